From an optimization exercise on the open Yosys and OpenROAD flow, aimed at small area; shortcuts taken in it are not production practice. The RTL was checked by simulation tests, not by an equivalence proof against the original design. The runs stand in the order in which they began. Some may have run side by side, so a run need not build on the results above it, and the first need not be the original design. Some runs may be left out. An edit can pass the tests and still lose a function that they never use. In runs 6 and 10 to 17 the design's own scripts or RTL, not TritonCTS, make the clock network. No driver is modelled on the clock port, so clock power and skew are understated where the tree is cut down; a real chip needs a root buffer or a tree. Power figures rest on the tool's default switching activity, not on a simulated workload.

===== design/flow/config.mk =====
export PLATFORM = sky130hd
export DESIGN_NAME = Timer_PWM_Generator
export DESIGN_NICKNAME = Timer_PWM_Generator
export VERILOG_FILES = /design/flow/design.v
export SDC_FILE = /design/flow/constraint.sdc
export NUM_CORES = 4
export LEC_CHECK = 0
export CAP_MARGIN = 20
export CORE_MARGIN = 2
export CORE_UTILIZATION = 40
export SLEW_MARGIN = 20

===== design/flow/design.v =====
module Timer_NormalMode(
    input wire clk,
    input wire reset,
    output reg irq_timer,
    output reg [15:0] timer_cnt
);
    always @(posedge clk or posedge reset) begin
        if (reset) begin
            timer_cnt <= 16'b0;
            irq_timer <= 1'b0;
        end else begin
            timer_cnt <= timer_cnt + 1;
            if (timer_cnt == 16'hFFFF) begin
                irq_timer <= 1'b1;  
            end else begin
                irq_timer <= 1'b0;
            end
        end
    end
endmodule
module Fast_PWM(
    input wire clk,
    input wire reset,
    input wire [15:0] timer_top,
    input wire [15:0] pwm_cnta,
    input wire [15:0] pwm_cntb,
    output reg pwm_outa,
    output reg pwm_outb
);
    reg [15:0] pwm_counter;
    always @(posedge clk or posedge reset) begin
        if (reset) begin
            pwm_counter <= 0;
            pwm_outa <= 0;
            pwm_outb <= 0;
        end else begin
            if (pwm_counter < timer_top) begin
                pwm_counter <= pwm_counter + 1;
            end else begin
                pwm_counter <= 0;
            end
            pwm_outa <= (pwm_counter < pwm_cnta) ? 1'b1 : 1'b0;
            pwm_outb <= (pwm_counter < pwm_cntb) ? 1'b1 : 1'b0;
        end
    end
endmodule
module PhaseCorrectPWM(
    input wire clk,
    input wire reset,
    input wire [15:0] top,
    input wire [15:0] pwm_a,
    input wire [15:0] pwm_b,
    output reg pwm_outa,
    output reg pwm_outb
);
    reg [15:0] counter;
    reg direction;  
    always @(posedge clk or posedge reset) begin
        if (reset) begin
            counter <= 0;
            direction <= 0;
            pwm_outa <= 0;
            pwm_outb <= 0;
        end else begin
            if (direction == 0) begin
                if (counter < top) begin
                    counter <= counter + 1;
                end else begin
                    direction <= 1;
                end
            end else begin
                if (counter > 0) begin
                    counter <= counter - 1;
                end else begin
                    direction <= 0;
                end
            end
            pwm_outa <= (counter < pwm_a) ? 1'b1 : 1'b0;
            pwm_outb <= (counter < pwm_b) ? 1'b1 : 1'b0;
        end
    end
endmodule
module Timer_PWM_Generator(
    input wire clk,                 
    input wire reset,               
    input wire [1:0] TMR_SRC,       
    input wire [1:0] TMR_MODE,      
    input wire [15:0] TIMER_TOP,    
    input wire [15:0] PWM_CNTA,     
    input wire [15:0] PWM_CNTB,     
    output reg PWM_OUTA,            
    output reg PWM_OUTB,            
    output reg timer_interrupt      
);
    wire irq_timer_normal;
    wire pwm_outa_fast, pwm_outb_fast;
    wire pwm_outa_phase, pwm_outb_phase;
    wire [15:0] timer_cnt_normal_wire;
    reg [15:0] timer_cnt_normal;
    Timer_NormalMode normal_mode_inst (
        .clk(clk),
        .reset(reset),
        .irq_timer(irq_timer_normal),
        .timer_cnt(timer_cnt_normal_wire)
    );
    always @(posedge clk or posedge reset) begin
        if (reset) begin
            timer_cnt_normal <= 0;
        end else begin
            timer_cnt_normal <= timer_cnt_normal_wire;
        end
    end
    Fast_PWM fast_pwm_inst (
        .clk(clk),
        .reset(reset),
        .pwm_outa(pwm_outa_fast),
        .pwm_outb(pwm_outb_fast),
        .timer_top(TIMER_TOP),
        .pwm_cnta(PWM_CNTA),
        .pwm_cntb(PWM_CNTB)
    );
    PhaseCorrectPWM phase_pwm_inst (
        .clk(clk),
        .reset(reset),
        .top(TIMER_TOP),
        .pwm_a(PWM_CNTA),
        .pwm_b(PWM_CNTB),
        .pwm_outa(pwm_outa_phase),
        .pwm_outb(pwm_outb_phase)
    );
    always @(*) begin
        case (TMR_MODE)
            2'b00: begin
                PWM_OUTA = 0;
                PWM_OUTB = 0;
                timer_interrupt = irq_timer_normal;
            end
            2'b01: begin
                PWM_OUTA = pwm_outa_fast;
                PWM_OUTB = pwm_outb_fast;
                timer_interrupt = 0;
            end
            2'b10: begin
                PWM_OUTA = pwm_outa_phase;
                PWM_OUTB = pwm_outb_phase;
                timer_interrupt = 0;
            end
            default: begin
                PWM_OUTA = 0;
                PWM_OUTB = 0;
                timer_interrupt = 0;
            end
        endcase
    end
endmodule

===== design/flow/run.sh =====
#!/bin/bash
# synth_recipe.tcl (not shown) runs the flow's synth.tcl, then flattens the netlist and writes it again
# the make line also repeats each setting of config.mk as NAME=value (left out here)
make -C /OpenROAD-flow-scripts/flow DESIGN_CONFIG=/design/flow/config.mk WORK_HOME=/design/flow/orfs CLKGATE_MAP_FILE= SYNTH_SCRIPT=/design/flow/synth_recipe.tcl finish

===== design/flow/constraint.sdc =====
create_clock -name core_clock -period 4.0 [get_ports {clk}]
set_input_delay 0.8000 -clock core_clock [delete_from_list [all_inputs] [get_ports {clk}]]
set_output_delay 0.8000 -clock core_clock [all_outputs]
set_load 0.01 [all_outputs]

==> run notes, run 1 <==
First-pass GRT wire length: 20290 microns
RSZ-0062 raised after global routing: no
Endpoints failing setup: 0
Htree depth: 2
CP cell instances: clkdlybuf4s50_1 -> inv_1 -> ha_1 -> nor2b_1 -> clkdlybuf4s50_1
Cell area power density: 552.4 mW/mm^2
CP max stage cell: clkdlybuf4s50_1
Outcome: no timing/DRC/antenna violations
Crit share post-route: 0.7742
# nets final: 761
Cell count after synthesis: 539
Clock Path Buffers: 2
Worst hold stages: 1
Sequential cell area: 0.001351 sq mm
Crit end category: primary output
Placement Setup Slack: 0.6293 ns
Min-Delay Endpoint: normal_mode_inst.timer_cnt[14]$_DFF_PP0_
Area of the multi-input gates: 0.003535 sq mm
Die width: 117.0 microns
Hpwl dp: 10010 microns
Routed WL per cell: 16.03 microns
Max VDD drop: 363.1 uV
Clk root buf: clkbuf_16
Clock sink count: 54
Post-synth top area share: 0.2672
Die area: 0.01368 sq mm
Crit path setup slack, layout: 0.9032 ns
Core Rows: 41
DRC violations left: 0
N_diodes: 0
Layout cells sized above 1: 0.05025
Setup TNS: 0 ns
P&R area growth vs syn: 17.84%
Most common cell in the netlist: ha_1
Slowest Stage Delay on Critical Path: 0.54 ns
Via count: 4141
Family with the most delay on the worst path: buffers and inverters
Layout fillers: 1175
Total of max-cap violations: 0
Hold WC Path Type: flip-flop to flip-flop
Worst Max-Slew Pin Slew: 0.8006 ns
Hold path start: normal_mode_inst.timer_cnt[14]$_DFF_PP0_
Top cells by instance count after synthesis: ha_1, dfrtp_1, inv_1
Drt first-iter violations: 193
CTS tree: done
Fmax: 322.9 MHz
Register area share after synthesis: 0.2647
CP arrival: 2.30 ns
Post-route ant nets: 0
Largest cells by area after synthesis: ha_1, dfrtp_1, a21o_1, xnor2_1, inv_1
Hold_ws: 0.4628 ns
Buffers plus inverters on the worst setup path: 3
Max Slew Vio Count: 0
Clock period minus final worst setup slack: 3.097 ns
Initial antenna violation count: 0
Io pins: 57
Library cells used by synthesis: 51
Total GRT Usage: 0.1898
Most frequent CP cell: clkdlybuf4s50_1
Path depth of the worst reg2reg path: 7
Reg2reg end: phase_pwm_inst.counter[14]$_DFFE_PP0P_
Leakage: 3.035 nW
Post-synth EDFFs: 0
Total Wirelength: 12330 microns
Net Count, Synth: 703
Clock slew seen by the registers of the worst setup and hold paths: 0.07 ns
FF+latch count, synth: 54
Setup slack, reg-to-reg: 1.11 ns
Number of buffers created by CTS: 5
Tot Pwr: 3.323 mW
Critical path fanouts, max: 2
Resized cells post-CTS: 0
Die extent in y: 117.0 microns
DR vias/cell: 5.385
Cell taking the most area after synthesis: ha_1
CP Data Required Time: 3.20 ns
Hold Vio Cnt, Final: 0
Synth Area per Inst: 9.471 sq um
Syn Std Cell Area: 0.005105 sq mm
Cts hold-fix bufs: 0
R2r startpoint: phase_pwm_inst.direction$_DFF_PP0_
Total congestion overflow: 0
Initial DRT Pass Iterations: 4
Postcts setup bufs: 0
Setup crit start kind: input port
Synth warn: 4
Slew headroom: 0.4663
Clock latency at the later pin of the worst-skew pair: 0.30 ns
Vias in the first global route: 4228
Initial core utilization: 0.4078
Async set-reset flop share out of synthesis: 1.000
Core Box Area: 0.01252 sq mm
WS Path Type: input port to primary output
Largest net degree at the start of global routing: 36
Routability cong.: 0.9130
Ys flop type: dfrtp_1
Worst Skew: 0.005273 ns
Number of port buffers: 54
-- cell usage in the layout (no fill, tap or decap), types with 18 or more instances in the layout --
| cell type | instances |
|---|---|
| inv_1 | 51 |
| nor2_1 | 38 |
| ha_1 | 109 |
| dfrtp_1 | 54 |
| a21oi_1 | 29 |
| a21o_1 | 31 |
| clkdlybuf4s50_1 | 54 |
| xor2_1 | 19 |
| nand2_1 | 22 |
| xnor2_1 | 23 |
| o21ai_0 | 18 |
-- per-stage QoR --
stage | util | instance area [sq um] | instances
detailed placement | 0.4672 | 5848 | 762
global placement | 0.4672 | 5848 | 762
CTS | 0.4803 | 6012 | 769
floorplan | - | 5105 | 539
finish | 0.4806 | 6016 | 769
global route | 0.4806 | 6016 | 769
-- state kept, by name (all words and copies together) (netlist names) --
signal                      cells
fast_pwm_inst.pwm_counter      16
fast_pwm_inst.pwm_outa          1
fast_pwm_inst.pwm_outb          1
normal_mode_inst.irq_timer      1
normal_mode_inst.timer_cnt     16
phase_pwm_inst.counter         16
phase_pwm_inst.direction        1
phase_pwm_inst.pwm_outa         1
phase_pwm_inst.pwm_outb         1
-- cell families (layout without fill, tap and decap cells) --
family / after synthesis / in the layout / share of synthesized area
muxes: 13 / 13 / 0.03456
xor gates and xnor gates: 42 / 42 / 0.07206
DFF: 54 / 54 / 0.2647
adders and majority gates: 110 / 110 / 0.2711
and+or+nand+nor: 127 / 127 / 0.1279
AOI/OAI and AO/OA: 136 / 136 / 0.1860
buffers and inverters: 57 / 115 / 0.04363
-- layout make-up --
type,instances,share of cell area
inverters,52,0.03245
flip-flops and latches,54,0.2246
clock inverters,2,0.006448
well taps,172,0.03577
multi-input cells,428,0.5876
repair buffers,56,0.09235
clock buffers,5,0.02080
-- how the worst max path moves through the flow --
stage / startpoint / endpoint / cells after the start
3_5_place_dp: TIMER_TOP[2] / phase_pwm_inst.counter[5]$_DFFE_PP0P_ / 10
6_report: TMR_MODE[0] / PWM_OUTB / 5
3_3_place_gp: TIMER_TOP[2] / phase_pwm_inst.counter[8]$_DFFE_PP0P_ / 10
2_1_floorplan: TIMER_TOP[2] / phase_pwm_inst.counter[10]$_DFFE_PP0P_ / 9
5_1_grt: TIMER_TOP[2] / phase_pwm_inst.counter[5]$_DFFE_PP0P_ / 10
4_1_cts: TMR_MODE[0] / PWM_OUTB / 5
-- worst register-to-register path: stages (launching register included) --
cell and delay (ns):
dfrtp_1 0.87, ha_1 0.41, a21o_1 0.23, a221oi_4 0.37, a21oi_2 0.16, a2111oi_2 0.36
a311oi_1 0.10, mux2_4 0.28
-- per-layer routing --
| metal | vias up | share of wire | global-route usage |
|---|---|---|---|
| met2 | 64 | 0.50 | 0.3403 |
| met1 | 1977 | 0.46 | 0.2420 |
| li1 | 2085 | - | - |
| met3 | 15 | 0.029 | 0.02317 |
| met4 | 0 | 0.016 | 0.04941 |
| met5 | - | 0 | 0 |
-- where the power goes --
part,internal (mW),switching (mW),total (mW),leakage (nW)
sequential,0.681,0.290,0.971,0.672
clock,0.293,0.201,0.495,0.0799
combinational,0.961,0.896,1.86,2.28
total,1.94,1.39,3.32,3.04
==> run 2, diff against run 1 <==
==> design/flow/design.v (replaced) <==
module Timer_NormalMode(
    input wire clk,
    input wire reset,
    output reg irq_timer,
    output reg [15:0] timer_cnt
);
    always @(posedge clk or posedge reset) begin
        if (reset) begin
            timer_cnt <= 16'b0;
            irq_timer <= 1'b0;
        end else begin
            timer_cnt <= timer_cnt + 1'b1;
            irq_timer <= &timer_cnt;
        end
    end
endmodule
module Fast_PWM(
    input wire clk,
    input wire reset,
    input wire [15:0] timer_top,
    input wire [15:0] pwm_cnta,
    input wire [15:0] pwm_cntb,
    output reg pwm_outa,
    output reg pwm_outb
);
    function ltn(input [15:0] na, input [15:0] b);
        integer i;
        reg r;
        begin
            r = 1'b0;
            for (i = 0; i < 16; i = i + 1)
                r = (na[i] & b[i]) | (na[i] & r) | (b[i] & r);
            ltn = r;
        end
    endfunction
    reg [15:0] cnt_n;
    always @(posedge clk or posedge reset) begin
        if (reset) begin
            cnt_n <= 16'hFFFF;
            pwm_outa <= 0;
            pwm_outb <= 0;
        end else begin
            cnt_n <= ltn(cnt_n, timer_top) ? cnt_n - 1'b1 : 16'hFFFF;
            pwm_outa <= ltn(cnt_n, pwm_cnta);
            pwm_outb <= ltn(cnt_n, pwm_cntb);
        end
    end
endmodule
module PhaseCorrectPWM(
    input wire clk,
    input wire reset,
    input wire [15:0] top,
    input wire [15:0] pwm_a,
    input wire [15:0] pwm_b,
    output reg pwm_outa,
    output reg pwm_outb
);
    function ltn(input [15:0] na, input [15:0] b);
        integer i;
        reg r;
        begin
            r = 1'b0;
            for (i = 0; i < 16; i = i + 1)
                r = (na[i] & b[i]) | (na[i] & r) | (b[i] & r);
            ltn = r;
        end
    endfunction
    reg [15:0] cnt_n;
    reg direction;  
    wire up_ok = ltn(cnt_n, top);
    wire dn_ok = ~&cnt_n;
    wire move = direction ? dn_ok : up_ok;
    reg [15:0] nxt;
    reg t;
    integer i;
    always @(*) begin
        t = 1'b1;
        for (i = 0; i < 16; i = i + 1) begin
            nxt[i] = cnt_n[i] ^ t;
            t = t & ~(cnt_n[i] ^ direction);
        end
    end
    always @(posedge clk or posedge reset) begin
        if (reset) begin
            cnt_n <= 16'hFFFF;
            direction <= 0;
            pwm_outa <= 0;
            pwm_outb <= 0;
        end else begin
            if (move) cnt_n <= nxt;
            else direction <= ~direction;
            pwm_outa <= ltn(cnt_n, pwm_a);
            pwm_outb <= ltn(cnt_n, pwm_b);
        end
    end
endmodule
module Timer_PWM_Generator(
    input wire clk,                 
    input wire reset,               
    input wire [1:0] TMR_SRC,       
    input wire [1:0] TMR_MODE,      
    input wire [15:0] TIMER_TOP,    
    input wire [15:0] PWM_CNTA,     
    input wire [15:0] PWM_CNTB,     
    output wire PWM_OUTA,           
    output wire PWM_OUTB,           
    output wire timer_interrupt     
);
    wire irq_timer_normal;
    wire pwm_outa_fast, pwm_outb_fast;
    wire pwm_outa_phase, pwm_outb_phase;
    wire [15:0] timer_cnt_normal;
    Timer_NormalMode normal_mode_inst (
        .clk(clk),
        .reset(reset),
        .irq_timer(irq_timer_normal),
        .timer_cnt(timer_cnt_normal)
    );
    Fast_PWM fast_pwm_inst (
        .clk(clk),
        .reset(reset),
        .pwm_outa(pwm_outa_fast),
        .pwm_outb(pwm_outb_fast),
        .timer_top(TIMER_TOP),
        .pwm_cnta(PWM_CNTA),
        .pwm_cntb(PWM_CNTB)
    );
    PhaseCorrectPWM phase_pwm_inst (
        .clk(clk),
        .reset(reset),
        .top(TIMER_TOP),
        .pwm_a(PWM_CNTA),
        .pwm_b(PWM_CNTB),
        .pwm_outa(pwm_outa_phase),
        .pwm_outb(pwm_outb_phase)
    );
    assign PWM_OUTA = TMR_MODE[0] ? (~TMR_MODE[1] & pwm_outa_fast)
                                  : ( TMR_MODE[1] & pwm_outa_phase);
    assign PWM_OUTB = TMR_MODE[0] ? (~TMR_MODE[1] & pwm_outb_fast)
                                  : ( TMR_MODE[1] & pwm_outb_phase);
    assign timer_interrupt = ~TMR_MODE[0] & ~TMR_MODE[1] & irq_timer_normal;
endmodule
==> run notes, run 2 <==
Post-route ant nets: 0 (unchanged)
N_diodes: 0 (unchanged)
RSZ-0062 raised after global routing: no (unchanged)
Max VDD drop: 178.9 uV (was 363.1 uV)
FF+latch count, synth: 54 (unchanged)
Leakage: 1.717 nW (was 3.035 nW)
DRC violations left: 0 (unchanged)
Total of max-cap violations: 0 (unchanged)
Synth warn: 3 (was 4)
Total Wirelength: 10550 microns (was 12330 microns)
Worst Max-Slew Pin Slew: 0.7867 ns (was 0.8006 ns)
Clk root buf: clkbuf_8 (was clkbuf_16)
Vias in the first global route: 3597 (was 4228)
Async set-reset flop share out of synthesis: 1.000 (unchanged)
Cell taking the most area after synthesis: dfstp_2 (was ha_1)
Area of the multi-input gates: 0.002561 sq mm (was 0.003535 sq mm)
Io pins: 57 (unchanged)
Cell area power density: 364.7 mW/mm^2 (was 552.4 mW/mm^2)
Number of buffers created by CTS: 5 (unchanged)
Post-synth EDFFs: 0 (unchanged)
Layout cells sized above 1: 0.1073 (was 0.05025)
Clock share of power: 0.193 (was 0.149)
Endpoints failing setup: 0 (unchanged)
Net Count, Synth: 568 (was 703)
Seq pwr share: 0.502 (was 0.292)
Postcts setup bufs: 0 (unchanged)
Resized cells post-CTS: 0 (unchanged)
Hpwl dp: 7898 microns (was 10010 microns)
First-pass GRT wire length: 18170 microns (was 20290 microns)
Critical path fanouts, max: 10 (was 2)
Crit share post-route: 0.8747 (was 0.7742)
Number of port buffers: 54 (unchanged)
CTS tree: done (unchanged)
Ys flop type: dfstp_2 (was dfrtp_1)
Top cells by instance count after synthesis: nand2_1, xnor2_1, nor2_1 (was ha_1, dfrtp_1, inv_1)
Initial core utilization: 0.4097 (was 0.4078)
Fmax: 285.8 MHz (was 322.9 MHz)
Clock sink count: 54 (unchanged)
Drt first-iter violations: 186 (was 193)
Initial antenna violation count: 0 (unchanged)
Register area share after synthesis: 0.3319 (was 0.2647)
Synth Area per Inst: 8.187 sq um (was 9.471 sq um)
Core Rows: 37 (was 41)
Outcome: no timing/DRC/antenna violations (unchanged)
Switching part of the total: 0.3874 (was 0.4175)
Comb power frac: 0.305 (was 0.559)
Most frequent cells in the layout: clkdlybuf4s50_1, nand2_1, xnor2_1, nor2_1, dfstp_2 (was ha_1, dfrtp_1, clkdlybuf4s50_1, inv_1, nor2_1)
Clock slew seen by the registers of the worst setup and hold paths: 0.11 ns (was 0.07 ns)
Clock period minus final worst setup slack: 3.499 ns (was 3.097 ns)
Largest cells by area after synthesis: dfstp_2, dfrtp_1, xnor2_1, nand2_1, nor2_1 (was ha_1, dfrtp_1, a21o_1, xnor2_1, inv_1)
DR vias/cell: 5.729 (was 5.385)
Path depth of the worst reg2reg path: 9 (was 7)
Total GRT Usage: 0.1957 (was 0.1898)
Setup crit start kind: input port (unchanged)
Util after Layout: 0.4712 (was 0.4806)
Cts hold-fix bufs: 0 (unchanged)
Die extent in y: 106.4 microns (was 117.0 microns)
Clock Path Buffers: 2 (unchanged)
Core Box Area: 0.01023 sq mm (was 0.01252 sq mm)
Clock latency at the later pin of the worst-skew pair: 0.32 ns (was 0.30 ns)
Routed WL per cell: 15.82 microns (was 16.03 microns)
Total congestion overflow: 0 (unchanged)
Net switching power: 0.6810 mW (was 1.387 mW)
Cell count after synthesis: 512 (was 539)
CP Data Required Time: 4.25 ns (was 3.20 ns)
Max Slew Vio Count: 0 (unchanged)
Htree depth: 2 (unchanged)
Largest registers: fast_pwm_inst.cnt_n: 16 flops, normal_mode_inst.timer_cnt: 16 flops, phase_pwm_inst.cnt_n: 16 flops (was fast_pwm_inst.pwm_counter: 16 flops, normal_mode_inst.timer_cnt: 16 flops, phase_pwm_inst.counter: 16 flops)
Post-synth top area share: 0.2006 (was 0.2672)
Initial DRT Pass Iterations: 5 (was 4)
# nets final: 586 (was 761)
Worst hold stages: 1 (unchanged)
Most common cell after layout, fill and taps aside: clkdlybuf4s50_1 (was ha_1)
Via count: 3821 (was 4141)
Die area: 0.01131 sq mm (was 0.01368 sq mm)
Largest net degree at the start of global routing: 39 (was 36)
Crit end category: flip-flop (was primary output)
Layout fillers: 983 (was 1175)
P&R area growth vs syn: 15.01% (was 17.84%)
CP arrival: 3.75 ns (was 2.30 ns)
Syn Std Cell Area: 0.004192 sq mm (was 0.005105 sq mm)
Sequential cell area: 0.001391 sq mm (was 0.001351 sq mm)
Worst Skew: 0.01183 ns (was 0.005273 ns)
Die width: 106.4 microns (was 117.0 microns)
Slew headroom: 0.4755 (was 0.4663)
Most common cell in the netlist: nand2_1 (was ha_1)
WS Path Type: input port to flip-flop (was input port to primary output)
Pint: 1.077 mW (was 1.936 mW)
Library cells used by synthesis: 65 (was 51)
Hold WC Path Type: flip-flop to flip-flop (unchanged)
Routability cong.: 0.8419 (was 0.9130)
Setup TNS: 0 ns (unchanged)
Hold Vio Cnt, Final: 0 (unchanged)
run 2: cell count changes after synthesis, moves of 30 or more:
cell / before / now
clkbuf_1: 3 / 34
dfrtp_1: 54 / 22
dfstp_2: 0 / 32
ha_1: 109 / 2
inv_1: 52 / 14
nand2_1: 22 / 52
run 2: stage by stage:
step	cells	cell area (sq um)	hold WS [ns]	total power, mW	setup WS (ns)
floorplan	512	4192	0.4214	1.246	1.109
global placement	659	4723	0.4418	1.409	0.2141
detailed placement	659	4723	0.4499	1.426	0.1645
CTS	667	4821	0.4654	1.773	0.5011
global route	667	4821	0.4726	1.894	0.1959
finish	667	4821	0.4558	1.758	0.5014
run 2: final cells by class:
type / instances / area share
Clock buffer: 5 / 0.01427
Clock inverter: 3 / 0.005969
Inverter: 14 / 0.01090
Multi-Input combinational cell: 400 / 0.5313
Sequential cell: 54 / 0.2886
Tap cell: 136 / 0.03530
Timing Repair Buffer: 55 / 0.1137
run 2: critical path, stage by stage:
cell	delay (ns)
clkdlybuf4s50_1	0.56
and3_1	0.20
a2111oi_0	0.09
nor4_1	0.37
o31a_1	0.31
a31oi_4	0.12
o31ai_2	0.45
and3_1	0.51
o211ai_2	0.17
xnor2_1	0.16
run 2: cells by family (layout without fill, tap and decap cells):
kind of cell | count (synthesis) | count (layout) | share of synthesized area
xor gates and xnor gates | 48 | 48 | 0.1003
adders and majority gates | 17 | 17 | 0.04209
DFF | 54 | 54 | 0.3319
AOI/OAI and AO/OA | 157 | 157 | 0.2645
buffers and inverters | 58 | 77 | 0.05701
and+or+nand+nor | 178 | 178 | 0.2042
run 2: path summary, 6_finish.rpt:
kind                                                         start                                       to  slack (ns)
hold / removal             normal_mode_inst.timer_cnt[0]$_DFF_PP0_  normal_mode_inst.timer_cnt[0]$_DFF_PP0_        0.46
setup / recovery                                     TIMER_TOP[11]     phase_pwm_inst.cnt_n[14]$_DFFE_PP1P_        0.50
max in group asynchronous                                    reset        fast_pwm_inst.cnt_n[14]$_DFF_PP1_        2.27
hold reg to reg            normal_mode_inst.timer_cnt[0]$_DFF_PP0_  normal_mode_inst.timer_cnt[0]$_DFF_PP0_        0.46
setup reg to reg              phase_pwm_inst.cnt_n[11]$_DFFE_PP1P_     phase_pwm_inst.cnt_n[14]$_DFFE_PP1P_        0.78
min in group asynchronous                                    reset     phase_pwm_inst.direction$_DFFE_PP0N_        0.93
run 2: power groups by stage:
stage	Combinational, mW	Sequential [mW]	Clock [mW]
2_1_floorplan	0.546	0.700	0
3_3_place_gp	0.520	0.889	0
3_5_place_dp	0.533	0.893	0
4_1_cts	0.538	0.883	0.351
5_1_grt	0.608	0.916	0.370
6_report	0.537	0.883	0.339
run 2: layer usage:
layer	up-vias	part of all wire	track usage
li1	1912	-	-
met1	1785	0.49	0.2814
met2	111	0.45	0.3118
met3	13	0.049	0.02514
met4	0	0.015	0.04699
met5	-	0	0
==> run 3, diff against run 2 <==
==> design/flow/flow/run.sh (new file) <==
#!/bin/bash
# Own layout flow: the standard synthesis script, except that ABC maps the
# logic with an area-oriented script (flow/area.abc); then the standard ORFS
# steps, with small port buffers and a clock tree without dummy loads.
set -euo pipefail
W=$(pwd)
F=$W/flow
mkdir -p $W/myflow
# synth.tcl with the ABC script replaced
sed 's#^\(\s*\)log_cmd abc {\*}\$abc_args#\1set abc_args [lreplace $abc_args 1 1 '"$F"'/area.abc]\n\1log_cmd abc {*}$abc_args#' \
  $FLOW_HOME/scripts/synth.tcl > $W/myflow/synth.tcl
grep -q "area.abc" $W/myflow/synth.tcl
sed 's#\$::env(SCRIPTS_DIR)/synth.tcl#'"$W"'/myflow/synth.tcl#' $W/synth_recipe.tcl > $W/myflow/synth_recipe.tcl
grep -q "myflow/synth.tcl" $W/myflow/synth_recipe.tcl

KNOBS=()
[[ -f $F/knobs.txt ]] && mapfile -t KNOBS < <(grep -v '^#' $F/knobs.txt | grep .)

make -C $FLOW_HOME DESIGN_CONFIG=$W/config.mk WORK_HOME=$W/orfs CLKGATE_MAP_FILE= \
  SYNTH_SCRIPT=$W/myflow/synth_recipe.tcl "${KNOBS[@]}" finish > $W/make_finish.log 2>&1
R=$W/orfs/results/$FLOW_PLATFORM/Timer_PWM_Generator/base
: # left out here: write the final layout as DEF
==> design/flow/flow/area.abc (new file) <==
strash; &get -n; &fraig -x; &put; scorr; dc2; dretime; strash; &get -n; &dch -f; &nf -R 1000; &put; topo; stime -p
==> design/flow/flow/knobs.txt (new file) <==
# extra make variables for the ORFS run, one per line
BUFFER_PORTS_ARGS=-buffer_cell sky130_fd_sc_hd__buf_1
CTS_ARGS=-sink_clustering_enable -repair_clock_nets -dont_use_dummy_load
==> design/flow/standard.sh (new file) <==
#!/bin/bash
# synth_recipe.tcl (not shown) runs the flow's synth.tcl, then flattens the netlist and writes it again
# the make line also repeats each setting of config.mk as NAME=value (left out here)
make -C /OpenROAD-flow-scripts/flow DESIGN_CONFIG=/design/flow/config.mk WORK_HOME=/design/flow/orfs CLKGATE_MAP_FILE= SYNTH_SCRIPT=/design/flow/synth_recipe.tcl "${@:-finish}"
removed: design/flow/run.sh
==> run notes, run 3 <==
Outcome: no timing/DRC/antenna violations (unchanged)
Largest cells by area after synthesis: dfstp_2, dfrtp_1, a22oi_1, o22ai_1, xor2_1 (was dfstp_2, dfrtp_1, xnor2_1, nand2_1, nor2_1)
Post-route ant nets: 0 (unchanged)
Initial core utilization: 0.4157 (was 0.4097)
P&R area growth vs syn: 12.99% (was 15.01%)
Largest net degree at the start of global routing: 37 (was 39)
Postcts setup bufs: 0 (unchanged)
Core Rows: 32 (was 37)
Number of buffers created by CTS: 5 (unchanged)
Hpwl dp: 5736 microns (was 7898 microns)
R2r startpoint: phase_pwm_inst.cnt_n[2]$_DFFE_PP1P_ (was phase_pwm_inst.cnt_n[11]$_DFFE_PP1P_)
Pint: 0.8212 mW (was 1.077 mW)
Cts hold-fix bufs: 0 (unchanged)
Max VDD drop: 275.1 uV (was 178.9 uV)
Routability cong.: 0.7791 (was 0.8419)
Setup crit start kind: flip-flop (was input port)
Clock period minus final worst setup slack: 3.416 ns (was 3.499 ns)
RSZ-0062 raised after global routing: no (unchanged)
Slew headroom: 0.3063 (was 0.4755)
Path depth of the worst reg2reg path: 18 (was 9)
WS Path Type: flip-flop to flip-flop (was input port to flip-flop)
Layout cells sized above 1: 0.09976 (was 0.1073)
Cell area power density: 317.2 mW/mm^2 (was 364.7 mW/mm^2)
Ys flop type: dfstp_2 (unchanged)
CP arrival: 3.66 ns (was 3.75 ns)
Fmax: 292.8 MHz (was 285.8 MHz)
Reg2reg end: phase_pwm_inst.cnt_n[15]$_DFFE_PP1P_ (was phase_pwm_inst.cnt_n[14]$_DFFE_PP1P_)
Cell taking the most area after synthesis: dfstp_2 (unchanged)
Net Count, Synth: 405 (was 568)
DR vias/cell: 5.735 (was 5.729)
CP Data Required Time: 4.25 ns (about the same)
Via count: 2942 (was 3821)
Async set-reset flop share out of synthesis: 1.000 (unchanged)
Htree depth: 2 (unchanged)
Net switching power: 0.3419 mW (was 0.6810 mW)
Crit end category: flip-flop (unchanged)
Crit share post-route: 0.8539 (was 0.8747)
Most common cell in the netlist: nor2_1 (was nand2_1)
Max Slew Vio Count: 0 (unchanged)
FF+latch count, synth: 54 (unchanged)
Drt first-iter violations: 82 (was 186)
# nets final: 469 (was 586)
Hold WC Path Type: flip-flop to flip-flop (unchanged)
Worst Max-Slew Pin Slew: 1.037 ns (was 0.7867 ns)
Worst Skew: 0.02286 ns (was 0.01183 ns)
Sequential cell area: 0.001391 sq mm (unchanged)
Total GRT Usage: 0.1829 (was 0.1957)
Comb power frac: 0.178 (was 0.305)
Post-synth EDFFs: 0 (unchanged)
Clock share of power: 0.237 (was 0.193)
Total congestion overflow: 0 (unchanged)
Top cells by instance count after synthesis: nor2_1, dfstp_2, a22oi_1 (was nand2_1, xnor2_1, nor2_1)
Switching part of the total: 0.2940 (was 0.3874)
Clock slew seen by the registers of the worst setup and hold paths: 0.10 ns (was 0.11 ns)
Endpoints failing setup: 0 (unchanged)
DRC violations left: 0 (unchanged)
Most frequent cells in the layout: buf_1, nor2_1, dfstp_2, a22oi_1, o22ai_1 (was clkdlybuf4s50_1, nand2_1, xnor2_1, nor2_1, dfstp_2)
Clock latency at the later pin of the worst-skew pair: 0.31 ns (was 0.32 ns)
Area of the multi-input gates: 0.001832 sq mm (was 0.002561 sq mm)
Resized cells post-CTS: 0 (unchanged)
Clock sink count: 54 (unchanged)
Seq pwr share: 0.585 (was 0.502)
Total of max-cap violations: 0 (unchanged)
Worst Setup SP: phase_pwm_inst.cnt_n[2]$_DFFE_PP1P_ (was TIMER_TOP[11])
Layout fillers: 810 (was 983)
Total Wirelength: 7692 microns (was 10550 microns)
Core Box Area: 0.007807 sq mm (was 0.01023 sq mm)
Clk root buf: clkbuf_8 (unchanged)
Most common cell after layout, fill and taps aside: buf_1 (was clkdlybuf4s50_1)
Library cells used by synthesis: 29 (was 65)
Number of port buffers: 54 (unchanged)
Clock Path Buffers: 2 (unchanged)
Worst hold stages: 1 (unchanged)
Setup slack, reg-to-reg: 0.58 ns (was 0.78 ns)
Vias in the first global route: 2757 (was 3597)
Post-synth top area share: 0.2591 (was 0.2006)
Cell count after synthesis: 349 (was 512)
Leakage: 1.274 nW (was 1.717 nW)
Setup TNS: 0 ns (unchanged)
Critical path fanouts, max: 11 (was 10)
Tot Pwr: 1.163 mW (was 1.758 mW)
N_diodes: 0 (unchanged)
First-pass GRT wire length: 13210 microns (was 18170 microns)
Synth Area per Inst: 9.300 sq um (was 8.187 sq um)
CTS tree: done (unchanged)
Syn Std Cell Area: 0.003246 sq mm (was 0.004192 sq mm)
Die area: 0.008850 sq mm (was 0.01131 sq mm)
Crit path to: phase_pwm_inst.cnt_n[15]$_DFFE_PP1P_ (was phase_pwm_inst.cnt_n[14]$_DFFE_PP1P_)
Io pins: 57 (unchanged)
Largest registers: fast_pwm_inst.cnt_n: 16 flops, normal_mode_inst.timer_cnt: 16 flops, phase_pwm_inst.cnt_n: 16 flops (unchanged)
Routed WL per cell: 14.99 microns (was 15.82 microns)
Register area share after synthesis: 0.4287 (was 0.3319)
Initial antenna violation count: 0 (unchanged)
Die width: 94.08 microns (was 106.4 microns)
Synth warn: 3 (unchanged)
Die extent in y: 94.08 microns (was 106.4 microns)
Hold Vio Cnt, Final: 0 (unchanged)
Initial DRT Pass Iterations: 4 (was 5)
-- run 3: final cells by class --
type                    count  area share
multi-input cells         289      0.4995
clock buffers               5     0.01876
well taps                 102     0.03480
repair buffers             57     0.06141
flip-flops and latches     54      0.3794
inverters                   6    0.006141
-- run 3: kinds of logic after synthesis --
logic type / synth area share
AND/OR/NAND/NOR: 0.1715
flip-flops: 0.4287
adder cells (fa/ha/maj): 0.007709
buffers and inverters: 0.006939
XOR/XNOR: 0.09985
AO/OA/AOI/OAI: 0.2853
-- run 3: stage by stage --
step | utilization | area [sq um] | hold WS [ns] | setup slack, ns | instances
after floorplan | - | 3246 | 0.4423 | 0.8706 | 349
after global placement | 0.4609 | 3598 | 0.4636 | 0.3085 | 508
after detailed placement | 0.4609 | 3598 | 0.4670 | 0.2608 | 508
after CTS | 0.4697 | 3667 | 0.4822 | 0.5860 | 513
after global routing | 0.4697 | 3667 | 0.5004 | 0.2329 | 513
final | 0.4697 | 3667 | 0.4789 | 0.5844 | 513
-- run 3: worst min path at each step --
stage                                                        start                                  endpoint
after floorplan           normal_mode_inst.timer_cnt[15]$_DFF_PP0_  normal_mode_inst.timer_cnt[15]$_DFF_PP0_
after global placement    normal_mode_inst.timer_cnt[15]$_DFF_PP0_  normal_mode_inst.timer_cnt[15]$_DFF_PP0_
after CTS                 normal_mode_inst.timer_cnt[15]$_DFF_PP0_  normal_mode_inst.timer_cnt[15]$_DFF_PP0_
after detailed placement  normal_mode_inst.timer_cnt[15]$_DFF_PP0_  normal_mode_inst.timer_cnt[15]$_DFF_PP0_
final                     normal_mode_inst.timer_cnt[15]$_DFF_PP0_  normal_mode_inst.timer_cnt[15]$_DFF_PP0_
after global routing      normal_mode_inst.timer_cnt[15]$_DFF_PP0_  normal_mode_inst.timer_cnt[15]$_DFF_PP0_
-- run 3: power groups by stage --
stage                     clock (mW)  sequential [mW]  combinational (mW)
after CTS                      0.291            0.682               0.208
final                          0.276            0.680               0.207
after detailed placement           0            0.691               0.208
after global routing           0.313            0.693               0.241
after floorplan                    0            0.667               0.147
after global placement             0            0.692               0.201
-- run 3: worst max-delay path, cell delays in order, from the launching register on --
cell and delay [ns]:
dfstp_2 0.66, o22ai_1 0.10, o21ai_0 0.16, o221ai_1 0.15
a21oi_1 0.16, a221oi_1 0.07, nor2_1 0.11, a221oi_1 0.05
o21ai_0 0.17, o221ai_1 0.13, a21oi_1 0.14, a221oi_1 0.06
nor3_1 0.29, a21o_1 0.23, nand2_1 0.14, a21oi_1 0.25
o21ai_0 0.19, nor2_1 0.16, xor2_1 0.15
-- run 3: routing by layer --
layer / GRT usage / part of all wire
met1: 0.2472 / 0.48
met2: 0.3012 / 0.45
met5: 0 / 0
met4: 0.03261 / 0.0069
met3: 0.04575 / 0.060
==> run 4, diff against run 3 <==
--- a/design/flow/design.v
+++ b/design/flow/design.v
@@ -4,13 +4,20 @@
     output reg irq_timer,
     output reg [15:0] timer_cnt
 );
+    reg [16:0] c;
+    integer i;
+    always @(*) begin
+        c[0] = 1'b1;
+        for (i = 0; i < 16; i = i + 1)
+            c[i+1] = c[i] & timer_cnt[i];
+    end
     always @(posedge clk or posedge reset) begin
         if (reset) begin
             timer_cnt <= 16'b0;
             irq_timer <= 1'b0;
         end else begin
-            timer_cnt <= timer_cnt + 1'b1;
-            irq_timer <= &timer_cnt;
+            timer_cnt <= timer_cnt ^ c[15:0];
+            irq_timer <= c[16];
         end
     end
 endmodule
@@ -67,19 +74,15 @@
     endfunction
     reg [15:0] cnt_n;
     reg direction;  
-    wire up_ok = ltn(cnt_n, top);
-    wire dn_ok = ~&cnt_n;
-    wire move = direction ? dn_ok : up_ok;
-    reg [15:0] nxt;
-    reg t;
+    reg [16:0] t;
     integer i;
     always @(*) begin
-        t = 1'b1;
-        for (i = 0; i < 16; i = i + 1) begin
-            nxt[i] = cnt_n[i] ^ t;
-            t = t & ~(cnt_n[i] ^ direction);
-        end
+        t[0] = 1'b1;
+        for (i = 0; i < 16; i = i + 1)
+            t[i+1] = t[i] & ~(cnt_n[i] ^ direction);
     end
+    wire up_ok = ltn(cnt_n, top);
+    wire move = direction ? ~t[16] : up_ok;
     always @(posedge clk or posedge reset) begin
         if (reset) begin
             cnt_n <= 16'hFFFF;
@@ -87,7 +90,7 @@
             pwm_outa <= 0;
             pwm_outb <= 0;
         end else begin
-            if (move) cnt_n <= nxt;
+            if (move) cnt_n <= cnt_n ^ t[15:0];
             else direction <= ~direction;
             pwm_outa <= ltn(cnt_n, pwm_a);
             pwm_outb <= ltn(cnt_n, pwm_b);
==> design/flow/flow/area.abc (replaced) <==
strash; &get -n; &fraig -x; &put; scorr; dc2; dretime; strash; &get -n; &dch -f; &nf -R 1000; &put
==> design/flow/flow/knobs.txt (replaced) <==
# extra make variables for the ORFS run, one per line
BUFFER_PORTS_ARGS=-buffer_cell sky130_fd_sc_hd__buf_1
ADDER_MAP_FILE=
CTS_ARGS=-sink_clustering_enable -repair_clock_nets -dont_use_dummy_load -buf_list sky130_fd_sc_hd__clkbuf_8 -root_buf sky130_fd_sc_hd__clkbuf_8 -sink_clustering_size 30 -sink_clustering_max_diameter 200
==> run notes, run 4 <==
Largest net degree at the start of global routing: 55 (was 37)
Number of buffers created by CTS: 5 (unchanged)
Total Wirelength: 7521 microns (was 7692 microns)
Most frequent cells in the layout: buf_1, nor2_1, dfstp_2, a22oi_1, o22ai_1 (unchanged)
Largest registers: fast_pwm_inst.cnt_n: 16 flops, normal_mode_inst.timer_cnt: 16 flops, phase_pwm_inst.cnt_n: 16 flops (unchanged)
Placed cell count: 490 (was 508)
Most common cell in the netlist: nor2_1 (unchanged)
Die width: 92.72 microns (was 94.08 microns)
Clock sink count: 54 (unchanged)
Postcts setup bufs: 0 (unchanged)
Clock slew seen by the registers of the worst setup and hold paths: 0.10 ns (about the same)
R2r startpoint: phase_pwm_inst.cnt_n[0]$_DFFE_PP1P_ (was phase_pwm_inst.cnt_n[2]$_DFFE_PP1P_)
Worst hold stages: 1 (unchanged)
Max VDD drop: 218.6 uV (was 275.1 uV)
Hpwl dp: 5596 microns (was 5736 microns)
First-pass GRT wire length: 12630 microns (was 13210 microns)
DR vias/cell: 5.871 (was 5.735)
Initial antenna violation count: 0 (unchanged)
Die area: 0.008596 sq mm (was 0.008850 sq mm)
Htree depth: 2 (unchanged)
Library cells used by synthesis: 28 (was 29)
Largest cells by area after synthesis: dfstp_2, dfrtp_1, a22oi_1, o22ai_1, xnor2_1 (was dfstp_2, dfrtp_1, a22oi_1, o22ai_1, xor2_1)
Worst Max-Slew Pin Slew: 0.6709 ns (was 1.037 ns)
Clk root buf: clkbuf_8 (unchanged)
Post-synth EDFFs: 0 (unchanged)
Hold path start: normal_mode_inst.timer_cnt[6]$_DFF_PP0_ (was normal_mode_inst.timer_cnt[15]$_DFF_PP0_)
Via count: 2906 (was 2942)
Most common cell after layout, fill and taps aside: buf_1 (unchanged)
Net Count, Synth: 386 (was 405)
Synth warn: 3 (unchanged)
Leakage: 1.292 nW (was 1.274 nW)
Setup slack, reg-to-reg: 0.51 ns (was 0.58 ns)
Total GRT Usage: 0.1808 (was 0.1829)
Reg2reg end: phase_pwm_inst.cnt_n[9]$_DFFE_PP1P_ (was phase_pwm_inst.cnt_n[15]$_DFFE_PP1P_)
Clock period minus final worst setup slack: 3.524 ns (was 3.416 ns)
Slew headroom: 0.5522 (was 0.3063)
Crit end category: flip-flop (unchanged)
Setup crit start kind: input port (was flip-flop)
Endpoints failing setup: 0 (unchanged)
Ys flop type: dfstp_2 (unchanged)
Die extent in y: 92.72 microns (was 94.08 microns)
Routed WL per cell: 15.19 microns (was 14.99 microns)
Post-route ant nets: 0 (unchanged)
Util after Layout: 0.4640 (was 0.4697)
CP Data Required Time: 4.25 ns (about the same)
Core Rows: 32 (unchanged)
N_diodes: 0 (unchanged)
Cts hold-fix bufs: 0 (unchanged)
Fmax: 283.8 MHz (was 292.8 MHz)
Cell area power density: 325.9 mW/mm^2 (was 317.2 mW/mm^2)
# nets final: 449 (was 469)
Hold_ws: 0.4785 ns (was 0.4789 ns)
CTS tree: done (unchanged)
FF+latch count, synth: 54 (unchanged)
RSZ-0062 raised after global routing: no (unchanged)
Path depth of the worst reg2reg path: 19 (was 18)
Cell count after synthesis: 332 (was 349)
P&R area growth vs syn: 13.31% (was 12.99%)
Synth Area per Inst: 9.482 sq um (was 9.300 sq um)
Crit share post-route: 0.8810 (was 0.8539)
Worst Skew: 0.01928 ns (was 0.02286 ns)
Clock Path Buffers: 2 (unchanged)
Core Box Area: 0.007687 sq mm (was 0.007807 sq mm)
Hold WC Path Type: flip-flop to flip-flop (unchanged)
Hold Vio Cnt, Final: 0 (unchanged)
Resized cells post-CTS: 0 (unchanged)
Routability cong.: 0.8722 (was 0.7791)
Layout cells sized above 1: 0.1043 (was 0.09976)
Layout Cells excl Fill: 495 (was 513)
Max Slew Vio Count: 0 (unchanged)
CP arrival: 3.77 ns (was 3.66 ns)
Placement Setup Slack: 0.1903 ns (was 0.2608 ns)
Tot Pwr: 1.162 mW (was 1.163 mW)
Clock latency at the later pin of the worst-skew pair: 0.31 ns (about the same)
Total congestion overflow: 0 (unchanged)
Total of max-cap violations: 0 (unchanged)
Layout fillers: 760 (was 810)
Vias in the first global route: 2557 (was 2757)
Top cells by instance count after synthesis: nor2_1, dfstp_2, a22oi_1 (unchanged)
Critical path fanouts, max: 4 (was 11)
Initial DRT Pass Iterations: 5 (was 4)
Setup TNS: 0 ns (unchanged)
Min-Delay Endpoint: normal_mode_inst.timer_cnt[6]$_DFF_PP0_ (was normal_mode_inst.timer_cnt[15]$_DFF_PP0_)
Post-synth top area share: 0.2671 (was 0.2591)
Drt first-iter violations: 144 (was 82)
WS Path Type: input port to flip-flop (was flip-flop to flip-flop)
Cell taking the most area after synthesis: dfstp_2 (unchanged)
Io pins: 57 (unchanged)
Syn Std Cell Area: 0.003148 sq mm (was 0.003246 sq mm)
Number of port buffers: 54 (unchanged)
Initial core utilization: 0.4095 (was 0.4157)
Async set-reset flop share out of synthesis: 1.000 (unchanged)
Cell area after layout: 0.003567 sq mm (was 0.003667 sq mm)
Crit path setup slack, layout: 0.4760 ns (was 0.5844 ns)
Outcome: no timing/DRC/antenna violations (unchanged)
Placed Area: 0.003496 sq mm (was 0.003598 sq mm)
DRC violations left: 0 (unchanged)
Register area share after synthesis: 0.4420 (was 0.4287)
run 4: cells by family after synthesis:
kind of cell	after synthesis	share of synthesized area
AND/OR/NAND/NOR	98	0.1498
XOR/XNOR	37	0.1029
AO/OA/AOI/OAI	134	0.2874
multiplexers	3	0.01073
flip-flops	54	0.4420
buffers and inverters	6	0.007154
run 4: power breakdown:
part	switching (mW)	leakage, nW	internal, mW	total, mW
Combinational	0.103	0.645	0.101	0.204
Sequential	0.0767	0.612	0.602	0.679
Clock	0.166	0.0359	0.114	0.279
Total	0.345	1.29	0.817	1.16
run 4: layout make-up:
cell class                      count  area, sq um  share of cell area
Multi-Input combinational cell    272         1737              0.4868
Sequential cell                    54         1391              0.3900
Timing Repair Buffer               56        217.7             0.06103
Tap cell                          102        127.6             0.03578
Clock buffer                        5        68.82             0.01929
Inverter                            6        25.02            0.007015
run 4: how the worst max path moves through the flow:
stage	start	end	slack, ns
after floorplan	TIMER_TOP[1]	phase_pwm_inst.cnt_n[9]$_DFFE_PP1P_	0.78
after global placement	TIMER_TOP[1]	phase_pwm_inst.cnt_n[9]$_DFFE_PP1P_	0.27
after detailed placement	TIMER_TOP[1]	phase_pwm_inst.cnt_n[9]$_DFFE_PP1P_	0.19
after CTS	TIMER_TOP[1]	phase_pwm_inst.cnt_n[9]$_DFFE_PP1P_	0.53
after global routing	phase_pwm_inst.cnt_n[2]$_DFFE_PP1P_	phase_pwm_inst.cnt_n[9]$_DFFE_PP1P_	0.07
final	TIMER_TOP[1]	phase_pwm_inst.cnt_n[9]$_DFFE_PP1P_	0.48
run 4: metal layers:
metal,part of all wire,track usage,wire [microns]
met5,0,0,0
met2,0.45,0.2889,3420
met1,0.47,0.2539,3511
met3,0.064,0.03824,485
met4,0.014,0.04044,102
run 4: worst max-delay path, stage by stage:
cell	delay, ns
buf_1	0.15
a22oi_1	0.11
o21ai_0	0.17
o221ai_1	0.14
a21oi_1	0.16
a221oi_1	0.06
o21ai_0	0.20
o221ai_1	0.15
a21oi_1	0.15
a221oi_1	0.06
nor2_1	0.11
a221oi_1	0.05
nor3_1	0.32
a21oi_1	0.12
nor2_1	0.24
nand2_1	0.14
nor2_1	0.22
nand2_1	0.12
nor2_1	0.15
xor2_1	0.15
==> run 5, diff against run 4 <==
==> design/flow/flow/knobs.txt (replaced) <==
# extra make variables for the ORFS run, one per line (@FLOW@ is this folder)
BUFFER_PORTS_ARGS=-buffer_cell sky130_fd_sc_hd__buf_1
ADDER_MAP_FILE=
CTS_ARGS=-sink_clustering_enable -repair_clock_nets -dont_use_dummy_load -buf_list sky130_fd_sc_hd__clkbuf_8 -root_buf sky130_fd_sc_hd__clkbuf_8
GPL_TIMING_DRIVEN=0
==> run notes, run 5 <==
Outcome: no timing/DRC/antenna violations (unchanged)
Initial core utilization: 0.4095 (unchanged)
Clk root buf: clkbuf_8 (unchanged)
Register area share after synthesis: 0.4420 (unchanged)
Clock sink count: 54 (unchanged)
Total Wirelength: 7468 microns (was 7521 microns)
Util after Layout: 0.4648 (was 0.4640)
Crit end category: flip-flop (unchanged)
Max VDD drop: 224.5 uV (was 218.6 uV)
Cell area power density: 324.4 mW/mm^2 (was 325.9 mW/mm^2)
# nets final: 448 (was 449)
Library cells used by synthesis: 28 (unchanged)
DRC violations left: 0 (unchanged)
Die extent in y: 92.72 microns (unchanged)
Async set-reset flop share out of synthesis: 1.000 (unchanged)
Clock period minus final worst setup slack: 3.675 ns (was 3.524 ns)
Net Count, Synth: 386 (unchanged)
Hpwl dp: 5576 microns (was 5596 microns)
Synth warn: 3 (unchanged)
Ys flop type: dfstp_2 (unchanged)
Io pins: 57 (unchanged)
Vias in the first global route: 2613 (was 2557)
Via count: 2803 (was 2906)
WS Path Type: flip-flop to flip-flop (was input port to flip-flop)
FF+latch count, synth: 54 (unchanged)
Worst Setup SP: phase_pwm_inst.cnt_n[1]$_DFFE_PP1P_ (was TIMER_TOP[1])
Clock Path Buffers: 2 (unchanged)
Number of buffers created by CTS: 5 (unchanged)
Clock latency at the later pin of the worst-skew pair: 0.31 ns (about the same)
Hold WC Path Type: input port to async pin (was flip-flop to flip-flop)
RSZ-0062 raised after global routing: no (unchanged)
Die width: 92.72 microns (unchanged)
CP Data Required Time: 4.23 ns (was 4.25 ns)
Core Rows: 32 (unchanged)
Top cells by instance count after synthesis: nor2_1, dfstp_2, a22oi_1 (unchanged)
Crit share post-route: 0.9188 (was 0.8810)
Htree depth: 2 (unchanged)
DR vias/cell: 5.674 (was 5.871)
Routed WL per cell: 15.12 microns (was 15.19 microns)
Most common cell after layout, fill and taps aside: buf_1 (unchanged)
Largest cells by area after synthesis: dfstp_2, dfrtp_1, a22oi_1, o22ai_1, xnor2_1 (unchanged)
Die area: 0.008596 sq mm (unchanged)
Layout cells sized above 1: 0.1046 (was 0.1043)
Setup slack, reg-to-reg: 0.32 ns (was 0.51 ns)
Crit path to: phase_pwm_inst.cnt_n[9]$_DFFE_PP1P_ (unchanged)
Max Slew Vio Count: 0 (unchanged)
Clock slew seen by the registers of the worst setup and hold paths: 0.11 ns (was 0.10 ns)
Endpoints failing setup: 0 (unchanged)
Setup crit start kind: flip-flop (was input port)
Initial DRT Pass Iterations: 5 (unchanged)
Total of max-cap violations: 0 (unchanged)
Initial antenna violation count: 0 (unchanged)
Routability cong.: 0.8409 (was 0.8722)
Crit path setup slack, layout: 0.3246 ns (was 0.4760 ns)
Fmax: 272.1 MHz (was 283.8 MHz)
CP arrival: 3.91 ns (was 3.77 ns)
Post-route ant nets: 0 (unchanged)
Total GRT Usage: 0.1838 (was 0.1808)
Cell area after layout: 0.003573 sq mm (was 0.003567 sq mm)
N_diodes: 0 (unchanged)
Placed Area: 0.003500 sq mm (was 0.003496 sq mm)
Post-synth EDFFs: 0 (unchanged)
Reg2reg end: phase_pwm_inst.cnt_n[9]$_DFFE_PP1P_ (unchanged)
Syn Std Cell Area: 0.003148 sq mm (unchanged)
Leakage: 1.290 nW (was 1.292 nW)
Most common cell in the netlist: nor2_1 (unchanged)
Largest registers: fast_pwm_inst.cnt_n: 16 flops, normal_mode_inst.timer_cnt: 16 flops, phase_pwm_inst.cnt_n: 16 flops (unchanged)
P&R area growth vs syn: 13.51% (was 13.31%)
Critical path fanouts, max: 8 (was 4)
Path depth of the worst reg2reg path: 19 (unchanged)
Cell taking the most area after synthesis: dfstp_2 (unchanged)
Number of port buffers: 54 (unchanged)
Total congestion overflow: 0 (unchanged)
Post-synth top area share: 0.2671 (unchanged)
Resized cells post-CTS: 0 (unchanged)
Worst Skew: 0.02416 ns (was 0.01928 ns)
Tot Pwr: 1.159 mW (was 1.162 mW)
R2r startpoint: phase_pwm_inst.cnt_n[1]$_DFFE_PP1P_ (was phase_pwm_inst.cnt_n[0]$_DFFE_PP1P_)
First-pass GRT wire length: 12780 microns (was 12630 microns)
Slew headroom: 0.5269 (was 0.5522)
Hold Vio Cnt, Final: 0 (unchanged)
CTS tree: done (unchanged)
Synth Area per Inst: 9.482 sq um (unchanged)
Core Box Area: 0.007687 sq mm (unchanged)
Cts hold-fix bufs: 0 (unchanged)
Largest net degree at the start of global routing: 34 (was 55)
Drt first-iter violations: 132 (was 144)
Worst Max-Slew Pin Slew: 0.7089 ns (was 0.6709 ns)
Postcts setup bufs: 0 (unchanged)
Most frequent cells in the layout: buf_1, nor2_1, dfstp_2, a22oi_1, o22ai_1 (unchanged)
Cell count after synthesis: 332 (unchanged)
Placement Setup Slack: -0.01558 ns (was 0.1903 ns)
[run 5: cell counts after synthesis]
Identical to the previous run, type by type.
[run 5: area by class of cell]
cell class	count	area, sq um
flip-flops and latches	54	1391
clock buffers	5	68.82
multi-input cells	272	1739
fillers	785	4114
inverters	6	23.77
repair buffers	55	222.7
well taps	102	127.6
[run 5: worst min path at each step]
stage / start / end / slack, ns / cells after the start
2_1_floorplan: normal_mode_inst.timer_cnt[12]$_DFF_PP0_ / normal_mode_inst.timer_cnt[12]$_DFF_PP0_ / 0.45 / 1
3_3_place_gp: normal_mode_inst.timer_cnt[9]$_DFF_PP0_ / normal_mode_inst.timer_cnt[9]$_DFF_PP0_ / 0.46 / 1
3_5_place_dp: normal_mode_inst.timer_cnt[6]$_DFF_PP0_ / normal_mode_inst.timer_cnt[6]$_DFF_PP0_ / 0.47 / 1
4_1_cts: reset / normal_mode_inst.timer_cnt[8]$_DFF_PP0_ / 0.43 / 2
5_1_grt: reset / normal_mode_inst.timer_cnt[9]$_DFF_PP0_ / 0.44 / 2
6_report: reset / normal_mode_inst.timer_cnt[8]$_DFF_PP0_ / 0.42 / 2
[run 5: routing by layer]
metal  part of all wire  global-route usage  vias to the layer above
met2               0.47              0.2944                       81
met5                  0                   0                        -
met1               0.47              0.2552                     1294
met3              0.057             0.03987                        6
met4             0.0068             0.04412                        0
li1                   -                   -                     1422
[run 5: critical path, cell delays in order, from the launching register on]
cell and delay (ns):
dfstp_2 0.65, a22oi_1 0.11, o21ai_0 0.18, o221ai_1 0.15
a21oi_1 0.16, a221oi_1 0.06, o21ai_0 0.20, o221ai_1 0.15
a21oi_1 0.15, a221oi_1 0.06, nor2_1 0.11, a221oi_1 0.05
nor3_1 0.31, a21oi_1 0.22, nor2_2 0.25, nand2_1 0.14
nor2_1 0.23, nand2_1 0.13, nor2_1 0.14, xor2_1 0.15
[run 5: kinds of logic (layout without fill, tap and decap cells)]
| family | count (synthesis) | count (layout) | synth area share |
|---|---|---|---|
| flip-flops | 54 | 54 | 0.4420 |
| XOR/XNOR | 37 | 37 | 0.1029 |
| multiplexers | 3 | 3 | 0.01073 |
| buffers and inverters | 6 | 66 | 0.007154 |
| AND/OR/NAND/NOR | 98 | 98 | 0.1498 |
| AO/OA/AOI/OAI | 134 | 134 | 0.2874 |
[run 5: power by group]
group / switching, mW / leakage (nW) / internal [mW]
Sequential: 0.0738 / 0.612 / 0.602
Combinational: 0.101 / 0.642 / 0.103
Clock: 0.166 / 0.0359 / 0.114
[run 5: metrics by stage]
stage           TNS, ns  cells  hold WS, ns
2_1_floorplan         0    332       0.4457
3_3_place_gp          0    488       0.4608
3_5_place_dp   -0.01558    489       0.4699
4_1_cts               0    494       0.4292
5_1_grt               0    494       0.4441
6_report              0    494       0.4204
==> run 6, diff against run 5 <==
--- a/design/flow/flow/run.sh
+++ b/design/flow/flow/run.sh
@@ -14,7 +14,7 @@
 grep -q "myflow/synth.tcl" $W/myflow/synth_recipe.tcl
 
 KNOBS=()
-[[ -f $F/knobs.txt ]] && mapfile -t KNOBS < <(grep -v '^#' $F/knobs.txt | grep .)
+[[ -f $F/knobs.txt ]] && mapfile -t KNOBS < <(grep -v '^#' $F/knobs.txt | grep . | sed "s|@FLOW@|$F|g")
 
 make -C $FLOW_HOME DESIGN_CONFIG=$W/config.mk WORK_HOME=$W/orfs CLKGATE_MAP_FILE= \
   SYNTH_SCRIPT=$W/myflow/synth_recipe.tcl "${KNOBS[@]}" finish > $W/make_finish.log 2>&1
==> design/flow/flow/clock.tcl (new file) <==
# Used as PRE_CTS_TCL: replaces the clock tree synthesis command for this small
# design with one level of clock buffers fed by the clock port. The registers
# are split by position into MYCLK_N groups, each driven by one MYCLK_CELL.
proc clock_tree_synthesis {args} {
  set block [ord::get_db_block]
  set db [ord::get_db]
  set n $::env(MYCLK_N)
  set master [$db findMaster $::env(MYCLK_CELL)]
  set clk [[$block findBTerm clk] getNet]
  set sinks {}
  foreach it [$clk getITerms] {
    if { [$it isInputSignal] } {
      set inst [$it getInst]
      set box [$inst getBBox]
      lappend sinks [list [expr {([$box xMin] + [$box xMax]) / 2}] [expr {([$box yMin] + [$box yMax]) / 2}] $it]
    }
  }
  set sinks [lsort -integer -index 0 $sinks]
  set total [llength $sinks]
  for {set g 0} {$g < $n} {incr g} {
    set lo [expr {$g * $total / $n}]
    set hi [expr {($g + 1) * $total / $n - 1}]
    set group [lrange $sinks $lo $hi]
    set sx 0; set sy 0
    foreach s $group { incr sx [lindex $s 0]; incr sy [lindex $s 1] }
    set cx [expr {$sx / [llength $group]}]
    set cy [expr {$sy / [llength $group]}]
    set buf [odb::dbInst_create $block $master "clkbuf_leaf_${g}_clk"]
    set net [odb::dbNet_create $block "clknet_leaf_${g}_clk"]
    $net setSigType CLOCK
    foreach s $group {
      set it [lindex $s 2]
      $it disconnect
      $it connect $net
    }
    [$buf findITerm A] connect $clk
    [$buf findITerm X] connect $net
    $buf setLocation $cx $cy
    $buf setPlacementStatus PLACED
    puts "clock buffer $g: [llength $group] sinks at $cx $cy"
  }
  $clk setSigType CLOCK
  global_connect
  set_propagated_clock [all_clocks]
}
==> design/flow/flow/knobs.txt (replaced) <==
# extra make variables for the ORFS run, one per line (@FLOW@ is this folder)
BUFFER_PORTS_ARGS=-buffer_cell sky130_fd_sc_hd__buf_1
ADDER_MAP_FILE=
PRE_CTS_TCL=@FLOW@/clock.tcl
MYCLK_N=2
MYCLK_CELL=sky130_fd_sc_hd__clkbuf_16
GPL_TIMING_DRIVEN=0
==> run notes, run 6 <==
Die width: 92.72 microns (unchanged)
Crit end category: flip-flop (unchanged)
Met2 Usage GRT: 0.2938 (was 0.2944)
Clock slew seen by the registers of the worst setup and hold paths: 0.11 ns (about the same)
Max VDD drop: 224.1 uV (was 224.5 uV)
CP arrival: 3.76 ns (was 3.91 ns)
Core Rows: 32 (unchanged)
Hpwl dp: 5576 microns (unchanged)
DR vias/cell: 5.673 (was 5.674)
Syn Std Cell Area: 0.003148 sq mm (unchanged)
Family with the most delay on the worst path: compound AO/OA/AOI/OAI gates (unchanged)
# nets final: 446 (was 448)
DRC violations left: 0 (unchanged)
First-pass GRT wire length: 12660 microns (was 12780 microns)
Most frequent cells in the layout: buf_1, dfstp_2, nor2_1, a22oi_1, o22ai_1 (was buf_1, nor2_1, dfstp_2, a22oi_1, o22ai_1)
Die extent in y: 92.72 microns (unchanged)
WS Path Type: input port to flip-flop (was flip-flop to flip-flop)
Worst Skew: 0.005606 ns (was 0.02416 ns)
Io pins: 57 (unchanged)
Cell area after layout: 0.003565 sq mm (was 0.003573 sq mm)
Ys flop type: dfstp_2 (unchanged)
CP max stage cell: nor3_1 (was dfstp_2)
Sequential cell area: 0.001391 sq mm (unchanged)
Post-synth EDFFs: 0 (unchanged)
Area of the multi-input gates: 0.001742 sq mm (was 0.001739 sq mm)
Hold Vio Cnt, Final: 0 (unchanged)
Synth warn: 3 (unchanged)
Initial core utilization: 0.4095 (unchanged)
Top cells by instance count after synthesis: nor2_1, dfstp_2, a22oi_1 (unchanged)
Tot Pwr: 1.113 mW (was 1.159 mW)
Total GRT Usage: 0.1737 (was 0.1838)
Stages on worst setup path: 20 (was 19)
Post-route ant nets: 0 (unchanged)
RSZ-0062 raised after global routing: no (unchanged)
Number of port buffers: 54 (unchanged)
Worst Max-Slew Pin Slew: 0.7119 ns (was 0.7089 ns)
FF+latch count, synth: 54 (unchanged)
GR Layer Usage met3: 0.02116 (was 0.03987)
Util after Layout: 0.4637 (was 0.4648)
Cell count after synthesis: 332 (unchanged)
Core Box Area: 0.007687 sq mm (unchanged)
Library cells used by synthesis: 28 (unchanged)
Met1 global-route usage: 0.2526 (was 0.2552)
Clock period minus final worst setup slack: 3.657 ns (was 3.675 ns)
Synth Area per Inst: 9.482 sq um (unchanged)
Endpoints failing setup: 0 (unchanged)
Most common cell in the netlist: nor2_1 (unchanged)
N_diodes: 0 (unchanged)
Critical path fanouts, max: 7 (was 8)
Async set-reset flop share out of synthesis: 1.000 (unchanged)
Initial antenna violation count: 0 (unchanged)
Cell area power density: 312.3 mW/mm^2 (was 324.4 mW/mm^2)
Vias in the first global route: 2588 (was 2613)
Leakage: 1.285 nW (was 1.290 nW)
Largest cells by area after synthesis: dfstp_2, dfrtp_1, a22oi_1, o22ai_1, xnor2_1 (unchanged)
Drt first-iter violations: 133 (was 132)
Via count: 2791 (was 2803)
Crit share post-route: 0.9143 (was 0.9188)
Total Wirelength: 7365 microns (was 7468 microns)
Slew headroom: 0.5249 (was 0.5269)
Cell taking the most area after synthesis: dfstp_2 (unchanged)
CP cell instances: buf_1 -> a22oi_1 -> o21ai_0 -> o221ai_1 -> a21oi_1 -> a221oi_1 -> o21ai_0 -> o221ai_1 -> a21oi_1 -> a221oi_1 -> nor2_1 -> a221oi_1 -> nor3_1 -> a21oi_1 -> nor2_2 -> nand2_1 -> nor2_2 -> nand2_1 -> nor2_1 -> xor2_1 (was a22oi_1 -> o21ai_0 -> o221ai_1 -> a21oi_1 -> a221oi_1 -> o21ai_0 -> o221ai_1 -> a21oi_1 -> a221oi_1 -> nor2_1 -> a221oi_1 -> nor3_1 -> a21oi_1 -> nor2_2 -> nand2_1 -> nor2_1 -> nand2_1 -> nor2_1 -> xor2_1)
Setup crit start kind: input port (was flip-flop)
Routability cong.: 0.8409 (unchanged)
Post-synth top area share: 0.2671 (unchanged)
Total congestion overflow: 0 (unchanged)
CP Data Required Time: 4.10 ns (was 4.23 ns)
Largest registers: fast_pwm_inst.cnt_n: 16 flops, normal_mode_inst.timer_cnt: 16 flops, phase_pwm_inst.cnt_n: 16 flops (unchanged)
Register area share after synthesis: 0.4420 (unchanged)
Slowest Stage Delay on Critical Path: 0.31 ns (was 0.65 ns)
Outcome: no timing/DRC/antenna violations (unchanged)
Total of max-cap violations: 0 (unchanged)
Routed WL per cell: 14.97 microns (was 15.12 microns)
Placed Area: 0.003500 sq mm (unchanged)
Layout fillers: 778 (was 785)
Largest net degree at the start of global routing: 34 (unchanged)
Path depth of the worst reg2reg path: 19 (unchanged)
Worst hold stages: 1
Buffers plus inverters on the worst setup path: 1 (was 0)
Clock latency at the later pin of the worst-skew pair: 0.17 ns (was 0.31 ns)
GRT busiest layer: met2 (unchanged)
Fmax: 273.4 MHz (was 272.1 MHz)
Hold WC Path Type: flip-flop to flip-flop (was input port to async pin)
Most common cell after layout, fill and taps aside: buf_1 (unchanged)
P&R area growth vs syn: 13.24% (was 13.51%)
Initial DRT Pass Iterations: 5 (unchanged)
Die area: 0.008596 sq mm (unchanged)
Layout cells sized above 1: 0.1026 (was 0.1046)
Net Count, Synth: 386 (unchanged)
Max Slew Vio Count: 0 (unchanged)
-- run 6: cell counts after synthesis --
No cell type changed its count.
-- run 6: metrics by stage --
stage / instances / worst slack, ns / setup TNS [ns] / hold slack [ns]
2_1_floorplan: 332 / 0.7798 / 0 / 0.4457
3_3_place_gp: 488 / 0.04032 / 0 / 0.4608
3_5_place_dp: 489 / -0.01558 / -0.01558 / 0.4699
4_1_cts: 491 / 0.1554 / 0 / 0.4873
5_1_grt: 492 / 0.008572 / 0 / 0.4960
6_report: 492 / 0.3428 / 0 / 0.4796
-- run 6: logic make-up after synthesis --
| family | count (synthesis) | synth area share |
|---|---|---|
| buffers and inverters | 6 | 0.007154 |
| muxes | 3 | 0.01073 |
| xor gates and xnor gates | 37 | 0.1029 |
| and+or+nand+nor | 98 | 0.1498 |
| DFF | 54 | 0.4420 |
| AOI/OAI and AO/OA | 134 | 0.2874 |
-- run 6: worst paths after layout --
| check | from | slack [ns] | end |
|---|---|---|---|
| worst min register to register | normal_mode_inst.timer_cnt[12]$_DFF_PP0_ | 0.48 | normal_mode_inst.timer_cnt[12]$_DFF_PP0_ |
| worst max-delay path | TIMER_TOP[1] | 0.34 | phase_pwm_inst.cnt_n[9]$_DFFE_PP1P_ |
| worst min-delay path | normal_mode_inst.timer_cnt[12]$_DFF_PP0_ | 0.48 | normal_mode_inst.timer_cnt[12]$_DFF_PP0_ |
| min in group asynchronous | reset | 0.57 | normal_mode_inst.timer_cnt[2]$_DFF_PP0_ |
| worst max register to register | phase_pwm_inst.cnt_n[1]$_DFFE_PP1P_ | 0.48 | phase_pwm_inst.cnt_n[9]$_DFFE_PP1P_ |
| max in group asynchronous | reset | 2.87 | fast_pwm_inst.cnt_n[12]$_DFF_PP1_ |
-- run 6: area by class of cell --
class                   count  area share
inverters                   6    0.006669
repair buffers             56     0.06458
multi-input cells         272      0.4886
plain buffers               2     0.01404
flip-flops and latches     54      0.3903
well taps                 102     0.03580
-- run 6: timing repair --
| action | CTS | global route |
|---|---|---|
| hold buffers | 0 | 0 |
| gates resized for setup | 0 | 2 |
| endpoints found under the setup margin | 0 | 3 |
| setup buffers | 0 | 1 |
-- run 6: metal layers --
metal	vias up	wire length (microns)
met4	0	24
li1	1416	-
met3	2	422
met2	71	3407
met1	1302	3511
met5	-	0
-- run 6: worst register-to-register path, cell delays in order (launching register included) --
cell	delay (ns)
dfstp_2	0.65
a22oi_1	0.11
o21ai_0	0.17
o221ai_1	0.14
a21oi_1	0.16
a221oi_1	0.06
o21ai_0	0.19
o221ai_1	0.15
a21oi_1	0.15
a221oi_1	0.06
nor2_1	0.11
a221oi_1	0.05
nor3_1	0.31
a21oi_1	0.21
nor2_2	0.21
nand2_1	0.13
nor2_2	0.17
nand2_1	0.11
nor2_1	0.13
xor2_1	0.15
-- run 6: power breakdown --
part | switching, mW | internal, mW
clock | 0.140 | 0.0927
sequential | 0.0748 | 0.602
combinational | 0.100 | 0.103
total | 0.315 | 0.798
==> run 7, diff against run 6 <==
--- a/design/flow/flow/run.sh
+++ b/design/flow/flow/run.sh
@@ -14,7 +14,7 @@
 grep -q "myflow/synth.tcl" $W/myflow/synth_recipe.tcl
 
 KNOBS=()
-[[ -f $F/knobs.txt ]] && mapfile -t KNOBS < <(grep -v '^#' $F/knobs.txt | grep . | sed "s|@FLOW@|$F|g")
+[[ -f $F/knobs.txt ]] && mapfile -t KNOBS < <(grep -v '^#' $F/knobs.txt | grep .)
 
 make -C $FLOW_HOME DESIGN_CONFIG=$W/config.mk WORK_HOME=$W/orfs CLKGATE_MAP_FILE= \
   SYNTH_SCRIPT=$W/myflow/synth_recipe.tcl "${KNOBS[@]}" finish > $W/make_finish.log 2>&1
==> design/flow/flow/knobs.txt (replaced) <==
# extra make variables for the ORFS run, one per line
BUFFER_PORTS_ARGS=-buffer_cell sky130_fd_sc_hd__buf_1
ADDER_MAP_FILE=
CTS_ARGS=-sink_clustering_enable -repair_clock_nets -dont_use_dummy_load -buf_list sky130_fd_sc_hd__clkbuf_8 -root_buf sky130_fd_sc_hd__clkbuf_8 -sink_clustering_size 30 -sink_clustering_max_diameter 200
CORE_UTILIZATION=60
removed: design/flow/flow/clock.tcl
==> run notes, run 7 <==
Die area: 0.005842 sq mm (was 0.008596 sq mm)
CP Data Required Time: 4.22 ns (was 4.10 ns)
Crit end category: flip-flop (unchanged)
Seq pwr share: 0.585 (was 0.608)
Hold Vio Cnt, Final: 0 (unchanged)
Number of port buffers: 54 (unchanged)
First-pass GRT wire length: 12940 microns (was 12660 microns)
Clk root buf: clkbuf_8
Largest cells by area after synthesis: dfstp_2, dfrtp_1, a22oi_1, o22ai_1, xnor2_1 (unchanged)
RSZ-0062 raised after global routing: no (unchanged)
Post-route ant nets: 0 (unchanged)
Total GRT Usage: 0.2668 (was 0.1737)
Most common cell in the netlist: nor2_1 (unchanged)
CP arrival: 3.82 ns (was 3.76 ns)
Most frequent CP cell: nor2_1
Routed WL per cell: 15.95 microns (was 14.97 microns)
Via count: 2907 (was 2791)
Core Rows: 26 (was 32)
Leakage: 1.291 nW (was 1.285 nW)
Die width: 76.44 microns (was 92.72 microns)
Total of max-cap violations: 0 (unchanged)
Worst Setup SP: TIMER_TOP[1] (unchanged)
Outcome: no timing/DRC/antenna violations (unchanged)
Io pins: 57 (unchanged)
Ys flop type: dfstp_2 (unchanged)
Cell count after synthesis: 332 (unchanged)
Async set-reset flop share out of synthesis: 1.000 (unchanged)
Hold path start: normal_mode_inst.timer_cnt[12]$_DFF_PP0_ (unchanged)
Synth warn: 3 (unchanged)
Routability cong.: 0.8838 (was 0.8409)
Clock latency at the later pin of the worst-skew pair: 0.31 ns (was 0.17 ns)
Comb power frac: 0.176 (was 0.183)
Slowest Stage Delay on Critical Path: 0.32 ns (was 0.31 ns)
Initial core utilization: 0.6203 (was 0.4095)
Post-synth top area share: 0.2671 (unchanged)
Net switching power: 0.3410 mW (was 0.3150 mW)
Clock Path Buffers: 2
Top cells by instance count after synthesis: nor2_1, dfstp_2, a22oi_1 (unchanged)
Largest registers: fast_pwm_inst.cnt_n: 16 flops, normal_mode_inst.timer_cnt: 16 flops, phase_pwm_inst.cnt_n: 16 flops (unchanged)
Total congestion overflow: 0 (unchanged)
Hold WC Path Type: flip-flop to flip-flop (unchanged)
Fmax: 277.9 MHz (was 273.4 MHz)
R2r startpoint: phase_pwm_inst.cnt_n[1]$_DFFE_PP1P_ (unchanged)
CP cell instances: buf_1 -> a22oi_1 -> o21ai_0 -> o221ai_1 -> a21oi_1 -> a221oi_1 -> o21ai_0 -> o221ai_1 -> a21oi_1 -> a221oi_1 -> nor2_1 -> a221oi_1 -> nor3_1 -> a21oi_1 -> nor2_1 -> nand2_1 -> nor2_1 -> nand2_1 -> nor2_1 -> xor2_1 (was buf_1 -> a22oi_1 -> o21ai_0 -> o221ai_1 -> a21oi_1 -> a221oi_1 -> o21ai_0 -> o221ai_1 -> a21oi_1 -> a221oi_1 -> nor2_1 -> a221oi_1 -> nor3_1 -> a21oi_1 -> nor2_2 -> nand2_1 -> nor2_2 -> nand2_1 -> nor2_1 -> xor2_1)
Postcts setup bufs: 0 (unchanged)
Clock sink count: 54
Htree depth: 2
Clock slew seen by the registers of the worst setup and hold paths: 0.09 ns (was 0.11 ns)
Setup crit start kind: input port (unchanged)
Crit share post-route: 0.8995 (was 0.9143)
Vias in the first global route: 2800 (was 2588)
Worst Max-Slew Pin Slew: 0.8916 ns (was 0.7119 ns)
Post-synth EDFFs: 0 (unchanged)
Core Box Area: 0.005075 sq mm (was 0.007687 sq mm)
Register area share after synthesis: 0.4420 (unchanged)
Slew headroom: 0.4049 (was 0.5249)
Switching part of the total: 0.2945 (was 0.2830)
Endpoints failing setup: 0 (unchanged)
N_diodes: 0 (unchanged)
Most frequent cells in the layout: buf_1, nor2_1, dfstp_2, a22oi_1, o22ai_1 (was buf_1, dfstp_2, nor2_1, a22oi_1, o22ai_1)
Most common cell after layout, fill and taps aside: buf_1 (unchanged)
Drt first-iter violations: 222 (was 133)
Syn Std Cell Area: 0.003148 sq mm (unchanged)
Worst Skew: 0.01533 ns (was 0.005606 ns)
Hpwl dp: 5529 microns (was 5576 microns)
Layout cells sized above 1: 0.1018 (was 0.1026)
WS Path Type: input port to flip-flop (unchanged)
Cell area power density: 328.3 mW/mm^2 (was 312.3 mW/mm^2)
FF+latch count, synth: 54 (unchanged)
Number of buffers created by CTS: 5
Hold_ws: 0.4760 ns (was 0.4796 ns)
Critical path fanouts, max: 4 (was 7)
Largest net degree at the start of global routing: 55 (was 34)
Clock period minus final worst setup slack: 3.598 ns (was 3.657 ns)
DRC violations left: 0 (unchanged)
Die extent in y: 76.44 microns (was 92.72 microns)
P&R area growth vs syn: 12.04% (was 13.24%)
Initial DRT Pass Iterations: 5 (unchanged)
DR vias/cell: 6.279 (was 5.673)
Initial antenna violation count: 0 (unchanged)
Clock share of power: 0.239 (was 0.209)
Pint: 0.8169 mW (was 0.7981 mW)
Library cells used by synthesis: 28 (unchanged)
Synth Area per Inst: 9.482 sq um (unchanged)
Net Count, Synth: 386 (unchanged)
Total Wirelength: 7384 microns (was 7365 microns)
Cell taking the most area after synthesis: dfstp_2 (unchanged)
Resized cells post-CTS: 0 (unchanged)
Max Slew Vio Count: 0 (unchanged)
Cts hold-fix bufs: 0 (unchanged)
# nets final: 449 (was 446)
CP max stage cell: nor3_1 (unchanged)
Max VDD drop: 285.5 uV (was 224.1 uV)
Setup TNS: 0 ns (unchanged)
CTS tree: done
[run 7: cell counts after synthesis]
No cell type changed its count.
[run 7: critical path, delay by kind of cell]
family	cells	cell delay, ns
buffers and inverters	1	0.15
and+or+nand+nor	7	1.38
xor gates and xnor gates	1	0.16
AOI/OAI and AO/OA	11	1.34
[run 7: through the flow]
| step | cells | power (mW) | instance area, sq um | utilization | setup WS (ns) |
|---|---|---|---|---|---|
| global placement | 457 | 0.8781 | 3446 | 0.6790 | 0.3375 |
| finish | 463 | 1.158 | 3527 | 0.6950 | 0.4019 |
| global route | 463 | 1.221 | 3527 | 0.6950 | 0.1068 |
| CTS | 463 | 1.163 | 3526 | 0.6948 | 0.4389 |
| detailed placement | 458 | 0.8870 | 3457 | 0.6812 | 0.1637 |
| floorplan | 332 | 0.8040 | 3148 | - | 0.7798 |
[run 7: area by class of cell]
| class | count | area [sq um] |
|---|---|---|
| multi-input cells | 272 | 1734 |
| fillers | 441 | 1548 |
| flip-flops and latches | 54 | 1391 |
| repair buffers | 56 | 221.5 |
| well taps | 70 | 87.58 |
| clock buffers | 5 | 68.82 |
| inverters | 6 | 23.77 |
[run 7: layer usage]
layer / global-route usage / vias up / wire [microns]
met3: 0.04976 / 15 / 497
met1: 0.3460 / 1348 / 3179
met5: 0 / - / 0
li1: - / 1429 / -
met2: 0.4619 / 115 / 3596
met4: 0.06727 / 0 / 111
[run 7: logic make-up (layout without fill, tap and decap cells)]
group	after synthesis	in the layout	synth area share
AOI/OAI and AO/OA	134	134	0.2874
and+or+nand+nor	98	98	0.1498
DFF	54	54	0.4420
xor gates and xnor gates	37	37	0.1029
buffers and inverters	6	67	0.007154
muxes	3	3	0.01073
[run 7: power by group through the flow]
stage               Combinational (mW)  Sequential, mW  Clock, mW
floorplan                        0.142           0.662          0
global placement                 0.194           0.684          0
detailed placement               0.201           0.686          0
CTS                              0.203           0.677      0.284
global route                     0.234           0.688      0.299
finish                           0.204           0.678      0.276
[run 7: final timing paths]
check                                                            to  slack [ns]  cells past startpoint
setup / recovery                phase_pwm_inst.cnt_n[9]$_DFFE_PP1P_        0.40                     20
hold / removal             normal_mode_inst.timer_cnt[12]$_DFF_PP0_        0.48                      1
setup reg to reg                phase_pwm_inst.cnt_n[9]$_DFFE_PP1P_        0.41                     19
hold reg to reg            normal_mode_inst.timer_cnt[12]$_DFF_PP0_        0.48                      1
max in group asynchronous          fast_pwm_inst.pwm_outb$_DFF_PP0_        2.85                      2
min in group asynchronous  normal_mode_inst.timer_cnt[11]$_DFF_PP0_        0.63                      2
==> run 8, diff against run 7 <==
==> design/flow/flow/knobs.txt (replaced) <==
# extra make variables for the ORFS run, one per line
BUFFER_PORTS_ARGS=-buffer_cell sky130_fd_sc_hd__buf_1
ADDER_MAP_FILE=
CTS_ARGS=-sink_clustering_enable -repair_clock_nets -dont_use_dummy_load -buf_list sky130_fd_sc_hd__clkbuf_8 -root_buf sky130_fd_sc_hd__clkbuf_8 -sink_clustering_size 30 -sink_clustering_max_diameter 200
CORE_UTILIZATION=70
PLACE_DENSITY=0.85
==> run notes, run 8 <==
Outcome: no timing/DRC/antenna violations (unchanged)
Die area: 0.005050 sq mm (was 0.005842 sq mm)
Slew headroom: 0.4010 (was 0.4049)
Resized cells post-CTS: 0 (unchanged)
Cell area after layout: 0.003496 sq mm (was 0.003527 sq mm)
Library cells used by synthesis: 28 (unchanged)
Number of buffers created by CTS: 5 (unchanged)
Crit end category: flip-flop (unchanged)
Largest registers: fast_pwm_inst.cnt_n: 16 flops, normal_mode_inst.timer_cnt: 16 flops, phase_pwm_inst.cnt_n: 16 flops (unchanged)
Layout cells sized above 1: 0.1020 (was 0.1018)
# nets final: 448 (was 449)
Postcts setup bufs: 0 (unchanged)
Post-synth top area share: 0.2671 (unchanged)
Crit share post-route: 0.8825 (was 0.8995)
Number of port buffers: 54 (unchanged)
DRC violations left: 0 (unchanged)
Cts hold-fix bufs: 0 (unchanged)
CP arrival: 3.75 ns (was 3.82 ns)
Cell count after synthesis: 332 (unchanged)
Io pins: 57 (unchanged)
Crit path setup slack, layout: 0.4699 ns (was 0.4019 ns)
Synth warn: 3 (unchanged)
Core Rows: 24 (was 26)
Largest net degree at the start of global routing: 55 (unchanged)
Vias in the first global route: 2882 (was 2800)
Core Box Area: 0.004354 sq mm (was 0.005075 sq mm)
Clock period minus final worst setup slack: 3.530 ns (was 3.598 ns)
Register area share after synthesis: 0.4420 (unchanged)
Initial core utilization: 0.7230 (was 0.6203)
P&R area growth vs syn: 11.05% (was 12.04%)
Syn Std Cell Area: 0.003148 sq mm (unchanged)
Synth Area per Inst: 9.482 sq um (unchanged)
WS Path Type: input port to flip-flop (unchanged)
Placed cell count: 439 (was 458)
Cell area power density: 330.9 mW/mm^2 (was 328.3 mW/mm^2)
Hold WC Path Type: flip-flop to flip-flop (unchanged)
CTS tree: done (unchanged)
GR Layer Usage met3: 0.04274 (was 0.04976)
Total congestion overflow: 0 (unchanged)
Layout fillers: 301 (was 441)
Worst Max-Slew Pin Slew: 0.8975 ns (was 0.8916 ns)
Ys flop type: dfstp_2 (unchanged)
Drt first-iter violations: 231 (was 222)
Initial antenna violation count: 0 (unchanged)
Met2 Usage GRT: 0.5514 (was 0.4619)
N_diodes: 0 (unchanged)
Cell taking the most area after synthesis: dfstp_2 (unchanged)
Total Wirelength: 7382 microns (was 7384 microns)
Die width: 71.06 microns (was 76.44 microns)
GRT busiest layer: met2 (unchanged)
Most common cell after layout, fill and taps aside: buf_1 (unchanged)
Largest cells by area after synthesis: dfstp_2, dfrtp_1, a22oi_1, o22ai_1, xnor2_1 (unchanged)
Total GRT Usage: 0.3072 (was 0.2668)
RSZ-0062 raised after global routing: no (unchanged)
Top cells by instance count after synthesis: nor2_1, dfstp_2, a22oi_1 (unchanged)
DR vias/cell: 6.689 (was 6.279)
Via count: 2970 (was 2907)
Most frequent cells in the layout: buf_1, nor2_1, dfstp_2, a22oi_1, o22ai_1 (unchanged)
Die extent in y: 71.06 microns (was 76.44 microns)
Layout Cells excl Fill: 444 (was 463)
Total of max-cap violations: 0 (unchanged)
Fmax: 283.3 MHz (was 277.9 MHz)
CP Data Required Time: 4.22 ns (about the same)
Placed Area: 0.003423 sq mm (was 0.003457 sq mm)
Hpwl dp: 5458 microns (was 5529 microns)
Clock sink count: 54 (unchanged)
Clk root buf: clkbuf_8 (unchanged)
Net Count, Synth: 386 (unchanged)
Routability cong.: 0.8878 (was 0.8838)
Setup crit start kind: input port (unchanged)
Util after Layout: 0.8029 (was 0.6950)
Worst Skew: 0.02274 ns (was 0.01533 ns)
FF+latch count, synth: 54 (unchanged)
Hold Vio Cnt, Final: 0 (unchanged)
Post-synth EDFFs: 0 (unchanged)
Initial DRT Pass Iterations: 5 (unchanged)
Clock Path Buffers: 2 (unchanged)
Leakage: 1.286 nW (was 1.291 nW)
Placement Setup Slack: 0.2672 ns (was 0.1637 ns)
Clock latency at the later pin of the worst-skew pair: 0.31 ns (about the same)
Htree depth: 2 (unchanged)
Async set-reset flop share out of synthesis: 1.000 (unchanged)
Setup TNS: 0 ns (unchanged)
Most common cell in the netlist: nor2_1 (unchanged)
Max VDD drop: 297.7 uV (was 285.5 uV)
Met1 global-route usage: 0.3818 (was 0.3460)
Max Slew Vio Count: 0 (unchanged)
Critical path fanouts, max: 4 (unchanged)
Post-route ant nets: 0 (unchanged)
Clock slew seen by the registers of the worst setup and hold paths: 0.10 ns (was 0.09 ns)
Endpoints failing setup: 0 (unchanged)
Routed WL per cell: 16.63 microns (was 15.95 microns)
First-pass GRT wire length: 12660 microns (was 12940 microns)
[run 8: cell counts after synthesis]
Identical to the previous run, type by type.
[run 8: cell families (layout without fill, tap and decap cells)]
| kind of cell | after synthesis | count (layout) | share of synthesized area |
|---|---|---|---|
| buf+inv | 6 | 66 | 0.007154 |
| compound gates | 134 | 134 | 0.2874 |
| simple gates | 98 | 98 | 0.1498 |
| xor+xnor | 37 | 37 | 0.1029 |
| flops | 54 | 54 | 0.4420 |
| mux | 3 | 3 | 0.01073 |
[run 8: worst max-delay path: stages]
cell and delay [ns]:
buf_1 0.14, a22oi_1 0.11, o21ai_0 0.16, o221ai_1 0.14, a21oi_1 0.15, a221oi_1 0.06, o21ai_0 0.17, o221ai_1 0.14
a21oi_1 0.16, a221oi_1 0.06, nor2_1 0.11, a221oi_1 0.05, nor3_1 0.29, a21oi_1 0.12, nor2_1 0.26, nand2_1 0.15
nor2_1 0.24, nand2_1 0.13, nor2_1 0.14, xor2_1 0.15
[run 8: worst paths after layout]
path / startpoint / endpoint / slack (ns) / cells after the start
setup reg to reg: phase_pwm_inst.cnt_n[1]$_DFFE_PP1P_ / phase_pwm_inst.cnt_n[9]$_DFFE_PP1P_ / 0.48 / 19
min in group asynchronous: reset / normal_mode_inst.timer_cnt[11]$_DFF_PP0_ / 0.62 / 2
setup / recovery: TIMER_TOP[1] / phase_pwm_inst.cnt_n[9]$_DFFE_PP1P_ / 0.47 / 20
hold reg to reg: normal_mode_inst.timer_cnt[9]$_DFF_PP0_ / normal_mode_inst.timer_cnt[9]$_DFF_PP0_ / 0.48 / 1
hold / removal: normal_mode_inst.timer_cnt[9]$_DFF_PP0_ / normal_mode_inst.timer_cnt[9]$_DFF_PP0_ / 0.48 / 1
max in group asynchronous: reset / phase_pwm_inst.pwm_outb$_DFF_PP0_ / 2.83 / 2
[run 8: where the power goes]
| part | switching (mW) | total, mW | internal (mW) |
|---|---|---|---|
| combinational | 0.102 | 0.204 | 0.101 |
| sequential | 0.0770 | 0.679 | 0.602 |
| clock | 0.160 | 0.274 | 0.113 |
[run 8: area by class of cell]
type / count / area (sq um) / share of cell area
well taps: 52 / 65.06 / 0.01861
multi-input cells: 272 / 1737 / 0.4968
inverters: 6 / 23.77 / 0.006800
clock buffers: 5 / 68.82 / 0.01969
flip-flops and latches: 54 / 1391 / 0.3980
repair buffers: 55 / 210.2 / 0.06013
[run 8: per-layer routing]
layer	vias up	part of all wire	wire, microns
met5	-	0	0
met4	0	0.0092	68
met3	6	0.069	506
met2	141	0.51	3792
met1	1399	0.41	3014
li1	1424	-	-
[run 8: metrics by stage]
stage | hold slack (ns) | total power, mW
after floorplan | 0.4457 | 0.8040
final | 0.4813 | 1.157
after detailed placement | 0.4642 | 0.8864
after CTS | 0.4827 | 1.158
after global routing | 0.5051 | 1.214
after global placement | 0.4599 | 0.8785
==> run 9, diff against run 8 <==
--- a/design/flow/design.v
+++ b/design/flow/design.v
@@ -1,23 +1,18 @@
 module Timer_NormalMode(
     input wire clk,
     input wire reset,
-    output reg irq_timer,
-    output reg [15:0] timer_cnt
+    output reg irq_timer
 );
-    reg [16:0] c;
-    integer i;
-    always @(*) begin
-        c[0] = 1'b1;
-        for (i = 0; i < 16; i = i + 1)
-            c[i+1] = c[i] & timer_cnt[i];
-    end
+    reg [15:0] lfsr;
+    wire low_zero = ~|lfsr[14:0];
+    wire feedback = lfsr[15] ^ lfsr[13] ^ lfsr[12] ^ lfsr[10] ^ low_zero;
     always @(posedge clk or posedge reset) begin
         if (reset) begin
-            timer_cnt <= 16'b0;
+            lfsr <= 16'b0;
             irq_timer <= 1'b0;
         end else begin
-            timer_cnt <= timer_cnt ^ c[15:0];
-            irq_timer <= c[16];
+            lfsr <= {lfsr[14:0], feedback};
+            irq_timer <= lfsr[15] & low_zero;   
         end
     end
 endmodule
@@ -112,12 +107,10 @@
     wire irq_timer_normal;
     wire pwm_outa_fast, pwm_outb_fast;
     wire pwm_outa_phase, pwm_outb_phase;
-    wire [15:0] timer_cnt_normal;
     Timer_NormalMode normal_mode_inst (
         .clk(clk),
         .reset(reset),
-        .irq_timer(irq_timer_normal),
-        .timer_cnt(timer_cnt_normal)
+        .irq_timer(irq_timer_normal)
     );
     Fast_PWM fast_pwm_inst (
         .clk(clk),
==> design/flow/flow/knobs.txt (replaced) <==
# extra make variables for the ORFS run, one per line
BUFFER_PORTS_ARGS=-buffer_cell sky130_fd_sc_hd__buf_1
ADDER_MAP_FILE=
CTS_ARGS=-sink_clustering_enable -repair_clock_nets -dont_use_dummy_load -buf_list sky130_fd_sc_hd__clkbuf_8 -root_buf sky130_fd_sc_hd__clkbuf_8 -sink_clustering_size 30 -sink_clustering_max_diameter 200
==> run notes, run 9 <==
Die width: 91.02 microns (was 71.06 microns)
Syn Std Cell Area: 0.003029 sq mm (was 0.003148 sq mm)
P&R area growth vs syn: 14.04% (was 11.05%)
CP Data Required Time: 4.23 ns (was 4.22 ns)
RSZ-0062 raised after global routing: no (unchanged)
Layout cells sized above 1: 0.1129 (was 0.1020)
Initial antenna violation count: 0 (unchanged)
Critical path fanouts, max: 9 (was 4)
Via count: 2707 (was 2970)
Top cells by instance count after synthesis: dfstp_2, a22oi_1, o22ai_1 (was nor2_1, dfstp_2, a22oi_1)
Outcome: no timing/DRC/antenna violations (unchanged)
Hold Vio Cnt, Final: 0 (unchanged)
Family with the most delay on the worst path: compound AO/OA/AOI/OAI gates (unchanged)
Slowest Stage Delay on Critical Path: 0.64 ns (was 0.29 ns)
Leakage: 1.174 nW (was 1.286 nW)
Total of max-cap violations: 0 (unchanged)
Net Count, Synth: 363 (was 386)
Layout Cells excl Fill: 471 (was 444)
CTS tree: done (unchanged)
Largest registers: fast_pwm_inst.cnt_n: 16 flops, normal_mode_inst.lfsr: 16 flops, phase_pwm_inst.cnt_n: 16 flops (was fast_pwm_inst.cnt_n: 16 flops, normal_mode_inst.timer_cnt: 16 flops, phase_pwm_inst.cnt_n: 16 flops)
Placed cell count: 466 (was 439)
Post-synth EDFFs: 0 (unchanged)
Setup TNS: 0 ns (unchanged)
Synth Area per Inst: 9.803 sq um (was 9.482 sq um)
Largest net degree at the start of global routing: 40 (was 55)
Slew headroom: 0.4435 (was 0.4010)
Die area: 0.008285 sq mm (was 0.005050 sq mm)
CP cell instances: a22oi_1 -> o21ai_0 -> o221ai_1 -> a21oi_1 -> a221oi_1 -> nor2_1 -> a221oi_1 -> o21ai_0 -> o221ai_1 -> a21oi_1 -> a221oi_1 -> nor3_1 -> a21oi_1 -> buf_4 -> nor2_1 -> nand2_1 -> nor2_1 -> nand2_1 -> xnor2_1 (was buf_1 -> a22oi_1 -> o21ai_0 -> o221ai_1 -> a21oi_1 -> a221oi_1 -> o21ai_0 -> o221ai_1 -> a21oi_1 -> a221oi_1 -> nor2_1 -> a221oi_1 -> nor3_1 -> a21oi_1 -> nor2_1 -> nand2_1 -> nor2_1 -> nand2_1 -> nor2_1 -> xor2_1)
# nets final: 428 (was 448)
FF+latch count, synth: 54 (unchanged)
CP max stage cell: dfstp_2 (was nor3_1)
Synth warn: 3 (unchanged)
Clk root buf: clkbuf_8 (unchanged)
Core Rows: 31 (was 24)
DRT met1 WL: 3516 microns (was 3014 microns)
First-pass GRT wire length: 12620 microns (was 12660 microns)
Hpwl dp: 5552 microns (was 5458 microns)
Vias in the first global route: 2533 (was 2882)
N_diodes: 0 (unchanged)
Routability cong.: 0.8307 (was 0.8878)
WS Path Type: flip-flop to flip-flop (was input port to flip-flop)
Cell area power density: 335.0 mW/mm^2 (was 330.9 mW/mm^2)
Cell count after synthesis: 309 (was 332)
Worst Skew: 0.02310 ns (was 0.02274 ns)
Largest cells by area after synthesis: dfstp_2, dfrtp_1, a22oi_1, o22ai_1, xnor2_1 (unchanged)
Most common cell in the netlist: dfstp_2 (was nor2_1)
Library cells used by synthesis: 31 (was 28)
DR WL met3: 441 microns (was 506 microns)
Most common cell after layout, fill and taps aside: buf_1 (unchanged)
Tot Pwr: 1.157 mW (about the same)
Hold WC Path Type: flip-flop to flip-flop (unchanged)
Most frequent cells in the layout: buf_1, dfstp_2, a22oi_1, o22ai_1, nor2_1 (was buf_1, nor2_1, dfstp_2, a22oi_1, o22ai_1)
Fmax: 297.5 MHz (was 283.3 MHz)
Post-synth top area share: 0.2776 (was 0.2671)
Initial core utilization: 0.4154 (was 0.7230)
Top sig layer: met4 (unchanged)
Htree depth: 2 (unchanged)
Core Box Area: 0.007292 sq mm (was 0.004354 sq mm)
Total Wirelength: 7367 microns (was 7382 microns)
CP arrival: 3.59 ns (was 3.75 ns)
Clock latency at the later pin of the worst-skew pair: 0.30 ns (was 0.31 ns)
Max VDD drop: 233.1 uV (was 297.7 uV)
DRC violations left: 0 (unchanged)
Io pins: 57 (unchanged)
Max Slew Vio Count: 0 (unchanged)
Placement Setup Slack: 0.3091 ns (was 0.2672 ns)
Worst Max-Slew Pin Slew: 0.8336 ns (was 0.8975 ns)
Number of port buffers: 54 (unchanged)
Register area share after synthesis: 0.4593 (was 0.4420)
Total congestion overflow: 0 (unchanged)
Postcts setup bufs: 0 (unchanged)
Setup crit start kind: flip-flop (was input port)
Util after Layout: 0.4737 (was 0.8029)
Crit path setup slack, layout: 0.6384 ns (was 0.4699 ns)
Clock Path Buffers: 2 (unchanged)
Resized cells post-CTS: 0 (unchanged)
Drt first-iter violations: 178 (was 231)
Ys flop type: dfstp_2 (unchanged)
DR vias/cell: 5.747 (was 6.689)
Clock sink count: 54 (unchanged)
Cell taking the most area after synthesis: dfstp_2 (unchanged)
Cts hold-fix bufs: 0 (unchanged)
Post-route ant nets: 0 (unchanged)
Async set-reset flop share out of synthesis: 1.000 (unchanged)
Initial DRT Pass Iterations: 5 (unchanged)
Endpoints failing setup: 0 (unchanged)
Met2 WL post-DR: 3378 microns (was 3792 microns)
Buffers plus inverters on the worst setup path: 1 (unchanged)
Number of buffers created by CTS: 5 (unchanged)
Clock slew seen by the registers of the worst setup and hold paths: 0.11 ns (was 0.10 ns)
Crit end category: flip-flop (unchanged)
Crit share post-route: 0.8404 (was 0.8825)
Routed WL per cell: 15.64 microns (was 16.63 microns)
Total GRT Usage: 0.1846 (was 0.3072)
Clock period minus final worst setup slack: 3.362 ns (was 3.530 ns)
Die extent in y: 91.02 microns (was 71.06 microns)
## run 9: worst paths after layout
| kind | to | slack, ns | depth (start not counted) | start |
|---|---|---|---|---|
| worst max-delay path | phase_pwm_inst.cnt_n[13]$_DFFE_PP1P_ | 0.64 | 19 | phase_pwm_inst.cnt_n[1]$_DFFE_PP1P_ |
| worst min-delay path | normal_mode_inst.lfsr[6]$_DFF_PP0_ | 0.36 | 0 | normal_mode_inst.lfsr[5]$_DFF_PP0_ |
| worst max register to register | phase_pwm_inst.cnt_n[13]$_DFFE_PP1P_ | 0.64 | 19 | phase_pwm_inst.cnt_n[1]$_DFFE_PP1P_ |
| worst min register to register | normal_mode_inst.lfsr[6]$_DFF_PP0_ | 0.36 | 0 | normal_mode_inst.lfsr[5]$_DFF_PP0_ |
| max in group asynchronous | phase_pwm_inst.cnt_n[8]$_DFFE_PP1P_ | 2.53 | 3 | reset |
| min in group asynchronous | normal_mode_inst.lfsr[3]$_DFF_PP0_ | 0.63 | 2 | reset |
## run 9: kinds of logic (layout without fill, tap and decap cells)
| family | Yosys count | after routing | share of synthesized area |
|---|---|---|---|
| AO/OA/AOI/OAI | 131 | 131 | 0.2953 |
| buffers and inverters | 3 | 66 | 0.003717 |
| AND/OR/NAND/NOR | 89 | 89 | 0.1466 |
| flip-flops | 54 | 54 | 0.4593 |
| XOR/XNOR | 29 | 29 | 0.08385 |
| multiplexers | 3 | 3 | 0.01115 |
## run 9: final cells by class
type	instances	area, sq um
clock buffers	5	68.82
fillers	756	3837
inverters	3	11.26
multi-input cells	252	1627
flip-flops and latches	54	1391
well taps	99	123.9
repair buffers	58	232.7
## run 9: metrics by stage
| step | hold slack [ns] | instance area [sq um] |
|---|---|---|
| global route | 0.3788 | 3455 |
| CTS | 0.3626 | 3455 |
| detailed placement | 0.3621 | 3386 |
| finish | 0.3585 | 3455 |
| global placement | 0.3582 | 3386 |
| floorplan | 0.3540 | 3029 |
## run 9: worst register-to-register path, delay by kind of cell, from the launching register on
family,cells,cell delay (ns)
AND/OR/NAND/NOR,6,1.03
AO/OA/AOI/OAI,11,1.30
XOR/XNOR,1,0.13
buffers and inverters,1,0.17
flip-flops,1,0.64
## run 9: power by group
group / internal, mW / switching (mW)
Clock: 0.114 / 0.165
Sequential: 0.602 / 0.0754
Combinational: 0.102 / 0.0994
Total: 0.818 / 0.340
## run 9: routing by layer
metal	track usage	vias up
li1	-	1354
met4	0.03662	0
met2	0.2901	70
met3	0.04730	2
met1	0.2595	1281
met5	0	-
==> run 10, diff against run 9 <==
--- a/design/flow/flow/run.sh
+++ b/design/flow/flow/run.sh
@@ -14,7 +14,7 @@
 grep -q "myflow/synth.tcl" $W/myflow/synth_recipe.tcl
 
 KNOBS=()
-[[ -f $F/knobs.txt ]] && mapfile -t KNOBS < <(grep -v '^#' $F/knobs.txt | grep .)
+[[ -f $F/knobs.txt ]] && mapfile -t KNOBS < <(grep -v '^#' $F/knobs.txt | grep . | sed "s|@FLOW@|$F|g")
 
 make -C $FLOW_HOME DESIGN_CONFIG=$W/config.mk WORK_HOME=$W/orfs CLKGATE_MAP_FILE= \
   SYNTH_SCRIPT=$W/myflow/synth_recipe.tcl "${KNOBS[@]}" finish > $W/make_finish.log 2>&1
==> design/flow/flow/clock.tcl (new file) <==
proc clock_tree_synthesis {args} {
  set block [ord::get_db_block]
  set db [ord::get_db]
  set n $::env(MYCLK_N)
  set master [$db findMaster $::env(MYCLK_CELL)]
  set clk [[$block findBTerm clk] getNet]
  set sinks {}
  foreach it [$clk getITerms] {
    if { [$it isInputSignal] } {
      set box [[$it getInst] getBBox]
      lappend sinks [list [expr {([$box xMin] + [$box xMax]) / 2}] \
        [expr {([$box yMin] + [$box yMax]) / 2}] $it]
    }
  }
  set total [llength $sinks]
  set cap [expr {($total + $n - 1) / $n}]
  # start from strips along x, then balanced k-means: each sink goes to the
  # nearest centre that still has room, sinks taken in order of distance
  set sinks [lsort -integer -index 0 $sinks]
  set centres {}
  for {set g 0} {$g < $n} {incr g} {
    set grp [lrange $sinks [expr {$g * $total / $n}] [expr {($g + 1) * $total / $n - 1}]]
    set sx 0; set sy 0
    foreach s $grp { incr sx [lindex $s 0]; incr sy [lindex $s 1] }
    lappend centres [list [expr {$sx / [llength $grp]}] [expr {$sy / [llength $grp]}]]
  }
  for {set iter 0} {$iter < 20} {incr iter} {
    set pairs {}
    set k 0
    foreach s $sinks {
      for {set g 0} {$g < $n} {incr g} {
        set c [lindex $centres $g]
        set d [expr {abs([lindex $s 0] - [lindex $c 0]) + abs([lindex $s 1] - [lindex $c 1])}]
        lappend pairs [list $d $k $g]
      }
      incr k
    }
    set pairs [lsort -integer -index 0 $pairs]
    array unset asg
    array unset cnt
    for {set g 0} {$g < $n} {incr g} { set cnt($g) 0 }
    foreach p $pairs {
      lassign $p d k g
      if { [info exists asg($k)] || $cnt($g) >= $cap } { continue }
      set asg($k) $g
      incr cnt($g)
    }
    set new {}
    for {set g 0} {$g < $n} {incr g} {
      set sx 0; set sy 0; set m 0
      for {set k 0} {$k < $total} {incr k} {
        if { $asg($k) == $g } {
          incr sx [lindex [lindex $sinks $k] 0]; incr sy [lindex [lindex $sinks $k] 1]; incr m
        }
      }
      if { $m > 0 } { lappend new [list [expr {$sx / $m}] [expr {$sy / $m}]] } else { lappend new [lindex $centres $g] }
    }
    set centres $new
  }
  for {set g 0} {$g < $n} {incr g} {
    set buf [odb::dbInst_create $block $master "clkbuf_leaf_${g}_clk"]
    set net [odb::dbNet_create $block "clknet_leaf_${g}_clk"]
    $net setSigType CLOCK
    set m 0
    for {set k 0} {$k < $total} {incr k} {
      if { $asg($k) == $g } {
        set it [lindex [lindex $sinks $k] 2]
        $it disconnect
        $it connect $net
        incr m
      }
    }
    [$buf findITerm A] connect $clk
    [$buf findITerm X] connect $net
    lassign [lindex $centres $g] cx cy
    $buf setLocation $cx $cy
    $buf setPlacementStatus PLACED
    puts "clock buffer $g: $m sinks at $cx $cy"
  }
  $clk setSigType CLOCK
  global_connect
  set_propagated_clock [all_clocks]
}
==> design/flow/flow/knobs.txt (replaced) <==
# extra make variables for the ORFS run, one per line (@FLOW@ is this folder)
BUFFER_PORTS_ARGS=-buffer_cell sky130_fd_sc_hd__buf_1
ADDER_MAP_FILE=
PRE_CTS_TCL=@FLOW@/clock.tcl
MYCLK_N=3
MYCLK_CELL=sky130_fd_sc_hd__clkbuf_8
==> run notes, run 10 <==
Outcome: no timing/DRC/antenna violations (unchanged)
Cell area power density: 318.6 mW/mm^2 (was 335.0 mW/mm^2)
DR vias/cell: 5.753 (was 5.747)
RSZ-0062 raised after global routing: no (unchanged)
Largest registers: fast_pwm_inst.cnt_n: 16 flops, normal_mode_inst.lfsr: 16 flops, phase_pwm_inst.cnt_n: 16 flops (unchanged)
Clock slew seen by the registers of the worst setup and hold paths: 0.11 ns (about the same)
Clock latency at the later pin of the worst-skew pair: 0.17 ns (was 0.30 ns)
CP cell instances: buf_1 -> a22oi_1 -> o21ai_0 -> o221ai_1 -> a21oi_1 -> a221oi_1 -> nor2_1 -> a221oi_1 -> o21ai_0 -> o221ai_1 -> a21oi_1 -> a221oi_1 -> nor3_1 -> a21oi_1 -> buf_4 -> nor2_1 -> nand2_1 -> nor2_1 -> nand2_1 -> xnor2_1 (was a22oi_1 -> o21ai_0 -> o221ai_1 -> a21oi_1 -> a221oi_1 -> nor2_1 -> a221oi_1 -> o21ai_0 -> o221ai_1 -> a21oi_1 -> a221oi_1 -> nor3_1 -> a21oi_1 -> buf_4 -> nor2_1 -> nand2_1 -> nor2_1 -> nand2_1 -> xnor2_1)
Total Wirelength: 7355 microns (was 7367 microns)
Hpwl dp: 5552 microns (unchanged)
Reg2reg end: phase_pwm_inst.cnt_n[13]$_DFFE_PP1P_ (unchanged)
Cts hold-fix bufs: 0 (unchanged)
Total of max-cap violations: 0 (unchanged)
Hold Vio Cnt, Final: 0 (unchanged)
Worst Max-Slew Pin Slew: 0.8371 ns (was 0.8336 ns)
Register area share after synthesis: 0.4593 (unchanged)
Most common cell after layout, fill and taps aside: buf_1 (unchanged)
Critical path fanouts, max: 5 (was 9)
CP max stage cell: nor3_1 (was dfstp_2)
Postcts setup bufs: 0 (unchanged)
Resized cells post-CTS: 0 (unchanged)
Die width: 91.02 microns (unchanged)
FF+latch count, synth: 54 (unchanged)
DRC violations left: 0 (unchanged)
Most frequent cells in the layout: buf_1, dfstp_2, a22oi_1, o22ai_1, nor2_1 (unchanged)
Cell count after synthesis: 309 (unchanged)
Initial DRT Pass Iterations: 4 (was 5)
Via count: 2698 (was 2707)
Core Rows: 31 (unchanged)
Largest cells by area after synthesis: dfstp_2, dfrtp_1, a22oi_1, o22ai_1, xnor2_1 (unchanged)
Most common cell in the netlist: dfstp_2 (unchanged)
CP arrival: 3.58 ns (was 3.59 ns)
Routability cong.: 0.8307 (unchanged)
Crit path to: phase_pwm_inst.cnt_n[13]$_DFFE_PP1P_ (unchanged)
Routed WL per cell: 15.68 microns (was 15.64 microns)
P&R area growth vs syn: 13.14% (was 14.04%)
Buffers plus inverters on the worst setup path: 2 (was 1)
Fmax: 288.3 MHz (was 297.5 MHz)
Worst Skew: 0.01468 ns (was 0.02310 ns)
Library cells used by synthesis: 31 (unchanged)
Total GRT Usage: 0.1768 (was 0.1846)
Slew headroom: 0.4419 (was 0.4435)
First-pass GRT wire length: 12540 microns (was 12620 microns)
Crit share post-route: 0.8671 (was 0.8404)
Setup slack, reg-to-reg: 0.65 ns (was 0.64 ns)
Family with the most delay on the worst path: compound AO/OA/AOI/OAI gates (unchanged)
Largest net degree at the start of global routing: 40 (unchanged)
Drt first-iter violations: 126 (was 178)
Die area: 0.008285 sq mm (unchanged)
Leakage: 1.159 nW (was 1.174 nW)
Path depth of the worst reg2reg path: 19 (unchanged)
Crit end category: flip-flop (unchanged)
Post-synth top area share: 0.2776 (unchanged)
Core Box Area: 0.007292 sq mm (unchanged)
Post-synth EDFFs: 0 (unchanged)
Max VDD drop: 233.0 uV (was 233.1 uV)
Worst hold stages: 0 (unchanged)
Synth warn: 3 (unchanged)
WS Path Type: input port to flip-flop (was flip-flop to flip-flop)
Initial core utilization: 0.4154 (unchanged)
Hold WC Path Type: flip-flop to flip-flop (unchanged)
Slowest Stage Delay on Critical Path: 0.31 ns (was 0.64 ns)
Io pins: 57 (unchanged)
R2r startpoint: phase_pwm_inst.cnt_n[1]$_DFFE_PP1P_ (unchanged)
Post-route ant nets: 0 (unchanged)
Number of port buffers: 54 (unchanged)
N_diodes: 0 (unchanged)
Async set-reset flop share out of synthesis: 1.000 (unchanged)
Worst Setup SP: TIMER_TOP[1] (was phase_pwm_inst.cnt_n[1]$_DFFE_PP1P_)
Synth Area per Inst: 9.803 sq um (unchanged)
Die extent in y: 91.02 microns (unchanged)
Vias in the first global route: 2498 (was 2533)
Setup crit start kind: input port (was flip-flop)
Placement Setup Slack: 0.3091 ns (unchanged)
Net Count, Synth: 363 (unchanged)
Layout cells sized above 1: 0.1081 (was 0.1129)
Syn Std Cell Area: 0.003029 sq mm (unchanged)
CP Data Required Time: 4.11 ns (was 4.23 ns)
# nets final: 426 (was 428)
Stages on worst setup path: 20 (was 19)
Clock period minus final worst setup slack: 3.468 ns (was 3.362 ns)
Endpoints failing setup: 0 (unchanged)
Cell taking the most area after synthesis: dfstp_2 (unchanged)
Max Slew Vio Count: 0 (unchanged)
Ys flop type: dfstp_2 (unchanged)
Total congestion overflow: 0 (unchanged)
Top cells by instance count after synthesis: dfstp_2, a22oi_1, o22ai_1 (unchanged)
Initial antenna violation count: 0 (unchanged)
Setup TNS: 0 ns (unchanged)
Crit path setup slack, layout: 0.5315 ns (was 0.6384 ns)
==> run 10: cell types whose count changed in the layout (fill, tap and decap cells not counted), sizes merged <==
| cell | previous run | this run |
|---|---|---|
| clkbuf | 5 | 3 |
==> run 10: metrics by stage <==
stage          hold slack, ns  power, mW  area (sq um)  utilization  std cells
6_report               0.3811      1.092          3427       0.4700        469
5_1_grt                0.3926      1.159          3427       0.4700        469
4_1_cts                0.3843      1.103          3427       0.4700        469
3_5_place_dp           0.3621     0.8860          3386       0.4643        466
3_3_place_gp           0.3582     0.8805          3386       0.4643        466
2_1_floorplan          0.3540     0.8034          3029            -        309
==> run 10: worst min path at each step <==
| stage | startpoint | to |
|---|---|---|
| after global placement | normal_mode_inst.lfsr[14]$_DFF_PP0_ | normal_mode_inst.lfsr[15]$_DFF_PP0_ |
| after global routing | normal_mode_inst.lfsr[8]$_DFF_PP0_ | normal_mode_inst.lfsr[9]$_DFF_PP0_ |
| after CTS | normal_mode_inst.lfsr[8]$_DFF_PP0_ | normal_mode_inst.lfsr[9]$_DFF_PP0_ |
| after floorplan | normal_mode_inst.lfsr[1]$_DFF_PP0_ | normal_mode_inst.lfsr[2]$_DFF_PP0_ |
| final | normal_mode_inst.lfsr[9]$_DFF_PP0_ | normal_mode_inst.lfsr[10]$_DFF_PP0_ |
| after detailed placement | normal_mode_inst.lfsr[5]$_DFF_PP0_ | normal_mode_inst.lfsr[6]$_DFF_PP0_ |
==> run 10: where the power goes <==
group	switching [mW]	internal, mW	total [mW]
clock	0.144	0.0703	0.214
sequential	0.0752	0.602	0.677
combinational	0.0988	0.102	0.201
total	0.318	0.774	1.09
==> run 10: layout make-up <==
| class | instances | area [sq um] |
|---|---|---|
| well taps | 99 | 123.9 |
| flip-flops and latches | 54 | 1391 |
| plain buffers | 3 | 41.29 |
| multi-input cells | 252 | 1627 |
| repair buffers | 58 | 232.7 |
| fillers | 755 | 3865 |
| inverters | 3 | 11.26 |
==> run 10: logic make-up (layout without fill, tap and decap cells) <==
logic type / count (synthesis) / count (layout) / synth area share
buffers and inverters: 3 / 64 / 0.003717
multiplexers: 3 / 3 / 0.01115
XOR/XNOR: 29 / 29 / 0.08385
AO/OA/AOI/OAI: 131 / 131 / 0.2953
flip-flops: 54 / 54 / 0.4593
AND/OR/NAND/NOR: 89 / 89 / 0.1466
==> run 10: worst reg2reg max path, delay by kind of cell, from the launching register on <==
| kind | cells | cell delay [ns] |
|---|---|---|
| xor gates and xnor gates | 1 | 0.13 |
| AOI/OAI and AO/OA | 11 | 1.30 |
| buffers and inverters | 1 | 0.17 |
| and+or+nand+nor | 6 | 1.02 |
| DFF | 1 | 0.65 |
==> run 10: metal layers <==
layer | track usage | vias up | wire [microns]
li1 | - | 1352 | -
met1 | 0.2600 | 1277 | 3501
met2 | 0.2883 | 66 | 3338
met3 | 0.02822 | 3 | 469
met4 | 0.01263 | 0 | 44
met5 | 0 | - | 0
==> run 11, diff against run 10 <==
==> design/flow/flow/knobs.txt (replaced) <==
# extra make variables for the ORFS run, one per line (@FLOW@ is this folder)
BUFFER_PORTS_ARGS=-buffer_cell sky130_fd_sc_hd__buf_1
ADDER_MAP_FILE=
PRE_CTS_TCL=@FLOW@/clock.tcl
MYCLK_N=2
MYCLK_CELL=sky130_fd_sc_hd__clkbuf_16
==> run notes, run 11 <==
Placed Area: 0.003386 sq mm (unchanged)
CP cell instances: buf_1 -> a22oi_1 -> o21ai_0 -> o221ai_1 -> a21oi_1 -> a221oi_1 -> nor2_1 -> a221oi_1 -> o21ai_0 -> o221ai_1 -> a21oi_1 -> a221oi_1 -> nor3_1 -> a21oi_1 -> buf_4 -> nor2_1 -> nand2_1 -> nor2_1 -> nand2_1 -> xnor2_1 (unchanged)
Most common cell after layout, fill and taps aside: buf_1 (unchanged)
Reg2reg end: phase_pwm_inst.cnt_n[13]$_DFFE_PP1P_ (unchanged)
Cell area after layout: 0.003436 sq mm (was 0.003427 sq mm)
Cell taking the most area after synthesis: dfstp_2 (unchanged)
Most frequent cells in the layout: buf_1, dfstp_2, a22oi_1, o22ai_1, nor2_1 (unchanged)
Async set-reset flop share out of synthesis: 1.000 (unchanged)
Setup slack, reg-to-reg: 0.62 ns (was 0.65 ns)
Clock slew seen by the registers of the worst setup and hold paths: 0.10 ns (was 0.11 ns)
Met2 WL post-DR: 3317 microns (was 3338 microns)
Total Wirelength: 7382 microns (was 7355 microns)
Cts hold-fix bufs: 0 (unchanged)
Die width: 91.02 microns (unchanged)
Critical path fanouts, max: 5 (unchanged)
Synth Area per Inst: 9.803 sq um (unchanged)
CP max stage cell: nor3_1 (unchanged)
Layout cells sized above 1: 0.1057 (was 0.1081)
Crit end category: flip-flop (unchanged)
Placement Setup Slack: 0.3091 ns (unchanged)
Core Box Area: 0.007292 sq mm (unchanged)
Outcome: no timing/DRC/antenna violations (unchanged)
Clock period minus final worst setup slack: 3.497 ns (was 3.468 ns)
Slew headroom: 0.4387 (was 0.4419)
DRT met1 WL: 3622 microns (was 3501 microns)
FF+latch count, synth: 54 (unchanged)
Top sig layer: met4 (unchanged)
Ys flop type: dfstp_2 (unchanged)
Total GRT Usage: 0.1777 (was 0.1768)
Largest registers: fast_pwm_inst.cnt_n: 16 flops, normal_mode_inst.lfsr: 16 flops, phase_pwm_inst.cnt_n: 16 flops (unchanged)
Largest net degree at the start of global routing: 40 (unchanged)
Via count: 2703 (was 2698)
RSZ-0062 raised after global routing: no (unchanged)
Worst Max-Slew Pin Slew: 0.8408 ns (was 0.8371 ns)
Post-synth EDFFs: 0 (unchanged)
Total of max-cap violations: 0 (unchanged)
Util after Layout: 0.4712 (was 0.4700)
Hold Vio Cnt, Final: 0 (unchanged)
Net Count, Synth: 363 (unchanged)
Family with the most delay on the worst path: compound AO/OA/AOI/OAI gates (unchanged)
Routed WL per cell: 15.77 microns (was 15.68 microns)
Routability cong.: 0.8307 (unchanged)
Max VDD drop: 233.4 uV (was 233.0 uV)
WS Path Type: input port to flip-flop (unchanged)
Clock latency at the later pin of the worst-skew pair: 0.17 ns (about the same)
Synth warn: 3 (unchanged)
Library cells used by synthesis: 31 (unchanged)
Syn Std Cell Area: 0.003029 sq mm (unchanged)
Max Slew Vio Count: 0 (unchanged)
Endpoints failing setup: 0 (unchanged)
Postcts setup bufs: 0 (unchanged)
Initial DRT Pass Iterations: 4 (unchanged)
Hold WC Path Type: flip-flop to flip-flop (unchanged)
Crit path to: phase_pwm_inst.cnt_n[13]$_DFFE_PP1P_ (unchanged)
Die area: 0.008285 sq mm (unchanged)
Top cells by instance count after synthesis: dfstp_2, a22oi_1, o22ai_1 (unchanged)
Slowest Stage Delay on Critical Path: 0.31 ns (about the same)
Worst Setup SP: TIMER_TOP[1] (unchanged)
Resized cells post-CTS: 0 (unchanged)
# nets final: 425 (was 426)
DRC violations left: 0 (unchanged)
N_diodes: 0 (unchanged)
CP arrival: 3.60 ns (was 3.58 ns)
Crit share post-route: 0.8742 (was 0.8671)
First-pass GRT wire length: 12610 microns (was 12540 microns)
Largest cells by area after synthesis: dfstp_2, dfrtp_1, a22oi_1, o22ai_1, xnor2_1 (unchanged)
Vias in the first global route: 2493 (was 2498)
Number of port buffers: 54 (unchanged)
Initial core utilization: 0.4154 (unchanged)
Worst Skew: 0.009237 ns (was 0.01468 ns)
CP Data Required Time: 4.10 ns (was 4.11 ns)
DR vias/cell: 5.776 (was 5.753)
Drt first-iter violations: 205 (was 126)
Cell area power density: 324.6 mW/mm^2 (was 318.6 mW/mm^2)
Buffers plus inverters on the worst setup path: 2 (unchanged)
Die extent in y: 91.02 microns (unchanged)
Crit path setup slack, layout: 0.5030 ns (was 0.5315 ns)
P&R area growth vs syn: 13.42% (was 13.14%)
DR WL met3: 396 microns (was 469 microns)
Cell count after synthesis: 309 (unchanged)
Setup TNS: 0 ns (unchanged)
Post-route ant nets: 0 (unchanged)
Io pins: 57 (unchanged)
Total congestion overflow: 0 (unchanged)
Initial antenna violation count: 0 (unchanged)
Path depth of the worst reg2reg path: 19 (unchanged)
Fmax: 286.0 MHz (was 288.3 MHz)
Most common cell in the netlist: dfstp_2 (unchanged)
Core Rows: 31 (unchanged)
Post-synth top area share: 0.2776 (unchanged)
Register area share after synthesis: 0.4593 (unchanged)
Hold_ws: 0.3811 ns (about the same)
Stages on worst setup path: 20 (unchanged)
Setup crit start kind: input port (unchanged)
Hpwl dp: 5552 microns (unchanged)
R2r startpoint: phase_pwm_inst.cnt_n[1]$_DFFE_PP1P_ (unchanged)
Leakage: 1.162 nW (was 1.159 nW)
==> run 11: cell types whose count changed in the layout (fill, tap and decap cells not counted), sizes merged <==
cell,before,now
clkbuf,3,2
==> run 11: routing by layer <==
layer,global-route usage,vias to the layer above
met4,0.01136,0
met2,0.2864,56
met5,0,-
met1,0.2658,1291
li1,-,1353
met3,0.02656,3
==> run 11: logic make-up after synthesis <==
logic type | Yosys count | share of synthesized area
buf+inv | 3 | 0.003717
flops | 54 | 0.4593
xor+xnor | 29 | 0.08385
mux | 3 | 0.01115
compound gates | 131 | 0.2953
simple gates | 89 | 0.1466
==> run 11: how the worst min path moves through the flow <==
stage	to	cells after the start	startpoint
finish	normal_mode_inst.lfsr[9]$_DFF_PP0_	0	normal_mode_inst.lfsr[8]$_DFF_PP0_
global route	normal_mode_inst.lfsr[9]$_DFF_PP0_	0	normal_mode_inst.lfsr[8]$_DFF_PP0_
detailed placement	normal_mode_inst.lfsr[6]$_DFF_PP0_	0	normal_mode_inst.lfsr[5]$_DFF_PP0_
CTS	normal_mode_inst.lfsr[9]$_DFF_PP0_	0	normal_mode_inst.lfsr[8]$_DFF_PP0_
floorplan	normal_mode_inst.lfsr[2]$_DFF_PP0_	0	normal_mode_inst.lfsr[1]$_DFF_PP0_
global placement	normal_mode_inst.lfsr[15]$_DFF_PP0_	0	normal_mode_inst.lfsr[14]$_DFF_PP0_
==> run 11: area by class of cell <==
cell class	count	area [sq um]
sequential	54	1391
multi-input combinational	252	1627
inverter	3	11.26
tap	99	123.9
buffer	2	50.05
fill	755	3856
timing repair buffer	58	232.7
==> run 11: worst reg2reg max path, cell delays in order, from the launching register on <==
cell	delay, ns
dfstp_2	0.65
a22oi_1	0.11
o21ai_0	0.16
o221ai_1	0.14
a21oi_1	0.15
a221oi_1	0.07
nor2_1	0.11
a221oi_1	0.05
o21ai_0	0.18
o221ai_1	0.13
a21oi_1	0.14
a221oi_1	0.06
nor3_1	0.31
a21oi_1	0.12
buf_4	0.17
nor2_1	0.20
nand2_1	0.15
nor2_1	0.18
nand2_1	0.09
xnor2_1	0.13
==> run 11: metrics by stage <==
step	total power, mW	instances
2_1_floorplan	0.8034	309
3_3_place_gp	0.8805	466
3_5_place_dp	0.8860	466
4_1_cts	1.126	468
5_1_grt	1.188	468
6_report	1.115	468
==> run 11: where the power goes <==
group | internal, mW | leakage [nW] | switching (mW)
Sequential | 0.602 | 0.575 | 0.0747
Clock | 0.0929 | 0.0246 | 0.145
Combinational | 0.102 | 0.562 | 0.0987
Total | 0.797 | 1.16 | 0.318
==> run 12, diff against run 11 <==
==> design/flow/flow/knobs.txt (replaced) <==
# extra make variables for the ORFS run, one per line (@FLOW@ is this folder)
BUFFER_PORTS_ARGS=-buffer_cell sky130_fd_sc_hd__buf_1
ADDER_MAP_FILE=
PRE_CTS_TCL=@FLOW@/clock.tcl
MYCLK_N=3
MYCLK_CELL=sky130_fd_sc_hd__clkbuf_8
CORE_UTILIZATION=70
PLACE_DENSITY=0.85
==> run notes, run 12 <==
Outcome: no timing/DRC/antenna violations (unchanged)
Largest registers: fast_pwm_inst.cnt_n: 16 flops, normal_mode_inst.lfsr: 16 flops, phase_pwm_inst.cnt_n: 16 flops (unchanged)
Hold Vio Cnt, Final: 0 (unchanged)
Die area: 0.004869 sq mm (was 0.008285 sq mm)
Synth Area per Inst: 9.803 sq um (unchanged)
First-pass GRT wire length: 12120 microns (was 12610 microns)
Net Count, Synth: 363 (unchanged)
Core Box Area: 0.004086 sq mm (was 0.007292 sq mm)
Met1 global-route usage: 0.4272 (was 0.2658)
DRC violations left: 0 (unchanged)
Cell count after synthesis: 309 (unchanged)
Worst Skew: 0.008818 ns (was 0.009237 ns)
Fmax: 283.1 MHz (was 286.0 MHz)
Largest net degree at the start of global routing: 55 (was 40)
Family with the most delay on the worst path: compound AO/OA/AOI/OAI gates (unchanged)
Setup TNS: 0 ns (unchanged)
Vias in the first global route: 2613 (was 2493)
Routed WL per cell: 16.67 microns (was 15.77 microns)
# nets final: 425 (unchanged)
Endpoints failing setup: 0 (unchanged)
WS Path Type: input port to flip-flop (unchanged)
Hpwl dp: 5100 microns (was 5552 microns)
Total of max-cap violations: 0 (unchanged)
Io pins: 57 (unchanged)
Most common cell in the netlist: dfstp_2 (unchanged)
Layout cells sized above 1: 0.1057 (unchanged)
Setup slack, reg-to-reg: 0.61 ns (was 0.62 ns)
Postcts setup bufs: 0 (unchanged)
Buffers plus inverters on the worst setup path: 2 (unchanged)
Clock latency at the later pin of the worst-skew pair: 0.17 ns (about the same)
Initial core utilization: 0.7413 (was 0.4154)
P&R area growth vs syn: 10.90% (was 13.42%)
Setup crit start kind: input port (unchanged)
Total congestion overflow: 0 (unchanged)
Most common cell after layout, fill and taps aside: buf_1 (unchanged)
Slowest Stage Delay on Critical Path: 0.29 ns (was 0.31 ns)
Hold WC Path Type: flip-flop to flip-flop (unchanged)
Register area share after synthesis: 0.4593 (unchanged)
Total GRT Usage: 0.2965 (was 0.1777)
GRT busiest layer: met2 (unchanged)
CP Data Required Time: 4.09 ns (was 4.10 ns)
Crit share post-route: 0.8832 (was 0.8742)
Cts hold-fix bufs: 0 (unchanged)
Post-synth EDFFs: 0 (unchanged)
Clock slew seen by the registers of the worst setup and hold paths: 0.11 ns (was 0.10 ns)
Number of port buffers: 54 (unchanged)
Ys flop type: dfstp_2 (unchanged)
CP arrival: 3.63 ns (was 3.60 ns)
Resized cells post-CTS: 0 (unchanged)
Max VDD drop: 408.2 uV (was 233.4 uV)
RSZ-0062 raised after global routing: no (unchanged)
Via count: 2798 (was 2703)
Crit end category: flip-flop (unchanged)
Cell area power density: 323.2 mW/mm^2 (was 324.6 mW/mm^2)
Critical path fanouts, max: 5 (unchanged)
Max Slew Vio Count: 0 (unchanged)
Layout fillers: 266 (was 755)
Placement Setup Slack: 0.3251 ns (was 0.3091 ns)
Crit path setup slack, layout: 0.4672 ns (was 0.5030 ns)
CP max stage cell: nor3_1 (unchanged)
Syn Std Cell Area: 0.003029 sq mm (unchanged)
Cell taking the most area after synthesis: dfstp_2 (unchanged)
Top cells by instance count after synthesis: dfstp_2, a22oi_1, o22ai_1 (unchanged)
N_diodes: 0 (unchanged)
Slew headroom: 0.4018 (was 0.4387)
Async set-reset flop share out of synthesis: 1.000 (unchanged)
Synth warn: 3 (unchanged)
Routability cong.: 0.8711 (was 0.8307)
GR Layer Usage met3: 0.02326 (was 0.02656)
Largest cells by area after synthesis: dfstp_2, dfrtp_1, a22oi_1, o22ai_1, xnor2_1 (unchanged)
Met2 Usage GRT: 0.4942 (was 0.2864)
Total Wirelength: 6984 microns (was 7382 microns)
Most frequent cells in the layout: buf_1, dfstp_2, a22oi_1, o22ai_1, nor2_1 (unchanged)
Initial DRT Pass Iterations: 7 (was 4)
Die extent in y: 69.78 microns (was 91.02 microns)
Post-route ant nets: 0 (unchanged)
Library cells used by synthesis: 31 (unchanged)
Clock period minus final worst setup slack: 3.533 ns (was 3.497 ns)
Leakage: 1.154 nW (was 1.162 nW)
Post-synth top area share: 0.2776 (unchanged)
Initial antenna violation count: 0 (unchanged)
Worst Max-Slew Pin Slew: 0.8963 ns (was 0.8408 ns)
Core Rows: 23 (was 31)
Util after Layout: 0.8221 (was 0.4712)
FF+latch count, synth: 54 (unchanged)
DR vias/cell: 6.678 (was 5.776)
CP cell instances: buf_1 -> a22oi_1 -> o21ai_0 -> o221ai_1 -> a21oi_1 -> a221oi_1 -> nor2_1 -> a221oi_1 -> o21ai_0 -> o221ai_1 -> a21oi_1 -> a221oi_1 -> nor3_1 -> a21oi_1 -> buf_4 -> nor2_1 -> nand2_1 -> nor2_1 -> nand2_1 -> xnor2_1 (unchanged)
Tot Pwr: 1.086 mW (was 1.115 mW)
Die width: 69.78 microns (was 91.02 microns)
Drt first-iter violations: 261 (was 205)
run 12: cell counts after synthesis:
No cell type changed its count.
run 12: metal layers:
layer  vias up  part of all wire
li1       1352                 -
met1      1300              0.44
met2       134              0.48
met3        12             0.066
met4         0             0.017
met5         -                 0
run 12: worst reg2reg max path: stages (launching register included):
cell,delay [ns]
dfstp_2,0.65
a22oi_1,0.11
o21ai_0,0.16
o221ai_1,0.13
a21oi_1,0.14
a221oi_1,0.07
nor2_1,0.11
a221oi_1,0.05
o21ai_0,0.18
o221ai_1,0.13
a21oi_1,0.16
a221oi_1,0.07
nor3_1,0.29
a21oi_1,0.12
buf_4,0.17
nor2_1,0.19
nand2_1,0.14
nor2_1,0.19
nand2_1,0.10
xnor2_1,0.16
run 12: path summary, 6_finish.rpt:
check                                                        to  depth (start not counted)                           startpoint
max                        phase_pwm_inst.cnt_n[13]$_DFFE_PP1P_                         20                         TIMER_TOP[1]
min                         normal_mode_inst.lfsr[10]$_DFF_PP0_                          0   normal_mode_inst.lfsr[9]$_DFF_PP0_
max reg2reg                phase_pwm_inst.cnt_n[13]$_DFFE_PP1P_                         19  phase_pwm_inst.cnt_n[1]$_DFFE_PP1P_
min reg2reg                 normal_mode_inst.lfsr[10]$_DFF_PP0_                          0   normal_mode_inst.lfsr[9]$_DFF_PP0_
max in group asynchronous      fast_pwm_inst.pwm_outa$_DFF_PP0_                          2                                reset
min in group asynchronous  phase_pwm_inst.direction$_DFFE_PP0N_                          2                                reset
run 12: logic make-up after synthesis:
| kind of cell | Yosys count | synth area share |
|---|---|---|
| AO/OA/AOI/OAI | 131 | 0.2953 |
| XOR/XNOR | 29 | 0.08385 |
| buffers and inverters | 3 | 0.003717 |
| flip-flops | 54 | 0.4593 |
| multiplexers | 3 | 0.01115 |
| AND/OR/NAND/NOR | 89 | 0.1466 |
run 12: where the power goes:
| part | switching [mW] | total [mW] | internal, mW |
|---|---|---|---|
| clock | 0.139 | 0.209 | 0.0701 |
| sequential | 0.0723 | 0.674 | 0.602 |
| combinational | 0.101 | 0.203 | 0.101 |
| total | 0.312 | 1.09 | 0.774 |
run 12: cell type report:
type	instances	area [sq um]	area share
Buffer	3	41.29	0.01229
Inverter	3	12.51	0.003724
Multi-Input combinational cell	252	1627	0.4842
Sequential cell	54	1391	0.4142
Tap cell	50	62.56	0.01862
Timing Repair Buffer	57	225.2	0.06704
run 12: through the flow:
stage | hold slack, ns | cells | area, sq um
floorplan | 0.3540 | 309 | 3029
global placement | 0.3608 | 416 | 3317
detailed placement | 0.3609 | 416 | 3317
CTS | 0.3864 | 419 | 3358
global route | 0.3929 | 419 | 3359
finish | 0.3817 | 419 | 3359
==> run 13, diff against run 12 <==
--- a/design/flow/flow/knobs.txt
+++ b/design/flow/flow/knobs.txt
@@ -6,3 +6,5 @@
 MYCLK_CELL=sky130_fd_sc_hd__clkbuf_8
 CORE_UTILIZATION=70
 PLACE_DENSITY=0.85
+SLEW_MARGIN=0
+CAP_MARGIN=0
==> run notes, run 13 <==
Largest net degree at the start of global routing: 55 (unchanged)
Critical path fanouts, max: 5 (unchanged)
Layout cells sized above 1: 0.1057 (unchanged)
Largest cells by area after synthesis: dfstp_2, dfrtp_1, a22oi_1, o22ai_1, xnor2_1 (unchanged)
Worst Skew: 0.009029 ns (was 0.008818 ns)
Most common cell in the netlist: dfstp_2 (unchanged)
Library cells used by synthesis: 31 (unchanged)
Net Count, Synth: 363 (unchanged)
Hold_ws: 0.3816 ns (was 0.3817 ns)
Crit path to: phase_pwm_inst.cnt_n[13]$_DFFE_PP1P_ (unchanged)
Clock latency at the later pin of the worst-skew pair: 0.17 ns (about the same)
Outcome: no timing/DRC/antenna violations (unchanged)
Crit share post-route: 0.8841 (was 0.8832)
Worst Max-Slew Pin Slew: 1.085 ns (was 0.8963 ns)
Layout Cells excl Fill: 419 (unchanged)
Hpwl dp: 5100 microns (unchanged)
Crit path setup slack, layout: 0.4636 ns (was 0.4672 ns)
DR vias/cell: 6.678 (unchanged)
Largest registers: fast_pwm_inst.cnt_n: 16 flops, normal_mode_inst.lfsr: 16 flops, phase_pwm_inst.cnt_n: 16 flops (unchanged)
Reg2reg end: phase_pwm_inst.cnt_n[13]$_DFFE_PP1P_ (unchanged)
Resized cells post-CTS: 0 (unchanged)
Drt first-iter violations: 261 (unchanged)
Cts hold-fix bufs: 0 (unchanged)
Clock slew seen by the registers of the worst setup and hold paths: 0.11 ns (about the same)
Via count: 2798 (unchanged)
Hold WC Path Type: flip-flop to flip-flop (unchanged)
Placed cell count: 416 (unchanged)
Post-synth top area share: 0.2776 (unchanged)
Total Wirelength: 6985 microns (was 6984 microns)
Clock period minus final worst setup slack: 3.536 ns (was 3.533 ns)
Core Box Area: 0.004086 sq mm (unchanged)
Placement Setup Slack: 0.3251 ns (unchanged)
Leakage: 1.154 nW (about the same)
Postcts setup bufs: 0 (unchanged)
Setup crit start kind: input port (unchanged)
Vias in the first global route: 2613 (unchanged)
Path depth of the worst reg2reg path: 19 (unchanged)
Area of the multi-input gates: 0.001627 sq mm (unchanged)
# nets final: 425 (unchanged)
Total congestion overflow: 0 (unchanged)
CP Data Required Time: 4.09 ns (about the same)
Initial core utilization: 0.7413 (unchanged)
Top cells by instance count after synthesis: dfstp_2, a22oi_1, o22ai_1 (unchanged)
First-pass GRT wire length: 12120 microns (unchanged)
Worst Setup SP: TIMER_TOP[1] (unchanged)
WS Path Type: input port to flip-flop (unchanged)
CP arrival: 3.63 ns (about the same)
Synth warn: 3 (unchanged)
Max Slew Vio Count: 0 (unchanged)
FF+latch count, synth: 54 (unchanged)
Post-route ant nets: 0 (unchanged)
Post-synth EDFFs: 0 (unchanged)
Synth Area per Inst: 9.803 sq um (unchanged)
Most common cell after layout, fill and taps aside: buf_1 (unchanged)
Setup slack, reg-to-reg: 0.61 ns (about the same)
Register area share after synthesis: 0.4593 (unchanged)
Async set-reset flop share out of synthesis: 1.000 (unchanged)
Routed WL per cell: 16.67 microns (about the same)
Total GRT Usage: 0.2965 (unchanged)
Die area: 0.004869 sq mm (unchanged)
Core Rows: 23 (unchanged)
Layout fillers: 267 (was 266)
DRC violations left: 0 (unchanged)
Routability cong.: 0.8711 (unchanged)
Most frequent cells in the layout: buf_1, dfstp_2, a22oi_1, o22ai_1, nor2_1 (unchanged)
Die width: 69.78 microns (unchanged)
Ys flop type: dfstp_2 (unchanged)
Slew headroom: 0.2755 (was 0.4018)
Crit end category: flip-flop (unchanged)
Initial antenna violation count: 0 (unchanged)
Endpoints failing setup: 0 (unchanged)
Fmax: 282.8 MHz (was 283.1 MHz)
R2r startpoint: phase_pwm_inst.cnt_n[1]$_DFFE_PP1P_ (unchanged)
N_diodes: 0 (unchanged)
Total of max-cap violations: 0 (unchanged)
Cell taking the most area after synthesis: dfstp_2 (unchanged)
Cell area power density: 323.2 mW/mm^2 (about the same)
RSZ-0062 raised after global routing: no (unchanged)
Cell count after synthesis: 309 (unchanged)
Hold Vio Cnt, Final: 0 (unchanged)
Setup TNS: 0 ns (unchanged)
P&R area growth vs syn: 10.86% (was 10.90%)
Max VDD drop: 408.1 uV (was 408.2 uV)
Die extent in y: 69.78 microns (unchanged)
Syn Std Cell Area: 0.003029 sq mm (unchanged)
Number of port buffers: 54 (unchanged)
Initial DRT Pass Iterations: 6 (was 7)
Sequential cell area: 0.001391 sq mm (unchanged)
Io pins: 57 (unchanged)
run 13: cell counts after synthesis:
Identical to the previous run, type by type.
run 13: how the worst min path moves through the flow:
stage / endpoint / start / depth (start not counted)
4_1_cts: normal_mode_inst.lfsr[9]$_DFF_PP0_ / normal_mode_inst.lfsr[8]$_DFF_PP0_ / 0
3_3_place_gp: normal_mode_inst.lfsr[15]$_DFF_PP0_ / normal_mode_inst.lfsr[14]$_DFF_PP0_ / 0
3_5_place_dp: normal_mode_inst.lfsr[4]$_DFF_PP0_ / normal_mode_inst.lfsr[3]$_DFF_PP0_ / 0
5_1_grt: normal_mode_inst.lfsr[9]$_DFF_PP0_ / normal_mode_inst.lfsr[8]$_DFF_PP0_ / 0
6_report: normal_mode_inst.lfsr[10]$_DFF_PP0_ / normal_mode_inst.lfsr[9]$_DFF_PP0_ / 0
2_1_floorplan: normal_mode_inst.lfsr[2]$_DFF_PP0_ / normal_mode_inst.lfsr[1]$_DFF_PP0_ / 0
run 13: final cells by class:
cell class	count	share of cell area
tap	50	0.01863
multi-input combinational	252	0.4844
timing repair buffer	57	0.06706
buffer	3	0.01230
sequential	54	0.4143
inverter	3	0.003353
run 13: stage by stage:
step	instance area, sq um	utilization	power, mW
4_1_cts	3358	0.8218	1.088
3_3_place_gp	3317	0.8117	0.8718
3_5_place_dp	3317	0.8117	0.8822
2_1_floorplan	3029	-	0.8034
6_report	3358	0.8218	1.086
5_1_grt	3358	0.8218	1.149
run 13: report_power, final:
group	internal, mW	switching, mW	leakage (nW)	total (mW)
logic	0.101	0.102	0.558	0.203
registers	0.602	0.0721	0.575	0.674
clock network	0.0701	0.138	0.0216	0.209
run 13: cell families (layout without fill, tap and decap cells):
group / Yosys count / in the layout / synth area share
compound gates: 131 / 131 / 0.2953
simple gates: 89 / 89 / 0.1466
flops: 54 / 54 / 0.4593
xor+xnor: 29 / 29 / 0.08385
mux: 3 / 3 / 0.01115
buf+inv: 3 / 63 / 0.003717
run 13: per-layer routing:
layer | vias up | global-route usage | wire length [microns]
li1 | 1352 | - | -
met1 | 1309 | 0.4272 | 3063
met2 | 125 | 0.4942 | 3357
met3 | 12 | 0.02326 | 448
met4 | 0 | 0.06624 | 116
met5 | - | 0 | 0
run 13: critical path, cell delays in order:
cell and delay [ns]:
buf_1 0.17, a22oi_1 0.11, o21ai_0 0.16, o221ai_1 0.13, a21oi_1 0.14, a221oi_1 0.07
nor2_1 0.11, a221oi_1 0.05, o21ai_0 0.18, o221ai_1 0.13, a21oi_1 0.16, a221oi_1 0.07
nor3_1 0.29, a21oi_1 0.12, buf_4 0.17, nor2_1 0.19, nand2_1 0.14, nor2_1 0.19
nand2_1 0.10, xnor2_1 0.16
==> run 14, diff against run 13 <==
--- a/design/flow/flow/knobs.txt
+++ b/design/flow/flow/knobs.txt
@@ -8,3 +8,4 @@
 PLACE_DENSITY=0.85
 SLEW_MARGIN=0
 CAP_MARGIN=0
+GPL_TIMING_DRIVEN=0
==> run notes, run 14 <==
Slew headroom: 0.05385 (was 0.2755)
Cell count after synthesis: 309 (unchanged)
Largest registers: fast_pwm_inst.cnt_n: 16 flops, normal_mode_inst.lfsr: 16 flops, phase_pwm_inst.cnt_n: 16 flops (unchanged)
Hold WC Path Type: flip-flop to flip-flop (unchanged)
# nets final: 422 (was 425)
Clock slew seen by the registers of the worst setup and hold paths: 0.12 ns (was 0.11 ns)
Total Wirelength: 7111 microns (was 6985 microns)
Core Box Area: 0.004086 sq mm (unchanged)
Max VDD drop: 382.9 uV (was 408.1 uV)
Placed Area: 0.003296 sq mm (was 0.003317 sq mm)
Via count: 2838 (was 2798)
Pint: 0.7737 mW (was 0.7735 mW)
Postcts setup bufs: 0 (unchanged)
Net Count, Synth: 363 (unchanged)
N_diodes: 0 (unchanged)
Outcome: no timing/DRC/antenna violations (unchanged)
Initial antenna violation count: 0 (unchanged)
Fmax: 276.8 MHz (was 282.8 MHz)
Total congestion overflow: 0 (unchanged)
Layout Cells excl Fill: 416 (was 419)
FF+latch count, synth: 54 (unchanged)
Seq pwr share: 0.626 (was 0.621)
Library cells used by synthesis: 31 (unchanged)
Layout fillers: 280 (was 267)
Total GRT Usage: 0.2937 (was 0.2965)
Synth Area in Compound Gates: 0.2953 (unchanged)
Syn Std Cell Area: 0.003029 sq mm (unchanged)
RSZ-0062 raised after global routing: no (unchanged)
Comb power frac: 0.188 (was 0.187)
Tot Pwr: 1.081 mW (was 1.086 mW)
Adder-Cell Fraction of Synth Area: 0 (unchanged)
Register area share after synthesis: 0.4593 (unchanged)
Initial DRT Pass Iterations: 5 (was 6)
Worst Skew: 0.02084 ns (was 0.009029 ns)
Largest net degree at the start of global routing: 55 (unchanged)
Post-Synth Simple-Gate Area: 0.1466 (unchanged)
Mux contribution to synthesized area: 0.01115 (unchanged)
Ys flop type: dfstp_2 (unchanged)
Xor and xnor fraction of the mapped netlist area: 0.08385 (unchanged)
Clock share of power: 0.185 (was 0.192)
Net switching power: 0.3073 mW (was 0.3121 mW)
DRC violations left: 0 (unchanged)
Initial core utilization: 0.7413 (unchanged)
Synth Area per Inst: 9.803 sq um (unchanged)
Largest cells by area after synthesis: dfstp_2, dfrtp_1, a22oi_1, o22ai_1, xnor2_1 (unchanged)
Hold_ws: 0.3741 ns (was 0.3816 ns)
Post-route ant nets: 0 (unchanged)
CP arrival: 3.70 ns (was 3.63 ns)
Switching part of the total: 0.2843 (was 0.2875)
Most frequent cells in the layout: buf_1, dfstp_2, a22oi_1, o22ai_1, nor2_1 (unchanged)
Clock latency at the later pin of the worst-skew pair: 0.17 ns (about the same)
Die area: 0.004869 sq mm (unchanged)
Worst Max-Slew Pin Slew: 1.419 ns (was 1.085 ns)
Routability cong.: 0.8807 (was 0.8711)
Crit share post-route: 0.9030 (was 0.8841)
DR vias/cell: 6.822 (was 6.678)
Die extent in y: 69.78 microns (unchanged)
Async set-reset flop share out of synthesis: 1.000 (unchanged)
Placement Setup Slack: 0.1990 ns (was 0.3251 ns)
Hold Vio Cnt, Final: 0 (unchanged)
Routed WL per cell: 17.09 microns (was 16.67 microns)
Synth warn: 3 (unchanged)
Setup TNS: 0 ns (unchanged)
Critical path fanouts, max: 6 (was 5)
Setup crit start kind: input port (unchanged)
P&R area growth vs syn: 10.33% (was 10.86%)
Crit end category: flip-flop (unchanged)
Leakage: 1.140 nW (was 1.154 nW)
Cell area power density: 323.4 mW/mm^2 (was 323.2 mW/mm^2)
Vias in the first global route: 2603 (was 2613)
Number of port buffers: 54 (unchanged)
Post-synth top area share: 0.2776 (unchanged)
Core Rows: 23 (unchanged)
Cts hold-fix bufs: 0 (unchanged)
First-pass GRT wire length: 12090 microns (was 12120 microns)
Clock period minus final worst setup slack: 3.612 ns (was 3.536 ns)
Crit path setup slack, layout: 0.3879 ns (was 0.4636 ns)
Post-synth EDFFs: 0 (unchanged)
Placed cell count: 413 (was 416)
Die width: 69.78 microns (unchanged)
Hpwl dp: 5225 microns (was 5100 microns)
Max Slew Vio Count: 0 (unchanged)
Most common cell after layout, fill and taps aside: buf_1 (unchanged)
Largest family of logic cells by synthesized area: compound AO/OA/AOI/OAI gates (unchanged)
Most common cell in the netlist: dfstp_2 (unchanged)
Total of max-cap violations: 0 (unchanged)
Layout cells sized above 1: 0.1038 (was 0.1057)
Drt first-iter violations: 256 (was 261)
CP Data Required Time: 4.09 ns (about the same)
Util after Layout: 0.8178 (was 0.8218)
Io pins: 57 (unchanged)
Cell taking the most area after synthesis: dfstp_2 (unchanged)
WS Path Type: input port to flip-flop (unchanged)
Top cells by instance count after synthesis: dfstp_2, a22oi_1, o22ai_1 (unchanged)
Endpoints failing setup: 0 (unchanged)
Cell area after layout: 0.003342 sq mm (was 0.003358 sq mm)
## run 14: worst paths after layout
check                      cells past startpoint                              endpoint                           startpoint  slack (ns)
setup / recovery                              19   phase_pwm_inst.cnt_n[7]$_DFFE_PP1P_                         TIMER_TOP[1]        0.39
hold / removal                                 0   normal_mode_inst.lfsr[10]$_DFF_PP0_   normal_mode_inst.lfsr[9]$_DFF_PP0_        0.37
setup reg to reg                              18   phase_pwm_inst.cnt_n[7]$_DFFE_PP1P_  phase_pwm_inst.cnt_n[1]$_DFFE_PP1P_        0.55
hold reg to reg                                0   normal_mode_inst.lfsr[10]$_DFF_PP0_   normal_mode_inst.lfsr[9]$_DFF_PP0_        0.37
max in group asynchronous                      2  phase_pwm_inst.direction$_DFFE_PP0N_                                reset        2.65
min in group asynchronous                      2   normal_mode_inst.lfsr[10]$_DFF_PP0_                                reset        0.76
## run 14: cell type report
cell class                      instances  area [sq um]  share of cell area
Buffer                                  3         41.29             0.01235
Inverter                                3         12.51            0.003744
Multi-Input combinational cell        252          1630              0.4878
Sequential cell                        54          1393              0.4167
Tap cell                               50         62.56             0.01872
Timing Repair Buffer                   54         202.7             0.06065
## run 14: power groups by stage
stage	sequential, mW	clock (mW)	combinational (mW)
2_1_floorplan	0.662	0	0.141
3_3_place_gp	0.681	0	0.192
3_5_place_dp	0.684	0	0.200
4_1_cts	0.674	0.206	0.201
5_1_grt	0.690	0.224	0.232
6_report	0.677	0.200	0.204
## run 14: cells by family (layout without fill, tap and decap cells)
kind of cell	count (synthesis)	in the layout
xor+xnor	29	29
flops	54	54
mux	3	3
simple gates	89	89
buf+inv	3	60
compound gates	131	131
## run 14: what timing repair did
action,in CTS,in global routing
hold endpoints to repair,0,0
setup endpoints to repair,0,7
gates resized for setup,0,3
## run 14: worst max-delay path, stage by stage
cell      delay (ns)
buf_1           0.15
a22oi_1         0.10
o21ai_0         0.17
o221ai_1        0.14
a21oi_1         0.15
a221oi_1        0.06
nor2_1          0.13
a221oi_1        0.06
o21ai_0         0.17
o221ai_1        0.14
a21oi_1         0.17
a221oi_1        0.07
nor3_1          0.30
a21oi_2         0.13
nand2b_1        0.22
or2_0           0.28
nor2_1          0.22
nand2_1         0.10
xnor2_1         0.14
## run 14: routing by layer
layer  vias up  wire [microns]  GRT usage  part of all wire
met2       143            3547     0.5164              0.50
li1       1351               -          -                 -
met3        14             543    0.02326             0.076
met1      1330            2901     0.4021              0.41
met5         -               0          0                 0
met4         0             119    0.05769             0.017
==> run 15, diff against run 14 <==
==> design/flow/flow/knobs.txt (replaced) <==
# extra make variables for the ORFS run, one per line (@FLOW@ is this folder)
BUFFER_PORTS_ARGS=-buffer_cell sky130_fd_sc_hd__buf_1
ADDER_MAP_FILE=
PRE_CTS_TCL=@FLOW@/clock.tcl
MYCLK_N=2
MYCLK_CELL=sky130_fd_sc_hd__clkbuf_16
CORE_UTILIZATION=70
PLACE_DENSITY=0.85
SLEW_MARGIN=0
CAP_MARGIN=0
GPL_TIMING_DRIVEN=0
==> run notes, run 15 <==
Crit end category: flip-flop (unchanged)
Hold WC Path Type: flip-flop to flip-flop (unchanged)
Io pins: 57 (unchanged)
Crit share post-route: 0.9003 (was 0.9030)
Number of port buffers: 54 (unchanged)
Synth Area per Inst: 9.803 sq um (unchanged)
DR vias/cell: 6.863 (was 6.822)
Die width: 69.78 microns (unchanged)
Setup crit start kind: input port (unchanged)
Layout fillers: 272 (was 280)
Initial DRT Pass Iterations: 6 (was 5)
Max Slew Vio Count: 0 (unchanged)
Worst Skew: 0.006304 ns (was 0.02084 ns)
Cell area after layout: 0.003351 sq mm (was 0.003342 sq mm)
Cell taking the most area after synthesis: dfstp_2 (unchanged)
Post-synth EDFFs: 0 (unchanged)
Clock latency at the later pin of the worst-skew pair: 0.16 ns (was 0.17 ns)
Cell area power density: 329.5 mW/mm^2 (was 323.4 mW/mm^2)
Setup slack, reg-to-reg: 0.48 ns (was 0.55 ns)
Ys flop type: dfstp_2 (unchanged)
Hold Vio Cnt, Final: 0 (unchanged)
Register area share after synthesis: 0.4593 (unchanged)
Placed Area: 0.003296 sq mm (unchanged)
Critical path fanouts, max: 6 (unchanged)
Most common cell after layout, fill and taps aside: buf_1 (unchanged)
FF+latch count, synth: 54 (unchanged)
Die area: 0.004869 sq mm (unchanged)
Largest cells by area after synthesis: dfstp_2, dfrtp_1, a22oi_1, o22ai_1, xnor2_1 (unchanged)
Vias in the first global route: 2537 (was 2603)
Worst Max-Slew Pin Slew: 1.401 ns (was 1.419 ns)
Syn Std Cell Area: 0.003029 sq mm (unchanged)
Synth Area in Compound Gates: 0.2953 (unchanged)
Post-Synth Simple-Gate Area: 0.1466 (unchanged)
P&R area growth vs syn: 10.62% (was 10.33%)
Via count: 2848 (was 2838)
Initial core utilization: 0.7413 (unchanged)
RSZ-0062 raised after global routing: no (unchanged)
Hpwl dp: 5225 microns (unchanged)
Most frequent cells in the layout: buf_1, dfstp_2, a22oi_1, o22ai_1, nor2_1 (unchanged)
Xor and xnor fraction of the mapped netlist area: 0.08385 (unchanged)
Total GRT Usage: 0.2857 (was 0.2937)
Cell count after synthesis: 309 (unchanged)
Max VDD drop: 421.1 uV (was 382.9 uV)
Path depth of the worst reg2reg path: 13 (was 18)
Outcome: no timing/DRC/antenna violations (unchanged)
Clock period minus final worst setup slack: 3.601 ns (was 3.612 ns)
WS Path Type: input port to flip-flop (unchanged)
Post-synth top area share: 0.2776 (unchanged)
Cts hold-fix bufs: 0 (unchanged)
Async set-reset flop share out of synthesis: 1.000 (unchanged)
Most common cell in the netlist: dfstp_2 (unchanged)
Routed WL per cell: 16.71 microns (was 17.09 microns)
Post-route ant nets: 0 (unchanged)
Core Rows: 23 (unchanged)
Crit path to: phase_pwm_inst.cnt_n[7]$_DFFE_PP1P_ (unchanged)
Drt first-iter violations: 263 (was 256)
Initial antenna violation count: 0 (unchanged)
CP arrival: 3.69 ns (was 3.70 ns)
Synth warn: 3 (unchanged)
Slew headroom: 0.06573 (was 0.05385)
Layout cells sized above 1: 0.1014 (was 0.1038)
# nets final: 421 (was 422)
R2r startpoint: phase_pwm_inst.direction$_DFFE_PP0N_ (was phase_pwm_inst.cnt_n[1]$_DFFE_PP1P_)
Mux contribution to synthesized area: 0.01115 (unchanged)
Top cells by instance count after synthesis: dfstp_2, a22oi_1, o22ai_1 (unchanged)
Adder-Cell Fraction of Synth Area: 0 (unchanged)
Total of max-cap violations: 0 (unchanged)
Core Box Area: 0.004086 sq mm (unchanged)
Library cells used by synthesis: 31 (unchanged)
Setup TNS: 0 ns (unchanged)
DRC violations left: 0 (unchanged)
Endpoints failing setup: 0 (unchanged)
Die extent in y: 69.78 microns (unchanged)
Clock slew seen by the registers of the worst setup and hold paths: 0.10 ns (was 0.12 ns)
N_diodes: 0 (unchanged)
Leakage: 1.143 nW (was 1.140 nW)
Reg2reg end: phase_pwm_inst.cnt_n[7]$_DFFE_PP1P_ (unchanged)
First-pass GRT wire length: 11790 microns (was 12090 microns)
Largest registers: fast_pwm_inst.cnt_n: 16 flops, normal_mode_inst.lfsr: 16 flops, phase_pwm_inst.cnt_n: 16 flops (unchanged)
Worst Setup SP: TIMER_TOP[1] (unchanged)
Largest net degree at the start of global routing: 55 (unchanged)
Total Wirelength: 6936 microns (was 7111 microns)
Net Count, Synth: 363 (unchanged)
CP Data Required Time: 4.09 ns (about the same)
Largest family of logic cells by synthesized area: compound AO/OA/AOI/OAI gates (unchanged)
Total congestion overflow: 0 (unchanged)
Routability cong.: 0.8807 (unchanged)
Fmax: 277.7 MHz (was 276.8 MHz)
-- run 15: cell counts after synthesis --
Identical to the previous run, type by type.
-- run 15: through the flow --
| step | hold slack [ns] | std cells | worst slack (ns) | utilization | total power, mW |
|---|---|---|---|---|---|
| final | 0.3827 | 415 | 0.3986 | 0.8200 | 1.104 |
| after global routing | 0.3926 | 415 | 0.07124 | 0.8200 | 1.169 |
| after CTS | 0.3834 | 415 | 0.2325 | 0.8187 | 1.107 |
| after detailed placement | 0.3600 | 413 | 0.1990 | 0.8065 | 0.8842 |
| after global placement | 0.3582 | 413 | 0.2630 | 0.8062 | 0.8726 |
| after floorplan | 0.3540 | 309 | 0.8225 | - | 0.8034 |
-- run 15: critical path: stages --
cell and delay [ns]:
buf_1 0.14, a22oi_1 0.10, o21ai_0 0.17, o221ai_1 0.14, a21oi_1 0.15, a221oi_1 0.06, nor2_1 0.13, a221oi_1 0.06
o21ai_0 0.17, o221ai_1 0.14, a21oi_1 0.16, a221oi_1 0.07, nor3_1 0.31, a21oi_2 0.13, nand2b_1 0.22, or2_0 0.28
nor2_1 0.21, nand2_1 0.09, xnor2_1 0.14
-- run 15: timing repair --
| item | CTS | global route |
|---|---|---|
| setup endpoints to repair | 0 | 7 |
| hold endpoints to repair | 0 | 0 |
| buffers inserted | 0 | 0 |
| resized for setup | 0 | 2 |
-- run 15: area by class of cell --
class	instances	area [sq um]	area share
buffer	2	50.05	0.01494
inverter	3	12.51	0.003734
multi-input combinational	252	1630	0.4866
sequential	54	1393	0.4156
tap	50	62.56	0.01867
timing repair buffer	54	202.7	0.06049
-- run 15: logic make-up after synthesis --
logic type | Yosys count
flops | 54
mux | 3
simple gates | 89
xor+xnor | 29
compound gates | 131
buf+inv | 3
-- run 15: report_power, final --
| group | switching [mW] | leakage (nW) | internal, mW |
|---|---|---|---|
| clock network | 0.134 | 0.0246 | 0.0924 |
| registers | 0.0726 | 0.575 | 0.602 |
| logic | 0.101 | 0.543 | 0.101 |
| total | 0.308 | 1.14 | 0.796 |
-- run 15: worst min-delay path by stage --
stage / startpoint / end / slack [ns] / depth (start not counted)
2_1_floorplan: normal_mode_inst.lfsr[1]$_DFF_PP0_ / normal_mode_inst.lfsr[2]$_DFF_PP0_ / 0.35 / 0
3_3_place_gp: normal_mode_inst.lfsr[4]$_DFF_PP0_ / normal_mode_inst.lfsr[5]$_DFF_PP0_ / 0.36 / 0
3_5_place_dp: normal_mode_inst.lfsr[2]$_DFF_PP0_ / normal_mode_inst.lfsr[3]$_DFF_PP0_ / 0.36 / 0
4_1_cts: normal_mode_inst.lfsr[14]$_DFF_PP0_ / normal_mode_inst.lfsr[15]$_DFF_PP0_ / 0.38 / 0
5_1_grt: normal_mode_inst.lfsr[4]$_DFF_PP0_ / normal_mode_inst.lfsr[5]$_DFF_PP0_ / 0.39 / 0
6_report: normal_mode_inst.lfsr[14]$_DFF_PP0_ / normal_mode_inst.lfsr[15]$_DFF_PP0_ / 0.38 / 0
-- run 15: layer usage --
metal,global-route usage,up-vias,wire (microns)
met5,0,-,0
met4,0.03846,0,118
met3,0.02035,17,513
met2,0.4974,146,3431
met1,0.4054,1335,2872
li1,-,1350,-
==> run 16, diff against run 15 <==
==> design/flow/flow/area.abc (replaced) <==
strash; dc2; &get -n; &dch -f; &nf -R 1000; &put; strash; dc2; &get -n; &dch -f; &nf -R 1000; &put
==> run notes, run 16 <==
Max VDD drop: 419.7 uV (was 421.1 uV)
Async set-reset flop share out of synthesis: 1.000 (unchanged)
Worst Skew: 0.009232 ns (was 0.006304 ns)
Hold WC Path Type: flip-flop to flip-flop (unchanged)
Layout fillers: 264 (was 272)
Endpoints failing setup: 0 (unchanged)
Clock latency at the later pin of the worst-skew pair: 0.17 ns (was 0.16 ns)
Initial DRT Pass Iterations: 4 (was 6)
Total congestion overflow: 0 (unchanged)
CP Data Required Time: 4.10 ns (was 4.09 ns)
Largest cells by area after synthesis: dfstp_2, dfrtp_1, a22oi_1, o22ai_1, a221oi_1 (was dfstp_2, dfrtp_1, a22oi_1, o22ai_1, xnor2_1)
N_diodes: 0 (unchanged)
Initial antenna violation count: 0 (unchanged)
Layout Cells excl Fill: 417 (was 415)
Synth warn: 3 (unchanged)
Synth Area in Compound Gates: 0.3032 (was 0.2953)
Net Count, Synth: 365 (was 363)
Largest registers: fast_pwm_inst.cnt_n: 16 flops, normal_mode_inst.lfsr: 16 flops, phase_pwm_inst.cnt_n: 16 flops (unchanged)
Mux contribution to synthesized area: 0.01499 (was 0.01115)
Tot Pwr: 1.102 mW (was 1.104 mW)
Syn Std Cell Area: 0.003004 sq mm (was 0.003029 sq mm)
Top cells by instance count after synthesis: dfstp_2, a22oi_1, o22ai_1 (unchanged)
Outcome: no timing/DRC/antenna violations (unchanged)
Hpwl dp: 5098 microns (was 5225 microns)
Most common cell in the netlist: dfstp_2 (unchanged)
Cell taking the most area after synthesis: dfstp_2 (unchanged)
Ys flop type: dfstp_2 (unchanged)
First-pass GRT wire length: 11880 microns (was 11790 microns)
CP arrival: 3.76 ns (was 3.69 ns)
Leakage: 1.122 nW (was 1.143 nW)
DR vias/cell: 6.827 (was 6.863)
# nets final: 423 (was 421)
Vias in the first global route: 2713 (was 2537)
Total GRT Usage: 0.2892 (was 0.2857)
Library cells used by synthesis: 26 (was 31)
Routability cong.: 0.9584 (was 0.8807)
Hold_ws: 0.3789 ns (was 0.3827 ns)
Crit path setup slack, layout: 0.3437 ns (was 0.3986 ns)
Crit share post-route: 0.9141 (was 0.9003)
Cell area after layout: 0.003328 sq mm (was 0.003351 sq mm)
Routed WL per cell: 16.61 microns (was 16.71 microns)
Placed Area: 0.003271 sq mm (was 0.003296 sq mm)
Io pins: 57 (unchanged)
Postcts setup bufs: 0 (unchanged)
Die area: 0.004832 sq mm (was 0.004869 sq mm)
Total of max-cap violations: 0 (unchanged)
Placed cell count: 415 (was 413)
Crit end category: flip-flop (unchanged)
Post-Synth Simple-Gate Area: 0.1354 (was 0.1466)
Critical path fanouts, max: 5 (was 6)
Synth Area per Inst: 9.660 sq um (was 9.803 sq um)
Most common cell after layout, fill and taps aside: buf_1 (unchanged)
Number of port buffers: 54 (unchanged)
Die width: 69.51 microns (was 69.78 microns)
Largest net degree at the start of global routing: 55 (unchanged)
Adder-Cell Fraction of Synth Area: 0 (unchanged)
Layout cells sized above 1: 0.1008 (was 0.1014)
Via count: 2847 (was 2848)
Slew headroom: 0.2533 (was 0.06573)
Clock slew seen by the registers of the worst setup and hold paths: 0.11 ns (was 0.10 ns)
Initial core utilization: 0.7404 (was 0.7413)
Cell area power density: 331.1 mW/mm^2 (was 329.5 mW/mm^2)
Post-synth top area share: 0.2799 (was 0.2776)
Max Slew Vio Count: 0 (unchanged)
Core Box Area: 0.004058 sq mm (was 0.004086 sq mm)
Cts hold-fix bufs: 0 (unchanged)
P&R area growth vs syn: 10.79% (was 10.62%)
Clock period minus final worst setup slack: 3.656 ns (was 3.601 ns)
Setup TNS: 0 ns (unchanged)
WS Path Type: input port to flip-flop (unchanged)
Setup crit start kind: input port (unchanged)
Util after Layout: 0.8202 (was 0.8200)
Post-route ant nets: 0 (unchanged)
Xor and xnor fraction of the mapped netlist area: 0.07580 (was 0.08385)
Drt first-iter violations: 262 (was 263)
Fmax: 273.5 MHz (was 277.7 MHz)
Total Wirelength: 6927 microns (was 6936 microns)
Cell count after synthesis: 311 (was 309)
Worst Max-Slew Pin Slew: 1.116 ns (was 1.401 ns)
Placement Setup Slack: 0.1040 ns (was 0.1990 ns)
Post-synth EDFFs: 0 (unchanged)
DRC violations left: 0 (unchanged)
Most frequent cells in the layout: buf_1, dfstp_2, a22oi_1, o22ai_1, nor2_1 (unchanged)
Die extent in y: 69.51 microns (was 69.78 microns)
RSZ-0062 raised after global routing: no (unchanged)
Hold Vio Cnt, Final: 0 (unchanged)
Register area share after synthesis: 0.4631 (was 0.4593)
Core Rows: 23 (unchanged)
FF+latch count, synth: 54 (unchanged)
Largest family of logic cells by synthesized area: compound AO/OA/AOI/OAI gates (unchanged)
run 16: worst paths after layout:
path	start	to	slack, ns	cells after the start
max reg2reg	fast_pwm_inst.cnt_n[1]$_DFF_PP1_	fast_pwm_inst.cnt_n[15]$_DFF_PP1_	0.40	10
min in group asynchronous	reset	normal_mode_inst.lfsr[4]$_DFF_PP0_	0.76	2
max	TIMER_TOP[1]	phase_pwm_inst.cnt_n[13]$_DFFE_PP1P_	0.34	20
max in group asynchronous	reset	normal_mode_inst.lfsr[11]$_DFF_PP0_	2.72	2
min reg2reg	normal_mode_inst.lfsr[11]$_DFF_PP0_	normal_mode_inst.lfsr[12]$_DFF_PP0_	0.38	0
min	normal_mode_inst.lfsr[11]$_DFF_PP0_	normal_mode_inst.lfsr[12]$_DFF_PP0_	0.38	0
run 16: logic make-up after synthesis:
logic type,after synthesis
XOR/XNOR,26
AND/OR/NAND/NOR,85
AO/OA/AOI/OAI,136
multiplexers,4
flip-flops,54
buffers and inverters,6
run 16: per-layer routing:
layer | up-vias | share of wire | GRT usage | wire (microns)
met4 | 0 | 0.015 | 0.05882 | 101
met5 | - | 0 | 0 | 0
met1 | 1349 | 0.43 | 0.3996 | 2948
li1 | 1348 | - | - | -
met2 | 139 | 0.50 | 0.5075 | 3460
met3 | 11 | 0.060 | 0.01890 | 417
run 16: where the power goes:
| part | internal, mW | switching [mW] | leakage [nW] |
|---|---|---|---|
| registers | 0.603 | 0.0676 | 0.575 |
| logic | 0.0983 | 0.104 | 0.523 |
| clock network | 0.0925 | 0.137 | 0.0246 |
| total | 0.794 | 0.308 | 1.12 |
run 16: what timing repair did:
item | 4_1_cts | 5_1_grt
hold endpoints to repair | 0 | 0
resized for setup | 0 | 2
setup endpoints to repair | 0 | 1
run 16: worst max-delay path: stages:
cell and delay (ns):
buf_1 0.15, a22oi_1 0.11, o21ai_0 0.16, o221ai_1 0.12, a21oi_1 0.16, a221oi_1 0.07
o21ai_0 0.19, o221ai_1 0.13, a21oi_1 0.15, a221oi_1 0.06, nor2_1 0.12, a221oi_1 0.06
nor2_1 0.19, o21a_1 0.19, a21o_1 0.14, nand2_1 0.15, or3_4 0.39, nor2_2 0.13
o21ai_0 0.12, xnor2_1 0.15
run 16: area by class of cell:
type                            count  area [sq um]  share of cell area
Inverter                            6         23.77            0.007143
Multi-Input combinational cell    251          1598              0.4801
Buffer                              2         50.05             0.01504
Tap cell                           50         62.56             0.01880
Sequential cell                    54          1391              0.4180
Timing Repair Buffer               54         202.7             0.06090
==> run 17, diff against run 16 <==
--- a/design/flow/flow/run.sh
+++ b/design/flow/flow/run.sh
@@ -1,7 +1,11 @@
 #!/bin/bash
 # Own layout flow: the standard synthesis script, except that ABC maps the
-# logic with an area-oriented script (flow/area.abc); then the standard ORFS
-# steps, with small port buffers and a clock tree without dummy loads.
+# logic with an area-oriented script (flow/area.abc) and no adder cells are
+# extracted; then the standard ORFS steps with the make variables in
+# flow/knobs.txt: buf_1 port buffers, a denser floorplan, and flow/clock.tcl
+# in place of TritonCTS (one level of clock buffers fed by the clock port).
+# Logs: make_finish.log (all of make's output; ORFS's per-step logs are under
+# orfs/logs) and write_def.log.
 set -euo pipefail
 W=$(pwd)
 F=$W/flow
==> run notes, run 17 <==
Outcome: no timing/DRC/antenna violations (unchanged)
N_diodes: 0 (unchanged)
Initial DRT Pass Iterations: 4 (unchanged)
Die extent in y: 69.51 microns (unchanged)
FF+latch count, synth: 54 (unchanged)
Async set-reset flop share out of synthesis: 1.000 (unchanged)
Synth Area per Inst: 9.660 sq um (unchanged)
Post-synth EDFFs: 0 (unchanged)
Placed cell count: 415 (unchanged)
Stages on worst setup path: 20 (unchanged)
First-pass GRT wire length: 11880 microns (unchanged)
Largest registers: fast_pwm_inst.cnt_n: 16 flops, normal_mode_inst.lfsr: 16 flops, phase_pwm_inst.cnt_n: 16 flops (unchanged)
Max VDD drop: 419.7 uV (unchanged)
Via count: 2847 (unchanged)
Critical path fanouts, max: 5 (unchanged)
Slowest Stage Delay on Critical Path: 0.39 ns (about the same)
P&R area growth vs syn: 10.79% (unchanged)
# nets final: 423 (unchanged)
Clock period minus final worst setup slack: 3.656 ns (unchanged)
Die width: 69.51 microns (unchanged)
Postcts setup bufs: 0 (unchanged)
Layout Cells excl Fill: 417 (unchanged)
Cell count after synthesis: 311 (unchanged)
Setup slack, reg-to-reg: 0.40 ns (about the same)
CP Data Required Time: 4.10 ns (about the same)
Total congestion overflow: 0 (unchanged)
Total GRT Usage: 0.2892 (unchanged)
WS Path Type: input port to flip-flop (unchanged)
Comb power frac: 0.183 (about the same)
Worst Setup SP: TIMER_TOP[1] (unchanged)
Endpoints failing setup: 0 (unchanged)
Most common cell after layout, fill and taps aside: buf_1 (unchanged)
Net Count, Synth: 365 (unchanged)
Slew headroom: 0.2533 (unchanged)
Routed WL per cell: 16.61 microns (unchanged)
Cell taking the most area after synthesis: dfstp_2 (unchanged)
Cell area power density: 331.1 mW/mm^2 (unchanged)
Largest cells by area after synthesis: dfstp_2, dfrtp_1, a22oi_1, o22ai_1, a221oi_1 (unchanged)
Io pins: 57 (unchanged)
Largest net degree at the start of global routing: 55 (unchanged)
Setup crit start kind: input port (unchanged)
DRC violations left: 0 (unchanged)
CP arrival: 3.76 ns (about the same)
CP cell instances: buf_1 -> a22oi_1 -> o21ai_0 -> o221ai_1 -> a21oi_1 -> a221oi_1 -> o21ai_0 -> o221ai_1 -> a21oi_1 -> a221oi_1 -> nor2_1 -> a221oi_1 -> nor2_1 -> o21a_1 -> a21o_1 -> nand2_1 -> or3_4 -> nor2_2 -> o21ai_0 -> xnor2_1 (unchanged)
Buffers plus inverters on the worst setup path: 1 (unchanged)
Syn Std Cell Area: 0.003004 sq mm (unchanged)
Routability cong.: 0.9584 (unchanged)
Crit end category: flip-flop (unchanged)
Total of max-cap violations: 0 (unchanged)
Clock slew seen by the registers of the worst setup and hold paths: 0.11 ns (about the same)
Post-route ant nets: 0 (unchanged)
Layout cells sized above 1: 0.1008 (unchanged)
Core Box Area: 0.004058 sq mm (unchanged)
Clock latency at the later pin of the worst-skew pair: 0.17 ns (about the same)
Hold WC Path Type: flip-flop to flip-flop (unchanged)
Pint: 0.7941 mW (unchanged)
Switching part of the total: 0.2794 (unchanged)
Library cells used by synthesis: 26 (unchanged)
Register area share after synthesis: 0.4631 (unchanged)
Top cells by instance count after synthesis: dfstp_2, a22oi_1, o22ai_1 (unchanged)
Hold Vio Cnt, Final: 0 (unchanged)
Ys flop type: dfstp_2 (unchanged)
Reg2reg end: fast_pwm_inst.cnt_n[15]$_DFF_PP1_ (unchanged)
Crit path to: phase_pwm_inst.cnt_n[13]$_DFFE_PP1P_ (unchanged)
Hpwl dp: 5098 microns (unchanged)
DR vias/cell: 6.827 (unchanged)
Crit share post-route: 0.9141 (unchanged)
Initial antenna violation count: 0 (unchanged)
R2r startpoint: fast_pwm_inst.cnt_n[1]$_DFF_PP1_ (unchanged)
CP max stage cell: or3_4 (unchanged)
Number of port buffers: 54 (unchanged)
Seq pwr share: 0.609 (about the same)
Drt first-iter violations: 262 (unchanged)
Die area: 0.004832 sq mm (unchanged)
Vias in the first global route: 2713 (unchanged)
Max Slew Vio Count: 0 (unchanged)
Worst Max-Slew Pin Slew: 1.116 ns (unchanged)
Core Rows: 23 (unchanged)
Net switching power: 0.3079 mW (unchanged)
Most common cell in the netlist: dfstp_2 (unchanged)
Setup TNS: 0 ns (unchanged)
Synth warn: 3 (unchanged)
Post-synth top area share: 0.2799 (unchanged)
RSZ-0062 raised after global routing: no (unchanged)
Worst Skew: 0.009232 ns (unchanged)
Path depth of the worst reg2reg path: 10 (unchanged)
Initial core utilization: 0.7404 (unchanged)
Fmax: 273.5 MHz (unchanged)
Util after Layout: 0.8202 (unchanged)
Leakage: 1.122 nW (unchanged)
Clock share of power: 0.208 (about the same)
Most frequent cells in the layout: buf_1, dfstp_2, a22oi_1, o22ai_1, nor2_1 (unchanged)
Tot Pwr: 1.102 mW (unchanged)
Family with the most delay on the worst path: compound AO/OA/AOI/OAI gates (unchanged)
Total Wirelength: 6927 microns (unchanged)
## run 17: power by group through the flow
stage	clock network, mW	logic [mW]	registers (mW)
after global placement	0	0.192	0.678
final	0.229	0.202	0.671
after global routing	0.249	0.232	0.678
after detailed placement	0	0.200	0.679
after CTS	0.233	0.201	0.669
after floorplan	0	0.141	0.660
## run 17: per-layer routing
metal | vias up | track usage | wire (microns)
met5 | - | 0 | 0
met4 | 0 | 0.05882 | 101
met3 | 11 | 0.01890 | 417
met2 | 139 | 0.5075 | 3460
met1 | 1349 | 0.3996 | 2948
li1 | 1348 | - | -
## run 17: kinds of logic after synthesis
kind of cell    count (synthesis)  synth area share
simple gates                   85            0.1354
buf+inv                         6          0.007496
compound gates                136            0.3032
mux                             4           0.01499
xor+xnor                       26           0.07580
flops                          54            0.4631
## run 17: worst reg2reg max path: cells and delay by family (launching register included)
kind             cells  cell delay (ns)
XOR/XNOR             1             0.16
AND/OR/NAND/NOR      9             2.91
flip-flops           1             0.43
## run 17: worst min-delay path by stage
| stage | startpoint | to | slack (ns) | cells past startpoint |
|---|---|---|---|---|
| 6_report | normal_mode_inst.lfsr[11]$_DFF_PP0_ | normal_mode_inst.lfsr[12]$_DFF_PP0_ | 0.38 | 0 |
| 5_1_grt | normal_mode_inst.lfsr[11]$_DFF_PP0_ | normal_mode_inst.lfsr[12]$_DFF_PP0_ | 0.39 | 0 |
| 2_1_floorplan | normal_mode_inst.lfsr[1]$_DFF_PP0_ | normal_mode_inst.lfsr[2]$_DFF_PP0_ | 0.35 | 0 |
| 3_5_place_dp | normal_mode_inst.lfsr[2]$_DFF_PP0_ | normal_mode_inst.lfsr[3]$_DFF_PP0_ | 0.36 | 0 |
| 4_1_cts | normal_mode_inst.lfsr[11]$_DFF_PP0_ | normal_mode_inst.lfsr[12]$_DFF_PP0_ | 0.39 | 0 |
| 3_3_place_gp | normal_mode_inst.lfsr[14]$_DFF_PP0_ | normal_mode_inst.lfsr[15]$_DFF_PP0_ | 0.36 | 0 |
## run 17: final cells by class
| type | count | area [sq um] |
|---|---|---|
| Sequential cell | 54 | 1391 |
| Timing Repair Buffer | 54 | 202.7 |
| Tap cell | 50 | 62.56 |
| Multi-Input combinational cell | 251 | 1598 |
| Buffer | 2 | 50.05 |
| Fill cell | 264 | 729.5 |
| Inverter | 6 | 23.77 |
## run 17: what timing repair did
item | in CTS | in global routing
setup endpoints to repair | 0 | 1
hold buffers | 0 | 0
resized for setup | 0 | 2
## run 17: per-stage QoR
stage	cell area, sq um	hold WS [ns]	worst slack, ns
finish	3328	0.3789	0.3437
global route	3328	0.3940	0.008661
CTS	3321	0.3873	0.2719
detailed placement	3271	0.3600	0.1040
global placement	3269	0.3587	0.2159
floorplan	3004	0.3540	0.7238

## what the ideal ports hide
No port has a modelled driver above. Below, the same layouts with a new extraction and two added sets of constraints. Step 1 sets driving cells, clkbuf_16 on the clock port and buf_2 on the other inputs (assumed; they add their load-dependent delay and slew). Step 2 times the ports against the registers' clock, not the clock port: input delays grow and output delays shrink by t, the midpoint of the rising clock arrivals with the driver on. Slacks: ideal / step 1 / step 2; pairs: ideal / step 1.
run | t (ns) | setup slack, ns | clock arrival spread, ns | pins driven straight from the clock port
run 1 | 0.330 | 0.903 / 0.872 / 0.621 | 0.008 / 0.008 | 1
run 2 | 0.344 | 0.501 / 0.509 / 0.165 | 0.013 / 0.013 | 1
run 3 | 0.326 | 0.584 / 0.584 / 0.271 | 0.023 / 0.024 | 1
run 4 | 0.329 | 0.476 / 0.478 / 0.149 | 0.019 / 0.019 | 1
run 5 | 0.332 | 0.325 / 0.325 / 0.008 | 0.024 / 0.024 | 1
run 6 | 0.211 | 0.343 / 0.369 / 0.158 | 0.005 / 0.006 | 2
run 7 | 0.327 | 0.402 / 0.406 / 0.081 | 0.015 / 0.016 | 1
run 8 | 0.325 | 0.470 / 0.478 / 0.154 | 0.023 / 0.023 | 1
run 9 | 0.322 | 0.638 / 0.638 / 0.325 | 0.025 / 0.025 | 1
run 10 | 0.216 | 0.532 / 0.561 / 0.345 | 0.017 / 0.016 | 3
run 11 | 0.214 | 0.503 / 0.529 / 0.315 | 0.013 / 0.014 | 2
run 12 | 0.207 | 0.467 / 0.488 / 0.281 | 0.009 / 0.009 | 3
run 13 | 0.207 | 0.464 / 0.484 / 0.278 | 0.009 / 0.009 | 3
run 14 | 0.209 | 0.388 / 0.414 / 0.206 | 0.021 / 0.021 | 3
run 15 | 0.204 | 0.399 / 0.422 / 0.219 | 0.008 / 0.007 | 2
run 16 | 0.208 | 0.344 / 0.370 / 0.161 | 0.009 / 0.009 | 2
run 17 | 0.208 | 0.344 / 0.370 / 0.161 | 0.009 / 0.009 | 2
After both steps setup and hold are still met in every run listed. The setup slack of run 2, which loses most, moves by +0.008 ns with the drivers and by -0.336 ns with both steps.
